This is an optimization exercise on Yosys and OpenROAD, whose aim is small area, a short achievable clock period and few clock cycles, not a production implementation. Only simulation tests tie the RTL to the original design; equivalence was not proved. Order is by start time. A run may have started before the one above it ended, and the first run may already hold edits. Some runs may be left out. An edit can pass the tests and still lose a function that they never use.

==> design.v <==
`timescale 1ns / 1ps
module REG32(
                    input clk,
					input rst,
					input CE,
					input [31:0]D,
					output reg[31:0]Q
					);
	always @(posedge clk or posedge rst)
		if (rst==1)  Q <= 32'h00000000;
		else if (CE) Q <= D;
endmodule
`timescale 1ns / 1ps
module add_32(    input [31:0] a, 
				  input [31:0] b, 
				  output [31:0]c
    );
    assign c=a+b;
endmodule
`timescale 1ns / 1ps
module cmp_32(  input [31:0] a,
                input [31:0] b,
                input [2:0] ctrl,
                output c
    );
    parameter cmp_EQ  = 3'b001;
    parameter cmp_NE  = 3'b010;
    parameter cmp_LT  = 3'b011;
    parameter cmp_LTU = 3'b100;
    parameter cmp_GE  = 3'b101;
    parameter cmp_GEU = 3'b110;
    wire res_EQ  = a == b;
    wire res_NE  = ~res_EQ;
    wire res_LT  = (a[31] & ~b[31]) || (~(a[31] ^ b[31]) && a < b);
    wire res_LTU = a < b;
    wire res_GE  = ~res_LT;
    wire res_GEU = ~res_LTU;
    wire EQ  = ctrl == cmp_EQ ; 
    wire NE  = ctrl == cmp_NE ; 
    wire LT  = ctrl == cmp_LT ; 
    wire LTU = ctrl == cmp_LTU;
    wire GE  = ctrl == cmp_GE ; 
    wire GEU = ctrl == cmp_GEU;
    assign c = EQ  & res_EQ  |
               NE  & res_NE  |
               LT  & res_LT  |
               LTU & res_LTU |
               GE  & res_GE  |
               GEU & res_GEU ;
endmodule
`timescale 1ns / 1ps
module MUX2T1_32(input[31:0]I0,
				 input[31:0]I1,
				 input s,
				 output[31:0]o
    );
    assign o = s ? I1 : I0;
endmodule
`timescale 1ns / 1ps
module MUX4T1_32(
    input [1:0]s,
    input [31:0]I0, I1, I2, I3,
    output [31:0]o
    );
    wire s0 = s == 2'b00;
    wire s1 = s == 2'b01;
    wire s2 = s == 2'b10;
    wire s3 = s == 2'b11;
    assign o =  {32{s0}} & I0 |
                {32{s1}} & I1 |
                {32{s2}} & I2 |
                {32{s3}} & I3 ;
endmodule
`timescale 1ns / 1ps
module ALU(
    input[31:0] A, B,
    input[3:0] Control,
    output[31:0] res,
    output zero, overflow
);
    parameter ALU_ADD  = 4'b0001;
    parameter ALU_SUB  = 4'b0010;
    parameter ALU_AND  = 4'b0011;
    parameter ALU_OR   = 4'b0100;
    parameter ALU_XOR  = 4'b0101;
    parameter ALU_SLL  = 4'b0110;
    parameter ALU_SRL  = 4'b0111;
    parameter ALU_SLT  = 4'b1000;
    parameter ALU_SLTU = 4'b1001;
    parameter ALU_SRA  = 4'b1010;
    parameter ALU_Ap4  = 4'b1011;
    parameter ALU_Bout = 4'b1100;
    wire[4:0] shamt = B[4:0];
    wire[32:0] res_subu = {1'b0,A} - {1'b0,B};
    wire[31:0] res_ADD  = A + B;
    wire[31:0] res_SUB  = A - B;
    wire[31:0] res_AND  = A & B;
    wire[31:0] res_OR   = A | B;
    wire[31:0] res_XOR  = A ^ B;
    wire[31:0] res_SLL  = A << shamt;
    wire[31:0] res_SRL  = A >> shamt;
    wire add_of = A[31] & B[31] & ~res_ADD[31] |  
                  ~A[31] & ~B[31] & res_ADD[31];  
    wire sub_of = ~A[31] & B[31] & res_SUB[31] |  
                  A[31] & ~B[31] & ~res_SUB[31];  
    wire[31:0] res_SLT  = {31'b0, res_SUB[31] ^ sub_of};
    wire[31:0] res_SLTU = {31'b0, res_subu[32]};
    wire[31:0] res_SRA  = {{32{A[31]}}, A} >> shamt;
    wire[31:0] res_Ap4  = A + 4;
    wire[31:0] res_Bout = B;
    wire ADD  = Control == ALU_ADD ;
    wire SUB  = Control == ALU_SUB ;
    wire AND  = Control == ALU_AND ;
    wire OR   = Control == ALU_OR  ;
    wire XOR  = Control == ALU_XOR ;
    wire SLL  = Control == ALU_SLL ;
    wire SRL  = Control == ALU_SRL ;
    wire SLT  = Control == ALU_SLT ;
    wire SLTU = Control == ALU_SLTU;
    wire SRA  = Control == ALU_SRA ;
    wire Ap4  = Control == ALU_Ap4 ;
    wire Bout = Control == ALU_Bout;
    assign zero = ~|res;
    assign overflow = (Control == ALU_ADD && add_of) | 
                    (Control == ALU_SUB && sub_of);
    assign res = {32{ADD }} & res_ADD  |
                 {32{SUB }} & res_SUB  |
                 {32{AND }} & res_AND  |
                 {32{OR  }} & res_OR   |
                 {32{XOR }} & res_XOR  |
                 {32{SLL }} & res_SLL  |
                 {32{SRL }} & res_SRL  |
                 {32{SLT }} & res_SLT  |
                 {32{SLTU}} & res_SLTU |
                 {32{SRA }} & res_SRA  |
                 {32{Ap4 }} & res_Ap4  |
                 {32{Bout}} & res_Bout ;
endmodule
`timescale 1ns / 1ps
module ImmGen(
            input  wire [2:0] ImmSel,
            input  wire [31:0] inst_field,
            output[31:0] Imm_out
    );
    parameter Imm_type_I = 3'b001;
    parameter Imm_type_B = 3'b010;
    parameter Imm_type_J = 3'b011;
    parameter Imm_type_S = 3'b100;
    parameter Imm_type_U = 3'b101;
    wire I = ImmSel == Imm_type_I;
    wire B = ImmSel == Imm_type_B;
    wire J = ImmSel == Imm_type_J;
    wire S = ImmSel == Imm_type_S;
    wire U = ImmSel == Imm_type_U;
    wire[31:0] Imm_I = {{20{inst_field[31]}}, inst_field[31:20]};
    wire[31:0] Imm_B = {{20{inst_field[31]}}, inst_field[7], inst_field[30:25], inst_field[11:8], 1'b0};
    wire[31:0] Imm_J = {{12{inst_field[31]}}, inst_field[19:12], inst_field[20], inst_field[30:21],1'b0};
    wire[31:0] Imm_S = {{20{inst_field[31]}}, inst_field[31:25], inst_field[11:7]};
    wire[31:0] Imm_U = {inst_field[31:12], 12'b0};
    assign Imm_out = {32{I}} & Imm_I |
                     {32{B}} & Imm_B |
                     {32{J}} & Imm_J |
                     {32{S}} & Imm_S |
                     {32{U}} & Imm_U ;
endmodule
`timescale 1ns / 1ps
module CtrlUnit(
    input[31:0] inst,
    input cmp_res,
    output Branch, ALUSrc_A, ALUSrc_B, DatatoReg, RegWrite, mem_w,
        MIO, rs1use, rs2use,
    output [1:0] hazard_optype,
    output [2:0] ImmSel, cmp_ctrl,
    output [3:0] ALUControl,
    output JALR
);
    wire[6:0] funct7 = inst[31:25];
    wire[2:0] funct3 = inst[14:12];
    wire[6:0] opcode = inst[6:0];
    wire Rop = opcode == 7'b0110011;
    wire Iop = opcode == 7'b0010011;
    wire Bop = opcode == 7'b1100011;
    wire Lop = opcode == 7'b0000011;
    wire Sop = opcode == 7'b0100011;
    wire funct7_0  = funct7 == 7'h0;
    wire funct7_32 = funct7 == 7'h20;
    wire funct3_0 = funct3 == 3'h0;
    wire funct3_1 = funct3 == 3'h1;
    wire funct3_2 = funct3 == 3'h2;
    wire funct3_3 = funct3 == 3'h3;
    wire funct3_4 = funct3 == 3'h4;
    wire funct3_5 = funct3 == 3'h5;
    wire funct3_6 = funct3 == 3'h6;
    wire funct3_7 = funct3 == 3'h7;
    wire ADD  = Rop & funct3_0 & funct7_0;
    wire SUB  = Rop & funct3_0 & funct7_32;
    wire SLL  = Rop & funct3_1 & funct7_0;
    wire SLT  = Rop & funct3_2 & funct7_0;
    wire SLTU = Rop & funct3_3 & funct7_0;
    wire XOR  = Rop & funct3_4 & funct7_0;
    wire SRL  = Rop & funct3_5 & funct7_0;
    wire SRA  = Rop & funct3_5 & funct7_32;
    wire OR   = Rop & funct3_6 & funct7_0;
    wire AND  = Rop & funct3_7 & funct7_0;
    wire ADDI  = Iop & funct3_0;	
    wire SLTI  = Iop & funct3_2;
    wire SLTIU = Iop & funct3_3;
    wire XORI  = Iop & funct3_4;
    wire ORI   = Iop & funct3_6;
    wire ANDI  = Iop & funct3_7;
    wire SLLI  = Iop & funct3_1 & funct7_0;
    wire SRLI  = Iop & funct3_5 & funct7_0;
    wire SRAI  = Iop & funct3_5 & funct7_32;
    wire BEQ = Bop & funct3_0;
    wire BNE = Bop & funct3_1;
    wire BLT = Bop & funct3_4;
    wire BGE = Bop & funct3_5;
    wire BLTU = Bop & funct3_6;
    wire BGEU = Bop & funct3_7;
    wire LB =  Lop & funct3_0;
    wire LH =  Lop & funct3_1;
    wire LW =  Lop & funct3_2;
    wire LBU = Lop & funct3_4;
    wire LHU = Lop & funct3_5;
    wire SB = Sop & funct3_0;
    wire SH = Sop & funct3_1;
    wire SW = Sop & funct3_2;
    wire LUI   = opcode == 7'b0110111;
    wire AUIPC = opcode == 7'b0010111;
    wire JAL  =  opcode == 7'b1101111;
    assign JALR = (opcode == 7'b1100111) && funct3_0;
    wire R_valid = AND | OR | ADD | XOR | SLL | SRL | SRA | SUB | SLT | SLTU;
    wire I_valid = ANDI | ORI | ADDI | XORI | SLLI | SRLI | SRAI | SLTI | SLTIU;
    wire B_valid = BEQ | BNE | BLT | BGE | BLTU | BGEU;
    wire L_valid = LW | LH | LB | LHU | LBU;
    wire S_valid = SW | SH | SB;
    assign Branch = JAL | JALR | B_valid & cmp_res;
    parameter Imm_type_I = 3'b001;
    parameter Imm_type_B = 3'b010;
    parameter Imm_type_J = 3'b011;
    parameter Imm_type_S = 3'b100;
    parameter Imm_type_U = 3'b101;
    assign ImmSel = {3{I_valid | JALR | L_valid}} & Imm_type_I |
                    {3{B_valid}}                  & Imm_type_B |
                    {3{JAL}}                      & Imm_type_J |
                    {3{S_valid}}                  & Imm_type_S |
                    {3{LUI | AUIPC}}              & Imm_type_U ;
    parameter cmp_EQ  = 3'b001;
    parameter cmp_NE  = 3'b010;
    parameter cmp_LT  = 3'b011;
    parameter cmp_LTU = 3'b100;
    parameter cmp_GE  = 3'b101;
    parameter cmp_GEU = 3'b110;
    assign cmp_ctrl = {3{BEQ }} & cmp_EQ  |
                      {3{BNE }} & cmp_NE  |
                      {3{BLT }} & cmp_LT  |
                      {3{BLTU}} & cmp_LTU |
                      {3{BGE }} & cmp_GE  |
                      {3{BGEU}} & cmp_GEU ;
    assign ALUSrc_A = JAL | JALR | AUIPC;
    assign ALUSrc_B = I_valid | L_valid | S_valid | LUI | AUIPC;
    parameter ALU_ADD  = 4'b0001;
    parameter ALU_SUB  = 4'b0010;
    parameter ALU_AND  = 4'b0011;
    parameter ALU_OR   = 4'b0100;
    parameter ALU_XOR  = 4'b0101;
    parameter ALU_SLL  = 4'b0110;
    parameter ALU_SRL  = 4'b0111;
    parameter ALU_SLT  = 4'b1000;
    parameter ALU_SLTU = 4'b1001;
    parameter ALU_SRA  = 4'b1010;
    parameter ALU_Ap4  = 4'b1011;
    parameter ALU_Bout = 4'b1100;
    assign ALUControl = {4{ADD | ADDI | L_valid | S_valid | AUIPC}} & ALU_ADD  |
                        {4{SUB}}                                    & ALU_SUB  |
                        {4{AND | ANDI}}                             & ALU_AND  |
                        {4{OR | ORI}}                               & ALU_OR   |
                        {4{XOR | XORI}}                             & ALU_XOR  |
                        {4{SLL | SLLI}}                             & ALU_SLL  |
                        {4{SRL | SRLI}}                             & ALU_SRL  |
                        {4{SLT | SLTI}}                             & ALU_SLT  |
                        {4{SLTU | SLTIU}}                           & ALU_SLTU |
                        {4{SRA | SRAI}}                             & ALU_SRA  |
                        {4{JAL | JALR}}                             & ALU_Ap4  |
                        {4{LUI}}                                    & ALU_Bout ;
    assign DatatoReg = L_valid;
    assign RegWrite = R_valid | I_valid | JAL | JALR | L_valid | LUI | AUIPC;
    assign mem_w = S_valid;
    assign MIO = L_valid | S_valid;
    assign rs1use = R_valid | I_valid | B_valid | JALR | L_valid | S_valid ;
    assign rs2use = R_valid | B_valid | S_valid;
    parameter hazard_optype_ALU = 2'd1;
    parameter hazard_optype_LOAD = 2'd2;
    parameter hazard_optype_STORE = 2'd3;
    assign hazard_optype = {2{R_valid | I_valid | JAL | JALR | LUI | AUIPC}} & hazard_optype_ALU  | 
                            {2{L_valid}}                                     & hazard_optype_LOAD |
                            {2{S_valid}}                                     & hazard_optype_STORE;
endmodule
`timescale 1ns / 1ps
module     Regs(input clk,
				input rst,
				input [4:0] R_addr_A, 
				input [4:0] R_addr_B, 
				input [4:0] Wt_addr, 
				input [31:0]Wt_data, 
				input L_S, 
				output [31:0] rdata_A, 
				output [31:0] rdata_B,
				input [4:0] Debug_addr,          
				output[31:0] Debug_regs         
			  );
reg [31:0] register [1:31]; 				 
integer i;
	assign rdata_A = (R_addr_A == 0)? 0 : register[R_addr_A]; 	  
	assign rdata_B = (R_addr_B == 0)? 0 : register[R_addr_B];     
	always @(negedge clk )          
      begin
		if (rst==1) 	 begin 			 
		    for (i=1; i<32; i=i+1)
		    register[i] <= 0;	 
		end 
		else begin
		     if ((Wt_addr != 0) && (L_S == 1)) 	 
		     register[Wt_addr] <= Wt_data;
		end
	end
    assign Debug_regs = (Debug_addr == 0) ? 0 : register[Debug_addr];                
endmodule
`timescale 1ps/1ps
module HazardDetectionUnit(
    input clk,
    input Branch_ID, rs1use_ID, rs2use_ID,
    input[1:0] hazard_optype_ID,
    input[4:0] rd_EXE, rd_MEM, rs1_ID, rs2_ID, rs2_EXE,
    input cmu_stall,
    output PC_EN_IF, reg_FD_EN, reg_FD_stall, reg_FD_flush,
        reg_DE_EN, reg_DE_flush, reg_EM_EN, reg_EM_flush, reg_MW_EN,
    output forward_ctrl_ls,
    output[1:0] forward_ctrl_A, forward_ctrl_B
);
    assign reg_FD_EN = ~cmu_stall;
    assign reg_DE_EN = ~cmu_stall;
    assign reg_EM_EN = ~cmu_stall;
    assign reg_MW_EN = ~cmu_stall;
    assign reg_EM_flush = 0;
    reg[1:0] hazard_optype_EXE, hazard_optype_MEM;
    always@(posedge clk) begin
        hazard_optype_MEM <= hazard_optype_EXE & {2{~reg_EM_flush}};
        hazard_optype_EXE <= hazard_optype_ID & {2{~reg_DE_flush}};
    end
    parameter hazard_optype_ALU = 2'd1;
    parameter hazard_optype_LOAD = 2'd2;
    parameter hazard_optype_STORE = 2'd3;
    wire rs1_forward_1     = rs1use_ID && rs1_ID == rd_EXE && rd_EXE && hazard_optype_EXE == hazard_optype_ALU;
    wire rs1_forward_stall = rs1use_ID && rs1_ID == rd_EXE && rd_EXE && hazard_optype_EXE == hazard_optype_LOAD;
    wire rs1_forward_2     = rs1use_ID && rs1_ID == rd_MEM && rd_MEM && hazard_optype_MEM == hazard_optype_ALU;
    wire rs1_forward_3     = rs1use_ID && rs1_ID == rd_MEM && rd_MEM && hazard_optype_MEM == hazard_optype_LOAD;
    wire rs2_forward_1     = rs2use_ID && rs2_ID == rd_EXE && rd_EXE && hazard_optype_EXE == hazard_optype_ALU;
    wire rs2_forward_stall = rs2use_ID && rs2_ID == rd_EXE && rd_EXE && hazard_optype_EXE == hazard_optype_LOAD
                             && hazard_optype_ID != hazard_optype_STORE;
    wire rs2_forward_2     = rs2use_ID && rs2_ID == rd_MEM && rd_MEM && hazard_optype_MEM == hazard_optype_ALU;
    wire rs2_forward_3     = rs2use_ID && rs2_ID == rd_MEM && rd_MEM && hazard_optype_MEM == hazard_optype_LOAD;
    wire load_stall = rs1_forward_stall | rs2_forward_stall;
    assign PC_EN_IF = ~load_stall & ~cmu_stall;
    assign reg_FD_stall = load_stall;
    assign reg_FD_flush = Branch_ID;
    assign reg_DE_flush = load_stall;
    assign forward_ctrl_A = rs1_forward_1 ? 2'd1 :
                            rs1_forward_2 ? 2'd2 :
                            rs1_forward_3 ? 2'd3 : 2'd0;
    assign forward_ctrl_B = rs2_forward_1 ? 2'd1 :
                            rs2_forward_2 ? 2'd2 :
                            rs2_forward_3 ? 2'd3 : 2'd0;
    assign forward_ctrl_ls = rs2_EXE == rd_MEM && rd_MEM && hazard_optype_EXE == hazard_optype_STORE
                            && hazard_optype_MEM == hazard_optype_LOAD;
endmodule
`timescale 1ns / 1ps
module    REG_IF_ID(input clk,                                       
                    input rst,
                    input EN,                                       
                    input Data_stall,                               
                    input flush,                                    
                    input [31:0] PCOUT,                             
                    input [31:0] IR,                                
                    output reg[31:0] IR_ID,                         
                    output reg[31:0] PCurrent_ID                    
                );
    always @(posedge clk) begin
        if(rst) begin
             IR_ID <= 32'h00000000;                            
             PCurrent_ID <= 32'h00000000;                     
            end
        else if(EN)begin
                if(Data_stall)begin
                    IR_ID <= IR_ID;                           
                    PCurrent_ID <= PCurrent_ID;  end          
                else if(flush)begin
                        IR_ID <= 32'h00000013;               
                        PCurrent_ID <= PCurrent_ID;  end     
                else begin
                        IR_ID <= IR;                        
                        PCurrent_ID <= PCOUT;  end          
            end
            else begin
                IR_ID <= IR_ID;
                PCurrent_ID <= PCurrent_ID;
            end
    end
endmodule
`timescale 1ns / 1ps
module    REG_ID_EX(input clk,                                          
                    input rst,
                    input EN,                                           
                    input flush,                                        
                    input [31:0] IR_ID,                                 
                    input [31:0] PCurrent_ID,                           
                    input [4:0] rs1_addr,                                
                    input [4:0] rs2_addr,                                
                    input [31:0] rs1_data,                              
                    input [31:0] rs2_data,                              
                    input [31:0] Imm32,                                 
                    input [4:0]  rd_addr,                               
                    input ALUSrc_A,                              
                    input ALUSrc_B,                              
                    input [3:0]  ALUC,                                  
                    input DatatoReg,                             
                    input RegWrite,                                     
                    input WR,                                          
                    input [2:0] u_b_h_w,
                    input MIO,
                    output reg[31:0] PCurrent_EX,                      
                    output reg[31:0] IR_EX,                             
                    output reg[4:0]  rs1_EX,
                    output reg[4:0]  rs2_EX,
                    output reg[31:0] A_EX,                              
                    output reg[31:0] B_EX,                              
                    output reg[31:0] Imm32_EX,                           
                    output reg[4:0]  rd_EX,                            
                    output reg       ALUSrc_A_EX,                       
                    output reg       ALUSrc_B_EX,                       
                    output reg[3:0]  ALUC_EX,                           
                    output reg       DatatoReg_EX,                      
                    output reg       RegWrite_EX,                      
                    output reg       WR_EX,                             
                    output reg[2:0]  u_b_h_w_EX,
                    output reg       MIO_EX
                );
    always @(posedge clk ) begin                            
    if(rst) begin
        rd_EX        <= 0;
        RegWrite_EX  <= 0;
        WR_EX        <= 0;
        IR_EX        <= 32'h00000000;
        PCurrent_EX  <= 32'h00000000 ;
        rs1_EX       <= 0;
        rs2_EX       <= 0;
        MIO_EX       <= 0;
    end
    else if(EN)begin
            if(flush)begin                                
                IR_EX       <= 32'h00000000;              
                rd_EX       <= 0;                         
                RegWrite_EX <= 0;                         
                WR_EX       <= 0;                         
                PCurrent_EX <= PCurrent_ID;               
                MIO_EX       <= 0;
            end
            else begin                                    
                PCurrent_EX <= PCurrent_ID;               
                IR_EX       <= IR_ID;                     
                A_EX        <= rs1_data;                  
                B_EX        <= rs2_data;                  
                Imm32_EX    <= Imm32;                     
                rd_EX       <= rd_addr;                   
                rs1_EX      <= rs1_addr;
                rs2_EX      <= rs2_addr;
                ALUSrc_A_EX <= ALUSrc_A;                  
                ALUSrc_B_EX <= ALUSrc_B;                  
                ALUC_EX     <= ALUC;                      
                DatatoReg_EX<= DatatoReg;                
                RegWrite_EX <= RegWrite;                  
                WR_EX       <= WR;                        
                u_b_h_w_EX    <= u_b_h_w;
                MIO_EX       <= MIO;
                end
        end
    end
endmodule
`timescale 1ns / 1ps
module   REG_EX_MEM(input clk,                                       
                    input rst,
                    input EN,                                        
                    input flush,                                     
                    input [31:0] IR_EX,                              
                    input [31:0] PCurrent_EX,                        
                    input [31:0] ALUO_EX,                            
                    input [31:0] B_EX,                               
                    input [4:0]  rd_EX,                              
                    input DatatoReg_EX,                       
                    input RegWrite_EX,                               
                    input WR_EX,                                     
                    input[2:0] u_b_h_w_EX,
                    input MIO_EX,
                    output reg[31:0] PCurrent_MEM,                   
                    output reg[31:0] IR_MEM,                         
                    output reg[31:0] ALUO_MEM,                       
                    output reg[31:0] Datao_MEM,                      
                    output reg[4:0]  rd_MEM,                         
                    output reg       DatatoReg_MEM,                  
                    output reg       RegWrite_MEM,                   
                    output reg       WR_MEM,                          
                    output reg[2:0]  u_b_h_w_MEM,
                    output reg       MIO_MEM
                );
    always @(posedge clk) begin
        if(rst) begin
            IR_MEM       <= 0;
            PCurrent_MEM <= 0;
            rd_MEM       <= 0;
            RegWrite_MEM <= 0;
            WR_MEM       <= 0;
            MIO_MEM      <= 0;
        end
        else if(EN) begin                                       
                IR_MEM       <= IR_EX;
                PCurrent_MEM <= PCurrent_EX;                   
                ALUO_MEM     <= ALUO_EX;                       
                Datao_MEM    <= B_EX;                          
                DatatoReg_MEM <= DatatoReg_EX;                       
                RegWrite_MEM  <= RegWrite_EX;                  
                WR_MEM        <= WR_EX;                        
                rd_MEM        <= rd_EX;                        
                u_b_h_w_MEM   <= u_b_h_w_EX;
                MIO_MEM       <= MIO_EX;
        end
    end
endmodule
`timescale 1ns / 1ps
module   REG_MEM_WB(input clk,                                       
                    input rst,
                    input EN,                                       
                    input [31:0] IR_MEM,                              
                    input [31:0] PCurrent_MEM,                       
                    input [31:0] ALUO_MEM,                            
                    input [31:0] Datai,                               
                    input [4:0]  rd_MEM,                             
                    input DatatoReg_MEM,                       
                    input RegWrite_MEM,                              
                    output reg[31:0] PCurrent_WB,                  
                    output reg[31:0] IR_WB,                         
                    output reg[31:0] ALUO_WB,                       
                    output reg[31:0] MDR_WB,                        
                    output reg[4:0]  rd_WB,                        
                    output reg       DatatoReg_WB,                  
                    output reg       RegWrite_WB                   
                );
    always @(posedge clk) begin
        if(rst) begin
            rd_WB       <= 0;
            RegWrite_WB <= 0;
            IR_WB       <= 0;
            PCurrent_WB <= 0;
        end
        else if(EN)begin                                       
                IR_WB       <= IR_MEM;
                PCurrent_WB <= PCurrent_MEM;             
                ALUO_WB     <= ALUO_MEM;                     
                MDR_WB      <= Datai;                      
                rd_WB       <= rd_MEM;                        
                RegWrite_WB <= RegWrite_MEM;            
                DatatoReg_WB <= DatatoReg_MEM;           
            end
    end
endmodule
`timescale 1ns / 1ps
module  RV32core(
        input clk,                   
        input rst,                   
        output[29:0] imem_addr,      
        input [31:0] imem_data,      
        output[29:0] dmem_addr,      
        output       dmem_we,        
        output[3:0]  dmem_wstrb,     
        output[31:0] dmem_wdata,     
        input [31:0] dmem_rdata      
	);
    wire Branch_ctrl, JALR, RegWrite_ctrl, mem_w_ctrl, MIO_ctrl,
        ALUSrc_A_ctrl, ALUSrc_B_ctrl, DatatoReg_ctrl, rs1use_ctrl, rs2use_ctrl;
    wire[1:0] hazard_optype_ctrl;
    wire[2:0] ImmSel_ctrl, cmp_ctrl;
    wire[3:0] ALUControl_ctrl;
    wire forward_ctrl_ls;
    wire[1:0] forward_ctrl_A, forward_ctrl_B;
	wire PC_EN_IF;
	wire [31:0] PC_IF, next_PC_IF, PC_4_IF, inst_IF;
    wire reg_FD_EN,reg_FD_stall,reg_FD_flush, cmp_res_ID;
    wire [31:0] jump_PC_ID, PC_ID, inst_ID, Debug_regs, rs1_data_reg, rs2_data_reg,
        Imm_out_ID, rs1_data_ID, rs2_data_ID, addA_ID;
    wire reg_DE_EN, reg_DE_flush, RegWrite_EXE, mem_w_EXE, MIO_EXE,
        ALUSrc_A_EXE, ALUSrc_B_EXE, ALUzero_EXE, ALUoverflow_EXE, DatatoReg_EXE;
    wire[2:0] u_b_h_w_EXE;
    wire[3:0] ALUControl_EXE;
    wire[4:0] rs1_EXE, rs2_EXE, rd_EXE;
    wire[31:0] ALUout_EXE, PC_EXE, inst_EXE, rs1_data_EXE, rs2_data_EXE, Imm_EXE,
        ALUA_EXE, ALUB_EXE, Dataout_EXE;
    wire reg_EM_EN, reg_EM_flush, RegWrite_MEM, DatatoReg_MEM, mem_w_MEM, MIO_MEM;
    wire[2:0] u_b_h_w_MEM;
    wire[4:0] rd_MEM;
    wire[31:0] ALUout_MEM, PC_MEM, inst_MEM, Dataout_MEM, Datain_MEM;
    wire reg_MW_EN, RegWrite_WB, DatatoReg_WB;
    wire[4:0] rd_WB;
    wire [31:0] wt_data_WB, PC_WB, inst_WB, ALUout_WB, Datain_WB;
	REG32 REG_PC(.clk(clk),.rst(rst),.CE(PC_EN_IF),.D(next_PC_IF),.Q(PC_IF));
    add_32 add_IF(.a(PC_IF),.b(32'd4),.c(PC_4_IF));
    MUX2T1_32 mux_IF(.I0(PC_4_IF),.I1(jump_PC_ID),.s(Branch_ctrl),.o(next_PC_IF));
    assign imem_addr = PC_IF[31:2];
    assign inst_IF = imem_data;
    REG_IF_ID reg_IF_ID(.clk(clk),.rst(rst),.EN(reg_FD_EN),.Data_stall(reg_FD_stall),
        .flush(reg_FD_flush),.PCOUT(PC_IF),.IR(inst_IF),
        .IR_ID(inst_ID),.PCurrent_ID(PC_ID));
    CtrlUnit ctrl(.inst(inst_ID),.cmp_res(cmp_res_ID),.Branch(Branch_ctrl),.ALUSrc_A(ALUSrc_A_ctrl),
        .ALUSrc_B(ALUSrc_B_ctrl),.DatatoReg(DatatoReg_ctrl),.RegWrite(RegWrite_ctrl),
        .mem_w(mem_w_ctrl),.MIO(MIO_ctrl),.rs1use(rs1use_ctrl),.rs2use(rs2use_ctrl),
        .hazard_optype(hazard_optype_ctrl),.ImmSel(ImmSel_ctrl),.cmp_ctrl(cmp_ctrl),
        .ALUControl(ALUControl_ctrl),.JALR(JALR));
    Regs register(.clk(clk),.rst(rst),.L_S(RegWrite_WB),.R_addr_A(inst_ID[19:15]),
        .R_addr_B(inst_ID[24:20]),.rdata_A(rs1_data_reg),.rdata_B(rs2_data_reg),
        .Wt_addr(rd_WB),.Wt_data(wt_data_WB),
        .Debug_addr(5'd0),.Debug_regs(Debug_regs));
    ImmGen imm_gen(.ImmSel(ImmSel_ctrl),.inst_field(inst_ID),.Imm_out(Imm_out_ID));
    MUX4T1_32 mux_forward_A(.I0(rs1_data_reg),.I1(ALUout_EXE),.I2(ALUout_MEM),.I3(Datain_MEM),
        .s(forward_ctrl_A),.o(rs1_data_ID));
    MUX4T1_32 mux_forward_B(.I0(rs2_data_reg),.I1(ALUout_EXE),.I2(ALUout_MEM),.I3(Datain_MEM),
        .s(forward_ctrl_B),.o(rs2_data_ID));
    MUX2T1_32 mux_branch_ID(.I0(PC_ID),.I1(rs1_data_ID),.s(JALR),.o(addA_ID));
    add_32 add_branch_ID(.a(addA_ID),.b(Imm_out_ID),.c(jump_PC_ID));
    cmp_32 cmp_ID(.a(rs1_data_ID),.b(rs2_data_ID),.ctrl(cmp_ctrl),.c(cmp_res_ID));
    HazardDetectionUnit hazard_unit(.clk(clk),.Branch_ID(Branch_ctrl),.rs1use_ID(rs1use_ctrl),
        .rs2use_ID(rs2use_ctrl),.hazard_optype_ID(hazard_optype_ctrl),.rd_EXE(rd_EXE),
        .rd_MEM(rd_MEM),.rs1_ID(inst_ID[19:15]),.rs2_ID(inst_ID[24:20]),.rs2_EXE(rs2_EXE),.cmu_stall(1'b0),
        .PC_EN_IF(PC_EN_IF),.reg_FD_EN(reg_FD_EN),.reg_FD_stall(reg_FD_stall),
        .reg_FD_flush(reg_FD_flush),.reg_DE_EN(reg_DE_EN),.reg_DE_flush(reg_DE_flush),
        .reg_EM_EN(reg_EM_EN),.reg_EM_flush(reg_EM_flush),.reg_MW_EN(reg_MW_EN),
        .forward_ctrl_ls(forward_ctrl_ls),.forward_ctrl_A(forward_ctrl_A),
        .forward_ctrl_B(forward_ctrl_B));
    REG_ID_EX reg_ID_EX(.clk(clk),.rst(rst),.EN(reg_DE_EN),.flush(reg_DE_flush),.IR_ID(inst_ID),
		.PCurrent_ID(PC_ID),.rs1_addr(inst_ID[19:15]),.rs2_addr(inst_ID[24:20]),.rs1_data(rs1_data_ID),
		.rs2_data(rs2_data_ID),.Imm32(Imm_out_ID),.rd_addr(inst_ID[11:7]),.ALUSrc_A(ALUSrc_A_ctrl),
		.ALUSrc_B(ALUSrc_B_ctrl),.ALUC(ALUControl_ctrl),.DatatoReg(DatatoReg_ctrl),
        .RegWrite(RegWrite_ctrl),.WR(mem_w_ctrl),.u_b_h_w(inst_ID[14:12]),.MIO(MIO_ctrl),
        .PCurrent_EX(PC_EXE),.IR_EX(inst_EXE),.rs1_EX(rs1_EXE),.rs2_EX(rs2_EXE),
        .A_EX(rs1_data_EXE),.B_EX(rs2_data_EXE),.Imm32_EX(Imm_EXE),.rd_EX(rd_EXE),
        .ALUSrc_A_EX(ALUSrc_A_EXE),.ALUSrc_B_EX(ALUSrc_B_EXE),.ALUC_EX(ALUControl_EXE),
        .DatatoReg_EX(DatatoReg_EXE),.RegWrite_EX(RegWrite_EXE),.WR_EX(mem_w_EXE),
        .u_b_h_w_EX(u_b_h_w_EXE),.MIO_EX(MIO_EXE));
    MUX2T1_32 mux_A_EXE(.I0(rs1_data_EXE),.I1(PC_EXE),.s(ALUSrc_A_EXE),.o(ALUA_EXE));
    MUX2T1_32 mux_B_EXE(.I0(rs2_data_EXE),.I1(Imm_EXE),.s(ALUSrc_B_EXE),.o(ALUB_EXE));
    ALU alu(.A(ALUA_EXE),.B(ALUB_EXE),.Control(ALUControl_EXE),
        .res(ALUout_EXE),.zero(ALUzero_EXE),.overflow(ALUoverflow_EXE));
    MUX2T1_32 mux_forward_EXE(.I0(rs2_data_EXE),.I1(Datain_MEM),.s(forward_ctrl_ls),.o(Dataout_EXE));
    REG_EX_MEM reg_EXE_MEM(.clk(clk),.rst(rst),.EN(reg_EM_EN),.flush(reg_EM_flush),
        .IR_EX(inst_EXE),.PCurrent_EX(PC_EXE),.ALUO_EX(ALUout_EXE),.B_EX(Dataout_EXE),
        .rd_EX(rd_EXE),.DatatoReg_EX(DatatoReg_EXE),.RegWrite_EX(RegWrite_EXE),
        .WR_EX(mem_w_EXE),.u_b_h_w_EX(u_b_h_w_EXE),.MIO_EX(MIO_EXE),
        .PCurrent_MEM(PC_MEM),.IR_MEM(inst_MEM),.ALUO_MEM(ALUout_MEM),.Datao_MEM(Dataout_MEM),
        .rd_MEM(rd_MEM),.DatatoReg_MEM(DatatoReg_MEM),.RegWrite_MEM(RegWrite_MEM),
        .WR_MEM(mem_w_MEM),.u_b_h_w_MEM(u_b_h_w_MEM),.MIO_MEM(MIO_MEM));
    wire[1:0] byte_off = ALUout_MEM[1:0];
    wire is_b = u_b_h_w_MEM[1:0] == 2'b00;
    wire is_h = u_b_h_w_MEM[1:0] == 2'b01;
    assign dmem_addr  = ALUout_MEM[31:2];
    assign dmem_we    = mem_w_MEM;
    assign dmem_wstrb = is_b ? (4'b0001 << byte_off) :
                        is_h ? (byte_off[1] ? 4'b1100 : 4'b0011) : 4'b1111;
    assign dmem_wdata = is_b ? {4{Dataout_MEM[7:0]}} :
                        is_h ? {2{Dataout_MEM[15:0]}} : Dataout_MEM;
    wire[7:0]  ld_byte = dmem_rdata >> {byte_off, 3'b000};
    wire[15:0] ld_half = byte_off[1] ? dmem_rdata[31:16] : dmem_rdata[15:0];
    assign Datain_MEM = is_b ? {{24{~u_b_h_w_MEM[2] & ld_byte[7]}}, ld_byte} :
                        is_h ? {{16{~u_b_h_w_MEM[2] & ld_half[15]}}, ld_half} : dmem_rdata;
    REG_MEM_WB reg_MEM_WB(.clk(clk),.rst(rst),.EN(reg_MW_EN),.IR_MEM(inst_MEM),
        .PCurrent_MEM(PC_MEM),.ALUO_MEM(ALUout_MEM),.Datai(Datain_MEM),.rd_MEM(rd_MEM),
        .DatatoReg_MEM(DatatoReg_MEM),.RegWrite_MEM(RegWrite_MEM),
        .PCurrent_WB(PC_WB),.IR_WB(inst_WB),.ALUO_WB(ALUout_WB),.MDR_WB(Datain_WB),
        .rd_WB(rd_WB),.DatatoReg_WB(DatatoReg_WB),.RegWrite_WB(RegWrite_WB));
    MUX2T1_32 mux_WB(.I0(ALUout_WB),.I1(Datain_WB),.s(DatatoReg_WB),.o(wt_data_WB));
endmodule
==> run.sh <==
#!/bin/bash
# synth_recipe.tcl (not shown) runs the flow's synth.tcl, then flattens the netlist and writes it again
# the make line also repeats each setting of config.mk as NAME=value (left out here)
make -C /OpenROAD-flow-scripts/flow DESIGN_CONFIG=/design/flow/config.mk WORK_HOME=/design/flow/orfs CLKGATE_MAP_FILE= SYNTH_SCRIPT=/design/flow/synth_recipe.tcl finish
==> config.mk <==
export PLATFORM = sky130hd
export DESIGN_NAME = RV32core
export DESIGN_NICKNAME = RV32core
export VERILOG_FILES = /design/flow/design.v
export SDC_FILE = /design/flow/constraint.sdc
export NUM_CORES = 4
export LEC_CHECK = 0
export CAP_MARGIN = 20
export CORE_MARGIN = 2
export CORE_UTILIZATION = 40
export SLEW_MARGIN = 20
==> constraint.sdc <==
create_clock -name core_clock -period 13.0 [get_ports {clk}]
set_input_delay 2.6000 -clock core_clock [delete_from_list [all_inputs] [get_ports {clk}]]
set_output_delay 2.6000 -clock core_clock [all_outputs]
set_load 0.01 [all_outputs]
==> impl_results.rst, run 1 <==
.. list-table::
   :header-rows: 1

   * - Metric
     - Value
   * - Pins Over Slew Limit
     - 0
   * - Global-route wire length before repair
     - 475 mm
   * - Net count, final
     - 8169
   * - Post-synthesis compound-gate area fraction
     - 0.0962
   * - Total Die Area
     - 210000 um2
   * - Total routing usage reported by global routing
     - 0.316
   * - Max-Cap Viols
     - 0
   * - Average cell area after synthesis
     - 11.9 um2
   * - Arrival time of data at the critical path endpoint
     - 13.50 ns
   * - Area growth, synth to finish
     - 18.5%
   * - Post_cts resized
     - 0
   * - Most instantiated flip-flop cell in the synthesis netlist
     - edfxtp_1
   * - Peak fanout along the critical path
     - 82
   * - CP Launch Type
     - register
   * - Flops & latches, synth
     - 1420
   * - HP Class
     - reg2reg
   * - Clock buffer count from CTS
     - 159
   * - Post-CTS repair timing setup buffer count
     - 0
   * - Level count of the clock H-tree
     - 4
   * - Remaining number of nets flagged by the antenna check after routing
     - 0
   * - Antenna violations before repair
     - 9
   * - Total of warnings raised by yosys
     - 7
   * - Maximum number of pins on one net before global-route repair
     - 113
   * - Root buf cell
     - clkbuf_16
   * - Remaining global-route overflow
     - 0
   * - CTS hold repair buffers
     - 0
   * - DP Wirelength
     - 222 mm
   * - Count of cell types in the netlist
     - 106
   * - Post-Synth Simple-Gate Area
     - 0.116
   * - Asr flop ratio synth
     - 0.0225
   * - Share of layout cells above drive strength 1
     - 0.177
   * - Placed Instance Area
     - 88200 um2
   * - Fraction of the yosys area taken by sequential cells
     - 0.500
   * - Die Wd
     - 458 um
   * - Worst max-slew margin expressed relative to the limit
     - 0.133
   * - Delay of the slowest cell on the worst path
     - 0.75 ns
   * - CP cell instances
     - mux4_2 -> mux4_2 -> nor2_1 -> nor3_1 -> a221oi_1 -> o21ai_1 -> ha_1 -> and4_1 -> nand3_1 -> nor4_1 -> buf_4 -> xnor2_1 -> nor2_1 -> a21oi_1 -> o21ai_0 -> buf_4 -> o22ai_4 -> buf_12 -> buf_4 -> nand3_1 -> a21oi_1
   * - Finish-stage setup viols
     - 0
   * - Final hold vios
     - 0
   * - Area share of xor/xnor cells in the synthesized design
     - 0.00871
   * - CTS Sinks
     - 1420
   * - Synth Area in Adders
     - 0.0254
   * - Number of ports placed on the die boundary
     - 163
   * - Post-route DRC
     - 0
   * - Outcome
     - timing/DRC/antenna clean
   * - Non-Filler Cell Area, Final
     - 97800 um2
   * - Maximum count of clock buffers along a single path
     - 3
   * - Synth Instances
     - 6915
   * - Worst path required time
     - 13.71 ns
   * - Mux contribution to synthesized area
     - 0.213
   * - Die boundary height
     - 458 um
   * - Routed via count
     - 67888
   * - Number of search-and-repair iterations in the first detailed-routing pass
     - 9
   * - Setup TNS Final
     - 0 ns
   * - Total wirelength of the detailed-routed design
     - 341 mm
   * - Pin slew with the least headroom to its limit
     - 1.29 ns
   * - Number of input and output port buffers inserted
     - 162
   * - Clock tree skew after final layout
     - 0.109 ns
   * - Worst skew pair latency
     - 0.88 ns
   * - CTS tree
     - yes
   * - GP Congestion
     - 1.00
   * - Floorplan row count
     - 166
   * - Mean number of vias per cell
     - 6.31
   * - Number of enable-type register cells in the synthesized netlist
     - 1263
   * - Initial core utilization
     - 0.403
   * - Dominant cell type by count on the critical path
     - buf_4
   * - Number of global-route vias before repair
     - 67154
   * - Combinational family with the most area after synthesis
     - multiplexers
   * - Fill cell instance count of the final layout
     - 18303
   * - Average wire per standard cell
     - 31.7 um
   * - Endpoint type of the worst setup path
     - register
   * - Area of the mapped netlist
     - 82500 um2
   * - Slowest library cell on the worst path
     - nor4_1
   * - Number of DRC markers in iteration 0
     - 9793
   * - Clock transition time at the flip-flop clock pins of the worst setup and hold paths
     - 0.08 ns
   * - Kind of critical path
     - reg2reg
   * - Core Region
     - 205000 um2
   * - RSZ-0062 raised after global routing
     - false
==> cells by family after synthesis <==
kind of cell / Yosys count
adders and majority gates: 166
xor gates and xnor gates: 82
AOI/OAI and AO/OA: 1172
and+or+nand+nor: 2251
buffers and inverters: 822
other: 1
DFF: 1420
muxes: 1001
==> cell usage after synthesis, types with 67 or more instances <==
cell type,number,share of area
nor3_1,90,0.0055
a221oi_1,85,0.0090
mux2i_1,292,0.035
buf_2,69,0.0042
inv_1,179,0.0081
mux2_2,112,0.015
nand3_1,98,0.0059
o21ai_0,169,0.010
nor2_1,1284,0.058
buf_1,67,0.0030
edfxtp_1,1263,0.46
dfxtp_1,125,0.030
mux4_2,579,0.16
clkbuf_1,437,0.020
nand2_1,482,0.022
a21o_1,76,0.0069
a21oi_1,347,0.021
ha_1,163,0.025
nor2b_1,92,0.0070
==> cell usage in the layout (no fill, tap or decap), types with 32 or more instances in the layout <==
cell type,n
nor2_1,1280
edfxtp_1,1263
inv_1,1225
mux4_2,579
nand2_1,420
a21oi_1,346
mux2i_1,257
buf_4,223
o21ai_0,168
clkbuf_16,168
ha_1,163
clkdlybuf4s50_1,161
dfxtp_1,115
mux2_2,112
nand3_1,98
nor2b_1,90
nor3_1,86
a221oi_1,85
a21o_1,76
nand2_2,63
xnor2_1,56
o22ai_1,50
a211oi_1,48
o221ai_1,48
mux2i_4,41
nand2b_1,38
buf_12,38
o211ai_1,37
a31oi_1,37
dfrtp_1,32
a22oi_1,32
conb_1,32
==> metrics by stage <==
stage / hold slack (ns) / setup WS [ns] / utilization / std cells
2_1_floorplan: 0.375 / 0.699 / - / 6946
3_5_place_dp: 0.404 / 0.404 / 0.431 / 9432
3_3_place_gp: 0.404 / 0.456 / 0.430 / 9424
4_1_cts: 0.355 / 0.363 / 0.477 / 10743
5_1_grt: 0.351 / 0.0511 / 0.478 / 10753
6_report: 0.347 / 0.218 / 0.478 / 10755
==> worst max-delay path, delay by kind of cell, from the launching register on <==
kind                       cells  cell delay [ns]
muxes                          2             1.11
DFF                            1             0.37
adders and majority gates      1             0.44
buffers and inverters          4             1.04
AOI/OAI and AO/OA              6             1.44
xor gates and xnor gates       1             0.11
and+or+nand+nor                7             1.65
==> sequential cells by signal, indices dropped and copies added (netlist names), 32 cells and up <==
name                   flops
reg_IF_ID.PCurrent_ID     32
reg_MEM_WB.MDR_WB         32
reg_ID_EX.B_EX            32
reg_MEM_WB.ALUO_WB        32
REG_PC.Q                  32
reg_EXE_MEM.Datao_MEM     32
reg_EXE_MEM.ALUO_MEM      32
reg_IF_ID.IR_ID           32
reg_ID_EX.PCurrent_EX     32
reg_ID_EX.A_EX            32
register.register       1024
reg_ID_EX.Imm32_EX        32
==> path summary, 6_finish.rpt <==
kind | endpoint | start | depth (start not counted) | slack, ns
max in group asynchronous | REG_PC.Q[2] | rst | 3 | 10.30
hold reg to reg | hazard_unit.hazard_optype_MEM[0] | hazard_unit.hazard_optype_EXE[0] | 0 | 0.35
min in group asynchronous | REG_PC.Q[0] | rst | 3 | 2.22
hold / removal | hazard_unit.hazard_optype_MEM[0] | hazard_unit.hazard_optype_EXE[0] | 0 | 0.35
setup reg to reg | reg_IF_ID.IR_ID[21] | register.register[15][9] | 21 | 0.22
setup / recovery | reg_IF_ID.IR_ID[21] | register.register[15][9] | 21 | 0.22
==> area by class of cell <==
class	instances	area (um2)	share of cell area
flip-flops and latches	1420	41300	0.422
multi-input cells	4704	38600	0.395
clock inverters	1134	5110	0.0523
repair buffers	439	4470	0.0457
clock buffers	178	4240	0.0433
well taps	2688	3360	0.0344
inverters	189	717	0.00733
diodes	3	7.51	0.0000768
==> layer usage <==
layer	vias to the layer above	wire length [um]	GRT usage	part of all wire
met4	4	22000	0.196	0.065
met1	33871	123000	0.398	0.36
met2	4990	152000	0.473	0.45
met3	881	43600	0.102	0.13
li1	28142	-	-	-
met5	-	34	0	0.00010
Testbench counts, summed over its fixed seeds: cycles 100,157.
Power of run 1 is not shown: the default activity estimate is doubtful for this run.
==> run 2, diff against run 1 <==
==> design.v (replaced) <==
`timescale 1ns / 1ps
module  RV32core(
        input clk,                   
        input rst,                   
        output[29:0] imem_addr,      
        input [31:0] imem_data,      
        output[29:0] dmem_addr,      
        output       dmem_we,        
        output[3:0]  dmem_wstrb,     
        output[31:0] dmem_wdata,     
        input [31:0] dmem_rdata      
	);
    reg [29:0] pc;                   
    reg        d_valid;              
    reg [31:0] d_inst;
    reg [29:0] d_pc;
    reg        e_valid;              
    reg [31:0] e_a, e_b, e_c;        
    reg [1:0]  e_fa, e_fb, e_fc;     
    reg [4:0]  e_rd;
    reg        e_wr;                 
    reg [2:0]  e_f3;                 
    reg        e_sub;                
    reg        e_sra;                
    reg        e_br, e_pred, e_jalr, e_link, e_load, e_store;
    reg [31:0] m_res;                
    reg [31:0] m_wdata;
    reg [3:0]  m_wstrb;
    reg        m_we;
    reg [4:0]  m_rd;
    reg        m_wr, m_load;
    reg [2:0]  m_f3;
    reg [31:0] w_val;                
    reg [4:0]  w_rd;
    reg        w_wr;
    reg [31:1] rf_v;                 
    reg [31:0] rf [1:31];
    wire [4:0] d_rs1 = d_inst[19:15];
    wire [4:0] d_rs2 = d_inst[24:20];
    reg [31:0] rf_r1, rf_r2;
    integer i;
    always @* begin
        rf_r1 = 32'd0;
        rf_r2 = 32'd0;
        for (i = 1; i < 32; i = i + 1) begin
            rf_r1 = rf_r1 | ({32{d_rs1 == i[4:0] && rf_v[i]}} & rf[i]);
            rf_r2 = rf_r2 | ({32{d_rs2 == i[4:0] && rf_v[i]}} & rf[i]);
        end
    end
    genvar g;
    generate
        for (g = 1; g < 32; g = g + 1) begin : RF
            always @(posedge clk)
                if (w_wr && w_rd == g) rf[g] <= w_val;
        end
    endgenerate
    always @(posedge clk)
        if (rst) rf_v <= 31'd0;
        else if (w_wr) rf_v <= rf_v | (31'd1 << (w_rd - 5'd1));
    wire [6:0] op = d_inst[6:0];
    wire [2:0] f3 = d_inst[14:12];
    wire [4:0] rd = d_inst[11:7];
    wire is_lui   = op[6:2] == 5'b01101;
    wire is_auipc = op[6:2] == 5'b00101;
    wire is_jal   = op[6:2] == 5'b11011;
    wire is_jalr  = op[6:2] == 5'b11001;
    wire is_br    = op[6:2] == 5'b11000;
    wire is_load  = op[6:2] == 5'b00000;
    wire is_store = op[6:2] == 5'b01000;
    wire is_opi   = op[6:2] == 5'b00100;
    wire is_op    = op[6:2] == 5'b01100;
    wire use1 = ~(is_lui | is_auipc | is_jal);
    wire use2 = is_op | is_br | is_store;
    wire wr   = ~(is_br | is_store) & (rd != 5'd0);
    wire [31:0] imm_i = {{20{d_inst[31]}}, d_inst[31:20]};
    wire [31:0] imm_s = {{20{d_inst[31]}}, d_inst[31:25], d_inst[11:7]};
    wire [31:0] imm_b = {{20{d_inst[31]}}, d_inst[7], d_inst[30:25], d_inst[11:8], 1'b0};
    wire [31:0] imm_u = {d_inst[31:12], 12'b0};
    wire [31:0] imm_j = {{12{d_inst[31]}}, d_inst[19:12], d_inst[20], d_inst[30:21], 1'b0};
    wire [31:0] imm_pc = is_br ? imm_b : is_jal ? imm_j : imm_u;
    wire [29:0] d_tgt  = d_pc + imm_pc[31:2];
    wire [29:0] d_pc1  = d_pc + 30'd1;
    wire pred = is_jal | (is_br & d_inst[31]);
    wire byp1 = w_wr && w_rd == d_rs1;
    wire byp2 = w_wr && w_rd == d_rs2;
    wire [31:0] rs1v = byp1 ? w_val : rf_r1;
    wire [31:0] rs2v = byp2 ? w_val : rf_r2;
    wire f1m = e_valid && e_wr && e_rd == d_rs1;
    wire f1w = m_wr && m_rd == d_rs1;
    wire f2m = e_valid && e_wr && e_rd == d_rs2;
    wire f2w = m_wr && m_rd == d_rs2;
    wire stall = d_valid && e_valid && e_load && e_wr &&
                 ((use1 && e_rd == d_rs1) || (use2 && e_rd == d_rs2));
    wire [31:0] A = e_fa[0] ? m_res : e_fa[1] ? w_val : e_a;
    wire [31:0] B = e_fb[0] ? m_res : e_fb[1] ? w_val : e_b;
    wire [31:0] C = e_fc[0] ? m_res : e_fc[1] ? w_val : e_c;
    wire [31:0] Bx  = B ^ {32{e_sub}};
    wire [32:0] sum = {1'b0, A} + {1'b0, Bx} + {32'd0, e_sub};
    wire        eq  = A == B;
    wire        ltu = ~sum[32];
    wire        lt  = (A[31] ^ B[31]) ? A[31] : sum[31];
    wire        shl = ~e_f3[2];
    wire [31:0] A_rev;
    generate
        for (g = 0; g < 32; g = g + 1) begin : REV_A
            assign A_rev[g] = A[31 - g];
        end
    endgenerate
    wire [31:0] sh_in = shl ? A_rev : A;
    wire        sh_f  = e_sra & ~shl & A[31];
    wire [31:0] sh_1  = B[0] ? {sh_f,        sh_in[31:1]} : sh_in;
    wire [31:0] sh_2  = B[1] ? {{2{sh_f}},  sh_1[31:2]}  : sh_1;
    wire [31:0] sh_4  = B[2] ? {{4{sh_f}},  sh_2[31:4]}  : sh_2;
    wire [31:0] sh_8  = B[3] ? {{8{sh_f}},  sh_4[31:8]}  : sh_4;
    wire [31:0] sh_r  = B[4] ? {{16{sh_f}}, sh_8[31:16]} : sh_8;
    wire [31:0] sh_out;
    generate
        for (g = 0; g < 32; g = g + 1) begin : REV_S
            assign sh_out[g] = shl ? sh_r[31 - g] : sh_r[g];
        end
    endgenerate
    reg [31:0] alu;
    always @* begin
        case (e_f3)
            3'b000: alu = sum[31:0];
            3'b001: alu = sh_out;
            3'b010: alu = {31'd0, lt};
            3'b011: alu = {31'd0, ltu};
            3'b100: alu = A ^ B;
            3'b101: alu = sh_out;
            3'b110: alu = A | B;
            default: alu = A & B;
        endcase
    end
    wire [31:0] e_res = e_link ? C : alu;
    reg taken;
    always @* begin
        case (e_f3)
            3'b000: taken = eq;
            3'b001: taken = ~eq;
            3'b100: taken = lt;
            3'b101: taken = ~lt;
            3'b110: taken = ltu;
            default: taken = ~ltu;
        endcase
    end
    wire        redirect = e_valid && (e_jalr || (e_br && (taken != e_pred)));
    wire [29:0] e_tgt    = e_jalr ? sum[31:2] : C[31:2];
    wire [1:0] ea = sum[1:0];
    wire [3:0] st_strb = e_f3[1:0] == 2'b00 ? (4'b0001 << ea) :
                         e_f3[1:0] == 2'b01 ? (ea[1] ? 4'b1100 : 4'b0011) : 4'b1111;
    wire [31:0] st_data = e_f3[1:0] == 2'b00 ? {4{C[7:0]}} :
                          e_f3[1:0] == 2'b01 ? {2{C[15:0]}} : C;
    wire [1:0]  mo = m_res[1:0];
    wire [7:0]  ld_b = mo[1] ? (mo[0] ? dmem_rdata[31:24] : dmem_rdata[23:16])
                             : (mo[0] ? dmem_rdata[15:8]  : dmem_rdata[7:0]);
    wire [15:0] ld_h = mo[1] ? dmem_rdata[31:16] : dmem_rdata[15:0];
    wire [31:0] ld   = m_f3[1:0] == 2'b00 ? {{24{~m_f3[2] & ld_b[7]}}, ld_b} :
                       m_f3[1:0] == 2'b01 ? {{16{~m_f3[2] & ld_h[15]}}, ld_h} : dmem_rdata;
    assign imem_addr  = pc;
    assign dmem_addr  = m_res[31:2];
    assign dmem_we    = m_we;
    assign dmem_wstrb = m_wstrb;
    assign dmem_wdata = m_wdata;
    wire d_redirect = d_valid && pred && !stall;
    always @(posedge clk) begin
        if (rst) pc <= 30'd0;
        else if (redirect) pc <= e_tgt;
        else if (!stall) pc <= d_redirect ? d_tgt : pc + 30'd1;
        if (rst) d_valid <= 1'b0;
        else if (redirect || d_redirect) d_valid <= 1'b0;
        else if (!stall) d_valid <= 1'b1;
        if (!stall) begin
            d_inst <= imem_data;
            d_pc   <= pc;
        end
        if (rst) e_valid <= 1'b0;
        else e_valid <= d_valid && !stall && !redirect;
        e_a   <= (is_lui | is_auipc | is_jal) ? 32'd0 : rs1v;
        e_b   <= is_op | is_br ? rs2v :
                 is_store      ? imm_s :
                 is_lui        ? imm_u :
                 is_auipc      ? {d_tgt, 2'b00} : imm_i;
        e_c   <= is_store ? rs2v :
                 is_br    ? {(pred ? d_pc1 : d_tgt), 2'b00} : {d_pc1, 2'b00};
        e_fa  <= {f1w & ~f1m & use1, f1m & use1};
        e_fb  <= {f2w & ~f2m & (is_op | is_br), f2m & (is_op | is_br)};
        e_fc  <= {f2w & ~f2m & is_store, f2m & is_store};
        e_rd  <= rd;
        e_wr  <= wr;
        e_f3  <= (is_op | is_opi | is_br | is_load | is_store) ? f3 : 3'b000;
        e_sub <= is_br | (is_op & d_inst[30] & f3 == 3'b000) |
                 ((is_op | is_opi) & f3[2:1] == 2'b01);
        e_sra <= d_inst[30];
        e_br  <= is_br;
        e_pred <= pred;
        e_jalr <= is_jalr;
        e_link <= is_jal | is_jalr;
        e_load <= is_load;
        e_store <= is_store;
        if (rst) begin
            m_we <= 1'b0;
            m_wr <= 1'b0;
        end else begin
            m_we <= e_valid && e_store;
            m_wr <= e_valid && e_wr;
        end
        m_res   <= (e_load | e_store) ? sum[31:0] : e_res;
        m_wdata <= st_data;
        m_wstrb <= st_strb;
        m_rd    <= e_rd;
        m_load  <= e_load;
        m_f3    <= e_f3;
        if (rst) w_wr <= 1'b0;
        else w_wr <= m_wr;
        w_val <= m_load ? ld : m_res;
        w_rd  <= m_rd;
    end
endmodule
==> run 2 against run 1 <==
- wire length is 0.70% higher
- synthesized cell count is 17% lower
- final cell count is 25% lower
- first-iteration DRC count is 42% higher
- final area is 23% lower
- sequential cell count is 69 lower
- hold slack better by 0.036 ns
- worst setup slack better by 5.0 ns
- die area is 20% lower
- clock skew is 0.058 ns lower
- synthesized area is 20% lower
- critical endpoint is now pc[18]
- largest cell class unchanged
==> impl_results.rst, run 2 <==
.. list-table::
   :header-rows: 1

   * - Metric
     - Value
   * - Average wire per standard cell
     - 42.4 um (+34%)
   * - Post_cts resized
     - 0 (unchanged)
   * - Start point of the critical path
     - e_fa[1]
   * - Flops & latches, synth
     - 1351 (-4.9%)
   * - HP Class
     - reg2reg
   * - Total wirelength of the detailed-routed design
     - 343 mm (+0.70%)
   * - Setup TNS Final
     - 0 ns (unchanged)
   * - Die Wd
     - 411 um (-10%)
   * - Finish-stage setup viols
     - 0 (unchanged)
   * - Synth Instances
     - 5744 (-17%)
   * - CTS Sinks
     - 1351 (-4.9%)
   * - Remaining global-route overflow
     - 0 (unchanged)
   * - Number of input and output port buffers inserted
     - 160 (-1.2%)
   * - Number of DRC markers in iteration 0
     - 13871 (+42%)
   * - Largest area contributor in the netlist
     - edfxtp_1
   * - Worst Reg-to-Reg Cells
     - 16 (-24%)
   * - Delay of the slowest cell on the worst path
     - 0.99 ns (+0.24 ns)
   * - Slowest library cell on the worst path
     - dfxtp_2
   * - Minimum clock period
     - 7.82 ns
   * - Share of layout cells above drive strength 1
     - 0.110 (-0.0666)
   * - Number of ports placed on the die boundary
     - 163 (unchanged)
   * - Endpoint type of the worst setup path
     - register
   * - Placed Instance Area
     - 70500 um2 (-20%)
   * - Asr flop ratio synth
     - 0 (-0.0225)
   * - Maximum count of clock buffers along a single path
     - 3 (unchanged)
   * - CP Launch Type
     - register
   * - Antenna violations before repair
     - 14 (+5)
   * - DP Wirelength
     - 205 mm (-7.7%)
   * - Area growth, synth to finish
     - 14.0%
   * - Utilization of the core after routing
     - 0.458 (-0.0193)
   * - Peak fanout along the critical path
     - 32 (-61%)
   * - Total Die Area
     - 169000 um2 (-20%)
   * - Global-route wire length before repair
     - 456 mm (-3.8%)
   * - Most common cell after layout, fill and taps aside
     - edfxtp_1
   * - Synth top area share
     - 0.477 (+0.0171)
   * - Number of enable-type register cells in the synthesized netlist
     - 1052 (-17%)
   * - Core Region
     - 165000 um2 (-20%)
   * - CTS tree
     - yes
   * - Most used cells in the layout excluding fill and tap cells
     - edfxtp_1 (1052), a22oi_1 (452), nor2_1 (398), a21oi_1 (358), nand2_1 (306)
   * - Post-CTS repair timing setup buffer count
     - 0 (unchanged)
   * - Floorplan row count
     - 149 (-10%)
   * - RSZ-0062 raised after global routing
     - false
   * - GP Congestion
     - 1.02 (+1.5%)
   * - Synth Area in Adders
     - 0.0244 (-0.00105)
   * - Total routing usage reported by global routing
     - 0.392 (+0.0756)
   * - Most instantiated flip-flop cell in the synthesis netlist
     - edfxtp_1
   * - Number of search-and-repair iterations in the first detailed-routing pass
     - 12 (+3)
   * - Clock tree skew after final layout
     - 0.0507 ns (-0.0585 ns)
   * - Setup slack on the worst flop-to-flop path
     - 5.18 ns (+4.96 ns)
   * - Post-route DRC
     - 0 (unchanged)
   * - Worst max-slew margin expressed relative to the limit
     - 0.105 (-0.0276)
   * - Number of global-route vias before repair
     - 54902 (-18%)
   * - Post-synthesis compound-gate area fraction
     - 0.206 (+0.110)
   * - Synth area leaders
     - edfxtp_1 (48%), dfxtp_1 (9.0%), a22oi_1 (5.1%), a221oi_1 (3.2%), a22o_1 (3.1%)
   * - Maximum clock rate
     - 0.128 GHz
   * - Net count, final
     - 5968 (-27%)
   * - Area of the mapped netlist
     - 66300 um2 (-20%)
   * - Fraction of the yosys area taken by sequential cells
     - 0.567 (+0.0674)
   * - Final cycle utilization of the critical path
     - 0.602
   * - Most numerous cell types in the synthesized netlist
     - edfxtp_1 (1052), a22oi_1 (452), nor2_1 (416), clkbuf_1 (374), a21oi_1 (359)
   * - CP cell instances
     - mux2_2 -> mux2i_1 -> inv_1 -> ha_1 -> nand2_1 -> nor3_1 -> nand4_1 -> a311oi_1 -> nor2_1 -> a31oi_1 -> a41oi_1 -> buf_4 -> a221oi_2 -> nand4_1 -> nand3_2 -> mux2_2
   * - Pin slew with the least headroom to its limit
     - 1.33 ns (+0.0448 ns)
   * - Arrival time of data at the critical path endpoint
     - 8.51 ns (-4.99 ns)
   * - Root buf cell
     - clkbuf_16
   * - Final hold vios
     - 0 (unchanged)
   * - Routed via count
     - 59647 (-12%)
   * - Non-Filler Cell Area, Final
     - 75500 um2 (-23%)
   * - Clock buffer count from CTS
     - 147 (-7.5%)
   * - Remaining number of nets flagged by the antenna check after routing
     - 0 (unchanged)
   * - Mux contribution to synthesized area
     - 0.0499 (-0.163)
   * - Average cell area after synthesis
     - 11.5 um2 (-3.3%)
   * - Worst skew pair latency
     - 0.85 ns (-0.03 ns)
   * - Flip-flop count of the largest register after layout
     - 992 (-3.1%)
   * - Most used standard cell by instance count after synthesis
     - edfxtp_1
   * - Initial core utilization
     - 0.402 (-0.000856)
   * - Worst r2r dst
     - pc[18]
   * - Kind of critical path
     - reg2reg
   * - Max-Cap Viols
     - 0 (unchanged)
   * - FF-to-FF Start
     - e_fa[1]
   * - Clock transition time at the flip-flop clock pins of the worst setup and hold paths
     - 0.06 ns (-0.02 ns)
   * - Combinational family with the most area after synthesis
     - compound AO/OA/AOI/OAI gates
   * - Pins Over Slew Limit
     - 0 (unchanged)
   * - Worst path required time
     - 13.68 ns (-0.03 ns)
   * - Critical Path Sink
     - pc[18]
   * - Area share of xor/xnor cells in the synthesized design
     - 0.0196 (+0.0109)
   * - Level count of the clock H-tree
     - 4 (unchanged)
   * - Top reg by flops
     - rf
   * - Outcome
     - timing/DRC/antenna clean
   * - Mean number of vias per cell
     - 7.37 (+17%)
   * - Count of cell types in the netlist
     - 89 (-16%)
   * - CTS hold repair buffers
     - 0 (unchanged)
   * - Total of warnings raised by yosys
     - 2 (-5)
   * - Post-Synth Simple-Gate Area
     - 0.0961 (-0.0197)
   * - Die boundary height
     - 411 um (-10%)
   * - Maximum number of pins on one net before global-route repair
     - 83 (-27%)
-- run 2: worst min path at each step --
stage	from	to	slack, ns	depth (start not counted)
2_1_floorplan	e_f3[0]	m_f3[0]	0.33	0
3_3_place_gp	m_rd[3]	w_rd[3]	0.38	0
3_5_place_dp	m_rd[4]	w_rd[4]	0.39	0
4_1_cts	e_rd[4]	m_rd[4]	0.39	0
5_1_grt	e_rd[4]	m_rd[4]	0.39	0
6_report	e_rd[4]	m_rd[4]	0.38	0
-- run 2: kinds of logic (layout without fill, tap and decap cells) --
family | count (synthesis) | count (layout)
AOI/OAI and AO/OA | 1900 | 1900
buffers and inverters | 599 | 748
xor gates and xnor gates | 148 | 148
muxes | 274 | 274
other | 0 | 8
adders and majority gates | 128 | 128
DFF | 1351 | 1351
and+or+nand+nor | 1344 | 1344
-- run 2: layout make-up --
class                      count  area (um2)
sequential                  1351       37600
fill                       15162       89300
tap                         2189        2740
timing repair buffer         369        3180
clock buffer                 196        4050
clock inverter                72         885
antenna                        8        20.0
inverter                     111         420
multi-input combinational   3794       26600
-- run 2: stage by stage --
| stage | instances | worst slack, ns | hold WS, ns |
|---|---|---|---|
| 2_1_floorplan | 5744 | 8.06 | 0.329 |
| 3_3_place_gp | 7811 | 5.75 | 0.383 |
| 3_5_place_dp | 7811 | 5.69 | 0.386 |
| 4_1_cts | 8079 | 5.64 | 0.386 |
| 5_1_grt | 8082 | 5.12 | 0.389 |
| 6_report | 8090 | 5.18 | 0.383 |
-- run 2: critical path, delay by kind of cell, from the launching register on --
kind                     cells  cell delay, ns
AO/OA/AOI/OAI                4            1.88
adder cells (fa/ha/maj)      1            0.50
buffers and inverters        2            0.38
flip-flops                   1            0.99
multiplexers                 3            1.46
AND/OR/NAND/NOR              6            2.45
-- run 2: metal layers --
| metal | vias to the layer above | GRT usage | routed length [um] |
|---|---|---|---|
| li1 | 22769 | - | - |
| met4 | 16 | 0.233 | 26600 |
| met3 | 1555 | 0.166 | 58800 |
| met5 | - | 0.00452 | 149 |
| met1 | 28937 | 0.514 | 123000 |
| met2 | 6370 | 0.534 | 134000 |
Testbench counts for the RTL of run 2, summed over its fixed seeds: cycles 106,450.
Power of run 2 is not shown: the default activity estimate is doubtful for this run.
==> run 3, diff against run 2 <==
--- a/design.v
+++ b/design.v
@@ -14,14 +14,17 @@
     reg        d_valid;              
     reg [31:0] d_inst;
     reg [29:0] d_pc;
+    reg        d_fp;                 
     reg        e_valid;              
     reg [31:0] e_a, e_b, e_c;        
     reg [1:0]  e_fa, e_fb, e_fc;     
     reg [4:0]  e_rd;
     reg        e_wr;                 
     reg [2:0]  e_f3;                 
+    reg [2:0]  e_sz;                 
     reg        e_sub;                
     reg        e_sra;                
+    reg        e_sgn;                
     reg        e_br, e_pred, e_jalr, e_link, e_load, e_store;
     reg [31:0] m_res;                
     reg [31:0] m_wdata;
@@ -54,7 +57,7 @@
                 if (w_wr && w_rd == g) rf[g] <= w_val;
         end
     endgenerate
-    always @(posedge clk)
+    always @(posedge clk or posedge rst)
         if (rst) rf_v <= 31'd0;
         else if (w_wr) rf_v <= rf_v | (31'd1 << (w_rd - 5'd1));
     wire [6:0] op = d_inst[6:0];
@@ -80,7 +83,9 @@
     wire [31:0] imm_pc = is_br ? imm_b : is_jal ? imm_j : imm_u;
     wire [29:0] d_tgt  = d_pc + imm_pc[31:2];
     wire [29:0] d_pc1  = d_pc + 30'd1;
-    wire pred = is_jal | (is_br & d_inst[31]);
+    wire bpred = is_br & d_fp;               
+    wire pred  = is_jal | bpred;
+    wire [29:0] d_jtgt = d_pc + imm_j[31:2];
     wire byp1 = w_wr && w_rd == d_rs1;
     wire byp2 = w_wr && w_rd == d_rs2;
     wire [31:0] rs1v = byp1 ? w_val : rf_r1;
@@ -97,8 +102,7 @@
     wire [31:0] Bx  = B ^ {32{e_sub}};
     wire [32:0] sum = {1'b0, A} + {1'b0, Bx} + {32'd0, e_sub};
     wire        eq  = A == B;
-    wire        ltu = ~sum[32];
-    wire        lt  = (A[31] ^ B[31]) ? A[31] : sum[31];
+    wire        lt  = {A[31] ^ e_sgn, A[30:0]} < {B[31] ^ e_sgn, B[30:0]};
     wire        shl = ~e_f3[2];
     wire [31:0] A_rev;
     generate
@@ -125,7 +129,7 @@
             3'b000: alu = sum[31:0];
             3'b001: alu = sh_out;
             3'b010: alu = {31'd0, lt};
-            3'b011: alu = {31'd0, ltu};
+            3'b011: alu = {31'd0, lt};
             3'b100: alu = A ^ B;
             3'b101: alu = sh_out;
             3'b110: alu = A | B;
@@ -133,24 +137,14 @@
         endcase
     end
     wire [31:0] e_res = e_link ? C : alu;
-    reg taken;
-    always @* begin
-        case (e_f3)
-            3'b000: taken = eq;
-            3'b001: taken = ~eq;
-            3'b100: taken = lt;
-            3'b101: taken = ~lt;
-            3'b110: taken = ltu;
-            default: taken = ~ltu;
-        endcase
-    end
+    wire taken = (e_f3[2] ? lt : eq) ^ e_f3[0];
     wire        redirect = e_valid && (e_jalr || (e_br && (taken != e_pred)));
     wire [29:0] e_tgt    = e_jalr ? sum[31:2] : C[31:2];
     wire [1:0] ea = sum[1:0];
-    wire [3:0] st_strb = e_f3[1:0] == 2'b00 ? (4'b0001 << ea) :
-                         e_f3[1:0] == 2'b01 ? (ea[1] ? 4'b1100 : 4'b0011) : 4'b1111;
-    wire [31:0] st_data = e_f3[1:0] == 2'b00 ? {4{C[7:0]}} :
-                          e_f3[1:0] == 2'b01 ? {2{C[15:0]}} : C;
+    wire [3:0] st_strb = e_sz[1:0] == 2'b00 ? (4'b0001 << ea) :
+                         e_sz[1:0] == 2'b01 ? (ea[1] ? 4'b1100 : 4'b0011) : 4'b1111;
+    wire [31:0] st_data = e_sz[1:0] == 2'b00 ? {4{C[7:0]}} :
+                          e_sz[1:0] == 2'b01 ? {2{C[15:0]}} : C;
     wire [1:0]  mo = m_res[1:0];
     wire [7:0]  ld_b = mo[1] ? (mo[0] ? dmem_rdata[31:24] : dmem_rdata[23:16])
                              : (mo[0] ? dmem_rdata[15:8]  : dmem_rdata[7:0]);
@@ -162,35 +156,61 @@
     assign dmem_we    = m_we;
     assign dmem_wstrb = m_wstrb;
     assign dmem_wdata = m_wdata;
-    wire d_redirect = d_valid && pred && !stall;
+    wire d_redirect = d_valid && is_jal && !stall;
+    wire        f_bb   = imem_data[6:0] == 7'b1100011 && imem_data[31];
+    wire [9:0]  f_off  = {imem_data[7], imem_data[30:25], imem_data[11:9]};
+    wire [9:0]  kp0 = pc[9:0] ^ f_off, kg0 = pc[9:0] & f_off;
+    wire [9:0]  kp1 = {kp0[9:1] & kp0[8:0], kp0[0]};
+    wire [9:0]  kg1 = {kg0[9:1] | (kp0[9:1] & kg0[8:0]), kg0[0]};
+    wire [9:0]  kp2 = {kp1[9:2] & kp1[7:0], kp1[1:0]};
+    wire [9:0]  kg2 = {kg1[9:2] | (kp1[9:2] & kg1[7:0]), kg1[1:0]};
+    wire [9:0]  kp3 = {kp2[9:4] & kp2[5:0], kp2[3:0]};
+    wire [9:0]  kg3 = {kg2[9:4] | (kp2[9:4] & kg2[5:0]), kg2[3:0]};
+    wire [9:0]  kg4 = {kg3[9:8] | (kp3[9:8] & kg3[1:0]), kg3[7:0]};
+    wire [10:0] f_lo = {kg4[9], kp0 ^ {kg4[8:0], 1'b0}};
+    wire        f_fp   = f_bb && f_lo[10];
+    wire [29:0] f_tgt  = {pc[29:10], f_lo[9:0]};
+    wire [29:0] pc_nb  = redirect ? e_tgt : stall ? pc : d_redirect ? d_jtgt : pc + 30'd1;
+    wire        f_take = f_fp && !redirect && !stall && !d_redirect;
+    always @(posedge clk or posedge rst) begin
+        if (rst) begin
+            pc      <= 30'd0;
+            d_valid <= 1'b0;
+            e_valid <= 1'b0;
+            m_we    <= 1'b0;
+            m_wr    <= 1'b0;
+            w_wr    <= 1'b0;
+        end else begin
+            pc      <= f_take ? f_tgt : pc_nb;
+            d_valid <= !(redirect || d_redirect) && (stall ? d_valid : 1'b1);
+            e_valid <= d_valid && !stall && !redirect;
+            m_we    <= e_valid && e_store;
+            m_wr    <= e_valid && e_wr;
+            w_wr    <= m_wr;
+        end
+    end
     always @(posedge clk) begin
-        if (rst) pc <= 30'd0;
-        else if (redirect) pc <= e_tgt;
-        else if (!stall) pc <= d_redirect ? d_tgt : pc + 30'd1;
-        if (rst) d_valid <= 1'b0;
-        else if (redirect || d_redirect) d_valid <= 1'b0;
-        else if (!stall) d_valid <= 1'b1;
         if (!stall) begin
             d_inst <= imem_data;
             d_pc   <= pc;
-        end
-        if (rst) e_valid <= 1'b0;
-        else e_valid <= d_valid && !stall && !redirect;
+            d_fp   <= f_fp;
+        end
         e_a   <= (is_lui | is_auipc | is_jal) ? 32'd0 : rs1v;
         e_b   <= is_op | is_br ? rs2v :
                  is_store      ? imm_s :
                  is_lui        ? imm_u :
                  is_auipc      ? {d_tgt, 2'b00} : imm_i;
         e_c   <= is_store ? rs2v :
-                 is_br    ? {(pred ? d_pc1 : d_tgt), 2'b00} : {d_pc1, 2'b00};
+                 is_br    ? {(bpred ? d_pc1 : d_tgt), 2'b00} : {d_pc1, 2'b00};
         e_fa  <= {f1w & ~f1m & use1, f1m & use1};
         e_fb  <= {f2w & ~f2m & (is_op | is_br), f2m & (is_op | is_br)};
         e_fc  <= {f2w & ~f2m & is_store, f2m & is_store};
         e_rd  <= rd;
         e_wr  <= wr;
-        e_f3  <= (is_op | is_opi | is_br | is_load | is_store) ? f3 : 3'b000;
-        e_sub <= is_br | (is_op & d_inst[30] & f3 == 3'b000) |
-                 ((is_op | is_opi) & f3[2:1] == 2'b01);
+        e_f3  <= (is_op | is_opi | is_br) ? f3 : 3'b000;
+        e_sz  <= f3;
+        e_sub <= is_op & d_inst[30] & f3 == 3'b000;
+        e_sgn <= is_br ? ~f3[1] : ~f3[0];
         e_sra <= d_inst[30];
         e_br  <= is_br;
         e_pred <= pred;
@@ -198,21 +218,12 @@
         e_link <= is_jal | is_jalr;
         e_load <= is_load;
         e_store <= is_store;
-        if (rst) begin
-            m_we <= 1'b0;
-            m_wr <= 1'b0;
-        end else begin
-            m_we <= e_valid && e_store;
-            m_wr <= e_valid && e_wr;
-        end
-        m_res   <= (e_load | e_store) ? sum[31:0] : e_res;
+        m_res   <= e_res;
         m_wdata <= st_data;
         m_wstrb <= st_strb;
         m_rd    <= e_rd;
         m_load  <= e_load;
-        m_f3    <= e_f3;
-        if (rst) w_wr <= 1'b0;
-        else w_wr <= m_wr;
+        m_f3    <= e_sz;
         w_val <= m_load ? ld : m_res;
         w_rd  <= m_rd;
     end
==> flow/run.sh (new file) <==
#!/bin/bash
set -euo pipefail
bash standard.sh SETUP_SLACK_MARGIN=8.5 TNS_END_PERCENT=20 \
    "BUFFER_PORTS_ARGS=-buffer_cell sky130_fd_sc_hd__buf_4" \
    finish > standard_flow.log 2>&1
==> standard.sh (new file) <==
#!/bin/bash
# synth_recipe.tcl (not shown) runs the flow's synth.tcl, then flattens the netlist and writes it again
# the make line also repeats each setting of config.mk as NAME=value (left out here)
make -C /OpenROAD-flow-scripts/flow DESIGN_CONFIG=/design/flow/config.mk WORK_HOME=/design/flow/orfs CLKGATE_MAP_FILE= SYNTH_SCRIPT=/design/flow/synth_recipe.tcl "${@:-finish}"
--- a/config.mk
+++ b/config.mk
@@ -7,5 +7,5 @@
 export LEC_CHECK = 0
 export CAP_MARGIN = 20
 export CORE_MARGIN = 2
-export CORE_UTILIZATION = 40
+export CORE_UTILIZATION = 55
 export SLEW_MARGIN = 20
removed: run.sh
==> run 3 against run 2 <==
- count of clock-buffer cells in the layout decreased by 10
- critical path depth shrank 8
- non-clock buffer count is 56 higher
- synthesized cell count grew 6.3%
- final cell count down 1.6%
- register-to-register slack gained 2.9 ns
- via count up 8.8%
- core utilization is 17 points higher
- still clean
- first-iteration DRC count up 19%
==> impl_results.rst, run 3 <==
.. list-table::
   :header-rows: 1

   * - Metric
     - Value
   * - Endpoint type of the worst setup path
     - register
   * - FF/Latch Area
     - 38000 um2 (+1.2%)
   * - Worst path top cell family by delay
     - simple AND/OR/NAND/NOR gates
   * - CTS tree
     - yes
   * - Antenna violations before repair
     - 36 (+22)
   * - Worst hold slack across all endpoints
     - 0.336 ns (-0.0471 ns)
   * - Remaining number of nets flagged by the antenna check after routing
     - 0 (unchanged)
   * - CP cell instances
     - nor2b_1 -> and3_2 -> buf_4 -> a22o_1 -> a221oi_1 -> nand4_1 -> nor3_1 -> a21oi_1
   * - Clock transition time at the flip-flop clock pins of the worst setup and hold paths
     - 0.06 ns (about the same)
   * - Worst path required time
     - 13.55 ns (-0.13 ns)
   * - Arrival time of data at the critical path endpoint
     - 5.48 ns (-3.03 ns)
   * - Non-Filler Cell Area, Final
     - 79200 um2 (+4.9%)
   * - Synth area leaders
     - edfxtp_1 (45%), dfxtp_1 (6.8%), a22oi_1 (5.1%), ha_1 (3.5%), a221oi_1 (3.0%)
   * - Worst skew pair latency
     - 0.82 ns (-0.03 ns)
   * - Die Wd
     - 360 um (-12%)
   * - Most used cells in the layout excluding fill and tap cells
     - edfxtp_1 (1053), a22oi_1 (471), buf_4 (400), nor2_1 (330), a21oi_1 (323)
   * - CP Launch Type
     - register
   * - CTS hold repair buffers
     - 0 (unchanged)
   * - Peak fanout along the critical path
     - 19 (-41%)
   * - Post-synthesis compound-gate area fraction
     - 0.211 (+0.00466)
   * - Mean number of vias per cell
     - 8.15 (+11%)
   * - Finish-stage setup viols
     - 0 (unchanged)
   * - Number of enable-type register cells in the synthesized netlist
     - 1053 (+0.095%)
   * - Synth top area share
     - 0.453 (-0.0239)
   * - Number of ports placed on the die boundary
     - 163 (unchanged)
   * - Final cycle utilization of the critical path
     - 0.379 (-0.222)
   * - Most numerous cell types in the synthesized netlist
     - edfxtp_1 (1053), a22oi_1 (471), clkbuf_1 (381), nor2_1 (365), a21oi_1 (350)
   * - Average wire per standard cell
     - 44.4 um (+4.6%)
   * - Total of warnings raised by yosys
     - 2 (unchanged)
   * - Total wirelength of the detailed-routed design
     - 353 mm (+2.9%)
   * - Number of search-and-repair iterations in the first detailed-routing pass
     - 14 (+2)
   * - Global-route wire length before repair
     - 471 mm (+3.3%)
   * - Max-Cap Viols
     - 0 (unchanged)
   * - Share of layout cells above drive strength 1
     - 0.163 (+0.0530)
   * - Area of the mapped netlist
     - 69800 um2 (+5.4%)
   * - Average cell area after synthesis
     - 11.4 um2 (-0.85%)
   * - Initial core utilization
     - 0.555 (+0.153)
   * - Post-Synth Simple-Gate Area
     - 0.0977 (+0.00161)
   * - Synth Instances
     - 6104 (+6.3%)
   * - Most used standard cell by instance count after synthesis
     - edfxtp_1
   * - DP Cell Count
     - 7609 (-2.6%)
   * - RSZ-0062 raised after global routing
     - true
   * - Placed Instance Area
     - 72800 um2 (+3.3%)
   * - Mux contribution to synthesized area
     - 0.0500 (+0.0000753)
   * - Net count, final
     - 6438 (+7.9%)
   * - Outcome
     - timing/DRC/antenna clean
   * - Routed via count
     - 64888 (+8.8%)
   * - CTS Sinks
     - 1356 (+0.37%)
   * - Clock tree skew after final layout
     - 0.0520 ns (+0.00135 ns)
   * - Most instantiated flip-flop cell in the synthesis netlist
     - edfxtp_1
   * - Setup TNS Final
     - 0 ns (unchanged)
   * - Combinational family with the most area after synthesis
     - compound AO/OA/AOI/OAI gates
   * - Asr flop ratio synth
     - 0.0487 (+0.0487)
   * - HP Class
     - reg2reg
   * - Core Region
     - 126000 um2 (-24%)
   * - Flops & latches, synth
     - 1356 (+0.37%)
   * - Pin slew with the least headroom to its limit
     - 1.34 ns (+0.00554 ns)
   * - Total routing usage reported by global routing
     - 0.523 (+0.131)
   * - Level count of the clock H-tree
     - 4 (unchanged)
   * - Flip-flop count of the largest register after layout
     - 992 (unchanged)
   * - Die boundary height
     - 360 um (-12%)
   * - Maximum count of clock buffers along a single path
     - 3 (unchanged)
   * - Count of cell types in the netlist
     - 101 (+13%)
   * - Minimum clock period
     - 4.93 ns (-2.89 ns)
   * - Fraction of the yosys area taken by sequential cells
     - 0.545 (-0.0226)
   * - Total buffers and inverters traversed by the critical path
     - 1 (-1)
   * - Pins Over Slew Limit
     - 0 (unchanged)
   * - Maximum clock rate
     - 0.203 GHz (+59%)
   * - Maximum number of pins on one net before global-route repair
     - 69 (-17%)
   * - Root buf cell
     - clkbuf_16
   * - Area growth, synth to finish
     - 13.4%
   * - Number of input and output port buffers inserted
     - 162 (+1.3%)
   * - DP Wirelength
     - 215 mm (+5.1%)
   * - Synth Area in Adders
     - 0.0363 (+0.0119)
   * - Largest area contributor in the netlist
     - edfxtp_1
   * - Number of global-route vias before repair
     - 59020 (+7.5%)
   * - Most common cell after layout, fill and taps aside
     - edfxtp_1
   * - Area occupied by multi-input gates
     - 30200 um2 (+13%)
   * - Final hold vios
     - 0 (unchanged)
   * - Floorplan row count
     - 130 (-13%)
   * - Kind of critical path
     - reg2reg
   * - Total Die Area
     - 130000 um2 (-23%)
   * - Worst max-slew margin expressed relative to the limit
     - 0.0988 (-0.00628)
   * - Clock buffer count from CTS
     - 143 (-2.7%)
   * - Delay of the slowest cell on the worst path
     - 1.16 ns (+0.17 ns)
   * - Fill cell instance count of the final layout
     - 9895 (-35%)
   * - Area share of xor/xnor cells in the synthesized design
     - 0.0235 (+0.00390)
   * - Top reg by flops
     - rf
   * - Number of DRC markers in iteration 0
     - 16467 (+19%)
   * - GP Congestion
     - 1.08 (+6.6%)
   * - Remaining global-route overflow
     - 0 (unchanged)
   * - Slowest library cell on the worst path
     - and3_2
   * - Post-route DRC
     - 0 (unchanged)
   * - Number of standard cells in the layout, taps in and fillers out
     - 7958 (-1.6%)
[run 3: worst paths after layout]
path                                  from       end  slack, ns  cells past startpoint
worst max-delay path            d_inst[16]    e_a[8]       8.07                      8
worst min-delay path               e_sz[2]   m_f3[2]       0.34                      0
worst max register to register  d_inst[16]    e_a[8]       8.07                      8
worst min register to register     e_sz[2]   m_f3[2]       0.34                      0
max in group asynchronous              rst  rf_v[12]      10.24                      3
min in group asynchronous              rst    pc[13]       2.11                      3
[run 3: cells by family after synthesis]
group	Yosys count
mux	287
flops	1356
simple gates	1404
fa+ha+maj	200
xor+xnor	187
compound gates	2040
buf+inv	630
[run 3: cell type report]
type	instances	share of cell area
inverter	126	0.00653
multi-input combinational	4120	0.381
antenna	20	0.000632
tap	1650	0.0261
clock inverter	75	0.0116
clock buffer	186	0.0498
sequential	1356	0.480
timing repair buffer	425	0.0438
[run 3: repair_timing]
item                                    CTS  global route
setup buffers                            16            44
endpoints found under the hold margin     0             0
pin swaps                                 2            13
gates cloned                              1             7
gates resized for setup                  76           103
endpoints found under the setup margin  101            80
[run 3: stage by stage]
step | setup WS, ns | utilization
2_1_floorplan | 8.25 | -
3_3_place_gp | 6.84 | 0.579
3_5_place_dp | 6.74 | 0.579
4_1_cts | 8.42 | 0.622
5_1_grt | 8.33 | 0.629
6_report | 8.07 | 0.630
[run 3: routing by layer]
layer,vias up,global-route usage,routed length (um)
li1,24236,-,-
met1,30844,0.677,120000
met2,7676,0.676,132000
met3,2088,0.268,67900
met4,44,0.351,32300
met5,-,0.00370,385
Testbench counts for the RTL of run 3, summed over its fixed seeds: cycles 99,919.
Power of run 3 is not shown: the default activity estimate is doubtful for this run.
==> run 4, diff against run 3 <==
--- a/design.v
+++ b/design.v
@@ -18,6 +18,8 @@
     reg        e_valid;              
     reg [31:0] e_a, e_b, e_c;        
     reg [1:0]  e_fa, e_fb, e_fc;     
+    reg [4:0]  e_sh;                 
+    reg [1:0]  e_fs;                 
     reg [4:0]  e_rd;
     reg        e_wr;                 
     reg [2:0]  e_f3;                 
@@ -74,6 +76,7 @@
     wire is_op    = op[6:2] == 5'b01100;
     wire use1 = ~(is_lui | is_auipc | is_jal);
     wire use2 = is_op | is_br | is_store;
+    wire is_shift = (is_op | is_opi) & f3[1:0] == 2'b01;
     wire wr   = ~(is_br | is_store) & (rd != 5'd0);
     wire [31:0] imm_i = {{20{d_inst[31]}}, d_inst[31:20]};
     wire [31:0] imm_s = {{20{d_inst[31]}}, d_inst[31:25], d_inst[11:7]};
@@ -99,6 +102,7 @@
     wire [31:0] A = e_fa[0] ? m_res : e_fa[1] ? w_val : e_a;
     wire [31:0] B = e_fb[0] ? m_res : e_fb[1] ? w_val : e_b;
     wire [31:0] C = e_fc[0] ? m_res : e_fc[1] ? w_val : e_c;
+    wire [4:0]  S = e_fs[0] ? m_res[4:0] : e_fs[1] ? w_val[4:0] : e_sh;
     wire [31:0] Bx  = B ^ {32{e_sub}};
     wire [32:0] sum = {1'b0, A} + {1'b0, Bx} + {32'd0, e_sub};
     wire        eq  = A == B;
@@ -112,11 +116,11 @@
     endgenerate
     wire [31:0] sh_in = shl ? A_rev : A;
     wire        sh_f  = e_sra & ~shl & A[31];
-    wire [31:0] sh_1  = B[0] ? {sh_f,        sh_in[31:1]} : sh_in;
-    wire [31:0] sh_2  = B[1] ? {{2{sh_f}},  sh_1[31:2]}  : sh_1;
-    wire [31:0] sh_4  = B[2] ? {{4{sh_f}},  sh_2[31:4]}  : sh_2;
-    wire [31:0] sh_8  = B[3] ? {{8{sh_f}},  sh_4[31:8]}  : sh_4;
-    wire [31:0] sh_r  = B[4] ? {{16{sh_f}}, sh_8[31:16]} : sh_8;
+    wire [31:0] sh_1  = S[0] ? {sh_f,        sh_in[31:1]} : sh_in;
+    wire [31:0] sh_2  = S[1] ? {{2{sh_f}},  sh_1[31:2]}  : sh_1;
+    wire [31:0] sh_4  = S[2] ? {{4{sh_f}},  sh_2[31:4]}  : sh_2;
+    wire [31:0] sh_8  = S[3] ? {{8{sh_f}},  sh_4[31:8]}  : sh_4;
+    wire [31:0] sh_r  = S[4] ? {{16{sh_f}}, sh_8[31:16]} : sh_8;
     wire [31:0] sh_out;
     generate
         for (g = 0; g < 32; g = g + 1) begin : REV_S
@@ -205,6 +209,8 @@
         e_fa  <= {f1w & ~f1m & use1, f1m & use1};
         e_fb  <= {f2w & ~f2m & (is_op | is_br), f2m & (is_op | is_br)};
         e_fc  <= {f2w & ~f2m & is_store, f2m & is_store};
+        e_sh  <= !is_shift ? 5'd0 : is_op ? rs2v[4:0] : d_inst[24:20];
+        e_fs  <= {f2w & ~f2m & is_op & is_shift, f2m & is_op & is_shift};
         e_rd  <= rd;
         e_wr  <= wr;
         e_f3  <= (is_op | is_opi | is_br) ? f3 : 3'b000;
==> flow/run.sh (replaced) <==
#!/bin/bash
set -euo pipefail
bash standard.sh SETUP_SLACK_MARGIN=9.2 TNS_END_PERCENT=20 \
    "BUFFER_PORTS_ARGS=-buffer_cell sky130_fd_sc_hd__buf_4" \
    finish > standard_flow.log 2>&1
==> run 4 against run 3 <==
- still clean
- worst setup slack better by 0.54 ns
- global-route usage up 0.98 points
- final cell count up 3.3%
- count of clock-buffer cells in the layout down 8
- via count up 2.5%
- sequential share of layout area down 1.8 points
- critical endpoint is now e_b[15]
- synthesized area up 0.65%
- non-clock buffer count up 156
- wire length up 2.1%
- sequential cell count up 7
==> impl_results.rst, run 4 <==
.. list-table::
   :header-rows: 1

   * - Metric
     - Value
   * - CTS Sinks
     - 1363 (+0.52%)
   * - Maximum number of pins on one net before global-route repair
     - 67 (-2.9%)
   * - Mean number of vias per cell
     - 8.10 (-0.71%)
   * - Clock transition time at the flip-flop clock pins of the worst setup and hold paths
     - 0.06 ns (about the same)
   * - Root buf cell
     - clkbuf_16
   * - CP Launch Type
     - register
   * - Total wirelength of the detailed-routed design
     - 360 mm (+2.1%)
   * - Dominant cell type by count on the critical path
     - buf_4
   * - Total Die Area
     - 131000 um2 (+0.64%)
   * - Final cycle utilization of the critical path
     - 0.338 (-0.0415)
   * - Top reg by flops
     - rf
   * - Post-route DRC
     - 0 (unchanged)
   * - GP Congestion
     - 1.06 (-1.9%)
   * - Net count, final
     - 6685 (+3.8%)
   * - Pin slew with the least headroom to its limit
     - 1.41 ns (+0.0686 ns)
   * - Die boundary height
     - 361 um (+0.32%)
   * - Total routing usage reported by global routing
     - 0.533 (+0.00980)
   * - Final hold vios
     - 0 (unchanged)
   * - Routed via count
     - 66540 (+2.5%)
   * - Fraction of the yosys area taken by sequential cells
     - 0.543 (-0.00153)
   * - Largest area contributor in the netlist
     - edfxtp_1
   * - RSZ-0062 raised after global routing
     - true
   * - Average wire per standard cell
     - 43.8 um (-1.2%)
   * - Die Wd
     - 361 um (+0.32%)
   * - Maximum count of clock buffers along a single path
     - 3 (unchanged)
   * - Most common cell after layout, fill and taps aside
     - edfxtp_1
   * - Clock tree skew after final layout
     - 0.0429 ns (-0.00912 ns)
   * - CTS tree
     - yes
   * - Area growth, synth to finish
     - 17.8%
   * - Flops & latches, synth
     - 1363 (+0.52%)
   * - Endpoint type of the worst setup path
     - register
   * - Worst path required time
     - 13.70 ns (+0.15 ns)
   * - Total buffers and inverters traversed by the critical path
     - 3 (+2)
   * - Asr flop ratio synth
     - 0.0484 (-0.000250)
   * - Synth top area share
     - 0.450 (-0.00293)
   * - Share of layout cells above drive strength 1
     - 0.212 (+0.0484)
   * - Most used standard cell by instance count after synthesis
     - edfxtp_1
   * - Utilization of the core after routing
     - 0.651 (+0.0209)
   * - Finish-stage setup viols
     - 0 (unchanged)
   * - CP cell instances
     - buf_4 -> clkinvlp_4 -> and2_1 -> and3_2 -> buf_4 -> a22o_1 -> a221oi_1 -> nand4_1 -> nor3_1 -> a21oi_1 -> a221o_1
   * - Worst path top cell family by delay
     - simple AND/OR/NAND/NOR gates
   * - Number of DRC markers in iteration 0
     - 16467 (unchanged)
   * - Synth Instances
     - 6201 (+1.6%)
   * - Remaining number of nets flagged by the antenna check after routing
     - 0 (unchanged)
   * - Number of ports placed on the die boundary
     - 163 (unchanged)
   * - Number of input and output port buffers inserted
     - 162 (unchanged)
   * - Floorplan row count
     - 131 (+0.77%)
   * - Placed Instance Area
     - 73500 um2 (+0.86%)
   * - Remaining global-route overflow
     - 0 (unchanged)
   * - Count of cell types in the netlist
     - 98 (-3.0%)
   * - Setup TNS Final
     - 0 ns (unchanged)
   * - Outcome
     - timing/DRC/antenna clean
   * - Global-route wire length before repair
     - 484 mm (+2.6%)
   * - Maximum clock rate
     - 0.228 GHz (+12%)
   * - Synth area leaders
     - edfxtp_1 (45%), dfxtp_1 (7.0%), a22oi_1 (5.0%), ha_1 (3.5%), mux2i_1 (3.1%)
   * - Worst max-slew margin expressed relative to the limit
     - 0.0590 (-0.0398)
   * - Most used cells in the layout excluding fill and tap cells
     - edfxtp_1 (1053), buf_4 (497), a22oi_1 (468), nor2_1 (369), nand2_1 (307)
   * - Slowest library cell on the worst path
     - nor3_1
   * - Minimum clock period
     - 4.39 ns (-0.540 ns)
   * - Number of search-and-repair iterations in the first detailed-routing pass
     - 13 (-1)
   * - Number of enable-type register cells in the synthesized netlist
     - 1053 (unchanged)
   * - Worst skew pair latency
     - 0.83 ns (about the same)
   * - Area of the mapped netlist
     - 70300 um2 (+0.65%)
   * - Delay of the slowest cell on the worst path
     - 0.68 ns (-0.48 ns)
   * - Non-Filler Cell Area, Final
     - 82800 um2 (+4.5%)
   * - Initial core utilization
     - 0.552 (-0.00280)
   * - Max-Cap Viols
     - 0 (unchanged)
   * - Level count of the clock H-tree
     - 4 (unchanged)
   * - Number of global-route vias before repair
     - 60648 (+2.8%)
   * - DP Wirelength
     - 214 mm (-0.60%)
   * - Antenna violations before repair
     - 25 (-31%)
   * - Flip-flop count of the largest register after layout
     - 992 (unchanged)
   * - Pins Over Slew Limit
     - 0 (unchanged)
   * - HP Class
     - reg2reg
   * - Peak fanout along the critical path
     - 24 (+5)
   * - Arrival time of data at the critical path endpoint
     - 5.09 ns (-0.39 ns)
   * - Most numerous cell types in the synthesized netlist
     - edfxtp_1 (1053), a22oi_1 (469), nor2_1 (407), clkbuf_1 (402), a21oi_1 (374)
   * - Total of warnings raised by yosys
     - 2 (unchanged)
   * - Kind of critical path
     - reg2reg
   * - Most instantiated flip-flop cell in the synthesis netlist
     - edfxtp_1
   * - Clock buffer count from CTS
     - 145 (+1.4%)
   * - Average cell area after synthesis
     - 11.3 um2 (-0.92%)
   * - Core Region
     - 127000 um2 (+1.2%)
[run 4: final timing paths]
kind                            startpoint  endpoint  slack [ns]  cells after the start
max in group asynchronous              rst     pc[0]       10.17                      3
worst max register to register  d_inst[24]   e_b[15]        8.61                     11
worst max-delay path            d_inst[24]   e_b[15]        8.61                     11
min in group asynchronous              rst    pc[12]        2.12                      3
worst min register to register     e_sz[2]   m_f3[2]        0.32                      0
worst min-delay path               e_sz[2]   m_f3[2]        0.32                      0
[run 4: final cells by class]
class | instances | area, um2
Fill cell | 9779 | 44400
Antenna cell | 17 | 42.5
Timing Repair Buffer | 581 | 5030
Multi-Input combinational cell | 4208 | 32000
Tap cell | 1662 | 2080
Clock buffer | 178 | 3810
Inverter | 120 | 480
Sequential cell | 1363 | 38300
Clock inverter | 90 | 1070
[run 4: per-layer routing]
layer,global-route usage,vias up,share of wire
li1,-,24935,-
met1,0.688,31910,0.34
met2,0.692,7655,0.38
met3,0.290,2006,0.20
met4,0.325,34,0.083
met5,0.00333,-,0.00060
[run 4: logic make-up (layout without fill, tap and decap cells)]
group           Yosys count  after routing  share of synthesized area
other cells               0             17                          0
flops                  1363           1363                      0.543
mux                     287            287                     0.0480
fa+ha+maj               200            200                     0.0360
simple gates           1468           1470                      0.101
buf+inv                 633            969                     0.0371
xor+xnor                190            190                     0.0237
compound gates         2060           2061                      0.212
[run 4: stage by stage]
stage	std cells	hold slack, ns	setup slack, ns
final	8219	0.322	8.61
after global routing	8205	0.325	8.59
after CTS	8092	0.326	8.69
after detailed placement	7723	0.312	6.99
after global placement	7722	0.312	7.00
after floorplan	6201	0.310	8.20
[run 4: worst register-to-register path, stage by stage (launching register included)]
cell	delay (ns)
edfxtp_1	0.32
buf_4	0.27
clkinvlp_4	0.31
and2_1	0.27
and3_2	0.40
buf_4	0.41
a22o_1	0.35
a221oi_1	0.33
nand4_1	0.18
nor3_1	0.68
a21oi_1	0.38
a221o_1	0.39
[run 4: repair_timing]
item                                    CTS  global route
pin swaps                                72            72
gates cloned                              8             3
endpoints found under the setup margin  298           304
hold buffers                              0             0
buffers inserted                         93           107
gates resized for setup                 295           271
Testbench counts for the RTL of run 4, summed over its fixed seeds: cycles 99,919.
Power of run 4 is not shown: the default activity estimate is doubtful for this run.
==> run 5, diff against run 4 <==
--- a/design.v
+++ b/design.v
@@ -161,19 +161,13 @@
     assign dmem_wstrb = m_wstrb;
     assign dmem_wdata = m_wdata;
     wire d_redirect = d_valid && is_jal && !stall;
-    wire        f_bb   = imem_data[6:0] == 7'b1100011 && imem_data[31];
-    wire [9:0]  f_off  = {imem_data[7], imem_data[30:25], imem_data[11:9]};
-    wire [9:0]  kp0 = pc[9:0] ^ f_off, kg0 = pc[9:0] & f_off;
-    wire [9:0]  kp1 = {kp0[9:1] & kp0[8:0], kp0[0]};
-    wire [9:0]  kg1 = {kg0[9:1] | (kp0[9:1] & kg0[8:0]), kg0[0]};
-    wire [9:0]  kp2 = {kp1[9:2] & kp1[7:0], kp1[1:0]};
-    wire [9:0]  kg2 = {kg1[9:2] | (kp1[9:2] & kg1[7:0]), kg1[1:0]};
-    wire [9:0]  kp3 = {kp2[9:4] & kp2[5:0], kp2[3:0]};
-    wire [9:0]  kg3 = {kg2[9:4] | (kp2[9:4] & kg2[5:0]), kg2[3:0]};
-    wire [9:0]  kg4 = {kg3[9:8] | (kp3[9:8] & kg3[1:0]), kg3[7:0]};
-    wire [10:0] f_lo = {kg4[9], kp0 ^ {kg4[8:0], 1'b0}};
-    wire        f_fp   = f_bb && f_lo[10];
-    wire [29:0] f_tgt  = {pc[29:10], f_lo[9:0]};
+    wire        f_bb   = imem_data[6:0] == 7'b1100011 && imem_data[31] &&
+                         imem_data[7] && imem_data[30:27] == 4'b1111;
+    wire [4:0]  f_off  = {imem_data[26:25], imem_data[11:9]};
+    wire [5:0]  f_lo   = {1'b0, pc[4:0]} + {1'b0, f_off};
+    wire [24:0] pc_hm1 = pc[29:5] - 25'd1;
+    wire        f_fp   = f_bb;
+    wire [29:0] f_tgt  = {f_lo[5] ? pc[29:5] : pc_hm1, f_lo[4:0]};
     wire [29:0] pc_nb  = redirect ? e_tgt : stall ? pc : d_redirect ? d_jtgt : pc + 30'd1;
     wire        f_take = f_fp && !redirect && !stall && !d_redirect;
     always @(posedge clk or posedge rst) begin
==> flow/run.sh (replaced) <==
#!/bin/bash
set -euo pipefail
bash standard.sh SETUP_SLACK_MARGIN=9.4 TNS_END_PERCENT=20 \
    "BUFFER_PORTS_ARGS=-buffer_cell sky130_fd_sc_hd__buf_4" \
    finish > standard_flow.log 2>&1
--- a/config.mk
+++ b/config.mk
@@ -8,4 +8,6 @@
 export CAP_MARGIN = 20
 export CORE_MARGIN = 2
 export CORE_UTILIZATION = 55
+export CTS_CLUSTER_DIAMETER = 120
+export CTS_CLUSTER_SIZE = 24
 export SLEW_MARGIN = 20
==> run 5 against run 4 <==
- hold slack improved by 0.021 ns
- first-iteration DRC count increased by 2.8%
- sequential share of layout area increased by 1.1 points
- die area increased by 0.60%
- clock skew increased by 0.0012 ns
- highest routed layer unchanged
- worst setup slack improved by 0.032 ns
- final cell count decreased by 1.2%
- critical path depth increased by 6
- core utilization decreased by 1.7 points
- count of clock-buffer cells in the layout decreased by 63
- non-clock buffer count decreased by 14
- via count about the same
==> impl_results.rst, run 5 <==
.. list-table::
   :header-rows: 1

   * - Metric
     - Value
   * - Remaining global-route overflow
     - 0 (unchanged)
   * - Setup TNS Final
     - 0 ns (unchanged)
   * - CTS hold repair buffers
     - 0 (unchanged)
   * - Flip-flop count of the largest register after layout
     - 992 (unchanged)
   * - Average wire per standard cell
     - 45.2 um (+3.2%)
   * - Combinational family with the most area after synthesis
     - compound AO/OA/AOI/OAI gates
   * - Grt met1 use
     - 0.693 (+0.00496)
   * - Worst hold slack across all endpoints
     - 0.342 ns (+0.0206 ns)
   * - Remaining number of nets flagged by the antenna check after routing
     - 0 (unchanged)
   * - Final cycle utilization of the critical path
     - 0.335 (-0.00245)
   * - CP Launch Type
     - register
   * - Count of cell types in the netlist
     - 100 (+2.0%)
   * - Worst r2r dst
     - pc[4]
   * - Number of enable-type register cells in the synthesized netlist
     - 1053 (unchanged)
   * - Total routing usage reported by global routing
     - 0.542 (+0.00846)
   * - HP Class
     - reg2reg
   * - GP Congestion
     - 1.07 (+0.56%)
   * - Die Wd
     - 362 um (+0.30%)
   * - Post-route DRC
     - 0 (unchanged)
   * - Number of cells traversed by the worst hold path
     - 0 (unchanged)
   * - CTS Sinks
     - 1363 (unchanged)
   * - Asr flop ratio synth
     - 0.0484 (unchanged)
   * - Share of layout cells above drive strength 1
     - 0.205 (-0.00718)
   * - Source of the worst hold timing path
     - e_sz[2]
   * - Area share of xor/xnor cells in the synthesized design
     - 0.0244 (+0.000726)
   * - Kind of critical path
     - reg2reg
   * - Global-route wire length before repair
     - 490 mm (+1.2%)
   * - Outcome
     - timing/DRC/antenna clean
   * - Clock transition time at the flip-flop clock pins of the worst setup and hold paths
     - 0.10 ns (+0.04 ns)
   * - Most common cell after layout, fill and taps aside
     - edfxtp_1
   * - Initial core utilization
     - 0.554 (+0.00190)
   * - Most instantiated flip-flop cell in the synthesis netlist
     - edfxtp_1
   * - Number of DRC markers in iteration 0
     - 16924 (+2.8%)
   * - Level count of the clock H-tree
     - 3 (-1)
   * - Largest area contributor in the netlist
     - edfxtp_1
   * - Root buf cell
     - clkbuf_16
   * - Pins Over Slew Limit
     - 0 (unchanged)
   * - Critical Path Sink
     - pc[4]
   * - Synth top area share
     - 0.447 (-0.00269)
   * - Number of ports placed on the die boundary
     - 163 (unchanged)
   * - FF-to-FF Start
     - e_fb[1]
   * - Total buffers and inverters traversed by the critical path
     - 4 (+1)
   * - Maximum clock rate
     - 0.229 GHz (+0.73%)
   * - Worst Reg-to-Reg Cells
     - 17 (+6)
   * - GRT busiest layer
     - met2
   * - Most used cells in the layout excluding fill and tap cells
     - edfxtp_1 (1053), a22oi_1 (499), buf_4 (474), nor2_1 (329), nand2_1 (321)
   * - Net count, final
     - 6648 (-0.55%)
   * - Arrival time of data at the critical path endpoint
     - 4.98 ns (-0.11 ns)
   * - RSZ-0062 raised after global routing
     - true
   * - Mean number of vias per cell
     - 8.19 (+1.2%)
   * - Final hold vios
     - 0 (unchanged)
   * - Endpoint type of the worst setup path
     - register
   * - Met3 track utilization from global routing
     - 0.298 (+0.00832)
   * - Post-synthesis compound-gate area fraction
     - 0.210 (-0.00176)
   * - CTS tree
     - yes
   * - Die boundary height
     - 362 um (+0.30%)
   * - Clock buffer count from CTS
     - 69 (-52%)
   * - Flops & latches, synth
     - 1363 (unchanged)
   * - Peak fanout along the critical path
     - 7 (-71%)
   * - Total Die Area
     - 131000 um2 (+0.60%)
   * - Minimum clock period
     - 4.36 ns (-0.0319 ns)
   * - Minimum setup slack in the final design
     - 8.64 ns (+0.0319 ns)
   * - Number of global-route vias before repair
     - 60278 (-0.61%)
   * - Average cell area after synthesis
     - 11.3 um2 (-0.47%)
   * - Worst path top cell family by delay
     - compound AO/OA/AOI/OAI gates
   * - Fill cell instance count of the final layout
     - 9995 (+2.2%)
   * - Number of search-and-repair iterations in the first detailed-routing pass
     - 17 (+4)
   * - Mux contribution to synthesized area
     - 0.0499 (+0.00185)
   * - Total wirelength of the detailed-routed design
     - 367 mm (+2.0%)
   * - Clock tree skew after final layout
     - 0.0442 ns (+0.00124 ns)
   * - Total of warnings raised by yosys
     - 2 (unchanged)
   * - Area of the mapped netlist
     - 70700 um2 (+0.60%)
   * - Most numerous cell types in the synthesized netlist
     - edfxtp_1 (1053), a22oi_1 (499), clkbuf_1 (403), a21oi_1 (393), nor2_1 (371)
   * - Delay of the slowest cell on the worst path
     - 0.51 ns (-0.17 ns)
   * - Worst path required time
     - 13.62 ns (-0.08 ns)
   * - Synth Area in Adders
     - 0.0353 (-0.000747)
   * - Post-Synth Simple-Gate Area
     - 0.102 (+0.00174)
   * - Setup slack on the worst flop-to-flop path
     - 8.64 ns (+0.03 ns)
   * - Worst max-slew margin expressed relative to the limit
     - 0.120 (+0.0607)
   * - Synth Instances
     - 6268 (+1.1%)
   * - Maximum number of pins on one net before global-route repair
     - 68 (+1.5%)
   * - Pin slew with the least headroom to its limit
     - 1.31 ns (-0.0996 ns)
   * - Routed via count
     - 66519 (-0.032%)
   * - Most used standard cell by instance count after synthesis
     - edfxtp_1
   * - Worst skew pair latency
     - 0.77 ns (-0.06 ns)
   * - Top reg by flops
     - rf
   * - CP cell instances
     - buf_6 -> buf_16 -> mux2i_1 -> nor2_1 -> a21oi_2 -> ha_1 -> o21bai_1 -> a221oi_4 -> o22ai_2 -> nor4_4 -> o211ai_1 -> buf_4 -> mux2_4 -> a31o_4 -> buf_12 -> a211oi_2 -> a21oi_1
   * - Total stage count of the critical path
     - 17 (+6)
   * - Synth area leaders
     - edfxtp_1 (45%), dfxtp_1 (6.9%), a22oi_1 (5.3%), ha_1 (3.4%), mux2i_1 (3.3%)
   * - Maximum count of clock buffers along a single path
     - 3 (unchanged)
   * - Post-placement worst setup slack
     - 7.25 ns (+0.255 ns)
   * - Max-Cap Viols
     - 0 (unchanged)
   * - Met2 track demand over resource
     - 0.703 (+0.0111)
   * - Fraction of the yosys area taken by sequential cells
     - 0.540 (-0.00325)
   * - Start point of the critical path
     - e_fb[1]
   * - Antenna violations before repair
     - 25 (unchanged)
   * - Core Region
     - 128000 um2 (+0.26%)
   * - Finish-stage setup viols
     - 0 (unchanged)
   * - Number of input and output port buffers inserted
     - 162 (unchanged)
   * - Area growth, synth to finish
     - 14.4%
   * - DP Wirelength
     - 224 mm (+5.0%)
   * - Slowest library cell on the worst path
     - a211oi_2
   * - Floorplan row count
     - 131 (unchanged)
run 5: cell count changes after synthesis, sizes merged, moves of 17 or more:
| cell | before | now |
|---|---|---|
| o21ai | 235 | 252 |
| a221oi | 246 | 228 |
| nand2 | 312 | 335 |
| a21oi | 375 | 395 |
| a22oi | 469 | 499 |
| nor2 | 407 | 371 |
| inv | 117 | 138 |
run 5: logic make-up after synthesis:
| group | after synthesis |
|---|---|
| simple gates | 1485 |
| mux | 295 |
| compound gates | 2070 |
| buf+inv | 661 |
| xor+xnor | 197 |
| fa+ha+maj | 197 |
| flops | 1363 |
run 5: cell type report:
| type | instances | area, um2 | area share |
|---|---|---|---|
| sequential | 1363 | 38300 | 0.473 |
| tap | 1662 | 2080 | 0.0257 |
| clock buffer | 115 | 1940 | 0.0240 |
| clock inverter | 13 | 179 | 0.00221 |
| inverter | 139 | 531 | 0.00656 |
| antenna | 18 | 45.0 | 0.000557 |
| multi-input combinational | 4245 | 32700 | 0.405 |
| timing repair buffer | 567 | 5090 | 0.0629 |
run 5: repair_timing:
action,CTS,global route
resized for setup,483,218
cloned,17,2
endpoints found under the setup margin,266,284
pin swaps,116,93
buffers inserted,138,52
endpoints found under the hold margin,0,0
run 5: worst min-delay path by stage:
stage | slack (ns) | end
final | 0.34 | m_f3[2]
after global routing | 0.36 | m_f3[2]
after CTS | 0.34 | m_f3[2]
after detailed placement | 0.32 | m_f3[2]
after global placement | 0.31 | m_f3[2]
after floorplan | 0.31 | m_f3[2]
run 5: through the flow:
| stage | utilization | cells | cell area [um2] |
|---|---|---|---|
| after detailed placement | 0.578 | 7767 | 73700 |
| after global routing | 0.634 | 8106 | 80800 |
| final | 0.634 | 8122 | 80900 |
| after floorplan | - | 6268 | 70800 |
| after CTS | 0.622 | 8050 | 79300 |
| after global placement | 0.578 | 7767 | 73700 |
run 5: routing by layer:
layer / up-vias / part of all wire
li1: 24807 / -
met4: 43 / 0.088
met2: 7763 / 0.38
met3: 2119 / 0.20
met1: 31787 / 0.34
met5: - / 0.0022
Testbench counts for the RTL of run 5, summed over its fixed seeds: cycles 99,919.
Power of run 5 is not shown: the default activity estimate is doubtful for this run.
==> run 6, diff against run 5 <==
--- a/design.v
+++ b/design.v
@@ -17,9 +17,9 @@
     reg        d_fp;                 
     reg        e_valid;              
     reg [31:0] e_a, e_b, e_c;        
-    reg [1:0]  e_fa, e_fb, e_fc;     
+    reg        e_fa, e_fb, e_fc;     
     reg [4:0]  e_sh;                 
-    reg [1:0]  e_fs;                 
+    reg        e_fs;                 
     reg [4:0]  e_rd;
     reg        e_wr;                 
     reg [2:0]  e_f3;                 
@@ -35,9 +35,7 @@
     reg [4:0]  m_rd;
     reg        m_wr, m_load;
     reg [2:0]  m_f3;
-    reg [31:0] w_val;                
-    reg [4:0]  w_rd;
-    reg        w_wr;
+    wire [31:0] wb_val;              
     reg [31:1] rf_v;                 
     reg [31:0] rf [1:31];
     wire [4:0] d_rs1 = d_inst[19:15];
@@ -56,12 +54,12 @@
     generate
         for (g = 1; g < 32; g = g + 1) begin : RF
             always @(posedge clk)
-                if (w_wr && w_rd == g) rf[g] <= w_val;
+                if (m_wr && m_rd == g) rf[g] <= wb_val;
         end
     endgenerate
     always @(posedge clk or posedge rst)
         if (rst) rf_v <= 31'd0;
-        else if (w_wr) rf_v <= rf_v | (31'd1 << (w_rd - 5'd1));
+        else if (m_wr) rf_v <= rf_v | (31'd1 << (m_rd - 5'd1));
     wire [6:0] op = d_inst[6:0];
     wire [2:0] f3 = d_inst[14:12];
     wire [4:0] rd = d_inst[11:7];
@@ -89,20 +87,18 @@
     wire bpred = is_br & d_fp;               
     wire pred  = is_jal | bpred;
     wire [29:0] d_jtgt = d_pc + imm_j[31:2];
-    wire byp1 = w_wr && w_rd == d_rs1;
-    wire byp2 = w_wr && w_rd == d_rs2;
-    wire [31:0] rs1v = byp1 ? w_val : rf_r1;
-    wire [31:0] rs2v = byp2 ? w_val : rf_r2;
+    wire byp1 = m_wr && m_rd == d_rs1;
+    wire byp2 = m_wr && m_rd == d_rs2;
+    wire [31:0] rs1v = byp1 ? wb_val : rf_r1;
+    wire [31:0] rs2v = byp2 ? wb_val : rf_r2;
     wire f1m = e_valid && e_wr && e_rd == d_rs1;
-    wire f1w = m_wr && m_rd == d_rs1;
     wire f2m = e_valid && e_wr && e_rd == d_rs2;
-    wire f2w = m_wr && m_rd == d_rs2;
     wire stall = d_valid && e_valid && e_load && e_wr &&
                  ((use1 && e_rd == d_rs1) || (use2 && e_rd == d_rs2));
-    wire [31:0] A = e_fa[0] ? m_res : e_fa[1] ? w_val : e_a;
-    wire [31:0] B = e_fb[0] ? m_res : e_fb[1] ? w_val : e_b;
-    wire [31:0] C = e_fc[0] ? m_res : e_fc[1] ? w_val : e_c;
-    wire [4:0]  S = e_fs[0] ? m_res[4:0] : e_fs[1] ? w_val[4:0] : e_sh;
+    wire [31:0] A = e_fa ? m_res : e_a;
+    wire [31:0] B = e_fb ? m_res : e_b;
+    wire [31:0] C = e_fc ? m_res : e_c;
+    wire [4:0]  S = e_fs ? m_res[4:0] : e_sh;
     wire [31:0] Bx  = B ^ {32{e_sub}};
     wire [32:0] sum = {1'b0, A} + {1'b0, Bx} + {32'd0, e_sub};
     wire        eq  = A == B;
@@ -155,6 +151,7 @@
     wire [15:0] ld_h = mo[1] ? dmem_rdata[31:16] : dmem_rdata[15:0];
     wire [31:0] ld   = m_f3[1:0] == 2'b00 ? {{24{~m_f3[2] & ld_b[7]}}, ld_b} :
                        m_f3[1:0] == 2'b01 ? {{16{~m_f3[2] & ld_h[15]}}, ld_h} : dmem_rdata;
+    assign wb_val     = m_load ? ld : m_res;
     assign imem_addr  = pc;
     assign dmem_addr  = m_res[31:2];
     assign dmem_we    = m_we;
@@ -177,14 +174,12 @@
             e_valid <= 1'b0;
             m_we    <= 1'b0;
             m_wr    <= 1'b0;
-            w_wr    <= 1'b0;
         end else begin
             pc      <= f_take ? f_tgt : pc_nb;
             d_valid <= !(redirect || d_redirect) && (stall ? d_valid : 1'b1);
             e_valid <= d_valid && !stall && !redirect;
             m_we    <= e_valid && e_store;
             m_wr    <= e_valid && e_wr;
-            w_wr    <= m_wr;
         end
     end
     always @(posedge clk) begin
@@ -200,11 +195,11 @@
                  is_auipc      ? {d_tgt, 2'b00} : imm_i;
         e_c   <= is_store ? rs2v :
                  is_br    ? {(bpred ? d_pc1 : d_tgt), 2'b00} : {d_pc1, 2'b00};
-        e_fa  <= {f1w & ~f1m & use1, f1m & use1};
-        e_fb  <= {f2w & ~f2m & (is_op | is_br), f2m & (is_op | is_br)};
-        e_fc  <= {f2w & ~f2m & is_store, f2m & is_store};
+        e_fa  <= f1m & use1;
+        e_fb  <= f2m & (is_op | is_br);
+        e_fc  <= f2m & is_store;
         e_sh  <= !is_shift ? 5'd0 : is_op ? rs2v[4:0] : d_inst[24:20];
-        e_fs  <= {f2w & ~f2m & is_op & is_shift, f2m & is_op & is_shift};
+        e_fs  <= f2m & is_op & is_shift;
         e_rd  <= rd;
         e_wr  <= wr;
         e_f3  <= (is_op | is_opi | is_br) ? f3 : 3'b000;
@@ -224,7 +219,5 @@
         m_rd    <= e_rd;
         m_load  <= e_load;
         m_f3    <= e_sz;
-        w_val <= m_load ? ld : m_res;
-        w_rd  <= m_rd;
     end
 endmodule
==> run 6 against run 5 <==
- still clean on timing, DRC and antenna
- hold slack worse by 0.0012 ns
- synthesized cell count is 4.9% lower
- final area is 0.41% higher
- clock skew is 0.0093 ns lower
- wire length is 0.62% lower
- non-clock buffer count is 149 higher
- count of clock-buffer cells in the layout is 7 lower
- via count is 1.5% lower
- final cell count is 1.8% lower
- global-route usage is 1.1 points higher
- sequential cell count is 42 lower
==> impl_results.rst, run 6 <==
.. list-table::
   :header-rows: 1

   * - Metric
     - Value
   * - Slowest library cell on the worst path
     - a21oi_1
   * - Global-route wire length before repair
     - 481 mm (-1.7%)
   * - Pins Over Slew Limit
     - 0 (unchanged)
   * - Number of global-route vias before repair
     - 58310 (-3.3%)
   * - Area growth, synth to finish
     - 19.1%
   * - Clock buffer count from CTS
     - 67 (-2.9%)
   * - Level count of the clock H-tree
     - 3 (unchanged)
   * - Number of DRC markers in iteration 0
     - 16082 (-5.0%)
   * - CP cell instances
     - nor2b_1 -> and3_2 -> buf_4 -> a22oi_1 -> nand4_1 -> nor4_1 -> a21oi_1
   * - Core Region
     - 123000 um2 (-3.3%)
   * - Arrival time of data at the critical path endpoint
     - 4.82 ns (-0.16 ns)
   * - Top reg by flops
     - rf
   * - Setup TNS Final
     - 0 ns (unchanged)
   * - Remaining number of nets flagged by the antenna check after routing
     - 0 (unchanged)
   * - Final hold vios
     - 0 (unchanged)
   * - Delay of the slowest cell on the worst path
     - 0.84 ns (+0.33 ns)
   * - Most used standard cell by instance count after synthesis
     - edfxtp_1
   * - Worst path required time
     - 13.51 ns (-0.11 ns)
   * - Final cycle utilization of the critical path
     - 0.332 (-0.00395)
   * - CTS hold repair buffers
     - 0 (unchanged)
   * - RSZ-0062 raised after global routing
     - true
   * - Worst path top cell family by delay
     - simple AND/OR/NAND/NOR gates
   * - Utilization of the core after routing
     - 0.658 (+0.0243)
   * - Total buffers and inverters traversed by the critical path
     - 1 (-3)
   * - Flops & latches, synth
     - 1321 (-3.1%)
   * - CTS tree
     - yes
   * - Max-Cap Viols
     - 0 (unchanged)
   * - Number of ports placed on the die boundary
     - 163 (unchanged)
   * - Post-placement worst setup slack
     - 7.37 ns (+0.117 ns)
   * - Synth area leaders
     - edfxtp_1 (46%), dfxtp_1 (6.0%), a22oi_1 (4.9%), ha_1 (3.5%), a221oi_1 (3.0%)
   * - Pin slew with the least headroom to its limit
     - 1.37 ns (+0.0641 ns)
   * - Routed via count
     - 65502 (-1.5%)
   * - Total wirelength of the detailed-routed design
     - 365 mm (-0.62%)
   * - Maximum clock rate
     - 0.232 GHz (+1.2%)
   * - Total Die Area
     - 127000 um2 (-3.6%)
   * - Share of layout cells above drive strength 1
     - 0.244 (+0.0393)
   * - Finish-stage setup viols
     - 0 (unchanged)
   * - Synth top area share
     - 0.464 (+0.0167)
   * - Peak fanout along the critical path
     - 27 (+20)
   * - Most used cells in the layout excluding fill and tap cells
     - edfxtp_1 (1053), buf_4 (544), a22oi_1 (446), nand2_1 (363), nor2_1 (265)
   * - Mean number of vias per cell
     - 8.21 (+0.29%)
   * - Minimum clock period
     - 4.31 ns (-0.0513 ns)
   * - Total of warnings raised by yosys
     - 2 (unchanged)
   * - Initial core utilization
     - 0.553 (-0.00168)
   * - Asr flop ratio synth
     - 0.0492 (+0.000783)
   * - Maximum count of clock buffers along a single path
     - 3 (unchanged)
   * - Net count, final
     - 6529 (-1.8%)
   * - Synth Instances
     - 5960 (-4.9%)
   * - Average cell area after synthesis
     - 11.4 um2 (+1.4%)
   * - HP Class
     - reg2reg
   * - Endpoint type of the worst setup path
     - register
   * - Root buf cell
     - clkbuf_16
   * - Minimum setup slack in the final design
     - 8.69 ns (+0.0513 ns)
   * - Remaining global-route overflow
     - 0 (unchanged)
   * - Most numerous cell types in the synthesized netlist
     - edfxtp_1 (1053), a22oi_1 (449), clkbuf_1 (394), nand2_1 (370), a21oi_1 (319)
   * - Largest area contributor in the netlist
     - edfxtp_1
   * - Flip-flop count of the largest register after layout
     - 992 (unchanged)
   * - Average wire per standard cell
     - 45.8 um (+1.2%)
   * - Outcome
     - timing/DRC/antenna clean
   * - Number of standard cells in the layout, taps in and fillers out
     - 7975 (-1.8%)
   * - Most instantiated flip-flop cell in the synthesis netlist
     - edfxtp_1
   * - Floorplan row count
     - 129 (-1.5%)
   * - Count of cell types in the netlist
     - 88 (-12%)
   * - Number of enable-type register cells in the synthesized netlist
     - 1053 (unchanged)
   * - GP Congestion
     - 1.07 (-0.16%)
   * - DP Cell Count
     - 7437 (-4.2%)
   * - CP Launch Type
     - register
   * - Die Wd
     - 356 um (-1.8%)
   * - Fill cell instance count of the final layout
     - 9331 (-6.6%)
   * - Worst skew pair latency
     - 0.72 ns (-0.05 ns)
   * - Number of input and output port buffers inserted
     - 162 (unchanged)
   * - Area of the mapped netlist
     - 68100 um2 (-3.6%)
   * - Number of search-and-repair iterations in the first detailed-routing pass
     - 13 (-4)
   * - Clock transition time at the flip-flop clock pins of the worst setup and hold paths
     - 0.11 ns (about the same)
   * - Kind of critical path
     - reg2reg
   * - Post-route DRC
     - 0 (unchanged)
   * - Clock tree skew after final layout
     - 0.0349 ns (-0.00928 ns)
   * - DP Wirelength
     - 210 mm (-6.6%)
   * - Most common cell after layout, fill and taps aside
     - edfxtp_1
   * - Worst max-slew margin expressed relative to the limit
     - 0.0861 (-0.0335)
   * - CTS Sinks
     - 1321 (-3.1%)
   * - Antenna violations before repair
     - 28 (+12%)
   * - Die boundary height
     - 356 um (-1.8%)
   * - Maximum number of pins on one net before global-route repair
     - 66 (-2.9%)
   * - Total routing usage reported by global routing
     - 0.552 (+0.0108)
   * - Fraction of the yosys area taken by sequential cells
     - 0.548 (+0.00770)
-- run 6: cell types whose count changed after synthesis, sizes merged, moves of 14 or more --
cell    before  now
a21oi      395  319
nor2       371  306
nand3      202  146
mux2i      234  182
a22oi      499  449
o21a        68   21
dfxtp      244  203
nand2      335  370
a222oi      64   94
mux2        19   47
a211oi      54   36
o211ai      35   53
nand4      131  145
-- run 6: layout make-up --
| cell class | instances | area (um2) | area share |
|---|---|---|---|
| inverters | 139 | 554 | 0.00683 |
| flip-flops and latches | 1321 | 37400 | 0.461 |
| diodes | 20 | 50.0 | 0.000616 |
| multi-input cells | 4016 | 32200 | 0.396 |
| clock inverters | 13 | 179 | 0.00220 |
| clock buffers | 108 | 1850 | 0.0228 |
| well taps | 1637 | 2050 | 0.0252 |
| repair inverters | 5 | 35.0 | 0.000431 |
| repair buffers | 716 | 6900 | 0.0850 |
-- run 6: cell families (layout without fill, tap and decap cells) --
family                   count (synthesis)  after routing  share of synthesized area
AO/OA/AOI/OAI                         1953           1966                      0.207
XOR/XNOR                               176            176                     0.0226
adder cells (fa/ha/maj)                197            197                     0.0366
buffers and inverters                  638            981                     0.0377
flip-flops                            1321           1321                      0.548
multiplexers                           267            267                     0.0472
other                                    0             20                          0
AND/OR/NAND/NOR                       1408           1410                      0.101
-- run 6: layer usage --
layer | up-vias | global-route usage | share of wire
met2 | 7711 | 0.753 | 0.39
li1 | 24220 | - | -
met3 | 2513 | 0.278 | 0.19
met4 | 30 | 0.446 | 0.11
met1 | 31028 | 0.650 | 0.31
met5 | - | 0.0351 | 0.0021
-- run 6: repair_timing --
action / in CTS / in global routing
setup endpoints to repair: 1221 / 1157
gates resized for setup: 577 / 333
cloned: 37 / 9
pin swaps: 132 / 128
hold endpoints to repair: 0 / 0
buffers inserted: 205 / 146
-- run 6: path summary, 6_finish.rpt --
kind / start / end / slack [ns] / cells after the start
worst max register to register: d_inst[16] / e_a[4] / 8.69 / 7
worst min-delay path: e_sz[2] / m_f3[2] / 0.34 / 0
worst max-delay path: d_inst[16] / e_a[4] / 8.69 / 7
worst min register to register: e_sz[2] / m_f3[2] / 0.34 / 0
min in group asynchronous: rst / pc[12] / 2.19 / 3
max in group asynchronous: rst / rf_v[27] / 10.11 / 3
-- run 6: metrics by stage --
step / cell area (um2) / hold WS [ns]
2_1_floorplan: 68300 / 0.310
3_3_place_gp: 71200 / 0.311
3_5_place_dp: 71200 / 0.312
4_1_cts: 78200 / 0.338
5_1_grt: 81200 / 0.346
6_report: 81200 / 0.341
Testbench counts for the RTL of run 6, summed over its fixed seeds: cycles 99,919.
Power of run 6 is not shown: the default activity estimate is doubtful for this run.
==> run 7, diff against run 6 <==
--- a/design.v
+++ b/design.v
@@ -81,12 +81,11 @@
     wire [31:0] imm_b = {{20{d_inst[31]}}, d_inst[7], d_inst[30:25], d_inst[11:8], 1'b0};
     wire [31:0] imm_u = {d_inst[31:12], 12'b0};
     wire [31:0] imm_j = {{12{d_inst[31]}}, d_inst[19:12], d_inst[20], d_inst[30:21], 1'b0};
-    wire [31:0] imm_pc = is_br ? imm_b : is_jal ? imm_j : imm_u;
+    wire [31:0] imm_pc = d_inst[3] ? imm_j : imm_b;
     wire [29:0] d_tgt  = d_pc + imm_pc[31:2];
     wire [29:0] d_pc1  = d_pc + 30'd1;
     wire bpred = is_br & d_fp;               
     wire pred  = is_jal | bpred;
-    wire [29:0] d_jtgt = d_pc + imm_j[31:2];
     wire byp1 = m_wr && m_rd == d_rs1;
     wire byp2 = m_wr && m_rd == d_rs2;
     wire [31:0] rs1v = byp1 ? wb_val : rf_r1;
@@ -165,7 +164,7 @@
     wire [24:0] pc_hm1 = pc[29:5] - 25'd1;
     wire        f_fp   = f_bb;
     wire [29:0] f_tgt  = {f_lo[5] ? pc[29:5] : pc_hm1, f_lo[4:0]};
-    wire [29:0] pc_nb  = redirect ? e_tgt : stall ? pc : d_redirect ? d_jtgt : pc + 30'd1;
+    wire [29:0] pc_nb  = redirect ? e_tgt : stall ? pc : d_redirect ? d_tgt : pc + 30'd1;
     wire        f_take = f_fp && !redirect && !stall && !d_redirect;
     always @(posedge clk or posedge rst) begin
         if (rst) begin
@@ -188,11 +187,10 @@
             d_pc   <= pc;
             d_fp   <= f_fp;
         end
-        e_a   <= (is_lui | is_auipc | is_jal) ? 32'd0 : rs1v;
+        e_a   <= is_auipc ? {d_pc, 2'b00} : (is_lui | is_jal) ? 32'd0 : rs1v;
         e_b   <= is_op | is_br ? rs2v :
                  is_store      ? imm_s :
-                 is_lui        ? imm_u :
-                 is_auipc      ? {d_tgt, 2'b00} : imm_i;
+                 is_lui | is_auipc ? imm_u : imm_i;
         e_c   <= is_store ? rs2v :
                  is_br    ? {(bpred ? d_pc1 : d_tgt), 2'b00} : {d_pc1, 2'b00};
         e_fa  <= f1m & use1;
==> run 7 against run 6 <==
- still clean
- via count shrank 1.5%
- final cell count shrank 2.0%
- wire length grew 0.57%
- synthesized cell count shrank 3.1%
- synthesized area shrank 2.3%
- sequential cell count is the same
- global-route usage grew 1.2 points
- final area shrank 0.85%
- die area shrank 2.3%
- largest cell class unchanged
- highest routed layer unchanged
==> impl_results.rst, run 7 <==
.. list-table::
   :header-rows: 1

   * - Metric
     - Value
   * - Number of DRC markers in iteration 0
     - 15372 (-4.4%)
   * - Worst Reg-to-Reg Cells
     - 17 (+10)
   * - Global-route wire length before repair
     - 481 mm (about the same)
   * - Maximum clock rate
     - 0.237 GHz (+2.1%)
   * - Clock transition time at the flip-flop clock pins of the worst setup and hold paths
     - 0.11 ns (about the same)
   * - Minimum setup slack in the final design
     - 8.78 ns (+0.0877 ns)
   * - Pins Over Slew Limit
     - 0 (unchanged)
   * - Total wirelength of the detailed-routed design
     - 367 mm (+0.57%)
   * - Worst path top cell family by delay
     - compound AO/OA/AOI/OAI gates
   * - Kind of critical path
     - reg2reg
   * - Remaining number of nets flagged by the antenna check after routing
     - 0 (unchanged)
   * - HP Class
     - reg2reg
   * - Worst path required time
     - 13.59 ns (+0.08 ns)
   * - Asr flop ratio synth
     - 0.0492 (unchanged)
   * - Finish-stage setup viols
     - 0 (unchanged)
   * - Count of cell types in the netlist
     - 90 (+2.3%)
   * - Level count of the clock H-tree
     - 3 (unchanged)
   * - Top reg by flops
     - rf
   * - Endpoint type of the worst setup path
     - register
   * - Source of the worst hold timing path
     - e_sz[2]
   * - FF-to-FF Start
     - e_fb
   * - Number of search-and-repair iterations in the first detailed-routing pass
     - 14 (+1)
   * - DP Wirelength
     - 210 mm (about the same)
   * - Worst max-slew margin expressed relative to the limit
     - 0.159 (+0.0729)
   * - Synth Area in Adders
     - 0.0317 (-0.00490)
   * - Maximum number of pins on one net before global-route repair
     - 66 (unchanged)
   * - Die boundary height
     - 352 um (-1.1%)
   * - Antenna violations before repair
     - 28 (unchanged)
   * - Post-Synth Simple-Gate Area
     - 0.102 (+0.000634)
   * - Flip-flop count of the largest register after layout
     - 992 (unchanged)
   * - Final hold vios
     - 0 (unchanged)
   * - Fraction of the yosys area taken by sequential cells
     - 0.560 (+0.0128)
   * - Fill cell instance count of the final layout
     - 8923 (-4.4%)
   * - Number of ports placed on the die boundary
     - 163 (unchanged)
   * - Total of warnings raised by yosys
     - 2 (unchanged)
   * - Max-Cap Viols
     - 0 (unchanged)
   * - Flops & latches, synth
     - 1321 (unchanged)
   * - Initial core utilization
     - 0.555 (+0.00245)
   * - Worst Hold Path EP
     - m_f3[2]
   * - Synth top area share
     - 0.475 (+0.0108)
   * - Final cycle utilization of the critical path
     - 0.325 (-0.00675)
   * - Setup TNS Final
     - 0 ns (unchanged)
   * - Die Wd
     - 352 um (-1.1%)
   * - Largest area contributor in the netlist
     - edfxtp_1
   * - Synth Instances
     - 5776 (-3.1%)
   * - Root buf cell
     - clkbuf_16
   * - Worst skew pair latency
     - 0.76 ns (+0.04 ns)
   * - Combinational family with the most area after synthesis
     - compound AO/OA/AOI/OAI gates
   * - Dominant cell type by count on the critical path
     - buf_12
   * - Most common cell after layout, fill and taps aside
     - edfxtp_1
   * - CTS hold repair buffers
     - 0 (unchanged)
   * - Area growth, synth to finish
     - 20.9%
   * - Slowest library cell on the worst path
     - dfxtp_4
   * - Arrival time of data at the critical path endpoint
     - 4.81 ns (about the same)
   * - Outcome
     - timing/DRC/antenna clean
   * - Most numerous cell types in the synthesized netlist
     - edfxtp_1 (1053), a22oi_1 (405), clkbuf_1 (384), nand2_1 (368), nor2_1 (306)
   * - Total Die Area
     - 124000 um2 (-2.3%)
   * - Area share of xor/xnor cells in the synthesized design
     - 0.0210 (-0.00158)
   * - Clock tree skew after final layout
     - 0.0659 ns (+0.0310 ns)
   * - CP Launch Type
     - register
   * - Post-synthesis compound-gate area fraction
     - 0.205 (-0.00241)
   * - RSZ-0062 raised after global routing
     - true
   * - CP cell instances
     - buf_12 -> buf_16 -> buf_12 -> mux2i_4 -> buf_6 -> xnor2_2 -> ha_4 -> nand4_1 -> nor2_1 -> a211oi_2 -> o21a_4 -> o22ai_2 -> a311o_1 -> and3b_1 -> or3_4 -> mux2_4 -> a221o_1
   * - Setup slack on the worst flop-to-flop path
     - 8.78 ns (+0.09 ns)
   * - Area of the mapped netlist
     - 66600 um2 (-2.3%)
   * - Average wire per standard cell
     - 47.0 um (+2.6%)
   * - Maximum count of clock buffers along a single path
     - 3 (unchanged)
   * - Pin slew with the least headroom to its limit
     - 1.26 ns (-0.109 ns)
   * - Clock buffer count from CTS
     - 66 (-1.5%)
   * - Worst r2r dst
     - m_res[22]
   * - Post-route DRC
     - 0 (unchanged)
   * - Mean number of vias per cell
     - 8.25 (+0.46%)
   * - Number of input and output port buffers inserted
     - 162 (unchanged)
   * - Minimum clock period
     - 4.22 ns (-0.0877 ns)
   * - Delay of the slowest cell on the worst path
     - 0.45 ns (-0.39 ns)
   * - Number of global-route vias before repair
     - 57078 (-2.1%)
   * - Share of layout cells above drive strength 1
     - 0.262 (+0.0179)
   * - Most used cells in the layout excluding fill and tap cells
     - edfxtp_1 (1053), buf_4 (543), a22oi_1 (404), nand2_1 (355), a221oi_1 (267)
   * - Number of enable-type register cells in the synthesized netlist
     - 1053 (unchanged)
   * - CTS Sinks
     - 1321 (unchanged)
   * - Number of cells traversed by the worst hold path
     - 0 (unchanged)
   * - Core Region
     - 120000 um2 (-2.7%)
   * - Post-placement worst setup slack
     - 7.37 ns (+0.00553 ns)
   * - Net count, final
     - 6376 (-2.3%)
   * - Most used standard cell by instance count after synthesis
     - edfxtp_1
   * - Total buffers and inverters traversed by the critical path
     - 4 (+3)
   * - Synth area leaders
     - edfxtp_1 (47%), dfxtp_1 (6.1%), a22oi_1 (4.6%), a221oi_1 (3.6%), a22o_1 (3.3%)
   * - Peak fanout along the critical path
     - 8 (-70%)
   * - Total routing usage reported by global routing
     - 0.565 (+0.0122)
   * - Average cell area after synthesis
     - 11.5 um2 (+0.83%)
   * - Remaining global-route overflow
     - 0 (unchanged)
   * - CTS tree
     - yes
   * - Mux contribution to synthesized area
     - 0.0418 (-0.00547)
   * - Floorplan row count
     - 127 (-1.6%)
   * - Routed via count
     - 64492 (-1.5%)
   * - Most instantiated flip-flop cell in the synthesis netlist
     - edfxtp_1
   * - GP Congestion
     - 1.08 (+0.88%)
==> run 7: cell types whose count changed after synthesis, moves of 16 or more <==
cell and delta:
a21oi_1 -41, nand3_1 +32, o21ai_0 -25, a22oi_1 -44, a22o_1 +48, mux2i_1 -34
a21o_1 -36, nand4_1 -16, a222oi_1 -29, ha_1 -29, a221oi_1 +39
==> run 7: worst max path at each step <==
stage,slack (ns),depth (start not counted),startpoint,end
after detailed placement,7.37,15,e_fa,pc[23]
final,8.78,17,e_fb,m_res[22]
after global routing,8.76,16,e_fb,pc[7]
after floorplan,8.58,3,m_rd[3],rf[24][0]
after CTS,8.93,1,pc[15],imem_addr[15]
after global placement,7.38,11,imem_data[3],pc[18]
==> run 7: worst reg2reg max path, stage by stage (launching register included) <==
cell and delay, ns:
dfxtp_4 0.45, buf_12 0.14, buf_16 0.13, buf_12 0.17, mux2i_4 0.33, buf_6 0.15, xnor2_2 0.13, ha_4 0.27
nand4_1 0.11, nor2_1 0.06, a211oi_2 0.27, o21a_4 0.22, o22ai_2 0.08, a311o_1 0.32, and3b_1 0.22, or3_4 0.41
mux2_4 0.27, a221o_1 0.39
==> run 7: repair_timing <==
item,CTS,global route
endpoints found under the setup margin,1218,1087
pin swaps,147,83
resized for setup,556,411
cloned,49,15
buffers inserted,203,186
==> run 7: cell type report <==
type,instances,area [um2],area share
multi-input combinational,3849,31000,0.385
sequential,1321,37500,0.465
inverter,144,558,0.00693
clock buffer,93,1770,0.0220
timing repair buffer,755,7360,0.0914
antenna,24,60.1,0.000746
clock inverter,12,233,0.00289
tap,1612,2020,0.0251
timing repair inverter,6,42.5,0.000528
==> run 7: layer usage <==
| layer | share of wire | vias up | track usage |
|---|---|---|---|
| met4 | 0.12 | 41 | 0.501 |
| met3 | 0.19 | 2566 | 0.304 |
| met2 | 0.38 | 8036 | 0.739 |
| met1 | 0.31 | 30244 | 0.657 |
| met5 | 0.0040 | - | 0.0588 |
| li1 | - | 23605 | - |
==> run 7: cells by family (layout without fill, tap and decap cells) <==
group / count (synthesis) / count (layout)
AOI/OAI and AO/OA: 1861 / 1883
xor gates and xnor gates: 160 / 160
adders and majority gates: 167 / 167
buffers and inverters: 638 / 1010
DFF: 1321 / 1321
muxes: 229 / 235
other: 0 / 24
and+or+nand+nor: 1400 / 1404
==> run 7: metrics by stage <==
step                      cells  hold WS (ns)   util  instance area [um2]
after global routing       7799         0.350  0.671                80500
after detailed placement   7228         0.322  0.581                69700
final                      7816         0.348  0.671                80500
after global placement     7228         0.316  0.581                69700
after floorplan            5776         0.310      -                66900
after CTS                  7585         0.345  0.640                76700
Testbench counts for the RTL of run 7, summed over its fixed seeds: cycles 99,919.
Power of run 7 is not shown: the default activity estimate is doubtful for this run.
==> run 8, diff against run 7 <==
==> flow/run.sh (replaced) <==
#!/bin/bash
set -euo pipefail
bash standard.sh SETUP_SLACK_MARGIN=9.2 TNS_END_PERCENT=10 \
    "BUFFER_PORTS_ARGS=-buffer_cell sky130_fd_sc_hd__buf_4" \
    "CTS_ARGS=-sink_clustering_enable -repair_clock_nets -sink_clustering_size 24 -sink_clustering_max_diameter 120 -dont_use_dummy_load" \
    finish > standard_flow.log 2>&1
==> run 8 against run 7 <==
- still clean on timing, DRC and antenna
- final cell count fell by 3.3%
- global-route usage fell by 1.4 points
- final area fell by 4.3%
- maximum frequency fell by 0.84%
- wire length fell by 2.9%
- critical endpoint is now pc[13]
==> impl_results.rst, run 8 <==
.. list-table::
   :header-rows: 1

   * - Metric
     - Value
   * - Post-synthesis compound-gate area fraction
     - 0.205 (unchanged)
   * - Kind of critical path
     - reg2reg
   * - Arrival time of data at the critical path endpoint
     - 4.82 ns (about the same)
   * - Synth Area in Adders
     - 0.0317 (unchanged)
   * - Number of DRC markers in iteration 0
     - 15583 (+1.4%)
   * - Worst max-slew margin expressed relative to the limit
     - 0.154 (-0.00473)
   * - Slowest library cell on the worst path
     - dfxtp_1
   * - Antenna violations before repair
     - 29 (+3.6%)
   * - Synth top area share
     - 0.475 (unchanged)
   * - CP cell instances
     - mux2i_4 -> ha_4 -> buf_6 -> inv_2 -> a221oi_4 -> o21bai_2 -> o41ai_2 -> buf_4 -> a2111oi_4 -> buf_4 -> buf_6 -> buf_6 -> o311ai_4 -> buf_6 -> buf_12 -> buf_12 -> nand2_8 -> o31ai_1
   * - Mean number of vias per cell
     - 8.25 (about the same)
   * - Total wirelength of the detailed-routed design
     - 357 mm (-2.9%)
   * - Flip-flop count of the largest register after layout
     - 992 (unchanged)
   * - Minimum clock period
     - 4.26 ns (+0.0359 ns)
   * - DP Cell Count
     - 7221 (-0.097%)
   * - Post-route DRC
     - 0 (unchanged)
   * - Maximum number of pins on one net before global-route repair
     - 66 (unchanged)
   * - Peak fanout along the critical path
     - 7 (-1)
   * - Most used cells in the layout excluding fill and tap cells
     - edfxtp_1 (1053), buf_4 (436), a22oi_1 (405), nand2_1 (360), nor2_1 (278)
   * - Most instantiated flip-flop cell in the synthesis netlist
     - edfxtp_1
   * - Remaining number of nets flagged by the antenna check after routing
     - 0 (unchanged)
   * - Clock tree skew after final layout
     - 0.0977 ns (+0.0318 ns)
   * - FF-to-FF Start
     - e_a[14]
   * - Outcome
     - timing/DRC/antenna clean
   * - Total of warnings raised by yosys
     - 2 (unchanged)
   * - Number of search-and-repair iterations in the first detailed-routing pass
     - 17 (+3)
   * - Die boundary height
     - 352 um (unchanged)
   * - Maximum count of clock buffers along a single path
     - 3 (unchanged)
   * - CTS Sinks
     - 1321 (unchanged)
   * - Number of global-route vias before repair
     - 55717 (-2.4%)
   * - CTS tree
     - yes
   * - Setup TNS Final
     - 0 ns (unchanged)
   * - Level count of the clock H-tree
     - 3 (unchanged)
   * - Most used standard cell by instance count after synthesis
     - edfxtp_1
   * - Die Wd
     - 352 um (unchanged)
   * - Area of the mapped netlist
     - 66600 um2 (unchanged)
   * - Most numerous cell types in the synthesized netlist
     - edfxtp_1 (1053), a22oi_1 (405), clkbuf_1 (384), nand2_1 (368), nor2_1 (306)
   * - Remaining global-route overflow
     - 0 (unchanged)
   * - RSZ-0062 raised after global routing
     - true
   * - Average wire per standard cell
     - 47.2 um (+0.42%)
   * - Global-route wire length before repair
     - 469 mm (-2.5%)
   * - Largest area contributor in the netlist
     - edfxtp_1
   * - Dominant cell type by count on the critical path
     - buf_6
   * - Combinational family with the most area after synthesis
     - compound AO/OA/AOI/OAI gates
   * - Core Region
     - 120000 um2 (unchanged)
   * - Synth area leaders
     - edfxtp_1 (47%), dfxtp_1 (6.1%), a22oi_1 (4.6%), a221oi_1 (3.6%), a22o_1 (3.3%)
   * - Max-Cap Viols
     - 0 (unchanged)
   * - Total Die Area
     - 124000 um2 (unchanged)
   * - Delay of the slowest cell on the worst path
     - 0.70 ns (+0.25 ns)
   * - DP Wirelength
     - 207 mm (-1.4%)
   * - Area share of xor/xnor cells in the synthesized design
     - 0.0210 (unchanged)
   * - CP Launch Type
     - register
   * - Total routing usage reported by global routing
     - 0.550 (-0.0144)
   * - HP Class
     - reg2reg
   * - Worst skew pair latency
     - 0.74 ns (-0.02 ns)
   * - Number of input and output port buffers inserted
     - 162 (unchanged)
   * - Pins Over Slew Limit
     - 0 (unchanged)
   * - Asr flop ratio synth
     - 0.0492 (unchanged)
   * - Start point of the critical path
     - e_a[14]
   * - Endpoint type of the worst setup path
     - register
   * - Finish-stage setup viols
     - 0 (unchanged)
   * - Final cycle utilization of the critical path
     - 0.328 (+0.00276)
   * - Average cell area after synthesis
     - 11.5 um2 (unchanged)
   * - Number of ports placed on the die boundary
     - 163 (unchanged)
   * - Total buffers and inverters traversed by the critical path
     - 9 (+5)
   * - Fraction of the yosys area taken by sequential cells
     - 0.560 (unchanged)
   * - Root buf cell
     - clkbuf_16
   * - Most common cell after layout, fill and taps aside
     - edfxtp_1
   * - Top reg by flops
     - rf
   * - Floorplan row count
     - 127 (unchanged)
   * - Post-Synth Simple-Gate Area
     - 0.102 (unchanged)
   * - Pin slew with the least headroom to its limit
     - 1.26 ns (+0.000213 ns)
   * - Number of standard cells in the layout, taps in and fillers out
     - 7558 (-3.3%)
   * - GP Congestion
     - 1.05 (-3.0%)
   * - Worst path required time
     - 13.56 ns (-0.03 ns)
   * - Mux contribution to synthesized area
     - 0.0418 (unchanged)
   * - CTS hold repair buffers
     - 0 (unchanged)
   * - Clock buffer count from CTS
     - 66 (unchanged)
   * - Worst path top cell family by delay
     - compound AO/OA/AOI/OAI gates
   * - Flops & latches, synth
     - 1321 (unchanged)
   * - Net count, final
     - 6166 (-3.3%)
   * - Worst hold slack across all endpoints
     - 0.339 ns (-0.00893 ns)
   * - Clock transition time at the flip-flop clock pins of the worst setup and hold paths
     - 0.11 ns (about the same)
   * - Initial core utilization
     - 0.555 (unchanged)
   * - Final hold vios
     - 0 (unchanged)
   * - Number of enable-type register cells in the synthesized netlist
     - 1053 (unchanged)
   * - Area growth, synth to finish
     - 15.6%
   * - Count of cell types in the netlist
     - 90 (unchanged)
   * - Share of layout cells above drive strength 1
     - 0.211 (-0.0512)
   * - Source of the worst hold timing path
     - e_sz[2]
   * - Routed via count
     - 62342 (-3.3%)
   * - Maximum clock rate
     - 0.235 GHz (-0.84%)
   * - Synth Instances
     - 5776 (unchanged)
run 8: worst paths after layout:
| kind | slack [ns] | depth (start not counted) | endpoint |
|---|---|---|---|
| hold / removal | 0.34 | 0 | m_f3[2] |
| max in group asynchronous | 10.05 | 3 | pc[9] |
| setup reg to reg | 8.74 | 18 | pc[13] |
| setup / recovery | 8.74 | 18 | pc[13] |
| hold reg to reg | 0.34 | 0 | m_f3[2] |
| min in group asynchronous | 2.17 | 3 | rf_v[17] |
run 8: kinds of logic after synthesis:
family                   Yosys count
AO/OA/AOI/OAI                   1861
XOR/XNOR                         160
adder cells (fa/ha/maj)          167
buffers and inverters            638
flip-flops                      1321
multiplexers                     229
AND/OR/NAND/NOR                 1400
run 8: repair_timing:
| action | in CTS | in global routing |
|---|---|---|
| cloned | 38 | 11 |
| pin swaps | 91 | 69 |
| setup endpoints to repair | 963 | 798 |
| buffers inserted | 120 | 76 |
| resized for setup | 382 | 228 |
run 8: area by class of cell:
type / count / area, um2
Fill cell: 9281 / 43000
Timing Repair Buffer: 556 / 5250
Sequential cell: 1321 / 37400
Clock buffer: 66 / 1650
Antenna cell: 15 / 37.5
Multi-Input combinational cell: 3844 / 30100
Tap cell: 1612 / 2020
Inverter: 144 / 554
run 8: metal layers:
layer	GRT usage	part of all wire	vias up
li1	-	-	23087
met1	0.644	0.31	29310
met2	0.734	0.38	7430
met3	0.292	0.19	2472
met4	0.464	0.12	43
met5	0.0215	0.0022	-
run 8: per-stage QoR:
step | util | setup WS [ns] | cell area [um2]
after floorplan | - | 8.58 | 66900
after global placement | 0.581 | 7.37 | 69700
after detailed placement | 0.581 | 7.42 | 69700
after CTS | 0.625 | 8.84 | 75000
after global routing | 0.642 | 8.72 | 77000
final | 0.642 | 8.74 | 77000
Power of run 8 is not shown: the default activity estimate is doubtful for this run.
==> run 9, diff against run 8 <==
==> flow/run.sh (replaced) <==
#!/bin/bash
set -euo pipefail
bash standard.sh SETUP_SLACK_MARGIN=9.2 TNS_END_PERCENT=4 \
    "BUFFER_PORTS_ARGS=-buffer_cell sky130_fd_sc_hd__buf_4" \
    "CTS_ARGS=-sink_clustering_enable -repair_clock_nets -sink_clustering_size 24 -sink_clustering_max_diameter 120 -dont_use_dummy_load" \
    finish > standard_flow.log 2>&1
==> run 9 against run 8 <==
- count of clock-buffer cells in the layout did not move
- first-iteration DRC count fell by 0.75%
- sequential share of layout area rose by 0.42 points
- wire length fell by 0.71%
- final area fell by 0.88%
- critical path type unchanged
- critical endpoint is now e_a[19]
- largest cell class unchanged
==> impl_results.rst, run 9 <==
.. list-table::
   :header-rows: 1

   * - Metric
     - Value
   * - Synth area leaders
     - edfxtp_1 (47%), dfxtp_1 (6.1%), a22oi_1 (4.6%), a221oi_1 (3.6%), a22o_1 (3.3%)
   * - Average wire per standard cell
     - 47.1 um (-0.16%)
   * - Clock buffer count from CTS
     - 66 (unchanged)
   * - Clock transition time at the flip-flop clock pins of the worst setup and hold paths
     - 0.10 ns (about the same)
   * - Most common cell after layout, fill and taps aside
     - edfxtp_1
   * - Largest area contributor in the netlist
     - edfxtp_1
   * - GP Congestion
     - 1.05 (unchanged)
   * - Number of global-route vias before repair
     - 55808 (+0.16%)
   * - Peak fanout along the critical path
     - 17 (+10)
   * - Global-route wire length before repair
     - 469 mm (about the same)
   * - Minimum clock period
     - 4.33 ns (+0.0675 ns)
   * - Finish-stage setup viols
     - 0 (unchanged)
   * - Clock tree skew after final layout
     - 0.100 ns (+0.00233 ns)
   * - Number of DRC markers in iteration 0
     - 15466 (-0.75%)
   * - Outcome
     - timing/DRC/antenna clean
   * - DP Cell Count
     - 7221 (unchanged)
   * - Die Wd
     - 352 um (unchanged)
   * - Level count of the clock H-tree
     - 3 (unchanged)
   * - Most instantiated flip-flop cell in the synthesis netlist
     - edfxtp_1
   * - Max-Cap Viols
     - 0 (unchanged)
   * - Antenna violations before repair
     - 27 (-6.9%)
   * - Area of the mapped netlist
     - 66600 um2 (unchanged)
   * - DP Wirelength
     - 207 mm (unchanged)
   * - Total wirelength of the detailed-routed design
     - 354 mm (-0.71%)
   * - Pins Over Slew Limit
     - 0 (unchanged)
   * - Remaining global-route overflow
     - 0 (unchanged)
   * - Mean number of vias per cell
     - 8.28 (+0.43%)
   * - Total of warnings raised by yosys
     - 2 (unchanged)
   * - HP Class
     - reg2reg
   * - Flip-flop count of the largest register after layout
     - 992 (unchanged)
   * - Final hold vios
     - 0 (unchanged)
   * - Routed via count
     - 62263 (-0.13%)
   * - CTS Sinks
     - 1321 (unchanged)
   * - RSZ-0062 raised after global routing
     - true
   * - Asr flop ratio synth
     - 0.0492 (unchanged)
   * - Most numerous cell types in the synthesized netlist
     - edfxtp_1 (1053), a22oi_1 (405), clkbuf_1 (384), nand2_1 (368), nor2_1 (306)
   * - Net count, final
     - 6121 (-0.73%)
   * - Number of standard cells in the layout, taps in and fillers out
     - 7516 (-0.56%)
   * - Pin slew with the least headroom to its limit
     - 1.27 ns (+0.00782 ns)
   * - Final cycle utilization of the critical path
     - 0.333 (+0.00520)
   * - Initial core utilization
     - 0.555 (unchanged)
   * - Die boundary height
     - 352 um (unchanged)
   * - Number of ports placed on the die boundary
     - 163 (unchanged)
   * - Count of cell types in the netlist
     - 90 (unchanged)
   * - Worst max-slew margin expressed relative to the limit
     - 0.147 (-0.00714)
   * - Worst path required time
     - 13.59 ns (+0.03 ns)
   * - Number of search-and-repair iterations in the first detailed-routing pass
     - 14 (-3)
   * - Remaining number of nets flagged by the antenna check after routing
     - 0 (unchanged)
   * - Average cell area after synthesis
     - 11.5 um2 (unchanged)
   * - Fraction of the yosys area taken by sequential cells
     - 0.560 (unchanged)
   * - Arrival time of data at the critical path endpoint
     - 4.92 ns (+0.10 ns)
   * - Worst skew pair latency
     - 0.73 ns (about the same)
   * - Kind of critical path
     - reg2reg
   * - CTS hold repair buffers
     - 0 (unchanged)
   * - Total routing usage reported by global routing
     - 0.550 (about the same)
   * - Core Region
     - 120000 um2 (unchanged)
   * - Number of input and output port buffers inserted
     - 162 (unchanged)
   * - CTS tree
     - yes
   * - Number of enable-type register cells in the synthesized netlist
     - 1053 (unchanged)
   * - Setup TNS Final
     - 0 ns (unchanged)
   * - Post-route DRC
     - 0 (unchanged)
   * - Maximum clock rate
     - 0.231 GHz (-1.6%)
   * - Most used standard cell by instance count after synthesis
     - edfxtp_1
   * - Area growth, synth to finish
     - 14.6%
   * - Synth top area share
     - 0.475 (unchanged)
   * - Maximum count of clock buffers along a single path
     - 3 (unchanged)
   * - Most used cells in the layout excluding fill and tap cells
     - edfxtp_1 (1053), buf_4 (415), a22oi_1 (405), nand2_1 (362), nor2_1 (279)
   * - Root buf cell
     - clkbuf_16
   * - Top reg by flops
     - rf
   * - Flops & latches, synth
     - 1321 (unchanged)
   * - Floorplan row count
     - 127 (unchanged)
   * - Endpoint type of the worst setup path
     - register
   * - Share of layout cells above drive strength 1
     - 0.200 (-0.0105)
   * - CP Launch Type
     - register
   * - Maximum number of pins on one net before global-route repair
     - 66 (unchanged)
   * - Synth Instances
     - 5776 (unchanged)
   * - Total Die Area
     - 124000 um2 (unchanged)
[run 9: worst paths after layout]
path                            depth (start not counted)       start       end  slack [ns]
max in group asynchronous                               3         rst    pc[13]       10.10
worst max register to register                         10  d_inst[16]   e_a[19]        8.67
worst min-delay path                                    0     e_sz[2]   m_f3[2]        0.34
min in group asynchronous                               3         rst  rf_v[19]        2.17
worst max-delay path                                   10  d_inst[16]   e_a[19]        8.67
worst min register to register                          0     e_sz[2]   m_f3[2]        0.34
[run 9: through the flow]
| step | hold WS, ns | cell area, um2 | setup slack [ns] | utilization |
|---|---|---|---|---|
| final | 0.338 | 76300 | 8.67 | 0.636 |
| after global routing | 0.352 | 76300 | 8.79 | 0.636 |
| after CTS | 0.340 | 74900 | 8.84 | 0.624 |
| after detailed placement | 0.323 | 69700 | 7.42 | 0.581 |
| after global placement | 0.315 | 69700 | 7.37 | 0.581 |
| after floorplan | 0.310 | 66900 | 8.58 | - |
[run 9: area by class of cell]
| class | instances | area, um2 |
|---|---|---|
| fillers | 9389 | 43600 |
| flip-flops and latches | 1321 | 37400 |
| multi-input cells | 3841 | 29900 |
| repair buffers | 514 | 4780 |
| well taps | 1612 | 2020 |
| clock buffers | 66 | 1650 |
| inverters | 144 | 541 |
| diodes | 18 | 45.0 |
[run 9: logic make-up (layout without fill, tap and decap cells)]
group                      Yosys count  after routing  synth area share
buffers and inverters              638            724            0.0387
DFF                               1321           1321             0.560
and+or+nand+nor                   1400           1405             0.102
other                                0             18                 0
adders and majority gates          167            167            0.0317
muxes                              229            230            0.0418
AOI/OAI and AO/OA                 1861           1879             0.205
xor gates and xnor gates           160            160            0.0210
[run 9: worst max-delay path, cell delays in order, from the launching register on]
cell	delay (ns)
edfxtp_1	0.66
and2_0	0.48
and3_2	0.92
buf_4	0.63
a22o_1	0.25
a221oi_1	0.06
nand4_1	0.17
nor3_1	0.07
a21oi_1	0.58
o21ai_0	0.26
nand2_1	0.12
[run 9: what timing repair did]
item / CTS / global route
gates cloned: 38 / 4
resized for setup: 369 / 171
endpoints found under the setup margin: 963 / 844
buffers inserted: 118 / 40
pin swaps: 89 / 48
[run 9: routing by layer]
metal / GRT usage / routed length (um)
met1: 0.642 / 110000
met2: 0.737 / 136000
met3: 0.291 / 64600
met4: 0.466 / 42700
met5: 0.0215 / 563
Power of run 9 is not shown: the default activity estimate is doubtful for this run.

==> re-timing with driven ports <==
The flow's constraints put no driver on any port. The routed layouts listed below were extracted and timed again, unchanged, in two steps. Step 1 assumes that a clkbuf_16 drives the clock port and a buf_2 every other input. Step 2 also shifts input and output timing later by t, the mid clock arrival at the registers, as if the neighbouring blocks saw the same clock. Slacks: no drivers / after step 1 / after step 2; pairs: no drivers / after step 1.
run | t (ns) | setup WS [ns] | worst setup path after step 2 | worst register clock-pin slew, ns
run 2 | 0.911 | 5.176 / 5.176 / 5.176 | register to register | 0.07 / 0.07
run 3 | 0.879 | 8.067 / 8.067 / 7.757 | input to register | 0.07 / 0.07
run 4 | 0.893 | 8.607 / 8.607 / 7.820 | input to register | 0.07 / 0.07
run 5 | 0.832 | 8.639 / 8.639 / 8.110 | input to register | 0.11 / 0.11
run 6 | 0.779 | 8.690 / 8.690 / 8.013 | input to register | 0.11 / 0.11
run 7 | 0.810 | 8.778 / 8.778 / 8.196 | input to register | 0.11 / 0.11
run 8 | 0.770 | 8.742 / 8.695 / 8.129 | input to register | 0.11 / 0.11
run 9 | 0.763 | 8.675 / 8.650 / 8.121 | input to register | 0.11 / 0.11
After both steps setup and hold are still met in every run listed. For run 4, which loses most, drivers alone change the setup slack by 0.000 ns; drivers and shift together by -0.787 ns.
